From an optimization exercise on the open Yosys and OpenROAD flow, aimed at small area; shortcuts taken in it are not production practice. Where RTL was checked, it was by simulation tests only, not by an equivalence proof against the original. Order is by start time. A run may have started before the one above it ended, and the first run may already hold edits. The series may have gaps, and a smaller design here may also do less where the tests do not look. Function not checked in runs 7, 14, 16, 18, 21, 23 and 24: the RTL went through the layout flow alone. No activity file was given, so power comes from the tool's default toggle rates.

[flow/design.v]
module pulse_gen_tim
#(parameter WIDTH=25)
(
	input clk, enable, reset,
	input tim,  
	input [WIDTH-1:0] delay_in,
	input [WIDTH-1:0] duration_in,
	input [WIDTH-1:0] T_in,
	output reg out_signal
);
	reg [7:0] count [3:0];
	reg[31:0] value;
	reg		state;
	localparam S0 = 1'b0, S1 = 1'b1;
	reg [31:0] duration;
	reg [31:0] pulse_time;
	reg [31:0] delay;
	reg[20:0] count_tim; 
	reg equality_delay;
	reg equality_time;
	reg equality_dur;
	reg equality_zero;
	reg cout1;
	reg cout2;
	reg cout3;
always @ (posedge clk ) 
begin
	if (reset) begin
		out_signal<=1'b0;
		state <= S0;
		count_tim <= 21'd0;
		count[0] <= 8'd0;
		count[1] <= 8'd0;
		count[2] <= 8'd0;
		count[3] <= 8'd0;end
	else begin
		case (state)
			S0:begin
			  count[0] <= 8'd0;
			  count[1]    <= 8'd0;
			  count[2]    <= 8'd0;
			  count[3]    <= 8'd0;
			if(tim)count_tim<=count_tim+1'b1;
			else if (enable) begin
				state <= S1;
			end
			end
			S1:begin
				if (equality_delay)
					out_signal<=1'b1;
				if (equality_time)
					out_signal<=1'b0;
				if (equality_dur)
				begin
					out_signal<=1'b0;
					state <= S0;
					count_tim<=21'd0;
				end
			  count[0] <= count[0] + 8'd1;
			end
			default:state <= S0;
			endcase
			if(cout1)count[1]  <=count[1]+8'd1;
			if(cout2&&cout1)count[2]  <= count[2]+8'd1;
			if(cout3&&cout2&&cout1)count[3] <= count[3]+8'd1;
	end
end
always @ (posedge clk )begin
	if (reset) begin
	 equality_time <= 1'b0;
	 equality_delay <= 1'b0;
	 equality_dur <= 1'b0;
	 pulse_time <= 32'd0;
	 delay <= 32'd0;
	 duration <= 32'd0;
	 cout1 <= 1'b0;
	 cout2 <= 1'b0;
	 cout3 <= 1'b0;
	 value <= 32'd0;
	end else begin
	 equality_time<=value==pulse_time;
	 equality_delay<=value==delay;
	 equality_dur<=(value>=duration);
	if(state==S0)	begin
		 pulse_time<=T_in;
		 delay<=delay_in;
	end
	if(count_tim>duration_in)
		duration<=duration_in;
	else duration<=duration_in-count_tim;
	 cout1<=(count[0]==8'hfe);
	 cout2<=&count[1]; 
	 cout3<=&count[2]; 
	 value[(7):(0)] <= count[0];
	 value[(15):(8)] <= count[1];
	 value[(23):(16)] <= count[2];
	 value[(31):(24)] <= count[3];
	end
end
endmodule
[flow/run.sh]
#!/bin/bash
# synth_recipe.tcl (not shown) runs the flow's synth.tcl, then flattens the netlist and writes it again
# the make line also repeats each setting of config.mk as NAME=value (left out here)
make -C /OpenROAD-flow-scripts/flow DESIGN_CONFIG=/design/flow/config.mk WORK_HOME=/design/flow/orfs CLKGATE_MAP_FILE= SYNTH_SCRIPT=/design/flow/synth_recipe.tcl finish
[flow/config.mk]
export PLATFORM = sky130hd
export DESIGN_NAME = pulse_gen_tim
export DESIGN_NICKNAME = pulse_gen_tim
export VERILOG_FILES = /design/flow/design.v
export SDC_FILE = /design/flow/constraint.sdc
export NUM_CORES = 4
export LEC_CHECK = 0
export CAP_MARGIN = 20
export CORE_MARGIN = 2
export CORE_UTILIZATION = 40
export PLACE_DENSITY = 0.6
export SLEW_MARGIN = 20
[flow/constraint.sdc]
create_clock -name core_clock -period 5.0 [get_ports {clk}]
set_input_delay 1.0000 -clock core_clock [delete_from_list [all_inputs] [get_ports {clk}]]
set_output_delay 1.0000 -clock core_clock [all_outputs]
set_load 0.01 [all_outputs]
==> summary.md, run 1 <==
| Metric | Value |
|---|---|
| Critical Path, Cell by Cell | `clkdlybuf4s50_1, inv_1, ha_1, fa_1, nand2b_1, a21oi_2, o2111ai_2, nand3_2, a211oi_4, buf_4, mux2i_1, nor2_1` |
| Leakage power total | `4.17 nW` |
| Clock Root Buffer | `sky130_fd_sc_hd__clkbuf_16` |
| Critical path required time | `5280 ps` |
| Worst VDD drop | `218 µV` |
| Count of non-filler cells in the finished layout | `1340` |
| Die footprint | `23300 µm²` |
| WL/cell | `16.1 µm` |
| Starting Density | `40.6%` |
| Max frequency | `0.273 GHz` |
| Slew at the pin closest to its max-slew limit | `912 ps` |
| Die Width | `153 µm` |
| Outcome | `timing/DRC/antenna clean` |
| Setup repair bufs after CTS | `0` |
| Maximum number of pins on one net before global-route repair | `85` |
| Total count of max-transition violations in the final report | `0` |
| Post-CTS resize count | `0` |
| Category of the most critical setup path | `input port to flop` |
| Maximum clock insertion buffer count | `2` |
| Part of the Yosys area used for sequential elements | `38.3%` |
| Max capacitance violation total | `0` |
| Number of global-route vias before repair | `6606` |
| Number of H-tree levels | `4` |
| TritonCTS clock tree | `built` |
| Number of enable flip-flop cells after synthesis | `0` |
| Slowest cell on the critical path | `sky130_fd_sc_hd__a211oi_4` |
| Global-route wire length before repair | `34.6 mm` |
| Sequential cell area | `3390 µm²` |
| Initial DRC Count | `348` |
| Total global routing overflow | `0` |
| Routed vias/inst | `5.10` |
| Hold Path Class | `flop to flop` |
| Largest stage delay, worst path | `570 ps` |
| Top-Level Pins | `80` |
| Number of CTS-inserted buffers | `17` |
| Number of distinct standard cells referenced by the synthesized netlist | `67` |
| Flip-flop and latch count after synthesis | `169` |
| Number of placed cells counting well taps | `1307` |
| Sink count of the clock tree | `169` |
| Asr flop ratio synth | `0%` |
| Synth Flop Type | `sky130_fd_sc_hd__dfxtp_1` |
| Detail Route Antenna Nets | `0` |
| Latest clock arrival within the worst-skew pair | `430 ps` |
| Clk pin slew, worst setup/hold paths | `70 ps` |
| Unrepaired setup endpoints after global routing | `false` |
| PD cells | `296 nW/µm²` |
| Layout fillers | `2095` |
| Detailed Place HPWL | `15.5 mm` |
| Initial DRT Pass Iterations | `4` |
| Post-synthesis average cell area | `9.01 µm²` |
| Layout cells sized above 1 | `6.51%` |
| Antenna cell count | `0` |
| Clock skew after layout | `11.6 ps` |
| Arrival time reported for the critical path endpoint | `3940 ps` |
| Post-layout min period | `3660 ps` |
| Relative slew slack | `39.2%` |
| Worst setup SP type | `input port` |
| Synth Instances | `980` |
| Number of buffers inserted by port buffering | `79` |
| Total number of placement rows | `54` |
| Mapped Nets | `1119` |
| Number of hold-repair buffers added at the cts stage | `0` |
| DR DRC count | `0` |
| Period Utilization, post-route | `73.1%` |
| Maximum fanout along the worst path | `21` |
| Antenna violations before repair | `0` |
| Area taken by multi-input logic gates | `5080 µm²` |
| Core footprint | `21800 µm²` |
| Area added between synthesis and finish | `18.2%` |
| Final setup violation count | `0` |
| Vert. Die Dim | `153 µm` |
| Crit end category | `flop` |
| Number of vias in the routed layout | `6839` |
| Count of yosys warnings during synthesis | `2` |
| Final nets | `1186` |
| Synth Cell Area | `8830 µm²` |
| Routed wire length | `21.6 mm` |
| Count of endpoints failing hold in the final timing report | `0` |
| Post-Route Setup TNS | `0 ps` |
| Final weighted congestion of routability-driven global placement | `0.861` |
| Overall track demand over capacity in global routing | `18.7%` |
## sequential cells by signal (all words and copies together), names as in the netlist
| name | cells |
|---|---|
| out_signal | 1 |
| cout1 | 1 |
| cout2 | 1 |
| state | 1 |
| pulse_time | 25 |
| value | 32 |
| delay | 25 |
| equality_time | 1 |
| duration | 26 |
| count | 32 |
| cout3 | 1 |
| equality_delay | 1 |
| equality_dur | 1 |
| count_tim | 21 |
## per-stage QoR
| stage | utilization, % | hold slack [ps] | power (mW) | setup WS (ps) | instance area (µm²) |
|---|---|---|---|---|---|
| finish | 48.0 | 449 | 3.09 | 1340 | 10400 |
| global route | 48.0 | 476 | 3.23 | 1100 | 10400 |
| CTS | 47.9 | 455 | 3.12 | 1390 | 10400 |
| detailed placement | 45.2 | 444 | 1.84 | 931 | 9840 |
| global placement | 45.2 | 445 | 1.83 | 1010 | 9840 |
| floorplan | - | 395 | 1.71 | 1980 | 8830 |
## path summary, 6_finish.rpt
path                  start           to  slack [ps]  cells after the start
max          duration_in[0]  duration[8]        1340                     12
min           equality_time   out_signal         450                      1
max reg2reg    count_tim[3]  duration[8]        1910                     10
min reg2reg   equality_time   out_signal         450                      1
## report_power, final
part,switching [mW],internal (mW),leakage (nW)
registers,0.0301,1.40,1.38
clock network,0.606,0.677,0.279
logic,0.196,0.188,2.51
## Yosys cell counts (20+ instances only)
cell | n | area, µm²
sky130_fd_sc_hd__mux2i_1 | 69 | 691
sky130_fd_sc_hd__xnor2_1 | 39 | 342
sky130_fd_sc_hd__dfxtp_1 | 169 | 3380
sky130_fd_sc_hd__inv_1 | 53 | 199
sky130_fd_sc_hd__a21oi_1 | 49 | 245
sky130_fd_sc_hd__ha_1 | 59 | 738
sky130_fd_sc_hd__o21ai_0 | 30 | 150
sky130_fd_sc_hd__nor2b_1 | 44 | 275
sky130_fd_sc_hd__nor2_1 | 150 | 563
sky130_fd_sc_hd__nand2_1 | 39 | 146
sky130_fd_sc_hd__xor2_1 | 52 | 455
sky130_fd_sc_hd__nand3_1 | 20 | 100
## per-layer routing
metal	track usage (%)	part of all wire [%]	vias up
met5	0	0	-
met4	4.54	1.4	0
li1	-	-	3524
met2	30.0	46	127
met1	26.2	49	3171
met3	3.44	3.6	17
## kinds of logic after synthesis
family	after synthesis	synth area share, %
compound gates	147	11.5
fa+ha+maj	60	8.58
simple gates	349	20.1
flops	169	38.3
xor+xnor	91	9.02
buf+inv	91	4.19
mux	73	8.33
## worst max-delay path: cells and delay by family
| kind | cells | cell delay, ps |
|---|---|---|
| muxes | 1 | 230 |
| buffers and inverters | 3 | 920 |
| and+or+nand+nor | 3 | 430 |
| adders and majority gates | 2 | 400 |
| AOI/OAI and AO/OA | 3 | 970 |
## cell usage in the layout, fill, tap and decap left out, types with 14 or more instances in the layout
master,synthesis,routed
sky130_fd_sc_hd__inv_1,53,53
sky130_fd_sc_hd__a21oi_1,49,49
sky130_fd_sc_hd__dfxtp_1,169,168
sky130_fd_sc_hd__clkdlybuf4s50_1,0,78
sky130_fd_sc_hd__mux2i_1,69,69
sky130_fd_sc_hd__clkbuf_16,0,17
sky130_fd_sc_hd__nand4_1,15,15
sky130_fd_sc_hd__ha_1,59,59
sky130_fd_sc_hd__nand2_1,39,39
sky130_fd_sc_hd__nor2b_1,44,44
sky130_fd_sc_hd__nor4_1,14,14
sky130_fd_sc_hd__nor2_1,150,150
sky130_fd_sc_hd__o21ai_0,30,30
sky130_fd_sc_hd__xnor2_1,39,39
sky130_fd_sc_hd__xor2_1,52,52
sky130_fd_sc_hd__nand3_1,20,20
## cell type report
type | count | share of cell area [%]
sequential | 169 | 32.4
multi-input combinational | 720 | 48.7
tap | 280 | 3.36
timing repair buffer | 83 | 8.03
clock buffer | 19 | 4.24
clock inverter | 13 | 1.26
inverter | 56 | 2.01
==> run 2, diff against run 1 <==
==> flow/design.v (replaced) <==
module pulse_gen_tim
#(parameter WIDTH=25)
(
	input clk, enable, reset,
	input tim,  
	input [WIDTH-1:0] delay_in,
	input [WIDTH-1:0] duration_in,
	input [WIDTH-1:0] T_in,
	output reg out_signal
);
	reg [7:0] c0, c1, c2;
	reg [1:0] c3;
	reg cout1, cout2, cout3;
	reg state;
	localparam S0 = 1'b0, S1 = 1'b1;
	reg [WIDTH-1:0] pulse_time;
	reg [WIDTH-1:0] delay;
	reg [20:0] count_tim;
	reg [1:0] pre;
	reg [1:0] eq;
	wire [25:0] cnt = {c3, c2, c1, c0};
	wire [WIDTH-1:0] pt_nx = (state == S0) ? T_in : pulse_time;
	wire [WIDTH-1:0] dl_nx = (state == S0) ? delay_in : delay;
	wire [WIDTH-1:0] du_nx = ({4'd0, count_tim} > duration_in) ? duration_in
	                         : duration_in - {4'd0, count_tim};
	wire hit_u = cnt >= {1'b0, du_nx};
	wire hit_t = cnt == {1'b0, pt_nx};
	wire hit_d = cnt == {1'b0, dl_nx};
	wire [1:0] code = {hit_u | hit_t, hit_u | (~hit_t & hit_d)};
	wire clr = reset | (state == S0);
	wire fin = eq[1] & eq[0];
always @(posedge clk) begin
	if (state == S0) begin
		pulse_time <= T_in;
		delay <= delay_in;
	end
end
always @(posedge clk) begin
	if (reset) begin
		out_signal <= 1'b0;
		state <= S0;
		count_tim <= 21'd0;
		cout1 <= 1'b0;
		cout2 <= 1'b0;
		cout3 <= 1'b0;
		pre <= 2'b11;
		eq <= 2'b00;
	end else begin
		case (state)
		S0: begin
			if (tim) count_tim <= count_tim + 1'b1;
			else if (enable) state <= S1;
		end
		S1: begin
			if (eq[1]) out_signal <= 1'b0;
			else if (eq[0]) out_signal <= 1'b1;
			if (fin) begin
				state <= S0;
				count_tim <= 21'd0;
			end
		end
		endcase
		cout1 <= (c0 == 8'hfe);
		cout2 <= &c1;
		cout3 <= &c2;
		pre <= code;
		eq <= pre;
	end
end
always @(posedge clk) begin
	c0 <= clr ? 8'd0 : c0 + 8'd1;
	if (cout1 & ~reset) c1 <= c1 + 8'd1;
	else if (clr) c1 <= 8'd0;
	if (cout2 & cout1 & ~reset) c2 <= c2 + 8'd1;
	else if (clr) c2 <= 8'd0;
	if (cout3 & cout2 & cout1 & ~reset) c3 <= c3 + 2'd1;
	else if (clr) c3 <= 2'd0;
end
endmodule
==> summary.md, run 2 <==
| Metric | Value |
|---|---|
| Outcome | `timing/DRC/antenna clean (unchanged)` |
| Number of hold-repair buffers added at the cts stage | `0 (unchanged)` |
| Unrepaired setup endpoints after global routing | `false (unchanged)` |
| Number of cells on the worst hold path | `1 (unchanged)` |
| Starting Density | `40.7% (was 40.6%)` |
| Initial DRT Pass Iterations | `5 (was 4)` |
| Clock Root Buffer | `sky130_fd_sc_hd__clkbuf_16 (unchanged)` |
| Cell count along the critical path | `18 (was 12)` |
| Slowest cell on the critical path | `sky130_fd_sc_hd__clkdlybuf4s50_1 (was sky130_fd_sc_hd__a211oi_4)` |
| Number of global-route vias before repair | `5299 (was 6606)` |
| WL/cell | `16.3 µm (was 16.1 µm)` |
| Synth Cell Area | `6700 µm² (was 8830 µm²)` |
| Count of yosys warnings during synthesis | `1 (was 2)` |
| Detailed Place HPWL | `13.4 mm (was 15.5 mm)` |
| Detail Route Antenna Nets | `0 (unchanged)` |
| Synth Flop Type | `sky130_fd_sc_hd__dfxtp_1 (unchanged)` |
| Most frequent cell after synthesis | `sky130_fd_sc_hd__dfxtp_1 (unchanged)` |
| Worst setup SP type | `input port (unchanged)` |
| Highest-count cells in the layout ignoring fill and taps | `sky130_fd_sc_hd__dfxtp_1, sky130_fd_sc_hd__clkdlybuf4s50_1, sky130_fd_sc_hd__nor2_1 (was sky130_fd_sc_hd__dfxtp_1, sky130_fd_sc_hd__nor2_1, sky130_fd_sc_hd__clkdlybuf4s50_1)` |
| Routed wire length | `16.8 mm (was 21.6 mm)` |
| Area added between synthesis and finish | `19.9% (was 18.2%)` |
| Clock skew after layout | `11.5 ps (was 11.6 ps)` |
| Sink count of the clock tree | `106 (was 169)` |
| Most common cell after layout, fill and taps aside | `sky130_fd_sc_hd__dfxtp_1 (unchanged)` |
| Post-synth top area share | `26.3% (was 38.3%)` |
| Mapped Nets | `856 (was 1119)` |
| Arrival time reported for the critical path endpoint | `4900 ps (was 3940 ps)` |
| Count of endpoints failing hold in the final timing report | `0 (unchanged)` |
| Worst VDD drop | `191 µV (was 218 µV)` |
| Wire length on met3 | `536 µm (was 773 µm)` |
| Leakage power total | `3.25 nW (was 4.17 nW)` |
| Antenna violations before repair | `0 (unchanged)` |
| Sw power | `0.564 mW (was 0.831 mW)` |
| Worst path top cell family by delay | `compound AO/OA/AOI/OAI gates (unchanged)` |
| Final Core Density | `48.8% (was 48.0%)` |
| Final non-filler cell area | `8030 µm² (was 10400 µm²)` |
| Post-CTS resize count | `0 (unchanged)` |
| Post-synthesis average cell area | `9.24 µm² (was 9.01 µm²)` |
| Hold Path Class | `flop to flop (unchanged)` |
| Maximum number of pins on one net before global-route repair | `32 (was 85)` |
| Overall track demand over capacity in global routing | `19.1% (was 18.7%)` |
| Part of the power in registers | `46.6% (was 46.1%)` |
| Final worst hold slack | `484 ps (was 449 ps)` |
| Clock share of power | `34.3% (was 41.5%)` |
| Total number of placement rows | `47 (was 54)` |
| Max capacitance violation total | `0 (unchanged)` |
| Synth Instances | `725 (was 980)` |
| Die footprint | `17800 µm² (was 23300 µm²)` |
| Latest clock arrival within the worst-skew pair | `360 ps (was 430 ps)` |
| Top sig layer | `met4 (unchanged)` |
| Flip-flop and latch count after synthesis | `106 (was 169)` |
| Met2 routed wirelength | `8.08 mm (was 9.82 mm)` |
| Die Width | `133 µm (was 153 µm)` |
| Total count of max-transition violations in the final report | `0 (unchanged)` |
| Final nets | `935 (was 1186)` |
| Part of the Yosys area used for sequential elements | `34.4% (was 38.3%)` |
| Asr flop ratio synth | `0% (unchanged)` |
| Top-Level Pins | `80 (unchanged)` |
| Met1 wire length | `8.00 mm (was 10.7 mm)` |
| Setup repair bufs after CTS | `0 (unchanged)` |
| Global-route wire length before repair | `26.8 mm (was 34.6 mm)` |
| Vert. Die Dim | `133 µm (was 153 µm)` |
| Post-synthesis cell type with the largest combined area | `sky130_fd_sc_hd__dfxtp_1 (unchanged)` |
| Number of CTS-inserted buffers | `9 (was 17)` |
| Category of the most critical setup path | `input port to flop (unchanged)` |
| Number of buffers inserted by port buffering | `79 (unchanged)` |
| Most common library cells after synthesis | `sky130_fd_sc_hd__dfxtp_1, sky130_fd_sc_hd__nor2_1, sky130_fd_sc_hd__xnor2_1 (was sky130_fd_sc_hd__dfxtp_1, sky130_fd_sc_hd__nor2_1, sky130_fd_sc_hd__mux2i_1)` |
| Initial DRC Count | `260 (was 348)` |
| CP Buf/Inv Count | `2 (was 3)` |
| Maximum fanout along the worst path | `10 (was 21)` |
| Registers with the highest flip-flop counts | `delay: 25 flops, pulse_time: 25 flops, count_tim: 21 flops (was count: 32 flops, value: 32 flops, duration: 26 flops)` |
| Number of distinct standard cells referenced by the synthesized netlist | `56 (was 67)` |
| Clk pin slew, worst setup/hold paths | `80 ps (was 70 ps)` |
| Largest stage delay, worst path | `460 ps (was 570 ps)` |
| PD cells | `254 nW/µm² (was 296 nW/µm²)` |
| Total global routing overflow | `0 (unchanged)` |
| Net Sw Frac | `27.7% (was 26.9%)` |
| Relative slew slack | `48.1% (was 39.2%)` |
| DR DRC count | `0 (unchanged)` |
| Number of H-tree levels | `3 (was 4)` |
| Main area contributors after synthesis | `sky130_fd_sc_hd__dfxtp_1, sky130_fd_sc_hd__ha_1, sky130_fd_sc_hd__edfxtp_1, sky130_fd_sc_hd__mux2_2, sky130_fd_sc_hd__xnor2_1 (was sky130_fd_sc_hd__dfxtp_1, sky130_fd_sc_hd__ha_1, sky130_fd_sc_hd__mux2i_1, sky130_fd_sc_hd__nor2_1, sky130_fd_sc_hd__xor2_1)` |
| P_int | `1.47 mW (was 2.26 mW)` |
| Period Utilization, post-route | `93.0% (was 73.1%)` |
| Critical Path, Cell by Cell | `clkdlybuf4s50_1, ha_1, a21oi_1, o21ai_0, or3_1, o21ai_1, o211ai_1, buf_4, nor2_1, a21oi_1, ha_1, nand2b_1, a21o_1, a21o_1, a211oi_1, o21ai_0, a211oi_1, o21ai_1 (was clkdlybuf4s50_1, inv_1, ha_1, fa_1, nand2b_1, a21oi_2, o2111ai_2, nand3_2, a211oi_4, buf_4, mux2i_1, nor2_1)` |
| Routed vias/inst | `5.28 (was 5.10)` |
| Layout cells sized above 1 | `10.9% (was 6.51%)` |
| Final setup violation count | `0 (unchanged)` |
| Combinational fraction of design power | `19.1% (was 12.4%)` |
| Max frequency | `0.215 GHz (was 0.273 GHz)` |
| Final weighted congestion of routability-driven global placement | `0.870 (was 0.861)` |
| Cell area after placement | `7740 µm² (was 9840 µm²)` |
| TritonCTS clock tree | `built (unchanged)` |
| Critical path required time | `5250 ps (was 5280 ps)` |
| Number of vias in the routed layout | `5434 (was 6839)` |
| Core footprint | `16500 µm² (was 21800 µm²)` |
| Maximum clock insertion buffer count | `2 (unchanged)` |
| Antenna cell count | `0 (unchanged)` |
| Worst reg-to-reg path cell count | `18 (was 10)` |
| Number of enable flip-flop cells after synthesis | `18 (was 0)` |
| Slew at the pin closest to its max-slew limit | `779 ps (was 912 ps)` |
| Post-layout min period | `4650 ps (was 3660 ps)` |
| Crit end category | `flop (unchanged)` |
[run 2: cell count changes after synthesis, sizes merged, moves of 8 or more]
cell	before	now
nor2	150	76
dfxtp	169	88
xnor2	39	56
mux2	4	50
edfxtp	0	18
nor2b	44	8
o21ai	32	23
a21oi	51	36
xor2	52	39
ha	59	51
mux2i	69	15
inv	56	35
[run 2: stage by stage]
stage                     std cells  setup TNS (ps)  worst slack [ps]  power, mW
after floorplan                 725               0               849       1.21
final                          1029               0               348       2.04
after global placement         1013               0              27.9       1.35
after CTS                      1029               0               358       2.06
after global routing           1029               0              28.8       2.13
after detailed placement       1013           -31.5             -22.1       1.36
[run 2: final cells by class]
cell class	instances	area, µm²
multi-input combinational	560	4130
clock inverter	6	60.1
clock buffer	10	229
inverter	35	131
timing repair buffer	92	901
fill	1575	8430
sequential	106	2300
tap	220	275
[run 2: kinds of logic (layout without fill, tap and decap cells)]
family	Yosys count	count (layout)	share of synthesized area (%)
AND/OR/NAND/NOR	237	237	17.9
flip-flops	106	106	34.4
AO/OA/AOI/OAI	111	111	10.5
adder cells (fa/ha/maj)	52	52	9.83
XOR/XNOR	95	95	12.4
buffers and inverters	59	143	4.02
multiplexers	65	65	10.9
[run 2: power groups by stage]
stage / Clock [mW] / Combinational, mW / Sequential [mW]
CTS: 0.717 / 0.389 / 0.951
floorplan: 0 / 0.264 / 0.951
global route: 0.740 / 0.431 / 0.956
global placement: 0 / 0.379 / 0.968
finish: 0.698 / 0.389 / 0.950
detailed placement: 0 / 0.386 / 0.971
[run 2: metal layers]
metal | GRT usage (%) | vias up
met5 | 0 | -
met4 | 6.15 | 0
met3 | 2.51 | 15
met2 | 32.0 | 97
met1 | 25.5 | 2596
li1 | - | 2726
[run 2: worst paths after layout]
kind,startpoint,endpoint,slack (ps)
worst max-delay path,duration_in[6],pre[0],350
worst min-delay path,delay[23],delay[23],480
worst max register to register,count_tim[6],pre[0],1010
worst min register to register,delay[23],delay[23],480
==> run 3, diff against run 2 <==
--- a/flow/design.v
+++ b/flow/design.v
@@ -22,6 +22,6 @@
 	wire [WIDTH-1:0] pt_nx = (state == S0) ? T_in : pulse_time;
 	wire [WIDTH-1:0] dl_nx = (state == S0) ? delay_in : delay;
-	wire [WIDTH-1:0] du_nx = ({4'd0, count_tim} > duration_in) ? duration_in
-	                         : duration_in - {4'd0, count_tim};
+	wire [25:0] dmt = {1'b0, duration_in} - {5'd0, count_tim};
+	wire [WIDTH-1:0] du_nx = dmt[25] ? duration_in : dmt[24:0];
 	wire hit_u = cnt >= {1'b0, du_nx};
 	wire hit_t = cnt == {1'b0, pt_nx};
==> summary.md, run 3 <==
| Metric | Value |
|---|---|
| Maximum clock insertion buffer count | `2 (unchanged)` |
| Worst Slack Setup Final | `171 ps (was 348 ps)` |
| Slowest cell on the critical path | `sky130_fd_sc_hd__or4_4 (was sky130_fd_sc_hd__clkdlybuf4s50_1)` |
| Die footprint | `17600 µm² (was 17800 µm²)` |
| Critical path required time | `5270 ps (was 5250 ps)` |
| Latest clock arrival within the worst-skew pair | `360 ps (about the same)` |
| Most common cell after layout, fill and taps aside | `sky130_fd_sc_hd__dfxtp_1 (unchanged)` |
| Worst reg-to-reg path cell count | `17 (was 18)` |
| Count of non-filler cells in the finished layout | `1047 (was 1029)` |
| Leakage power total | `3.34 nW (was 3.25 nW)` |
| Number of vias in the routed layout | `5387 (was 5434)` |
| Total count of max-transition violations in the final report | `0 (unchanged)` |
| Detail Route Antenna Nets | `0 (unchanged)` |
| Flip-flop and latch count after synthesis | `106 (unchanged)` |
| Clk pin slew, worst setup/hold paths | `80 ps (about the same)` |
| Hold-critical path endpoint | `eq[0] (was delay[23])` |
| Crit Reg-Reg Startpoint | `count_tim[0] (was count_tim[6])` |
| Crit end category | `flop (unchanged)` |
| Number of H-tree levels | `3 (unchanged)` |
| Post-layout min period | `4830 ps (was 4650 ps)` |
| Relative slew slack | `49.4% (was 48.1%)` |
| Overall power of the completed layout | `2.03 mW (was 2.04 mW)` |
| Top-Level Pins | `80 (unchanged)` |
| Period Utilization, post-route | `96.6% (was 93.0%)` |
| Main area contributors after synthesis | `sky130_fd_sc_hd__dfxtp_1, sky130_fd_sc_hd__ha_1, sky130_fd_sc_hd__mux2_2, sky130_fd_sc_hd__edfxtp_1, sky130_fd_sc_hd__xnor2_1 (was sky130_fd_sc_hd__dfxtp_1, sky130_fd_sc_hd__ha_1, sky130_fd_sc_hd__edfxtp_1, sky130_fd_sc_hd__mux2_2, sky130_fd_sc_hd__xnor2_1)` |
| Largest stage delay, worst path | `540 ps (was 460 ps)` |
| Register-to-register path setup slack | `880 ps (was 1010 ps)` |
| Routed wire length | `16.6 mm (was 16.8 mm)` |
| WL/cell | `15.9 µm (was 16.3 µm)` |
| Part of the Yosys area used for sequential elements | `34.7% (was 34.4%)` |
| Detailed Place HPWL | `13.3 mm (was 13.4 mm)` |
| Most frequent cell after synthesis | `sky130_fd_sc_hd__dfxtp_1 (unchanged)` |
| Launch instance of the worst min-delay path | `pre[0] (was delay[23])` |
| Vert. Die Dim | `133 µm (about the same)` |
| Arrival time reported for the critical path endpoint | `5100 ps (was 4900 ps)` |
| Layout cells sized above 1 | `13.7% (was 10.9%)` |
| Number of buffers inserted by port buffering | `79 (unchanged)` |
| Post-Route Setup TNS | `0 ps (unchanged)` |
| Highest-count cells in the layout ignoring fill and taps | `sky130_fd_sc_hd__dfxtp_1, sky130_fd_sc_hd__nor2_1, sky130_fd_sc_hd__clkdlybuf4s50_1 (was sky130_fd_sc_hd__dfxtp_1, sky130_fd_sc_hd__clkdlybuf4s50_1, sky130_fd_sc_hd__nor2_1)` |
| Synth Flop Type | `sky130_fd_sc_hd__dfxtp_1 (unchanged)` |
| Number of hold-repair buffers added at the cts stage | `0 (unchanged)` |
| Outcome | `timing/DRC/antenna clean (unchanged)` |
| Slew at the pin closest to its max-slew limit | `759 ps (was 779 ps)` |
| Overall track demand over capacity in global routing | `18.9% (was 19.1%)` |
| Number of cells on the worst hold path | `1 (unchanged)` |
| Final weighted congestion of routability-driven global placement | `0.862 (was 0.870)` |
| Core footprint | `16400 µm² (was 16500 µm²)` |
| Count of yosys warnings during synthesis | `1 (unchanged)` |
| Worst setup SP type | `input port (unchanged)` |
| PD cells | `250 nW/µm² (was 254 nW/µm²)` |
| Worst VDD drop | `156 µV (was 191 µV)` |
| Category of the most critical setup path | `input port to flop (unchanged)` |
| Worst slack at placement | `-215 ps (was -22.1 ps)` |
| Layout fillers | `1525 (was 1575)` |
| Area added between synthesis and finish | `22.5% (was 19.9%)` |
| Clock skew after layout | `13.8 ps (was 11.5 ps)` |
| Number of global-route vias before repair | `5387 (was 5299)` |
| Synth Cell Area | `6640 µm² (was 6700 µm²)` |
| Max capacitance violation total | `0 (unchanged)` |
| Antenna violations before repair | `0 (unchanged)` |
| TritonCTS clock tree | `built (unchanged)` |
| Hold Path Class | `flop to flop (unchanged)` |
| Final worst hold slack | `455 ps (was 484 ps)` |
| Initial DRT Pass Iterations | `6 (was 5)` |
| Synth Instances | `728 (was 725)` |
| Die Width | `133 µm (about the same)` |
| Post-synthesis average cell area | `9.12 µm² (was 9.24 µm²)` |
| Clock Root Buffer | `sky130_fd_sc_hd__clkbuf_16 (unchanged)` |
| Number of placed cells counting well taps | `1029 (was 1013)` |
| Global-route wire length before repair | `26.5 mm (was 26.8 mm)` |
| Starting Density | `40.5% (was 40.7%)` |
| Antenna cell count | `0 (unchanged)` |
| Routed vias/inst | `5.15 (was 5.28)` |
| Critical Path, Cell by Cell | `clkdlybuf4s50_1, inv_1, ha_1, inv_1, fa_1, a21o_1, a221oi_2, buf_4, o21ai_1, a311oi_2, o31ai_2, nor4_2, xnor2_1, ha_1, nand4b_1, nor2_2, nand2_1, or4_4, o211ai_1 (was clkdlybuf4s50_1, ha_1, a21oi_1, o21ai_0, or3_1, o21ai_1, o211ai_1, buf_4, nor2_1, a21oi_1, ha_1, nand2b_1, a21o_1, a21o_1, a211oi_1, o21ai_0, a211oi_1, o21ai_1)` |
| Initial DRC Count | `277 (was 260)` |
| Post-synth top area share | `26.5% (was 26.3%)` |
| Maximum fanout along the worst path | `3 (was 10)` |
| Sink count of the clock tree | `106 (unchanged)` |
| Final setup violation count | `0 (unchanged)` |
| Final nets | `953 (was 935)` |
| Mapped Nets | `859 (was 856)` |
| Number of distinct standard cells referenced by the synthesized netlist | `57 (was 56)` |
| Maximum number of pins on one net before global-route repair | `34 (was 32)` |
| Reg2Reg Capture Point | `pre[0] (unchanged)` |
| Number of CTS-inserted buffers | `9 (unchanged)` |
| Post-synthesis cell type with the largest combined area | `sky130_fd_sc_hd__dfxtp_1 (unchanged)` |
| Asr flop ratio synth | `0% (unchanged)` |
| DR DRC count | `0 (unchanged)` |
| Count of endpoints failing hold in the final timing report | `0 (unchanged)` |
| Number of enable flip-flop cells after synthesis | `18 (unchanged)` |
| Total global routing overflow | `0 (unchanged)` |
| Total number of placement rows | `47 (unchanged)` |
| Registers with the highest flip-flop counts | `delay: 25 flops, pulse_time: 25 flops, count_tim: 21 flops (unchanged)` |
| Most common library cells after synthesis | `sky130_fd_sc_hd__dfxtp_1, sky130_fd_sc_hd__nor2_1 (was sky130_fd_sc_hd__dfxtp_1, sky130_fd_sc_hd__nor2_1, sky130_fd_sc_hd__xnor2_1)` |
| Max frequency | `0.207 GHz (was 0.215 GHz)` |
## run 3: cell types whose count changed after synthesis, moves of 6 or more
cell and change:
sky130_fd_sc_hd__nand2_1 +10, sky130_fd_sc_hd__xor2_1 +6, sky130_fd_sc_hd__clkbuf_1 +8, sky130_fd_sc_hd__mux2_2 +6, sky130_fd_sc_hd__nor2_1 +8
## run 3: power by group
group / internal [mW] / switching, mW
clock: 0.360 / 0.335
sequential: 0.916 / 0.0335
combinational: 0.211 / 0.180
total: 1.49 / 0.549
## run 3: per-stage QoR
stage,cell area (µm²),utilization [%]
floorplan,6640,-
global placement,7820,47.6
detailed placement,7820,47.6
CTS,8100,49.4
global route,8130,49.6
finish,8130,49.6
## run 3: worst max-delay path, delay by kind of cell
family | cells | cell delay, ps
simple gates | 5 | 1200
compound gates | 6 | 1160
fa+ha+maj | 3 | 870
buf+inv | 4 | 750
xor+xnor | 1 | 130
## run 3: layer usage
| layer | up-vias | part of all wire [%] | GRT usage (%) |
|---|---|---|---|
| li1 | 2729 | - | - |
| met1 | 2501 | 46 | 24.0 |
| met2 | 131 | 48 | 32.8 |
| met3 | 26 | 3.7 | 2.30 |
| met4 | 0 | 2.3 | 7.11 |
| met5 | - | 0 | 0 |
## run 3: final cells by class
| cell class | instances | area (µm²) | share of cell area (%) |
|---|---|---|---|
| inverter | 36 | 135 | 1.66 |
| clock inverter | 5 | 43.8 | 0.538 |
| timing repair buffer | 113 | 1050 | 12.9 |
| multi-input combinational | 556 | 4090 | 50.3 |
| clock buffer | 11 | 243 | 2.98 |
| tap | 220 | 275 | 3.38 |
| sequential | 106 | 2300 | 28.3 |
## run 3: repair_timing
action,CTS,global route
buffers inserted,0,2
setup endpoints to repair,0,2
gates resized for setup,0,4
## run 3: cells by family (layout without fill, tap and decap cells)
logic type | count (synthesis) | after routing | synth area share, %
flip-flops | 106 | 106 | 34.7
buffers and inverters | 66 | 165 | 4.01
AND/OR/NAND/NOR | 241 | 241 | 17.6
multiplexers | 64 | 64 | 10.6
AO/OA/AOI/OAI | 103 | 103 | 10.5
adder cells (fa/ha/maj) | 52 | 52 | 9.91
XOR/XNOR | 96 | 96 | 12.7
## run 3: worst max path at each step
stage                    from  endpoint  cells past startpoint
2_1_floorplan  duration_in[0]    pre[0]                     17
3_3_place_gp   duration_in[0]    pre[0]                     19
3_5_place_dp   duration_in[0]    pre[0]                     19
4_1_cts        duration_in[0]    pre[0]                     19
5_1_grt        duration_in[0]    pre[0]                     19
6_report       duration_in[0]    pre[0]                     19
==> run 4, diff against run 3 <==
==> flow/flow/run.sh (new file) <==
#!/bin/bash
set -euo pipefail
export BUFFER_PORTS_ARGS="-buffer_cell sky130_fd_sc_hd__buf_1"
export CTS_ARGS="-sink_clustering_enable -repair_clock_nets -dont_use_dummy_load"
bash standard.sh > standard.log 2>&1
==> flow/standard.sh (new file) <==
#!/bin/bash
# synth_recipe.tcl (not shown) runs the flow's synth.tcl, then flattens the netlist and writes it again
# the make line also repeats each setting of config.mk as NAME=value (left out here)
make -C /OpenROAD-flow-scripts/flow DESIGN_CONFIG=/design/flow/config.mk WORK_HOME=/design/flow/orfs CLKGATE_MAP_FILE= SYNTH_SCRIPT=/design/flow/synth_recipe.tcl "${@:-finish}"
removed: flow/run.sh
==> summary.md, run 4 <==
| Metric | Value |
|---|---|
| Max capacitance violation total | `0 (unchanged)` |
| Highest-count cells in the layout ignoring fill and taps | `sky130_fd_sc_hd__dfxtp_1, sky130_fd_sc_hd__nor2_1, sky130_fd_sc_hd__buf_1 (was sky130_fd_sc_hd__dfxtp_1, sky130_fd_sc_hd__nor2_1, sky130_fd_sc_hd__clkdlybuf4s50_1)` |
| Last element of the critical path | `pre[0] (unchanged)` |
| Number of placed cells counting well taps | `1004 (was 1029)` |
| Part of the power in registers | `49.8% (was 46.7%)` |
| Reg2Reg Capture Point | `pre[0] (unchanged)` |
| Detail Route Antenna Nets | `0 (unchanged)` |
| Number of enable flip-flop cells after synthesis | `18 (unchanged)` |
| Worst path top cell family by delay | `compound AO/OA/AOI/OAI gates (was simple AND/OR/NAND/NOR gates)` |
| Number of global-route vias before repair | `4953 (was 5387)` |
| Synth Flop Type | `sky130_fd_sc_hd__dfxtp_1 (unchanged)` |
| Worst Slack Setup Final | `478 ps (was 171 ps)` |
| Post-synth top area share | `26.5% (unchanged)` |
| Maximum fanout along the worst path | `4 (was 3)` |
| CP Buf/Inv Count | `3 (was 4)` |
| Max frequency | `0.221 GHz (was 0.207 GHz)` |
| TritonCTS clock tree | `built (unchanged)` |
| DR DRC count | `0 (unchanged)` |
| Final worst hold slack | `444 ps (was 455 ps)` |
| PD cells | `258 nW/µm² (was 250 nW/µm²)` |
| Antenna violations before repair | `0 (unchanged)` |
| Simple-Gate Fraction of Synth Area | `17.6% (unchanged)` |
| Worst slack at placement | `126 ps (was -215 ps)` |
| Main area contributors after synthesis | `sky130_fd_sc_hd__dfxtp_1, sky130_fd_sc_hd__ha_1, sky130_fd_sc_hd__mux2_2, sky130_fd_sc_hd__edfxtp_1, sky130_fd_sc_hd__xnor2_1 (unchanged)` |
| Post-synthesis cell type with the largest combined area | `sky130_fd_sc_hd__dfxtp_1 (unchanged)` |
| Starting Density | `40.5% (unchanged)` |
| Number of hold-repair buffers added at the cts stage | `0 (unchanged)` |
| Total global routing overflow | `0 (unchanged)` |
| Asr flop ratio synth | `0% (unchanged)` |
| Leakage power total | `2.97 nW (was 3.34 nW)` |
| Latest clock arrival within the worst-skew pair | `360 ps (about the same)` |
| Part of the Yosys area used for sequential elements | `34.7% (unchanged)` |
| Critical path required time | `5270 ps (about the same)` |
| Dominant combinational cell family by area after synthesis | `simple AND/OR/NAND/NOR gates (unchanged)` |
| Xor-xnor portion of the synthesized cell area | `12.7% (unchanged)` |
| Slowest cell on the critical path | `sky130_fd_sc_hd__or4_1 (was sky130_fd_sc_hd__or4_4)` |
| Final non-filler cell area | `7370 µm² (was 8130 µm²)` |
| Fraction of the mapped netlist area in compound gates | `10.5% (unchanged)` |
| Total number of placement rows | `47 (unchanged)` |
| Worst reg-to-reg path cell count | `16 (was 17)` |
| WL/cell | `15.2 µm (was 15.9 µm)` |
| Vert. Die Dim | `133 µm (unchanged)` |
| Relative slew slack | `43.5% (was 49.4%)` |
| Count of endpoints failing hold in the final timing report | `0 (unchanged)` |
| Number of buffers inserted by port buffering | `79 (unchanged)` |
| Die Width | `133 µm (unchanged)` |
| Overall track demand over capacity in global routing | `17.8% (was 18.9%)` |
| Registers with the highest flip-flop counts | `delay: 25 flops, pulse_time: 25 flops, count_tim: 21 flops (unchanged)` |
| Maximum number of pins on one net before global-route repair | `38 (was 34)` |
| Overall power of the completed layout | `1.90 mW (was 2.03 mW)` |
| Combinational fraction of design power | `17.5% (was 19.2%)` |
| Sink count of the clock tree | `106 (unchanged)` |
| Most common library cells after synthesis | `sky130_fd_sc_hd__dfxtp_1, sky130_fd_sc_hd__nor2_1 (unchanged)` |
| Final Core Density | `44.9% (was 49.6%)` |
| Worst VDD drop | `156 µV (about the same)` |
| Core footprint | `16400 µm² (unchanged)` |
| Most frequent cell after synthesis | `sky130_fd_sc_hd__dfxtp_1 (unchanged)` |
| Number of CTS-inserted buffers | `9 (unchanged)` |
| P_int | `1.39 mW (was 1.49 mW)` |
| Mapped Nets | `859 (unchanged)` |
| Total count of max-transition violations in the final report | `0 (unchanged)` |
| Synth Cell Area | `6640 µm² (unchanged)` |
| Number of vias in the routed layout | `5175 (was 5387)` |
| Antenna cell count | `0 (unchanged)` |
| Global-route wire length before repair | `24.9 mm (was 26.5 mm)` |
| Cell count along the critical path | `18 (was 19)` |
| Count of yosys warnings during synthesis | `1 (unchanged)` |
| Worst setup SP type | `input port (unchanged)` |
| Flip-flop and latch count after synthesis | `106 (unchanged)` |
| Cell area after placement | `7150 µm² (was 7820 µm²)` |
| Post-CTS resize count | `0 (unchanged)` |
| Post-layout min period | `4520 ps (was 4830 ps)` |
| Number of H-tree levels | `3 (unchanged)` |
| Critical Path, Cell by Cell | `buf_1, inv_1, ha_1, inv_1, fa_1, a21o_1, a221oi_2, o21ai_1, a311oi_2, o31ai_1, nor4_1, xnor2_1, ha_1, nand4b_1, nor2_1, nand2_1, or4_1, o211ai_1 (was clkdlybuf4s50_1, inv_1, ha_1, inv_1, fa_1, a21o_1, a221oi_2, buf_4, o21ai_1, a311oi_2, o31ai_2, nor4_2, xnor2_1, ha_1, nand4b_1, nor2_2, nand2_1, or4_4, o211ai_1)` |
| Number of distinct standard cells referenced by the synthesized netlist | `57 (unchanged)` |
| Most common cell after layout, fill and taps aside | `sky130_fd_sc_hd__dfxtp_1 (unchanged)` |
| Routed vias/inst | `5.11 (was 5.15)` |
| Arrival time reported for the critical path endpoint | `4790 ps (was 5100 ps)` |
| Final setup violation count | `0 (unchanged)` |
| Clk pin slew, worst setup/hold paths | `70 ps (was 80 ps)` |
| Period Utilization, post-route | `90.4% (was 96.6%)` |
| Register-to-register path setup slack | `850 ps (was 880 ps)` |
| Top-Level Pins | `80 (unchanged)` |
| Detailed Place HPWL | `12.2 mm (was 13.3 mm)` |
| Die footprint | `17600 µm² (unchanged)` |
| Initial DRT Pass Iterations | `5 (was 6)` |
| Clock share of power | `32.7% (was 34.1%)` |
| Adder-cell share of the synthesized area | `9.91% (unchanged)` |
| Clock skew after layout | `17.2 ps (was 13.8 ps)` |
| Routed wire length | `15.4 mm (was 16.6 mm)` |
| Largest stage delay, worst path | `570 ps (was 540 ps)` |
| Slew at the pin closest to its max-slew limit | `847 ps (was 759 ps)` |
| Crit Reg-Reg Startpoint | `count_tim[0] (unchanged)` |
| Multiplexer area fraction after synthesis | `10.6% (unchanged)` |
| Unrepaired setup endpoints after global routing | `false` |
| Final nets | `926 (was 953)` |
| Area added between synthesis and finish | `11.0% (was 22.5%)` |
| Post-synthesis average cell area | `9.12 µm² (unchanged)` |
| Initial DRC Count | `351 (was 277)` |
| Synth Instances | `728 (unchanged)` |
| Maximum clock insertion buffer count | `2 (unchanged)` |
| Post-Route Setup TNS | `0 ps (unchanged)` |
| Crit end category | `flop (unchanged)` |
| Hold Path Class | `flop to flop (unchanged)` |
| Layout cells sized above 1 | `9.58% (was 13.7%)` |
| Net Sw Frac | `26.7% (was 27.0%)` |
| Final weighted congestion of routability-driven global placement | `0.882 (was 0.862)` |
| Count of non-filler cells in the finished layout | `1013 (was 1047)` |
| Launching element of the worst setup path | `duration_in[0] (unchanged)` |
| Setup repair bufs after CTS | `0 (unchanged)` |
| Clock Root Buffer | `sky130_fd_sc_hd__clkbuf_16 (unchanged)` |
| Sw power | `0.507 mW (was 0.549 mW)` |
| Outcome | `timing/DRC/antenna clean (unchanged)` |
| Category of the most critical setup path | `input port to flop (unchanged)` |
## run 4: cell types whose count changed in the layout (fill, tap and decap cells not counted), sizes merged
cell,previous run,this run
buf,34,86
clkbuf,11,9
clkdlybuf4s50,79,0
clkinv,2,0
inv,39,36
## run 4: area by class of cell
class	count	area [µm²]
clock buffer	9	225
fill	1648	9040
inverter	36	135
multi-input combinational	556	4070
sequential	106	2300
tap	220	275
timing repair buffer	86	362
## run 4: power by group through the flow
stage | combinational, mW | clock (mW) | sequential, mW
6_report | 0.333 | 0.620 | 0.946
3_5_place_dp | 0.333 | 0 | 0.967
4_1_cts | 0.335 | 0.634 | 0.947
2_1_floorplan | 0.256 | 0 | 0.949
5_1_grt | 0.372 | 0.668 | 0.953
3_3_place_gp | 0.331 | 0 | 0.965
## run 4: layer usage
metal	track usage, %	part of all wire [%]	vias up
met5	0	0	-
met4	6.27	1.9	0
met3	2.53	3.6	21
met2	28.2	44	117
met1	24.9	50	2378
li1	-	-	2659
## run 4: kinds of logic (layout without fill, tap and decap cells)
family | Yosys count | after routing
muxes | 64 | 64
and+or+nand+nor | 241 | 241
xor gates and xnor gates | 96 | 96
adders and majority gates | 52 | 52
DFF | 106 | 106
AOI/OAI and AO/OA | 103 | 103
buffers and inverters | 66 | 131
## run 4: how the worst min path moves through the flow
stage | from | endpoint | slack (ps) | depth (start not counted)
floorplan | pre[0] | eq[0] | 410 | 1
global placement | eq[1] | out_signal | 430 | 1
detailed placement | eq[1] | out_signal | 440 | 1
CTS | eq[1] | out_signal | 450 | 1
global route | pre[0] | eq[0] | 470 | 1
finish | eq[1] | out_signal | 440 | 1
==> run 5, diff against run 4 <==
--- a/flow/config.mk
+++ b/flow/config.mk
@@ -9,4 +9,5 @@
 export CORE_MARGIN = 2
 export CORE_UTILIZATION = 40
+export CTS_BUF_LIST = sky130_fd_sc_hd__clkbuf_8
 export PLACE_DENSITY = 0.6
 export SLEW_MARGIN = 20
==> summary.md, run 5 <==
| Metric | Value |
|---|---|
| Outcome | `timing/DRC/antenna clean (unchanged)` |
| Final nets | `926 (unchanged)` |
| Clock share of power | `32.7% (about the same)` |
| Latest clock arrival within the worst-skew pair | `360 ps (about the same)` |
| Hold Path Class | `flop to flop (unchanged)` |
| Post-CTS resize count | `0 (unchanged)` |
| Die Width | `133 µm (unchanged)` |
| Arrival time reported for the critical path endpoint | `4790 ps (about the same)` |
| Maximum fanout along the worst path | `4 (unchanged)` |
| Starting Density | `40.5% (unchanged)` |
| TritonCTS clock tree | `built (unchanged)` |
| Area added between synthesis and finish | `11.0% (unchanged)` |
| Synth Instances | `728 (unchanged)` |
| Critical path required time | `5270 ps (about the same)` |
| Number of vias in the routed layout | `5175 (unchanged)` |
| CP Buf/Inv Count | `3 (unchanged)` |
| Post-synthesis cell type with the largest combined area | `sky130_fd_sc_hd__dfxtp_1 (unchanged)` |
| Highest-count cells in the layout ignoring fill and taps | `sky130_fd_sc_hd__dfxtp_1, sky130_fd_sc_hd__nor2_1, sky130_fd_sc_hd__buf_1 (unchanged)` |
| Count of endpoints failing hold in the final timing report | `0 (unchanged)` |
| Count of yosys warnings during synthesis | `1 (unchanged)` |
| Combinational fraction of design power | `17.5% (about the same)` |
| Sw power | `0.507 mW (unchanged)` |
| Max frequency | `0.221 GHz (unchanged)` |
| Slowest cell on the critical path | `sky130_fd_sc_hd__or4_1 (unchanged)` |
| Vert. Die Dim | `133 µm (unchanged)` |
| Routed vias/inst | `5.11 (unchanged)` |
| Number of H-tree levels | `3 (unchanged)` |
| Worst setup SP type | `input port (unchanged)` |
| Period Utilization, post-route | `90.4% (unchanged)` |
| Routed wire length | `15.4 mm (unchanged)` |
| Total count of max-transition violations in the final report | `0 (unchanged)` |
| Part of the power in registers | `49.8% (about the same)` |
| Critical Path, Cell by Cell | `buf_1, inv_1, ha_1, inv_1, fa_1, a21o_1, a221oi_2, o21ai_1, a311oi_2, o31ai_1, nor4_1, xnor2_1, ha_1, nand4b_1, nor2_1, nand2_1, or4_1, o211ai_1 (unchanged)` |
| Most frequent cell after synthesis | `sky130_fd_sc_hd__dfxtp_1 (unchanged)` |
| Registers with the highest flip-flop counts | `delay: 25 flops, pulse_time: 25 flops, count_tim: 21 flops (unchanged)` |
| Layout cells sized above 1 | `9.58% (unchanged)` |
| Largest stage delay, worst path | `570 ps (about the same)` |
| Mapped Nets | `859 (unchanged)` |
| Total global routing overflow | `0 (unchanged)` |
| Maximum number of pins on one net before global-route repair | `38 (unchanged)` |
| Setup repair bufs after CTS | `0 (unchanged)` |
| Top-Level Pins | `80 (unchanged)` |
| PD cells | `258 nW/µm² (unchanged)` |
| Clock skew after layout | `17.2 ps (unchanged)` |
| Initial DRT Pass Iterations | `5 (unchanged)` |
| Number of global-route vias before repair | `4953 (unchanged)` |
| Leakage power total | `2.97 nW (unchanged)` |
| Synth Flop Type | `sky130_fd_sc_hd__dfxtp_1 (unchanged)` |
| Core footprint | `16400 µm² (unchanged)` |
| Relative slew slack | `43.5% (unchanged)` |
| Final setup violation count | `0 (unchanged)` |
| Total number of placement rows | `47 (unchanged)` |
| Post-synth top area share | `26.5% (unchanged)` |
| Clk pin slew, worst setup/hold paths | `70 ps (about the same)` |
| Most common cell after layout, fill and taps aside | `sky130_fd_sc_hd__dfxtp_1 (unchanged)` |
| Post-Route Setup TNS | `0 ps (unchanged)` |
| Maximum clock insertion buffer count | `2 (unchanged)` |
| Net Sw Frac | `26.7% (unchanged)` |
| DR DRC count | `0 (unchanged)` |
| Post-synthesis average cell area | `9.12 µm² (unchanged)` |
| Flip-flop and latch count after synthesis | `106 (unchanged)` |
| Die footprint | `17600 µm² (unchanged)` |
| Category of the most critical setup path | `input port to flop (unchanged)` |
| Worst path top cell family by delay | `compound AO/OA/AOI/OAI gates (unchanged)` |
| Detailed Place HPWL | `12.2 mm (unchanged)` |
| Number of enable flip-flop cells after synthesis | `18 (unchanged)` |
| Initial DRC Count | `351 (unchanged)` |
| Main area contributors after synthesis | `sky130_fd_sc_hd__dfxtp_1, sky130_fd_sc_hd__ha_1, sky130_fd_sc_hd__mux2_2, sky130_fd_sc_hd__edfxtp_1, sky130_fd_sc_hd__xnor2_1 (unchanged)` |
| Number of buffers inserted by port buffering | `79 (unchanged)` |
| Crit end category | `flop (unchanged)` |
| Final weighted congestion of routability-driven global placement | `0.882 (unchanged)` |
| WL/cell | `15.2 µm (unchanged)` |
| Synth Cell Area | `6640 µm² (unchanged)` |
| Detail Route Antenna Nets | `0 (unchanged)` |
| Asr flop ratio synth | `0% (unchanged)` |
| Number of CTS-inserted buffers | `9 (unchanged)` |
| Overall track demand over capacity in global routing | `17.8% (unchanged)` |
| Final worst hold slack | `444 ps (unchanged)` |
| Post-layout min period | `4520 ps (unchanged)` |
| Slew at the pin closest to its max-slew limit | `847 ps (unchanged)` |
| Number of hold-repair buffers added at the cts stage | `0 (unchanged)` |
| Sink count of the clock tree | `106 (unchanged)` |
| Number of distinct standard cells referenced by the synthesized netlist | `57 (unchanged)` |
| Max capacitance violation total | `0 (unchanged)` |
| Unrepaired setup endpoints after global routing | `false (unchanged)` |
| Worst VDD drop | `156 µV (unchanged)` |
| Antenna cell count | `0 (unchanged)` |
| Most common library cells after synthesis | `sky130_fd_sc_hd__dfxtp_1, sky130_fd_sc_hd__nor2_1 (unchanged)` |
| P_int | `1.39 mW (unchanged)` |
| Part of the Yosys area used for sequential elements | `34.7% (unchanged)` |
| Clock Root Buffer | `sky130_fd_sc_hd__clkbuf_16 (unchanged)` |
| Antenna violations before repair | `0 (unchanged)` |
| Global-route wire length before repair | `24.9 mm (unchanged)` |
==> run 5: cell counts after synthesis <==
No cell type changed its count.
==> run 5: per-stage QoR <==
step                      power, mW  cells  instance area [µm²]  util [%]  worst slack, ps
final                          1.90   1013                 7370      44.9              478
after CTS                      1.92   1013                 7370      44.9              485
after floorplan                1.21    728                 6640         -              634
after detailed placement       1.30   1004                 7150      43.6              126
after global routing           1.99   1013                 7370      44.9              138
after global placement         1.30   1004                 7150      43.6              217
==> run 5: cell families after synthesis <==
logic type	after synthesis	synth area share, %
DFF	106	34.7
muxes	64	10.6
xor gates and xnor gates	96	12.7
adders and majority gates	52	9.91
buffers and inverters	66	4.01
AOI/OAI and AO/OA	103	10.5
and+or+nand+nor	241	17.6
==> run 5: worst register-to-register path: cells and delay by family, from the launching register on <==
kind	cells	cell delay [ps]
xor+xnor	1	110
fa+ha+maj	3	880
flops	1	400
compound gates	6	1470
simple gates	5	1150
buf+inv	1	50
==> run 5: worst paths after layout <==
check / slack [ps] / from / cells past startpoint / to
setup / recovery: 480 / duration_in[0] / 18 / pre[0]
hold / removal: 440 / eq[1] / 1 / out_signal
setup reg to reg: 850 / count_tim[0] / 16 / pre[0]
hold reg to reg: 440 / eq[1] / 1 / out_signal
==> run 5: per-layer routing <==
metal	vias up	wire [µm]	GRT usage [%]
li1	2659	-	-
met1	2378	7710	24.9
met2	117	6860	28.2
met3	21	562	2.53
met4	0	300	6.27
met5	-	0	0
==> run 5: layout make-up <==
cell class                 instances  area, µm²
multi-input combinational        556       4070
sequential                       106       2300
clock buffer                       9        225
tap                              220        275
timing repair buffer              86        362
inverter                          36        135
fill                            1648       9040
==> run 5: power groups by stage <==
stage | logic (mW) | clock network, mW | registers [mW]
3_3_place_gp | 0.331 | 0 | 0.965
4_1_cts | 0.335 | 0.634 | 0.947
2_1_floorplan | 0.256 | 0 | 0.949
5_1_grt | 0.372 | 0.668 | 0.953
3_5_place_dp | 0.333 | 0 | 0.967
6_report | 0.333 | 0.620 | 0.946
==> run 6, diff against run 5 <==
--- a/flow/config.mk
+++ b/flow/config.mk
@@ -8,6 +8,5 @@
 export CAP_MARGIN = 20
 export CORE_MARGIN = 2
-export CORE_UTILIZATION = 40
-export CTS_BUF_LIST = sky130_fd_sc_hd__clkbuf_8
-export PLACE_DENSITY = 0.6
+export CORE_UTILIZATION = 60
+export PLACE_DENSITY = 0.8
 export SLEW_MARGIN = 20
==> summary.md, run 6 <==
| Metric | Value |
|---|---|
| Vert. Die Dim | `109 µm (was 133 µm)` |
| Initial DRT Pass Iterations | `5 (unchanged)` |
| Maximum clock insertion buffer count | `2 (unchanged)` |
| Clk pin slew, worst setup/hold paths | `90 ps (was 70 ps)` |
| Max frequency | `0.216 GHz (was 0.221 GHz)` |
| Number of CTS-inserted buffers | `9 (unchanged)` |
| Number of vias in the routed layout | `5446 (was 5175)` |
| Relative slew slack | `47.5% (was 43.5%)` |
| Highest-count cells in the layout ignoring fill and taps | `sky130_fd_sc_hd__dfxtp_1, sky130_fd_sc_hd__nor2_1, sky130_fd_sc_hd__buf_1 (unchanged)` |
| Arrival time reported for the critical path endpoint | `4940 ps (was 4790 ps)` |
| Post-layout min period | `4640 ps (was 4520 ps)` |
| Main area contributors after synthesis | `sky130_fd_sc_hd__dfxtp_1, sky130_fd_sc_hd__ha_1, sky130_fd_sc_hd__mux2_2, sky130_fd_sc_hd__edfxtp_1, sky130_fd_sc_hd__xnor2_1 (unchanged)` |
| Layout cells sized above 1 | `9.58% (unchanged)` |
| Starting Density | `61.2% (was 40.5%)` |
| Setup repair bufs after CTS | `0 (unchanged)` |
| WL/cell | `16.4 µm (was 15.2 µm)` |
| Worst VDD drop | `234 µV (was 156 µV)` |
| Routed wire length | `15.3 mm (was 15.4 mm)` |
| Unrepaired setup endpoints after global routing | `false (unchanged)` |
| Detailed Place HPWL | `11.9 mm (was 12.2 mm)` |
| Synth Instances | `728 (unchanged)` |
| Final weighted congestion of routability-driven global placement | `0.860 (was 0.882)` |
| Number of H-tree levels | `3 (unchanged)` |
| Post-CTS resize count | `0 (unchanged)` |
| Most frequent cell after synthesis | `sky130_fd_sc_hd__dfxtp_1 (unchanged)` |
| Max capacitance violation total | `0 (unchanged)` |
| Period Utilization, post-route | `92.7% (was 90.4%)` |
| Post-synth top area share | `26.5% (unchanged)` |
| Number of placed cells counting well taps | `924 (was 1004)` |
| Clock Root Buffer | `sky130_fd_sc_hd__clkbuf_8 (was sky130_fd_sc_hd__clkbuf_16)` |
| Detail Route Antenna Nets | `0 (unchanged)` |
| Worst setup SP type | `input port (unchanged)` |
| Number of global-route vias before repair | `5363 (was 4953)` |
| PD cells | `240 nW/µm² (was 258 nW/µm²)` |
| Initial DRC Count | `319 (was 351)` |
| Die Width | `109 µm (was 133 µm)` |
| Most common cell after layout, fill and taps aside | `sky130_fd_sc_hd__dfxtp_1 (unchanged)` |
| Final non-filler cell area | `7180 µm² (was 7370 µm²)` |
| Total number of placement rows | `38 (was 47)` |
| Post-synthesis average cell area | `9.12 µm² (unchanged)` |
| Final Core Density | `66.2% (was 44.9%)` |
| Final setup violation count | `0 (unchanged)` |
| Sink count of the clock tree | `106 (unchanged)` |
| Overall track demand over capacity in global routing | `26.8% (was 17.8%)` |
| Sequential cell area | `2300 µm² (unchanged)` |
| Most common library cells after synthesis | `sky130_fd_sc_hd__dfxtp_1, sky130_fd_sc_hd__nor2_1 (unchanged)` |
| Outcome | `timing/DRC/antenna clean (unchanged)` |
| Hold Path Class | `flop to flop (unchanged)` |
| Cell area after placement | `7050 µm² (was 7150 µm²)` |
| Routed vias/inst | `5.84 (was 5.11)` |
| Area taken by multi-input logic gates | `4080 µm² (was 4070 µm²)` |
| Clock skew after layout | `34.7 ps (was 17.2 ps)` |
| Global-route wire length before repair | `24.9 mm (about the same)` |
| Maximum number of pins on one net before global-route repair | `58 (was 38)` |
| Count of endpoints failing hold in the final timing report | `0 (unchanged)` |
| Number of hold-repair buffers added at the cts stage | `0 (unchanged)` |
| Layout fillers | `891 (was 1648)` |
| Synth Cell Area | `6640 µm² (unchanged)` |
| Post-synthesis cell type with the largest combined area | `sky130_fd_sc_hd__dfxtp_1 (unchanged)` |
| Crit end category | `flop (unchanged)` |
| Antenna cell count | `0 (unchanged)` |
| Number of distinct standard cells referenced by the synthesized netlist | `57 (unchanged)` |
| Antenna violations before repair | `0 (unchanged)` |
| Count of non-filler cells in the finished layout | `933 (was 1013)` |
| Mapped Nets | `859 (unchanged)` |
| Latest clock arrival within the worst-skew pair | `390 ps (was 360 ps)` |
| Flip-flop and latch count after synthesis | `106 (unchanged)` |
| Synth Flop Type | `sky130_fd_sc_hd__dfxtp_1 (unchanged)` |
| Core footprint | `10800 µm² (was 16400 µm²)` |
| Final nets | `926 (unchanged)` |
| Total count of max-transition violations in the final report | `0 (unchanged)` |
| Slew at the pin closest to its max-slew limit | `787 ps (was 847 ps)` |
| DR DRC count | `0 (unchanged)` |
| Area added between synthesis and finish | `8.16% (was 11.0%)` |
| Critical path required time | `5300 ps (was 5270 ps)` |
| Leakage power total | `2.93 nW (was 2.97 nW)` |
| Asr flop ratio synth | `0% (unchanged)` |
| Total global routing overflow | `0 (unchanged)` |
| TritonCTS clock tree | `built (unchanged)` |
| Number of buffers inserted by port buffering | `79 (unchanged)` |
| Number of enable flip-flop cells after synthesis | `18 (unchanged)` |
| Maximum fanout along the worst path | `4 (unchanged)` |
| Category of the most critical setup path | `input port to flop (unchanged)` |
| Top-Level Pins | `80 (unchanged)` |
| Count of yosys warnings during synthesis | `1 (unchanged)` |
| Post-Route Setup TNS | `0 ps (unchanged)` |
| Part of the Yosys area used for sequential elements | `34.7% (unchanged)` |
| Registers with the highest flip-flop counts | `delay: 25 flops, pulse_time: 25 flops, count_tim: 21 flops (unchanged)` |
| Die footprint | `11900 µm² (was 17600 µm²)` |
## run 6: worst paths after layout
path / slack [ps] / cells past startpoint / from / to
hold / removal: 460 / 1 / eq[1] / out_signal
hold reg to reg: 460 / 1 / eq[1] / out_signal
setup / recovery: 360 / 18 / duration_in[0] / pre[0]
setup reg to reg: 680 / 16 / count_tim[0] / pre[0]
## run 6: cell type report
class | instances | share of cell area (%)
flip-flops and latches | 106 | 32.1
multi-input cells | 556 | 56.8
well taps | 140 | 2.44
inverters | 36 | 1.88
repair buffers | 86 | 5.04
clock buffers | 9 | 1.73
## run 6: critical path, stage by stage
cell and delay, ps:
sky130_fd_sc_hd__buf_1 90, sky130_fd_sc_hd__inv_1 60, sky130_fd_sc_hd__ha_1 170, sky130_fd_sc_hd__inv_1 60, sky130_fd_sc_hd__fa_1 400, sky130_fd_sc_hd__a21o_1 230, sky130_fd_sc_hd__a221oi_4 320, sky130_fd_sc_hd__o21ai_1 190
sky130_fd_sc_hd__a311oi_2 440, sky130_fd_sc_hd__o31ai_1 160, sky130_fd_sc_hd__nor4_1 270, sky130_fd_sc_hd__xnor2_1 120, sky130_fd_sc_hd__ha_1 310, sky130_fd_sc_hd__nand4b_1 110, sky130_fd_sc_hd__nor2_1 220, sky130_fd_sc_hd__nand2_1 110
sky130_fd_sc_hd__or4_1 570, sky130_fd_sc_hd__o211ai_1 110
## run 6: logic make-up (layout without fill, tap and decap cells)
| group | count (synthesis) | after routing | synth area share, % |
|---|---|---|---|
| AO/OA/AOI/OAI | 103 | 103 | 10.5 |
| XOR/XNOR | 96 | 96 | 12.7 |
| adder cells (fa/ha/maj) | 52 | 52 | 9.91 |
| buffers and inverters | 66 | 131 | 4.01 |
| flip-flops | 106 | 106 | 34.7 |
| multiplexers | 64 | 64 | 10.6 |
| AND/OR/NAND/NOR | 241 | 241 | 17.6 |
## run 6: routing by layer
layer | track usage, % | wire length (µm) | vias to the layer above
met5 | 0 | 0 | -
met4 | 6.78 | 295 | 0
met3 | 5.14 | 803 | 25
met2 | 47.3 | 7460 | 140
met1 | 33.6 | 6740 | 2622
li1 | - | - | 2659
## run 6: stage by stage
stage                     power, mW  hold WS (ps)  setup slack (ps)
after floorplan                1.21           414               634
after global placement         1.28           429               147
after detailed placement       1.30           439             0.135
after CTS                      1.73           453               371
after global routing           1.80           485               109
final                          1.72           457               365
## run 6: power breakdown
group	switching, mW	total, mW	internal [mW]
registers	0.0268	0.943	0.916
clock network	0.275	0.437	0.163
logic	0.184	0.344	0.160
==> run 7, diff against run 6 <==
--- a/flow/design.v
+++ b/flow/design.v
@@ -20,9 +20,41 @@
 	reg [1:0] eq;
 	wire [25:0] cnt = {c3, c2, c1, c0};
+	integer i;
+	reg [7:0] c0_inc, c1_inc, c2_inc;
+	reg [1:0] c3_inc;
+	reg [20:0] t_inc;
+	reg [25:0] dmt;      
+	reg [WIDTH-1:0] du_nx;
+	reg hit_u;
+	reg k;
+	always @(*) begin
+		k = 1'b1;
+		for (i = 0; i < 8; i = i + 1) begin c0_inc[i] = c0[i] ^ k; k = k & c0[i]; end
+		k = 1'b1;
+		for (i = 0; i < 8; i = i + 1) begin c1_inc[i] = c1[i] ^ k; k = k & c1[i]; end
+		k = 1'b1;
+		for (i = 0; i < 8; i = i + 1) begin c2_inc[i] = c2[i] ^ k; k = k & c2[i]; end
+		c3_inc = {c3[1] ^ c3[0], ~c3[0]};
+		k = 1'b1;
+		for (i = 0; i < 21; i = i + 1) begin t_inc[i] = count_tim[i] ^ k; k = k & count_tim[i]; end
+		k = 1'b0;
+		for (i = 0; i < 25; i = i + 1) begin
+			if (i < 21) begin
+				dmt[i] = duration_in[i] ^ count_tim[i] ^ k;
+				k = (~duration_in[i] & (count_tim[i] | k)) | (count_tim[i] & k);
+			end else begin
+				dmt[i] = duration_in[i] ^ k;
+				k = ~duration_in[i] & k;
+			end
+		end
+		dmt[25] = k;
+		du_nx = dmt[25] ? duration_in : dmt[24:0];
+		k = 1'b1;
+		for (i = 0; i < 25; i = i + 1)
+			k = (cnt[i] & ~du_nx[i]) | (~(cnt[i] ^ du_nx[i]) & k);
+		hit_u = cnt[25] | k;
+	end
 	wire [WIDTH-1:0] pt_nx = (state == S0) ? T_in : pulse_time;
 	wire [WIDTH-1:0] dl_nx = (state == S0) ? delay_in : delay;
-	wire [25:0] dmt = {1'b0, duration_in} - {5'd0, count_tim};
-	wire [WIDTH-1:0] du_nx = dmt[25] ? duration_in : dmt[24:0];
-	wire hit_u = cnt >= {1'b0, du_nx};
 	wire hit_t = cnt == {1'b0, pt_nx};
 	wire hit_d = cnt == {1'b0, dl_nx};
@@ -49,5 +81,5 @@
 		case (state)
 		S0: begin
-			if (tim) count_tim <= count_tim + 1'b1;
+			if (tim) count_tim <= t_inc;
 			else if (enable) state <= S1;
 		end
@@ -69,10 +101,10 @@
 end
 always @(posedge clk) begin
-	c0 <= clr ? 8'd0 : c0 + 8'd1;
-	if (cout1 & ~reset) c1 <= c1 + 8'd1;
+	c0 <= clr ? 8'd0 : c0_inc;
+	if (cout1 & ~reset) c1 <= c1_inc;
 	else if (clr) c1 <= 8'd0;
-	if (cout2 & cout1 & ~reset) c2 <= c2 + 8'd1;
+	if (cout2 & cout1 & ~reset) c2 <= c2_inc;
 	else if (clr) c2 <= 8'd0;
-	if (cout3 & cout2 & cout1 & ~reset) c3 <= c3 + 2'd1;
+	if (cout3 & cout2 & cout1 & ~reset) c3 <= c3_inc;
 	else if (clr) c3 <= 2'd0;
 end
--- a/flow/config.mk
+++ b/flow/config.mk
@@ -8,5 +8,5 @@
 export CAP_MARGIN = 20
 export CORE_MARGIN = 2
-export CORE_UTILIZATION = 60
-export PLACE_DENSITY = 0.8
+export CORE_UTILIZATION = 40
+export PLACE_DENSITY = 0.6
 export SLEW_MARGIN = 20
==> summary.md, run 7 <==
| Metric | Value |
|---|---|
| Overall track demand over capacity in global routing | `17.7% (was 26.8%)` |
| Flip-flop and latch count after synthesis | `106 (unchanged)` |
| Post-synthesis cell type with the largest combined area | `sky130_fd_sc_hd__dfxtp_1 (unchanged)` |
| Starting Density | `41.0% (was 61.2%)` |
| Final worst hold slack | `440 ps (was 457 ps)` |
| Area added between synthesis and finish | `19.8% (was 8.16%)` |
| Critical path required time | `5220 ps (was 5300 ps)` |
| Count of yosys warnings during synthesis | `1 (unchanged)` |
| Total number of placement rows | `44 (was 38)` |
| Number of CTS-inserted buffers | `9 (unchanged)` |
| DR DRC count | `0 (unchanged)` |
| Top-Level Pins | `80 (unchanged)` |
| Most common cell after layout, fill and taps aside | `sky130_fd_sc_hd__dfxtp_1 (unchanged)` |
| Net Sw Frac | `24.5% (was 28.1%)` |
| Sink count of the clock tree | `106 (unchanged)` |
| Overall power of the completed layout | `1.81 mW (was 1.72 mW)` |
| Antenna violations before repair | `0 (unchanged)` |
| Worst VDD drop | `162 µV (was 234 µV)` |
| Detail Route Antenna Nets | `0 (unchanged)` |
| Number of vias in the routed layout | `4292 (was 5446)` |
| Part of the power in registers | `52.6% (was 54.7%)` |
| Final nets | `822 (was 926)` |
| Asr flop ratio synth | `0% (unchanged)` |
| Maximum clock insertion buffer count | `2 (unchanged)` |
| Relative slew slack | `33.6% (was 47.5%)` |
| Count of endpoints failing hold in the final timing report | `0 (unchanged)` |
| Post-layout min period | `9960 ps (was 4640 ps)` |
| Final weighted congestion of routability-driven global placement | `0.860 (about the same)` |
| Period Utilization, post-route | `199% (was 92.7%)` |
| Layout cells sized above 1 | `21.8% (was 9.58%)` |
| Most frequent cell on the critical path | `sky130_fd_sc_hd__fa_2` |
| Mapped Nets | `703 (was 859)` |
| Sw power | `0.443 mW (was 0.485 mW)` |
| Category of the most critical setup path | `input port to flop (unchanged)` |
| Routed vias/inst | `5.12 (was 5.84)` |
| Routed wire length | `13.6 mm (was 15.3 mm)` |
| Cell area after placement | `6880 µm² (was 7050 µm²)` |
| Post-Route Setup TNS | `-9910 ps (was 0 ps)` |
| Maximum fanout along the worst path | `7 (was 4)` |
| Vert. Die Dim | `126 µm (was 109 µm)` |
| Total global routing overflow | `0 (unchanged)` |
| P_int | `1.37 mW (was 1.24 mW)` |
| Total count of max-transition violations in the final report | `0 (unchanged)` |
| Combinational fraction of design power | `13.9% (was 20.0%)` |
| Detailed Place HPWL | `10.9 mm (was 11.9 mm)` |
| Max frequency | `0.100 GHz (was 0.216 GHz)` |
| Number of global-route vias before repair | `4378 (was 5363)` |
| WL/cell | `16.2 µm (was 16.4 µm)` |
| Antenna cell count | `0 (unchanged)` |
| Die Width | `126 µm (was 109 µm)` |
| Leakage power total | `3.07 nW (was 2.93 nW)` |
| Global-route wire length before repair | `22.1 mm (was 24.9 mm)` |
| Final non-filler cell area | `7170 µm² (was 7180 µm²)` |
| Clock skew after layout | `14.4 ps (was 34.7 ps)` |
| Initial DRT Pass Iterations | `4 (was 5)` |
| Post-synth top area share | `29.4% (was 26.5%)` |
| Clk pin slew, worst setup/hold paths | `50 ps (was 90 ps)` |
| Die footprint | `15900 µm² (was 11900 µm²)` |
| Clock Root Buffer | `sky130_fd_sc_hd__clkbuf_16 (was sky130_fd_sc_hd__clkbuf_8)` |
| Largest stage delay, worst path | `360 ps (was 570 ps)` |
| Worst setup SP type | `input port (unchanged)` |
| Unrepaired setup endpoints after global routing | `true (was false)` |
| Final setup violation count | `2 (was 0)` |
| Part of the Yosys area used for sequential elements | `38.5% (was 34.7%)` |
| Registers with the highest flip-flop counts | `delay: 25 flops, pulse_time: 25 flops, count_tim: 21 flops (unchanged)` |
| Core footprint | `14600 µm² (was 10800 µm²)` |
| Number of distinct standard cells referenced by the synthesized netlist | `43 (was 57)` |
| Outcome | `failed layout checks (was timing/DRC/antenna clean)` |
| Highest-count cells in the layout ignoring fill and taps | `sky130_fd_sc_hd__dfxtp_1, sky130_fd_sc_hd__buf_1, sky130_fd_sc_hd__ha_1 (was sky130_fd_sc_hd__dfxtp_1, sky130_fd_sc_hd__nor2_1, sky130_fd_sc_hd__buf_1)` |
| Number of enable flip-flop cells after synthesis | `18 (unchanged)` |
| TritonCTS clock tree | `built (unchanged)` |
| Hold Path Class | `flop to flop (unchanged)` |
| Worst Slack Setup Final | `-4960 ps (was 365 ps)` |
| Post-synthesis average cell area | `11.1 µm² (was 9.12 µm²)` |
| Synth Flop Type | `sky130_fd_sc_hd__dfxtp_1 (unchanged)` |
| Number of buffers inserted by port buffering | `79 (unchanged)` |
| Initial DRC Count | `163 (was 319)` |
| CP Buf/Inv Count | `5 (was 3)` |
| PD cells | `252 nW/µm² (was 240 nW/µm²)` |
| Layout check failures | `setup timing` |
| Clock share of power | `33.4% (was 25.4%)` |
| Arrival time reported for the critical path endpoint | `10180 ps (was 4940 ps)` |
| Synth Instances | `538 (was 728)` |
| Latest clock arrival within the worst-skew pair | `350 ps (was 390 ps)` |
| Max capacitance violation total | `0 (unchanged)` |
| Most frequent cell after synthesis | `sky130_fd_sc_hd__dfxtp_1 (unchanged)` |
| Maximum number of pins on one net before global-route repair | `40 (was 58)` |
| Worst path top cell family by delay | `adder cells (was compound AO/OA/AOI/OAI gates)` |
| Most common library cells after synthesis | `sky130_fd_sc_hd__dfxtp_1, sky130_fd_sc_hd__ha_1, sky130_fd_sc_hd__nor2_1 (was sky130_fd_sc_hd__dfxtp_1, sky130_fd_sc_hd__nor2_1)` |
| Slowest cell on the critical path | `sky130_fd_sc_hd__fa_2 (was sky130_fd_sc_hd__or4_1)` |
| Synth Cell Area | `5980 µm² (was 6640 µm²)` |
| Slew at the pin closest to its max-slew limit | `995 ps (was 787 ps)` |
| Main area contributors after synthesis | `sky130_fd_sc_hd__dfxtp_1, sky130_fd_sc_hd__ha_1, sky130_fd_sc_hd__edfxtp_1, sky130_fd_sc_hd__mux2_2, sky130_fd_sc_hd__fa_1 (was sky130_fd_sc_hd__dfxtp_1, sky130_fd_sc_hd__ha_1, sky130_fd_sc_hd__mux2_2, sky130_fd_sc_hd__edfxtp_1, sky130_fd_sc_hd__xnor2_1)` |
| Number of H-tree levels | `3 (unchanged)` |
| Crit end category | `flop (unchanged)` |
[run 7: cell count changes after synthesis, sizes merged, moves of 12 or more]
cell   previous run  this run
a21o             20         5
a21oi            31         4
a22oi             3        19
fa                1        20
ha               51        66
nand2            51        21
nand3            21         7
nand4            17         5
nor2             84        44
o21ai            25         8
xnor2            51        17
xor2             45        30
[run 7: cells by family after synthesis]
family | share of synthesized area, %
adder cells (fa/ha/maj) | 20.5
buffers and inverters | 3.87
AO/OA/AOI/OAI | 6.38
XOR/XNOR | 6.88
multiplexers | 13.3
AND/OR/NAND/NOR | 10.6
flip-flops | 38.5
[run 7: through the flow]
step | utilization [%] | worst slack (ps) | cells
final | 49.1 | -4960 | 839
after global routing | 49.1 | -5290 | 839
after CTS | 49.0 | -4960 | 838
after detailed placement | 47.2 | -5490 | 828
after global placement | 47.2 | -5350 | 828
after floorplan | - | -4970 | 538
[run 7: repair_timing]
item / CTS / global route
gates resized for setup: 10 / 2
hold buffers: 0 / 0
gates cloned: 0 / 0
endpoints found under the setup margin: 2 / 2
buffers inserted: 1 / 1
[run 7: power groups by stage]
stage / logic, mW / registers [mW] / clock network, mW
final: 0.252 / 0.952 / 0.605
after CTS: 0.253 / 0.952 / 0.621
after global routing: 0.281 / 0.958 / 0.649
after detailed placement: 0.248 / 0.972 / 0
after global placement: 0.241 / 0.969 / 0
after floorplan: 0.175 / 0.953 / 0
[run 7: metal layers]
metal | global-route usage, % | up-vias | routed length, µm
met2 | 29.4 | 94 | 6320
li1 | - | 2118 | -
met4 | 6.01 | 0 | 261
met3 | 3.58 | 17 | 658
met5 | 0 | - | 0
met1 | 23.1 | 2063 | 6390
[run 7: worst reg2reg max path, delay by kind of cell (launching register included)]
kind,cells,cell delay (ps)
AO/OA/AOI/OAI,6,980
adder cells (fa/ha/maj),25,7420
buffers and inverters,3,250
flip-flops,1,380
multiplexers,1,220
AND/OR/NAND/NOR,1,160
[run 7: layout make-up]
type                            count  area (µm²)
Sequential cell                   106        2300
Multi-Input combinational cell    380        3610
Clock buffer                        9         225
Timing Repair Buffer              125         657
Tap cell                          184         230
Fill cell                        1361        7420
Inverter                           35         144
[run 7: final timing paths]
| path | cells past startpoint | slack [ps] | endpoint | from |
|---|---|---|---|---|
| max | 38 | -4960 | pre[0] | duration_in[0] |
| min reg2reg | 1 | 440 | eq[1] | pre[1] |
| min | 1 | 440 | eq[1] | pre[1] |
| max reg2reg | 36 | -4560 | pre[0] | count_tim[0] |
==> run 8, diff against run 7 <==
==> flow/design.v (replaced) <==
module pulse_gen_tim
#(parameter WIDTH=25)
(
	input clk, enable, reset,
	input tim,  
	input [WIDTH-1:0] delay_in,
	input [WIDTH-1:0] duration_in,
	input [WIDTH-1:0] T_in,
	output reg out_signal
);
	reg [7:0] c0, c1, c2;
	reg [1:0] c3;
	reg cout1, cout2, cout3;
	reg state;
	localparam S0 = 1'b0, S1 = 1'b1;
	reg [WIDTH-1:0] pulse_time;
	reg [WIDTH-1:0] delay;
	reg [20:0] count_tim;
	reg [1:0] pre;
	reg [1:0] eq;
	wire [25:0] cnt = {c3, c2, c1, c0};
	wire [WIDTH-1:0] pt_nx = (state == S0) ? T_in : pulse_time;
	wire [WIDTH-1:0] dl_nx = (state == S0) ? delay_in : delay;
	wire [25:0] dmt = {1'b0, duration_in} - {5'd0, count_tim};
	wire [WIDTH-1:0] du_nx = dmt[25] ? duration_in : dmt[24:0];
	wire hit_u = cnt >= {1'b0, du_nx};
	wire hit_t = cnt == {1'b0, pt_nx};
	wire hit_d = cnt == {1'b0, dl_nx};
	wire [1:0] code = {hit_u | hit_t, hit_u | (~hit_t & hit_d)};
	wire clr = reset | (state == S0);
	wire fin = eq[1] & eq[0];
always @(posedge clk) begin
	if (state == S0) begin
		pulse_time <= T_in;
		delay <= delay_in;
	end
end
always @(posedge clk) begin
	if (reset) begin
		out_signal <= 1'b0;
		state <= S0;
		count_tim <= 21'd0;
		cout1 <= 1'b0;
		cout2 <= 1'b0;
		cout3 <= 1'b0;
		pre <= 2'b11;
		eq <= 2'b00;
	end else begin
		case (state)
		S0: begin
			if (tim) count_tim <= count_tim + 1'b1;
			else if (enable) state <= S1;
		end
		S1: begin
			if (eq[1]) out_signal <= 1'b0;
			else if (eq[0]) out_signal <= 1'b1;
			if (fin) begin
				state <= S0;
				count_tim <= 21'd0;
			end
		end
		endcase
		cout1 <= (c0 == 8'hfe);
		cout2 <= &c1;
		cout3 <= &c2;
		pre <= code;
		eq <= pre;
	end
end
always @(posedge clk) begin
	c0 <= clr ? 8'd0 : c0 + 8'd1;
	if (cout1 & ~reset) c1 <= c1 + 8'd1;
	else if (clr) c1 <= 8'd0;
	if (cout2 & cout1 & ~reset) c2 <= c2 + 8'd1;
	else if (clr) c2 <= 8'd0;
	if (cout3 & cout2 & cout1 & ~reset) c3 <= c3 + 2'd1;
	else if (clr) c3 <= 2'd0;
end
endmodule
==> flow/flow/run.sh (replaced) <==
#!/bin/bash
set -euo pipefail
export BUFFER_PORTS_ARGS="-buffer_cell sky130_fd_sc_hd__buf_1"
export CTS_ARGS="-sink_clustering_enable -repair_clock_nets -dont_use_dummy_load -buf_list sky130_fd_sc_hd__clkbuf_8"
bash standard.sh > standard.log 2>&1
==> summary.md, run 8 <==
| Metric | Value |
|---|---|
| Outcome | `timing/DRC/antenna clean (was failed layout checks)` |
| Post-layout min period | `4490 ps (was 9960 ps)` |
| Sink count of the clock tree | `106 (unchanged)` |
| Crit end category | `flop (unchanged)` |
| Post-synthesis average cell area | `9.12 µm² (was 11.1 µm²)` |
| Most common cell after layout, fill and taps aside | `sky130_fd_sc_hd__dfxtp_1 (unchanged)` |
| Starting Density | `40.5% (was 41.0%)` |
| Main area contributors after synthesis | `sky130_fd_sc_hd__dfxtp_1, sky130_fd_sc_hd__ha_1, sky130_fd_sc_hd__mux2_2, sky130_fd_sc_hd__edfxtp_1, sky130_fd_sc_hd__xnor2_1 (was sky130_fd_sc_hd__dfxtp_1, sky130_fd_sc_hd__ha_1, sky130_fd_sc_hd__edfxtp_1, sky130_fd_sc_hd__mux2_2, sky130_fd_sc_hd__fa_1)` |
| Clk pin slew, worst setup/hold paths | `100 ps (was 50 ps)` |
| Number of hold-repair buffers added at the cts stage | `0 (unchanged)` |
| Critical Path, Cell by Cell | `buf_1, inv_1, ha_1, inv_1, fa_1, a21o_1, a221oi_2, o21ai_1, a311oi_2, o31ai_1, nor4_1, xnor2_1, ha_1, nand4b_1, nor2_1, nand2_1, or4_1, nand3b_1` |
| Maximum fanout along the worst path | `4 (was 7)` |
| Final weighted congestion of routability-driven global placement | `0.882 (was 0.860)` |
| Largest stage delay, worst path | `570 ps (was 360 ps)` |
| Layout fillers | `1655 (was 1361)` |
| Routed wire length | `15.4 mm (was 13.6 mm)` |
| Clock skew after layout | `21.8 ps (was 14.4 ps)` |
| Final nets | `926 (was 822)` |
| Flip-flop and latch count after synthesis | `106 (unchanged)` |
| Maximum clock insertion buffer count | `2 (unchanged)` |
| Total count of max-transition violations in the final report | `0 (unchanged)` |
| Post-synth top area share | `26.5% (was 29.4%)` |
| TritonCTS clock tree | `built (unchanged)` |
| Number of buffers inserted by port buffering | `79 (unchanged)` |
| Routed vias/inst | `5.09 (was 5.12)` |
| Slew at the pin closest to its max-slew limit | `844 ps (was 995 ps)` |
| Detailed Place HPWL | `12.2 mm (was 10.9 mm)` |
| Latest clock arrival within the worst-skew pair | `380 ps (was 350 ps)` |
| Highest-count cells in the layout ignoring fill and taps | `sky130_fd_sc_hd__dfxtp_1, sky130_fd_sc_hd__nor2_1, sky130_fd_sc_hd__buf_1 (was sky130_fd_sc_hd__dfxtp_1, sky130_fd_sc_hd__buf_1, sky130_fd_sc_hd__ha_1)` |
| Maximum number of pins on one net before global-route repair | `38 (was 40)` |
| Cell area after placement | `7150 µm² (was 6880 µm²)` |
| Unrepaired setup endpoints after global routing | `false (was true)` |
| Overall power of the completed layout | `1.72 mW (was 1.81 mW)` |
| Post-synthesis cell type with the largest combined area | `sky130_fd_sc_hd__dfxtp_1 (unchanged)` |
| Relative slew slack | `43.7% (was 33.6%)` |
| Top-Level Pins | `80 (unchanged)` |
| Critical path required time | `5300 ps (was 5220 ps)` |
| Setup repair bufs after CTS | `0 (was 1)` |
| Vert. Die Dim | `133 µm (was 126 µm)` |
| Die footprint | `17600 µm² (was 15900 µm²)` |
| Final Core Density | `44.3% (was 49.1%)` |
| Max capacitance violation total | `0 (unchanged)` |
| Mapped Nets | `859 (was 703)` |
| Post-Route Setup TNS | `0 ps (was -9910 ps)` |
| Total global routing overflow | `0 (unchanged)` |
| Core footprint | `16400 µm² (was 14600 µm²)` |
| Worst setup SP type | `input port (unchanged)` |
| Total number of placement rows | `47 (was 44)` |
| Antenna violations before repair | `0 (unchanged)` |
| Number of CTS-inserted buffers | `9 (unchanged)` |
| Die Width | `133 µm (was 126 µm)` |
| PD cells | `236 nW/µm² (was 252 nW/µm²)` |
| Leakage power total | `2.92 nW (was 3.07 nW)` |
| Registers with the highest flip-flop counts | `delay: 25 flops, pulse_time: 25 flops, count_tim: 21 flops (unchanged)` |
| Overall track demand over capacity in global routing | `17.8% (was 17.7%)` |
| Count of non-filler cells in the finished layout | `1013 (was 839)` |
| Count of endpoints failing hold in the final timing report | `0 (unchanged)` |
| Number of enable flip-flop cells after synthesis | `18 (unchanged)` |
| Area added between synthesis and finish | `9.50% (was 19.8%)` |
| Final non-filler cell area | `7270 µm² (was 7170 µm²)` |
| Period Utilization, post-route | `89.9% (was 199%)` |
| Part of the Yosys area used for sequential elements | `34.7% (was 38.5%)` |
| Synth Flop Type | `sky130_fd_sc_hd__dfxtp_1 (unchanged)` |
| Layout cells sized above 1 | `9.58% (was 21.8%)` |
| Number of distinct standard cells referenced by the synthesized netlist | `57 (was 43)` |
| Hold Path Class | `flop to flop (unchanged)` |
| Category of the most critical setup path | `input port to flop (unchanged)` |
| Most frequent cell after synthesis | `sky130_fd_sc_hd__dfxtp_1 (unchanged)` |
| Initial DRT Pass Iterations | `4 (unchanged)` |
| Worst VDD drop | `116 µV (was 162 µV)` |
| Most common library cells after synthesis | `sky130_fd_sc_hd__dfxtp_1, sky130_fd_sc_hd__nor2_1 (was sky130_fd_sc_hd__dfxtp_1, sky130_fd_sc_hd__ha_1, sky130_fd_sc_hd__nor2_1)` |
| Final setup violation count | `0 (was 2)` |
| Number of vias in the routed layout | `5160 (was 4292)` |
| Asr flop ratio synth | `0% (unchanged)` |
| Number of H-tree levels | `3 (unchanged)` |
| Synth Instances | `728 (was 538)` |
| CP Buf/Inv Count | `3 (was 5)` |
| Max frequency | `0.222 GHz (was 0.100 GHz)` |
| Global-route wire length before repair | `24.8 mm (was 22.1 mm)` |
| Count of yosys warnings during synthesis | `1 (unchanged)` |
| Worst path top cell family by delay | `compound AO/OA/AOI/OAI gates (was adder cells)` |
| Number of global-route vias before repair | `4946 (was 4378)` |
| Detail Route Antenna Nets | `0 (unchanged)` |
| Antenna cell count | `0 (unchanged)` |
| Synth Cell Area | `6640 µm² (was 5980 µm²)` |
| Initial DRC Count | `321 (was 163)` |
| Post-CTS resize count | `0 (was 10)` |
| Arrival time reported for the critical path endpoint | `4800 ps (was 10180 ps)` |
| WL/cell | `15.2 µm (was 16.2 µm)` |
| Slowest cell on the critical path | `sky130_fd_sc_hd__or4_1 (was sky130_fd_sc_hd__fa_2)` |
| Clock Root Buffer | `sky130_fd_sc_hd__clkbuf_8 (was sky130_fd_sc_hd__clkbuf_16)` |
| DR DRC count | `0 (unchanged)` |
| Number of placed cells counting well taps | `1004 (was 828)` |
-- run 8: cell types whose count changed after synthesis, sizes merged, moves of 12 or more --
| cell | previous run | this run |
|---|---|---|
| ha | 66 | 51 |
| nor2 | 44 | 84 |
| nand4 | 5 | 17 |
| a21oi | 4 | 31 |
| o21ai | 8 | 25 |
| xnor2 | 17 | 51 |
| fa | 20 | 1 |
| a22oi | 19 | 3 |
| xor2 | 30 | 45 |
| nand2 | 21 | 51 |
| a21o | 5 | 20 |
| nand3 | 7 | 21 |
-- run 8: cell type report --
type | count | area [µm²] | area share, %
Clock buffer | 9 | 124 | 1.70
Multi-Input combinational cell | 556 | 4070 | 56.0
Tap cell | 220 | 275 | 3.79
Inverter | 36 | 135 | 1.86
Sequential cell | 106 | 2300 | 31.7
Timing Repair Buffer | 86 | 362 | 4.97
-- run 8: logic make-up (layout without fill, tap and decap cells) --
group / after synthesis / after routing / synth area share (%)
buffers and inverters: 66 / 131 / 4.01
adder cells (fa/ha/maj): 52 / 52 / 9.91
AND/OR/NAND/NOR: 241 / 241 / 17.6
flip-flops: 106 / 106 / 34.7
AO/OA/AOI/OAI: 103 / 103 / 10.5
multiplexers: 64 / 64 / 10.6
XOR/XNOR: 96 / 96 / 12.7
-- run 8: per-stage QoR --
stage	hold WS [ps]	worst slack, ps
floorplan	414	634
global placement	433	217
detailed placement	439	126
CTS	453	521
global route	453	172
finish	447	505
-- run 8: metal layers --
layer  wire [µm]  share of wire [%]  track usage (%)
met1        7710                 50             24.8
met2        6870                 45             28.4
met3         534                3.5             2.41
met4         291                1.9             6.45
met5           0                  0                0
-- run 8: worst paths after layout --
kind,slack [ps],startpoint,cells past startpoint,end
worst max-delay path,510,duration_in[0],18,pre[1]
worst max register to register,830,count_tim[0],16,pre[1]
worst min register to register,450,eq[1],1,out_signal
worst min-delay path,450,eq[1],1,out_signal
-- run 8: power breakdown --
group	internal (mW)	total (mW)	switching, mW
Sequential	0.915	0.946	0.0304
Combinational	0.158	0.333	0.175
Clock	0.163	0.439	0.276
==> run 9, diff against run 8 <==
--- a/flow/design.v
+++ b/flow/design.v
@@ -22,7 +22,58 @@
 	wire [WIDTH-1:0] pt_nx = (state == S0) ? T_in : pulse_time;
 	wire [WIDTH-1:0] dl_nx = (state == S0) ? delay_in : delay;
-	wire [25:0] dmt = {1'b0, duration_in} - {5'd0, count_tim};
-	wire [WIDTH-1:0] du_nx = dmt[25] ? duration_in : dmt[24:0];
-	wire hit_u = cnt >= {1'b0, du_nx};
+	reg [26:0] cs_s, cs_c;
+	reg [26:0] yg, yp;
+	reg [25:0] xg, xp;
+	reg [24:0] bg, bp;
+	reg a0, a1, a2;
+	integer i, w;
+	always @(*) begin
+		for (i = 0; i < 27; i = i + 1) begin
+			a0 = (i < 26) ? cnt[i] : 1'b0;
+			a1 = (i < 21) ? count_tim[i] : 1'b0;
+			a2 = (i < 25) ? ~duration_in[i] : 1'b1;
+			cs_s[i] = a0 ^ a1 ^ a2;
+			cs_c[i] = (a0 & a1) | (a0 & a2) | (a1 & a2);
+		end
+		yg = cs_s & {cs_c[25:0], 1'b1};
+		yp = cs_s | {cs_c[25:0], 1'b1};
+		for (w = 27; w > 1; w = (w + 1) / 2) begin
+			for (i = 0; i < w / 2; i = i + 1) begin
+				yg[i] = yg[2*i+1] | (yp[2*i+1] & yg[2*i]);
+				yp[i] = yp[2*i+1] & yp[2*i];
+			end
+			if (w % 2) begin
+				yg[w/2] = yg[w-1];
+				yp[w/2] = yp[w-1];
+			end
+		end
+		xg = cnt & ~{1'b0, duration_in};
+		xp = cnt | ~{1'b0, duration_in};
+		xg[0] = xg[0] | xp[0];
+		for (w = 26; w > 1; w = (w + 1) / 2) begin
+			for (i = 0; i < w / 2; i = i + 1) begin
+				xg[i] = xg[2*i+1] | (xp[2*i+1] & xg[2*i]);
+				xp[i] = xp[2*i+1] & xp[2*i];
+			end
+			if (w % 2) begin
+				xg[w/2] = xg[w-1];
+				xp[w/2] = xp[w-1];
+			end
+		end
+		bg = duration_in & ~{4'd0, count_tim};
+		bp = duration_in | ~{4'd0, count_tim};
+		bg[0] = bg[0] | bp[0];
+		for (w = 25; w > 1; w = (w + 1) / 2) begin
+			for (i = 0; i < w / 2; i = i + 1) begin
+				bg[i] = bg[2*i+1] | (bp[2*i+1] & bg[2*i]);
+				bp[i] = bp[2*i+1] & bp[2*i];
+			end
+			if (w % 2) begin
+				bg[w/2] = bg[w-1];
+				bp[w/2] = bp[w-1];
+			end
+		end
+	end
+	wire hit_u = xg[0] | (bg[0] & yg[0]);
 	wire hit_t = cnt == {1'b0, pt_nx};
 	wire hit_d = cnt == {1'b0, dl_nx};
==> summary.md, run 9 <==
| Metric | Value |
|---|---|
| Outcome | `timing/DRC/antenna clean (unchanged)` |
| Post-synthesis average cell area | `9.25 µm² (was 9.12 µm²)` |
| Synth Flop Type | `sky130_fd_sc_hd__dfxtp_1 (unchanged)` |
| Sink count of the clock tree | `106 (unchanged)` |
| Worst VDD drop | `122 µV (was 116 µV)` |
| Post-synth top area share | `27.7% (was 26.5%)` |
| Post-layout min period | `3370 ps (was 4490 ps)` |
| Number of placed cells counting well taps | `968 (was 1004)` |
| Critical path required time | `5310 ps (was 5300 ps)` |
| Max frequency | `0.297 GHz (was 0.222 GHz)` |
| Slew at the pin closest to its max-slew limit | `753 ps (was 844 ps)` |
| Core footprint | `15700 µm² (was 16400 µm²)` |
| Worst path top cell family by delay | `simple AND/OR/NAND/NOR gates (was compound AO/OA/AOI/OAI gates)` |
| Number of global-route vias before repair | `5097 (was 4946)` |
| Final setup violation count | `0 (unchanged)` |
| Global-route wire length before repair | `25.1 mm (was 24.8 mm)` |
| Relative slew slack | `49.8% (was 43.7%)` |
| PD cells | `237 nW/µm² (was 236 nW/µm²)` |
| Xor-xnor portion of the synthesized cell area | `8.55% (was 12.7%)` |
| Maximum number of pins on one net before global-route repair | `25 (was 38)` |
| Detail Route Antenna Nets | `0 (unchanged)` |
| Period Utilization, post-route | `67.3% (was 89.9%)` |
| Multiplexer area fraction after synthesis | `8.98% (was 10.6%)` |
| Most frequent cell after synthesis | `sky130_fd_sc_hd__dfxtp_1 (unchanged)` |
| Part of the Yosys area used for sequential elements | `36.2% (was 34.7%)` |
| Registers with the highest flip-flop counts | `delay: 25 flops, pulse_time: 25 flops, count_tim: 21 flops (unchanged)` |
| Post-Route Setup TNS | `0 ps (unchanged)` |
| Number of CTS-inserted buffers | `9 (unchanged)` |
| Leakage power total | `2.55 nW (was 2.92 nW)` |
| Total number of placement rows | `46 (was 47)` |
| Routed wire length | `15.7 mm (was 15.4 mm)` |
| Initial DRT Pass Iterations | `4 (unchanged)` |
| Launch instance of the worst min-delay path | `pre[0] (was eq[1])` |
| Most common cell after layout, fill and taps aside | `sky130_fd_sc_hd__dfxtp_1 (unchanged)` |
| Number of distinct standard cells referenced by the synthesized netlist | `63 (was 57)` |
| Setup repair bufs after CTS | `0 (unchanged)` |
| Most common library cells after synthesis | `sky130_fd_sc_hd__dfxtp_1, sky130_fd_sc_hd__nor2_1, sky130_fd_sc_hd__inv_1 (was sky130_fd_sc_hd__dfxtp_1, sky130_fd_sc_hd__nor2_1)` |
| Main area contributors after synthesis | `sky130_fd_sc_hd__dfxtp_1, sky130_fd_sc_hd__edfxtp_1, sky130_fd_sc_hd__mux2_2, sky130_fd_sc_hd__fa_1, sky130_fd_sc_hd__xnor2_1 (was sky130_fd_sc_hd__dfxtp_1, sky130_fd_sc_hd__ha_1, sky130_fd_sc_hd__mux2_2, sky130_fd_sc_hd__edfxtp_1, sky130_fd_sc_hd__xnor2_1)` |
| Most frequent cell on the critical path | `sky130_fd_sc_hd__or4_1` |
| Number of H-tree levels | `3 (unchanged)` |
| Clock Root Buffer | `sky130_fd_sc_hd__clkbuf_8 (unchanged)` |
| Synth Instances | `687 (was 728)` |
| Simple-Gate Fraction of Synth Area | `20.5% (was 17.6%)` |
| Hold Path Class | `flop to flop (unchanged)` |
| Hold-critical path endpoint | `eq[0] (was out_signal)` |
| Crit end category | `flop (unchanged)` |
| Largest stage delay, worst path | `580 ps (was 570 ps)` |
| Clk pin slew, worst setup/hold paths | `90 ps (was 100 ps)` |
| Slowest cell on the critical path | `sky130_fd_sc_hd__fa_1 (was sky130_fd_sc_hd__or4_1)` |
| CP Buf/Inv Count | `2 (was 3)` |
| Part of the power in registers | `57.6% (was 55.1%)` |
| Post-synthesis cell type with the largest combined area | `sky130_fd_sc_hd__dfxtp_1 (unchanged)` |
| Fraction of the mapped netlist area in compound gates | `8.90% (was 10.5%)` |
| Max capacitance violation total | `0 (unchanged)` |
| Post-CTS resize count | `0 (unchanged)` |
| Count of non-filler cells in the finished layout | `977 (was 1013)` |
| Register-to-register path setup slack | `1990 ps (was 830 ps)` |
| Final weighted congestion of routability-driven global placement | `0.855 (was 0.882)` |
| Vert. Die Dim | `130 µm (was 133 µm)` |
| Area added between synthesis and finish | `9.59% (was 9.50%)` |
| Latest clock arrival within the worst-skew pair | `380 ps (about the same)` |
| WL/cell | `16.1 µm (was 15.2 µm)` |
| Flip-flop and latch count after synthesis | `106 (unchanged)` |
| Highest-count cells in the layout ignoring fill and taps | `sky130_fd_sc_hd__dfxtp_1, sky130_fd_sc_hd__nor2_1, sky130_fd_sc_hd__buf_1 (unchanged)` |
| Asr flop ratio synth | `0% (unchanged)` |
| Combinational fraction of design power | `15.8% (was 19.4%)` |
| Number of buffers inserted by port buffering | `79 (unchanged)` |
| Net Sw Frac | `27.0% (was 28.0%)` |
| Category of the most critical setup path | `input port to flop (unchanged)` |
| Adder-cell share of the synthesized area | `11.4% (was 9.91%)` |
| Number of vias in the routed layout | `5005 (was 5160)` |
| Mapped Nets | `800 (was 859)` |
| Crit Reg-Reg Startpoint | `state (was count_tim[0])` |
| Top-Level Pins | `80 (unchanged)` |
| Arrival time reported for the critical path endpoint | `3680 ps (was 4800 ps)` |
| Launching element of the worst setup path | `duration_in[19] (was duration_in[0])` |
| Maximum clock insertion buffer count | `2 (unchanged)` |
| P_int | `1.20 mW (was 1.24 mW)` |
| Number of hold-repair buffers added at the cts stage | `0 (unchanged)` |
| Number of enable flip-flop cells after synthesis | `18 (unchanged)` |
| Count of endpoints failing hold in the final timing report | `0 (unchanged)` |
| Worst setup SP type | `input port (unchanged)` |
| Dominant combinational cell family by area after synthesis | `simple AND/OR/NAND/NOR gates (unchanged)` |
| DR DRC count | `0 (unchanged)` |
| Final nets | `876 (was 926)` |
| TritonCTS clock tree | `built (unchanged)` |
| Antenna cell count | `0 (unchanged)` |
| Overall track demand over capacity in global routing | `19.2% (was 17.8%)` |
| Reg2Reg Capture Point | `pre[0] (was pre[1])` |
| Die Width | `130 µm (was 133 µm)` |
| Maximum fanout along the worst path | `6 (was 4)` |
| Detailed Place HPWL | `12.6 mm (was 12.2 mm)` |
| Initial DRC Count | `316 (was 321)` |
| Sw power | `0.444 mW (was 0.482 mW)` |
| Layout cells sized above 1 | `10.6% (was 9.58%)` |
| Number of cells on the worst hold path | `1 (unchanged)` |
| Clock share of power | `26.6% (was 25.6%)` |
| Total count of max-transition violations in the final report | `0 (unchanged)` |
| Worst reg-to-reg path cell count | `8 (was 16)` |
| Antenna violations before repair | `0 (unchanged)` |
| Routed vias/inst | `5.12 (was 5.09)` |
| Clock skew after layout | `17.7 ps (was 21.8 ps)` |
| Synth Cell Area | `6350 µm² (was 6640 µm²)` |
| Critical Path, Cell by Cell | `buf_1, inv_1, fa_1, o22ai_1, or4_1, or4_1, a211oi_1, a2111o_1, o211a_1, nor2_1, nand3_1 (was buf_1, inv_1, ha_1, inv_1, fa_1, a21o_1, a221oi_2, o21ai_1, a311oi_2, o31ai_1, nor4_1, xnor2_1, ha_1, nand4b_1, nor2_1, nand2_1, or4_1, nand3b_1)` |
| Count of yosys warnings during synthesis | `1 (unchanged)` |
| Starting Density | `40.4% (was 40.5%)` |
| Unrepaired setup endpoints after global routing | `false (unchanged)` |
| Total global routing overflow | `0 (unchanged)` |
| Die footprint | `16900 µm² (was 17600 µm²)` |
run 9: final cells by class:
type | count | area (µm²)
repair buffers | 82 | 319
inverters | 63 | 236
well taps | 216 | 270
multi-input cells | 501 | 3710
fillers | 1581 | 8750
flip-flops and latches | 106 | 2300
clock buffers | 9 | 124
run 9: logic make-up (layout without fill, tap and decap cells):
logic type	Yosys count	count (layout)
AO/OA/AOI/OAI	82	82
XOR/XNOR	62	62
adder cells (fa/ha/maj)	48	48
buffers and inverters	80	154
flip-flops	106	106
multiplexers	50	50
AND/OR/NAND/NOR	259	259
run 9: power groups by stage:
stage,combinational (mW),clock [mW],sequential (mW)
after floorplan,0.201,0,0.951
after global placement,0.254,0,0.966
after detailed placement,0.262,0,0.969
after CTS,0.263,0.451,0.949
after global routing,0.293,0.481,0.955
final,0.261,0.439,0.948
run 9: metrics by stage:
stage	area [µm²]	power (mW)	worst slack [ps]	utilization, %	hold slack [ps]
floorplan	6350	1.15	1730	-	414
global placement	6840	1.22	1370	43.5	448
detailed placement	6840	1.23	1260	43.5	445
CTS	6960	1.66	1650	44.3	447
global route	6960	1.73	1440	44.3	457
finish	6960	1.65	1630	44.3	446
run 9: how the worst max path moves through the flow:
| stage | cells after the start | slack [ps] | endpoint |
|---|---|---|---|
| floorplan | 10 | 1730 | pre[0] |
| global placement | 11 | 1370 | pre[0] |
| detailed placement | 11 | 1260 | pre[0] |
| CTS | 11 | 1650 | pre[0] |
| global route | 11 | 1440 | pre[0] |
| finish | 11 | 1630 | pre[0] |
run 9: per-layer routing:
layer  wire length [µm]  vias to the layer above  track usage [%]
met5                  0                        -                0
met4                246                        0             6.96
met3                601                       13             3.32
met2               7720                       78             33.2
met1               7140                     2405             24.0
li1                   -                     2509                -
==> run 10, diff against run 9 <==
--- a/flow/config.mk
+++ b/flow/config.mk
@@ -8,5 +8,5 @@
 export CAP_MARGIN = 20
 export CORE_MARGIN = 2
-export CORE_UTILIZATION = 40
-export PLACE_DENSITY = 0.6
+export CORE_UTILIZATION = 60
+export PLACE_DENSITY = 0.8
 export SLEW_MARGIN = 20
==> summary.md, run 10 <==
| Metric | Value |
|---|---|
| Outcome | `timing/DRC/antenna clean (unchanged)` |
| Antenna cell count | `0 (unchanged)` |
| Initial DRT Pass Iterations | `5 (was 4)` |
| Maximum clock insertion buffer count | `2 (unchanged)` |
| Overall track demand over capacity in global routing | `27.1% (was 19.2%)` |
| Antenna violations before repair | `0 (unchanged)` |
| Overall power of the completed layout | `1.64 mW (was 1.65 mW)` |
| Die footprint | `11400 µm² (was 16900 µm²)` |
| Final setup violation count | `0 (unchanged)` |
| Number of buffers inserted by port buffering | `79 (unchanged)` |
| Period Utilization, post-route | `67.7% (was 67.3%)` |
| Relative slew slack | `47.4% (was 49.8%)` |
| Synth Cell Area | `6350 µm² (unchanged)` |
| Post-CTS resize count | `0 (unchanged)` |
| Top-Level Pins | `80 (unchanged)` |
| Core footprint | `10300 µm² (was 15700 µm²)` |
| Number of distinct standard cells referenced by the synthesized netlist | `63 (unchanged)` |
| Arrival time reported for the critical path endpoint | `3680 ps (about the same)` |
| Largest stage delay, worst path | `580 ps (about the same)` |
| Crit end category | `flop (unchanged)` |
| Slew at the pin closest to its max-slew limit | `789 ps (was 753 ps)` |
| CP Buf/Inv Count | `2 (unchanged)` |
| WL/cell | `16.5 µm (was 16.1 µm)` |
| Layout fillers | `842 (was 1581)` |
| Number of global-route vias before repair | `5132 (was 5097)` |
| Area taken by multi-input logic gates | `3710 µm² (unchanged)` |
| Clock Root Buffer | `sky130_fd_sc_hd__clkbuf_8 (unchanged)` |
| Main area contributors after synthesis | `sky130_fd_sc_hd__dfxtp_1, sky130_fd_sc_hd__edfxtp_1, sky130_fd_sc_hd__mux2_2, sky130_fd_sc_hd__fa_1, sky130_fd_sc_hd__xnor2_1 (unchanged)` |
| Synth Instances | `687 (unchanged)` |
| Most common cell after layout, fill and taps aside | `sky130_fd_sc_hd__dfxtp_1 (unchanged)` |
| Sink count of the clock tree | `106 (unchanged)` |
| Worst setup SP type | `input port (unchanged)` |
| Mapped Nets | `800 (unchanged)` |
| Part of the Yosys area used for sequential elements | `36.2% (unchanged)` |
| Count of endpoints failing hold in the final timing report | `0 (unchanged)` |
| Number of enable flip-flop cells after synthesis | `18 (unchanged)` |
| Number of H-tree levels | `3 (unchanged)` |
| Flip-flop and latch count after synthesis | `106 (unchanged)` |
| Max capacitance violation total | `0 (unchanged)` |
| Total global routing overflow | `0 (unchanged)` |
| Number of hold-repair buffers added at the cts stage | `0 (unchanged)` |
| Final weighted congestion of routability-driven global placement | `0.885 (was 0.855)` |
| Unrepaired setup endpoints after global routing | `false (unchanged)` |
| Post-synthesis average cell area | `9.25 µm² (unchanged)` |
| Detailed Place HPWL | `11.8 mm (was 12.6 mm)` |
| TritonCTS clock tree | `built (unchanged)` |
| Area added between synthesis and finish | `8.01% (was 9.59%)` |
| DR DRC count | `0 (unchanged)` |
| Maximum number of pins on one net before global-route repair | `26 (was 25)` |
| Starting Density | `61.5% (was 40.4%)` |
| Slowest cell on the critical path | `sky130_fd_sc_hd__fa_1 (unchanged)` |
| Highest-count cells in the layout ignoring fill and taps | `sky130_fd_sc_hd__dfxtp_1, sky130_fd_sc_hd__nor2_1, sky130_fd_sc_hd__buf_1 (unchanged)` |
| Post-synthesis cell type with the largest combined area | `sky130_fd_sc_hd__dfxtp_1 (unchanged)` |
| Most common library cells after synthesis | `sky130_fd_sc_hd__dfxtp_1, sky130_fd_sc_hd__nor2_1, sky130_fd_sc_hd__inv_1 (unchanged)` |
| PD cells | `240 nW/µm² (was 237 nW/µm²)` |
| Die Width | `107 µm (was 130 µm)` |
| Clk pin slew, worst setup/hold paths | `80 ps (was 90 ps)` |
| Final nets | `876 (unchanged)` |
| Routed wire length | `14.8 mm (was 15.7 mm)` |
| Global-route wire length before repair | `24.3 mm (was 25.1 mm)` |
| Total count of max-transition violations in the final report | `0 (unchanged)` |
| Most frequent cell after synthesis | `sky130_fd_sc_hd__dfxtp_1 (unchanged)` |
| Total number of placement rows | `37 (was 46)` |
| Worst path top cell family by delay | `simple AND/OR/NAND/NOR gates (unchanged)` |
| Critical Path, Cell by Cell | `buf_1, inv_1, fa_1, o22ai_1, or4_1, or4_1, a211oi_1, a2111o_1, o211a_1, nor2_1, nand3_1 (unchanged)` |
| Category of the most critical setup path | `input port to flop (unchanged)` |
| Worst VDD drop | `113 µV (was 122 µV)` |
| Registers with the highest flip-flop counts | `delay: 25 flops, pulse_time: 25 flops, count_tim: 21 flops (unchanged)` |
| Latest clock arrival within the worst-skew pair | `380 ps (about the same)` |
| Maximum fanout along the worst path | `6 (unchanged)` |
| Initial DRC Count | `408 (was 316)` |
| Clock skew after layout | `27.4 ps (was 17.7 ps)` |
| Detail Route Antenna Nets | `0 (unchanged)` |
| Routed vias/inst | `5.80 (was 5.12)` |
| Setup repair bufs after CTS | `0 (unchanged)` |
| Vert. Die Dim | `107 µm (was 130 µm)` |
| Post-layout min period | `3390 ps (was 3370 ps)` |
| Post-synth top area share | `27.7% (unchanged)` |
| Synth Flop Type | `sky130_fd_sc_hd__dfxtp_1 (unchanged)` |
| Count of yosys warnings during synthesis | `1 (unchanged)` |
| Max frequency | `0.295 GHz (was 0.297 GHz)` |
| Post-Route Setup TNS | `0 ps (unchanged)` |
| Number of vias in the routed layout | `5200 (was 5005)` |
| Critical path required time | `5300 ps (was 5310 ps)` |
| Layout cells sized above 1 | `10.6% (unchanged)` |
| Most frequent cell on the critical path | `sky130_fd_sc_hd__or4_1 (unchanged)` |
| Leakage power total | `2.55 nW (unchanged)` |
| Asr flop ratio synth | `0% (unchanged)` |
| Sequential cell area | `2300 µm² (unchanged)` |
| Hold Path Class | `flop to flop (unchanged)` |
| Number of CTS-inserted buffers | `9 (unchanged)` |
run 10: cell counts in the layout (fill, tap and decap cells not counted):
No cell type changed its count.
run 10: area by class of cell:
cell class | instances | area share [%]
well taps | 136 | 2.48
repair buffers | 82 | 4.65
flip-flops and latches | 106 | 33.6
clock buffers | 9 | 1.80
inverters | 63 | 3.45
multi-input cells | 501 | 54.1
run 10: worst paths after layout:
| kind | from | end | slack (ps) | depth (start not counted) |
|---|---|---|---|---|
| min | pre[0] | eq[0] | 460 | 1 |
| max reg2reg | state | pre[0] | 1950 | 8 |
| min reg2reg | pre[0] | eq[0] | 460 | 1 |
| max | duration_in[19] | pre[0] | 1610 | 11 |
run 10: kinds of logic after synthesis:
| kind of cell | share of synthesized area [%] |
|---|---|
| AO/OA/AOI/OAI | 8.90 |
| XOR/XNOR | 8.55 |
| adder cells (fa/ha/maj) | 11.4 |
| buffers and inverters | 5.38 |
| flip-flops | 36.2 |
| multiplexers | 8.98 |
| AND/OR/NAND/NOR | 20.5 |
run 10: stage by stage:
step                      area, µm²  cells  hold WS, ps  util, %  worst slack, ps
final                          6860    897          457     66.5             1610
after global routing           6860    897          473     66.5             1500
after detailed placement       6740    888          446     65.3             1270
after CTS                      6860    897          460     66.5             1630
after floorplan                6350    687          414        -             1730
after global placement         6740    888          441     65.3             1370
run 10: layer usage:
layer | vias to the layer above | routed length [µm] | GRT usage (%) | part of all wire, %
met1 | 2467 | 6510 | 35.9 | 44
li1 | 2518 | - | - | -
met5 | - | 0 | 0 | 0
met4 | 0 | 382 | 10.0 | 2.6
met3 | 29 | 904 | 4.07 | 6.1
met2 | 186 | 6980 | 45.1 | 47
run 10: report_power, final:
part           internal [mW]  switching (mW)  leakage (nW)
sequential             0.916          0.0326         0.943
combinational          0.125           0.138          1.55
clock                  0.163           0.270        0.0647
total                   1.20           0.441          2.55
==> run 11, diff against run 10 <==
==> flow/flow/run.sh (replaced) <==
#!/bin/bash
# The standard layout with these changes:
#  - after the standard synthesis, the combinational logic is mapped again
#    by ABC with an area-oriented script (flow/area.abc); flip-flops are
#    kept as they are (same instances, names and cells);
#  - port buffers are the smallest buffer cell (buf_1);
#  - CTS uses clkbuf_8 and inserts no dummy loads.
set -euo pipefail
here=$(pwd)
R=$here/orfs/results/$FLOW_PLATFORM/pulse_gen_tim/base
LIB=$FLOW_HOME/platforms/$FLOW_PLATFORM/lib/sky130_fd_sc_hd__tt_025C_1v80.lib
YOSYS=$(command -v yosys || echo $FLOW_HOME/../tools/install/yosys/bin/yosys)
export BUFFER_PORTS_ARGS="-buffer_cell sky130_fd_sc_hd__buf_1"
export CTS_ARGS="-sink_clustering_enable -repair_clock_nets -dont_use_dummy_load -buf_list sky130_fd_sc_hd__clkbuf_8"

bash standard.sh synth > standard_synth.log 2>&1

cp $R/1_2_yosys.v $here/standard_netlist.v
DU=""
for c in sky130_fd_sc_hd__lpflow_bleeder_1 sky130_fd_sc_hd__lpflow_clkbufkapwr_1 sky130_fd_sc_hd__lpflow_clkbufkapwr_16 sky130_fd_sc_hd__lpflow_clkbufkapwr_2 sky130_fd_sc_hd__lpflow_clkbufkapwr_4 sky130_fd_sc_hd__lpflow_clkbufkapwr_8 sky130_fd_sc_hd__lpflow_clkinvkapwr_1 sky130_fd_sc_hd__lpflow_clkinvkapwr_16 sky130_fd_sc_hd__lpflow_clkinvkapwr_2 sky130_fd_sc_hd__lpflow_clkinvkapwr_4 sky130_fd_sc_hd__lpflow_clkinvkapwr_8 sky130_fd_sc_hd__lpflow_decapkapwr_12 sky130_fd_sc_hd__lpflow_decapkapwr_3 sky130_fd_sc_hd__lpflow_decapkapwr_4 sky130_fd_sc_hd__lpflow_decapkapwr_6 sky130_fd_sc_hd__lpflow_decapkapwr_8 sky130_fd_sc_hd__lpflow_inputiso0n_1 sky130_fd_sc_hd__lpflow_inputiso0p_1 sky130_fd_sc_hd__lpflow_inputiso1n_1 sky130_fd_sc_hd__lpflow_inputiso1p_1 sky130_fd_sc_hd__lpflow_inputisolatch_1 sky130_fd_sc_hd__lpflow_isobufsrc_1 sky130_fd_sc_hd__lpflow_isobufsrc_16 sky130_fd_sc_hd__lpflow_isobufsrc_2 sky130_fd_sc_hd__lpflow_isobufsrc_4 sky130_fd_sc_hd__lpflow_isobufsrc_8 sky130_fd_sc_hd__lpflow_isobufsrckapwr_16 sky130_fd_sc_hd__lpflow_lsbuf_lh_hl_isowell_tap_1 sky130_fd_sc_hd__lpflow_lsbuf_lh_hl_isowell_tap_2 sky130_fd_sc_hd__lpflow_lsbuf_lh_hl_isowell_tap_4 sky130_fd_sc_hd__lpflow_lsbuf_lh_isowell_4 sky130_fd_sc_hd__lpflow_lsbuf_lh_isowell_tap_1 sky130_fd_sc_hd__lpflow_lsbuf_lh_isowell_tap_2 sky130_fd_sc_hd__lpflow_lsbuf_lh_isowell_tap_4 sky130_fd_sc_hd__probe_p_8 sky130_fd_sc_hd__probec_p_8 ; do DU="$DU -dont_use $c"; done
cat > $here/remap.ys <<EOS
read_liberty -ignore_miss_func $LIB
read_verilog $here/standard_netlist.v
hierarchy -top $FLOW_TOP
setattr -mod -set blackbox 1 sky130_fd_sc_hd__df* sky130_fd_sc_hd__edf*
flatten
opt_clean
delete t:\$scopeinfo
abc -liberty $LIB $DU -script $here/flow/area.abc
opt_clean
hilomap -singleton -hicell sky130_fd_sc_hd__conb_1 HI -locell sky130_fd_sc_hd__conb_1 LO
stat -liberty $LIB
write_verilog -noattr -noexpr -nohex -nodec $here/remapped.v
EOS
$YOSYS -s $here/remap.ys > $here/remap.log 2>&1
cp $here/remapped.v $R/1_2_yosys.v
rm -f $R/1_synth.odb $R/1_synth.sdc

bash standard.sh > standard.log 2>&1
==> flow/flow/area.abc (new file) <==
strash; &get -n; &deepsyn -T 60; &put; dch -f; &get -n; &nf -R 1000; &put
--- a/flow/config.mk
+++ b/flow/config.mk
@@ -8,5 +8,5 @@
 export CAP_MARGIN = 20
 export CORE_MARGIN = 2
-export CORE_UTILIZATION = 60
-export PLACE_DENSITY = 0.8
+export CORE_UTILIZATION = 40
+export PLACE_DENSITY = 0.6
 export SLEW_MARGIN = 20
==> summary.md, run 11 <==
| Metric | Value |
|---|---|
| Outcome | `timing/DRC/antenna clean (unchanged)` |
| Largest stage delay, worst path | `250 ps (was 580 ps)` |
| Setup repair bufs after CTS | `0 (unchanged)` |
| Final nets | `825 (was 876)` |
| Crit end category | `flop (unchanged)` |
| Detail Route Antenna Nets | `0 (unchanged)` |
| Most common cell after layout, fill and taps aside | `sky130_fd_sc_hd__dfxtp_1 (unchanged)` |
| Die Width | `123 µm (was 107 µm)` |
| Final Core Density | `45.7% (was 66.5%)` |
| Count of endpoints failing hold in the final timing report | `0 (unchanged)` |
| Top-Level Pins | `80 (unchanged)` |
| Synth Instances | `654 (was 687)` |
| Starting Density | `40.9% (was 61.5%)` |
| Max frequency | `0.232 GHz (was 0.295 GHz)` |
| TritonCTS clock tree | `built (unchanged)` |
| Period Utilization, post-route | `86.1% (was 67.7%)` |
| Arrival time reported for the critical path endpoint | `4530 ps (was 3680 ps)` |
| PD cells | `256 nW/µm² (was 240 nW/µm²)` |
| Top sig layer | `met4 (unchanged)` |
| Category of the most critical setup path | `input port to flop (unchanged)` |
| Initial DRC Count | `374 (was 408)` |
| Latest clock arrival within the worst-skew pair | `380 ps (about the same)` |
| Hold Path Class | `flop to flop (unchanged)` |
| Antenna violations before repair | `0 (unchanged)` |
| Met1 wire length | `6.95 mm (was 6.51 mm)` |
| DR DRC count | `0 (unchanged)` |
| Number of CTS-inserted buffers | `9 (unchanged)` |
| Post-synthesis average cell area | `8.66 µm² (was 9.25 µm²)` |
| Clock Root Buffer | `sky130_fd_sc_hd__clkbuf_8 (unchanged)` |
| Sink count of the clock tree | `106 (unchanged)` |
| Worst slack at placement | `315 ps (was 1270 ps)` |
| Mapped Nets | `733 (was 800)` |
| Number of placed cells counting well taps | `915 (was 888)` |
| Number of vias in the routed layout | `5098 (was 5200)` |
| Critical path required time | `5220 ps (was 5300 ps)` |
| Post-CTS resize count | `0 (unchanged)` |
| Worst setup SP type | `input port (unchanged)` |
| Total count of max-transition violations in the final report | `0 (unchanged)` |
| Clk pin slew, worst setup/hold paths | `110 ps (was 80 ps)` |
| Registers with the highest flip-flop counts | `delay: 25 flops, pulse_time: 25 flops, count_tim: 21 flops (unchanged)` |
| Post-layout min period | `4310 ps (was 3390 ps)` |
| Global-route wire length before repair | `23.3 mm (was 24.3 mm)` |
| Die footprint | `15100 µm² (was 11400 µm²)` |
| Clock skew after layout | `37.4 ps (was 27.4 ps)` |
| Routed wire length | `14.9 mm (was 14.8 mm)` |
| Total global routing overflow | `0 (unchanged)` |
| Final setup violation count | `0 (unchanged)` |
| Overall track demand over capacity in global routing | `19.9% (was 27.1%)` |
| Number of H-tree levels | `3 (unchanged)` |
| Worst VDD drop | `115 µV (was 113 µV)` |
| Count of non-filler cells in the finished layout | `924 (was 897)` |
| Leakage power total | `2.17 nW (was 2.55 nW)` |
| Highest-count cells in the layout ignoring fill and taps | `sky130_fd_sc_hd__dfxtp_1, sky130_fd_sc_hd__buf_1, sky130_fd_sc_hd__clkinv_1 (was sky130_fd_sc_hd__dfxtp_1, sky130_fd_sc_hd__nor2_1, sky130_fd_sc_hd__buf_1)` |
| Slowest cell on the critical path | `sky130_fd_sc_hd__nor3_1 (was sky130_fd_sc_hd__fa_1)` |
| Relative slew slack | `42.6% (was 47.4%)` |
| Layout cells sized above 1 | `1.61% (was 10.6%)` |
| Vert. Die Dim | `123 µm (was 107 µm)` |
| Detailed Place HPWL | `11.7 mm (was 11.8 mm)` |
| WL/cell | `16.1 µm (was 16.5 µm)` |
| Count of yosys warnings during synthesis | `1 (unchanged)` |
| CP Buf/Inv Count | `2 (unchanged)` |
| Post-Route Setup TNS | `0 ps (unchanged)` |
| Worst Slack Setup Final | `693 ps (was 1610 ps)` |
| Worst path top cell family by delay | `simple AND/OR/NAND/NOR gates (unchanged)` |
| Overall power of the completed layout | `1.62 mW (was 1.64 mW)` |
| Maximum clock insertion buffer count | `2 (unchanged)` |
| Maximum number of pins on one net before global-route repair | `58 (was 26)` |
| Slew at the pin closest to its max-slew limit | `861 ps (was 789 ps)` |
| Number of buffers inserted by port buffering | `79 (unchanged)` |
| Critical Path, Cell by Cell | `buf_1, clkinv_1, nor3_1, and3_1, and2_0, and3_1, and2_0, and3_1, and2_0, and3_1, and2_0, and3_1, and2_0, and3_1, and2_0, nand2_1, xnor2_1, nor2_1 (was buf_1, inv_1, fa_1, o22ai_1, or4_1, or4_1, a211oi_1, a2111o_1, o211a_1, nor2_1, nand3_1)` |
| Max capacitance violation total | `0 (unchanged)` |
| Maximum fanout along the worst path | `5 (was 6)` |
| Antenna cell count | `0 (unchanged)` |
| Routed vias/inst | `5.52 (was 5.80)` |
| Total number of placement rows | `43 (was 37)` |
| Area added between synthesis and finish | `11.7% (was 8.01%)` |
| Synth Cell Area | `5660 µm² (was 6350 µm²)` |
| Final weighted congestion of routability-driven global placement | `0.877 (was 0.885)` |
| Number of hold-repair buffers added at the cts stage | `0 (unchanged)` |
| Met2 routed wirelength | `6.71 mm (was 6.98 mm)` |
| Number of global-route vias before repair | `4788 (was 5132)` |
| Core footprint | `13800 µm² (was 10300 µm²)` |
| Wire length on met3 | `836 µm (was 904 µm)` |
| Unrepaired setup endpoints after global routing | `false (unchanged)` |
| Initial DRT Pass Iterations | `5 (unchanged)` |
run 11: area by class of cell:
class	instances	area [µm²]
clock buffer	9	124
fill	1380	7500
inverter	71	267
multi-input combinational	477	3090
sequential	106	2300
tap	180	225
timing repair buffer	81	312
run 11: metal layers:
metal	GRT usage, %	vias to the layer above
met5	0	-
met4	8.52	0
met3	2.58	28
met2	32.2	140
met1	26.7	2370
li1	-	2560
run 11: report_power, final:
part	internal [mW]	total, mW	switching (mW)
clock network	0.163	0.428	0.266
logic	0.101	0.242	0.141
registers	0.916	0.946	0.0303
total	1.18	1.62	0.437
run 11: worst paths after layout:
kind	startpoint	to	slack, ps	depth (start not counted)
worst min register to register	pre[1]	eq[1]	430	1
worst max register to register	count_tim[0]	count_tim[20]	960	17
worst max-delay path	tim	count_tim[20]	690	18
worst min-delay path	pre[1]	eq[1]	430	1
run 11: metrics by stage:
step | cell area [µm²] | hold slack, ps
6_report | 6320 | 426
5_1_grt | 6320 | 434
4_1_cts | 6320 | 429
3_5_place_dp | 6200 | 435
3_3_place_gp | 6200 | 431
2_1_floorplan | 5660 | 412
==> run 12, diff against run 11 <==
--- a/flow/flow/run.sh
+++ b/flow/flow/run.sh
@@ -2,6 +2,6 @@
 # The standard layout with these changes:
 #  - after the standard synthesis, the combinational logic is mapped again
-#    by ABC with an area-oriented script (flow/area.abc); flip-flops are
-#    kept as they are (same instances, names and cells);
+#    by ABC with an area-oriented script (flow/area.abc); flip-flops and
+#    adder cells are kept as they are (same instances, names and cells);
 #  - port buffers are the smallest buffer cell (buf_1);
 #  - CTS uses clkbuf_8 and inserts no dummy loads.
@@ -23,5 +23,5 @@
 read_verilog $here/standard_netlist.v
 hierarchy -top $FLOW_TOP
-setattr -mod -set blackbox 1 sky130_fd_sc_hd__df* sky130_fd_sc_hd__edf*
+setattr -mod -set blackbox 1 sky130_fd_sc_hd__df* sky130_fd_sc_hd__edf* sky130_fd_sc_hd__fa_* sky130_fd_sc_hd__ha_*
 flatten
 opt_clean
==> flow/flow/area.abc (replaced) <==
strash; dc2; &get -n; &st; &dch -f; &nf -R 1000; &put
==> summary.md, run 12 <==
| Metric | Value |
|---|---|
| Leakage power total | `2.27 nW (was 2.17 nW)` |
| Cell area after placement | `6470 µm² (was 6200 µm²)` |
| Final nets | `848 (was 825)` |
| Post-synthesis average cell area | `9.21 µm² (was 8.66 µm²)` |
| Number of buffers inserted by port buffering | `79 (unchanged)` |
| Worst setup SP type | `input port (unchanged)` |
| Outcome | `timing/DRC/antenna clean (unchanged)` |
| Number of H-tree levels | `3 (unchanged)` |
| Clock skew after layout | `23.4 ps (was 37.4 ps)` |
| TritonCTS clock tree | `built (unchanged)` |
| Core footprint | `14500 µm² (was 13800 µm²)` |
| Synth Cell Area | `5920 µm² (was 5660 µm²)` |
| Critical path required time | `5250 ps (was 5220 ps)` |
| Number of vias in the routed layout | `5191 (was 5098)` |
| Starting Density | `40.9% (about the same)` |
| Period Utilization, post-route | `73.9% (was 86.1%)` |
| Die Width | `126 µm (was 123 µm)` |
| Clock Root Buffer | `sky130_fd_sc_hd__clkbuf_8 (unchanged)` |
| Maximum clock insertion buffer count | `2 (unchanged)` |
| Final non-filler cell area | `6600 µm² (was 6320 µm²)` |
| Highest-count cells in the layout ignoring fill and taps | `sky130_fd_sc_hd__clkinv_1, sky130_fd_sc_hd__dfxtp_1, sky130_fd_sc_hd__buf_1 (was sky130_fd_sc_hd__dfxtp_1, sky130_fd_sc_hd__buf_1, sky130_fd_sc_hd__clkinv_1)` |
| Total number of placement rows | `44 (was 43)` |
| Relative slew slack | `47.7% (was 42.6%)` |
| Clk pin slew, worst setup/hold paths | `100 ps (was 110 ps)` |
| Vert. Die Dim | `126 µm (was 123 µm)` |
| Count of endpoints failing hold in the final timing report | `0 (unchanged)` |
| Sink count of the clock tree | `106 (unchanged)` |
| Layout fillers | `1436 (was 1380)` |
| Crit end category | `flop (unchanged)` |
| Global-route wire length before repair | `25.9 mm (was 23.3 mm)` |
| Antenna violations before repair | `0 (unchanged)` |
| Worst reg-to-reg path cell count | `16 (was 17)` |
| Post-layout min period | `3690 ps (was 4310 ps)` |
| Category of the most critical setup path | `input port to flop (unchanged)` |
| Initial DRC Count | `423 (was 374)` |
| Maximum number of pins on one net before global-route repair | `29 (was 58)` |
| Max capacitance violation total | `0 (unchanged)` |
| Overall track demand over capacity in global routing | `20.6% (was 19.9%)` |
| Latest clock arrival within the worst-skew pair | `390 ps (was 380 ps)` |
| Worst VDD drop | `118 µV (was 115 µV)` |
| Slew at the pin closest to its max-slew limit | `784 ps (was 861 ps)` |
| Area added between synthesis and finish | `11.4% (was 11.7%)` |
| Post-Route Setup TNS | `0 ps (unchanged)` |
| Max frequency | `0.271 GHz (was 0.232 GHz)` |
| Number of global-route vias before repair | `5069 (was 4788)` |
| Antenna cell count | `0 (unchanged)` |
| Reg2Reg Capture Point | `pre[0] (was count_tim[20])` |
| Final setup violation count | `0 (unchanged)` |
| Hold-critical path endpoint | `eq[1] (unchanged)` |
| Total count of max-transition violations in the final report | `0 (unchanged)` |
| Number of hold-repair buffers added at the cts stage | `0 (unchanged)` |
| Crit Reg-Reg Startpoint | `c0[1] (was count_tim[0])` |
| Detail Route Antenna Nets | `0 (unchanged)` |
| Top-Level Pins | `80 (unchanged)` |
| Hold Path Class | `flop to flop (unchanged)` |
| Routed wire length | `16.0 mm (was 14.9 mm)` |
| Post-CTS resize count | `0 (unchanged)` |
| Initial DRT Pass Iterations | `5 (unchanged)` |
| Routed vias/inst | `5.66 (was 5.52)` |
| Final weighted congestion of routability-driven global placement | `0.860 (was 0.877)` |
| Arrival time reported for the critical path endpoint | `3950 ps (was 4530 ps)` |
| Setup repair bufs after CTS | `0 (unchanged)` |
| WL/cell | `17.5 µm (was 16.1 µm)` |
| PD cells | `246 nW/µm² (was 256 nW/µm²)` |
| Maximum fanout along the worst path | `2 (was 5)` |
| Mapped Nets | `756 (was 733)` |
| Synth Instances | `643 (was 654)` |
| Number of CTS-inserted buffers | `9 (unchanged)` |
| DR DRC count | `0 (unchanged)` |
| Count of yosys warnings during synthesis | `1 (unchanged)` |
| Unrepaired setup endpoints after global routing | `false (unchanged)` |
| Register-to-register path setup slack | `1440 ps (was 960 ps)` |
| Total global routing overflow | `0 (unchanged)` |
| Number of cells on the worst hold path | `1 (unchanged)` |
| Layout cells sized above 1 | `1.77% (was 1.61%)` |
| Launch instance of the worst min-delay path | `pre[1] (unchanged)` |
| Registers with the highest flip-flop counts | `delay: 25 flops, pulse_time: 25 flops, count_tim: 21 flops (unchanged)` |
| Die footprint | `15800 µm² (was 15100 µm²)` |
| Detailed Place HPWL | `12.6 mm (was 11.7 mm)` |
run 12: how the worst max path moves through the flow:
stage          slack [ps]       endpoint  cells past startpoint      startpoint
2_1_floorplan        1000  count_tim[20]                     14           state
3_3_place_gp         1010         pre[0]                     16  duration_in[1]
3_5_place_dp          940         pre[0]                     16  duration_in[0]
4_1_cts              1330         pre[0]                     16  duration_in[0]
5_1_grt              1060         pre[0]                     16  duration_in[1]
6_report             1310         pre[0]                     16  duration_in[0]
run 12: critical path, stage by stage:
cell and delay, ps:
sky130_fd_sc_hd__buf_1 110, sky130_fd_sc_hd__clkinv_1 120, sky130_fd_sc_hd__fa_1 500, sky130_fd_sc_hd__maj3_1 370, sky130_fd_sc_hd__maj3_1 370, sky130_fd_sc_hd__a21oi_1 130, sky130_fd_sc_hd__o2bb2ai_1 90, sky130_fd_sc_hd__o21ai_0 80
sky130_fd_sc_hd__nand2_1 80, sky130_fd_sc_hd__o2111ai_1 110, sky130_fd_sc_hd__o21ai_0 140, sky130_fd_sc_hd__a221oi_1 280, sky130_fd_sc_hd__o21a_1 170, sky130_fd_sc_hd__a31oi_1 40, sky130_fd_sc_hd__nor3_1 240, sky130_fd_sc_hd__o21ai_0 110
run 12: final cells by class:
| class | count | area [µm²] | share of cell area [%] |
|---|---|---|---|
| clock buffer | 9 | 124 | 1.88 |
| timing repair buffer | 81 | 312 | 4.72 |
| sequential | 106 | 2300 | 34.9 |
| inverter | 87 | 327 | 4.95 |
| multi-input combinational | 450 | 3300 | 50.0 |
| tap | 184 | 230 | 3.49 |
run 12: power breakdown:
| group | internal [mW] | switching, mW |
|---|---|---|
| clock | 0.162 | 0.277 |
| combinational | 0.101 | 0.137 |
| sequential | 0.913 | 0.0333 |
| total | 1.18 | 0.448 |
run 12: stage by stage:
step	setup slack (ps)	instances	utilization [%]	hold WS (ps)	total power, mW
2_1_floorplan	997	643	-	414	1.12
3_3_place_gp	1010	908	44.7	453	1.19
3_5_place_dp	939	908	44.7	429	1.20
4_1_cts	1330	917	45.5	433	1.63
5_1_grt	1060	917	45.6	450	1.70
6_report	1310	917	45.6	428	1.62
run 12: layer usage:
metal	track usage, %	up-vias	part of all wire [%]
met5	0	-	0
met3	3.65	20	6.2
li1	-	2535	-
met2	33.5	161	47
met4	7.91	0	2.1
met1	27.4	2475	45
==> run 13, diff against run 12 <==
--- a/flow/design.v
+++ b/flow/design.v
@@ -27,5 +27,7 @@
 	reg [24:0] bg, bp;
 	reg a0, a1, a2;
-	integer i, w;
+	reg gg, pp, y_co, x_co, b_co;
+	integer i, j;
+	localparam K = 6;
 	always @(*) begin
 		for (i = 0; i < 27; i = i + 1) begin
@@ -38,42 +40,40 @@
 		yg = cs_s & {cs_c[25:0], 1'b1};
 		yp = cs_s | {cs_c[25:0], 1'b1};
-		for (w = 27; w > 1; w = (w + 1) / 2) begin
-			for (i = 0; i < w / 2; i = i + 1) begin
-				yg[i] = yg[2*i+1] | (yp[2*i+1] & yg[2*i]);
-				yp[i] = yp[2*i+1] & yp[2*i];
+		y_co = 1'b0;
+		for (j = 0; j < 27; j = j + K) begin
+			gg = 1'b0;
+			pp = 1'b1;
+			for (i = j; i < j + K && i < 27; i = i + 1) begin
+				gg = yg[i] | (yp[i] & gg);
+				pp = pp & yp[i];
 			end
-			if (w % 2) begin
-				yg[w/2] = yg[w-1];
-				yp[w/2] = yp[w-1];
-			end
+			y_co = gg | (pp & y_co);
 		end
 		xg = cnt & ~{1'b0, duration_in};
 		xp = cnt | ~{1'b0, duration_in};
-		xg[0] = xg[0] | xp[0];
-		for (w = 26; w > 1; w = (w + 1) / 2) begin
-			for (i = 0; i < w / 2; i = i + 1) begin
-				xg[i] = xg[2*i+1] | (xp[2*i+1] & xg[2*i]);
-				xp[i] = xp[2*i+1] & xp[2*i];
+		x_co = 1'b1;
+		for (j = 0; j < 26; j = j + K) begin
+			gg = 1'b0;
+			pp = 1'b1;
+			for (i = j; i < j + K && i < 26; i = i + 1) begin
+				gg = xg[i] | (xp[i] & gg);
+				pp = pp & xp[i];
 			end
-			if (w % 2) begin
-				xg[w/2] = xg[w-1];
-				xp[w/2] = xp[w-1];
-			end
+			x_co = gg | (pp & x_co);
 		end
 		bg = duration_in & ~{4'd0, count_tim};
 		bp = duration_in | ~{4'd0, count_tim};
-		bg[0] = bg[0] | bp[0];
-		for (w = 25; w > 1; w = (w + 1) / 2) begin
-			for (i = 0; i < w / 2; i = i + 1) begin
-				bg[i] = bg[2*i+1] | (bp[2*i+1] & bg[2*i]);
-				bp[i] = bp[2*i+1] & bp[2*i];
+		b_co = 1'b1;
+		for (j = 0; j < 25; j = j + K) begin
+			gg = 1'b0;
+			pp = 1'b1;
+			for (i = j; i < j + K && i < 25; i = i + 1) begin
+				gg = bg[i] | (bp[i] & gg);
+				pp = pp & bp[i];
 			end
-			if (w % 2) begin
-				bg[w/2] = bg[w-1];
-				bp[w/2] = bp[w-1];
-			end
+			b_co = gg | (pp & b_co);
 		end
 	end
-	wire hit_u = xg[0] | (bg[0] & yg[0]);
+	wire hit_u = x_co | (b_co & y_co);
 	wire hit_t = cnt == {1'b0, pt_nx};
 	wire hit_d = cnt == {1'b0, dl_nx};
--- a/flow/flow/run.sh
+++ b/flow/flow/run.sh
@@ -2,6 +2,6 @@
 # The standard layout with these changes:
 #  - after the standard synthesis, the combinational logic is mapped again
-#    by ABC with an area-oriented script (flow/area.abc); flip-flops and
-#    adder cells are kept as they are (same instances, names and cells);
+#    by ABC with an area-oriented script (flow/area.abc); flip-flops are
+#    kept as they are (same instances, names and cells);
 #  - port buffers are the smallest buffer cell (buf_1);
 #  - CTS uses clkbuf_8 and inserts no dummy loads.
@@ -23,5 +23,5 @@
 read_verilog $here/standard_netlist.v
 hierarchy -top $FLOW_TOP
-setattr -mod -set blackbox 1 sky130_fd_sc_hd__df* sky130_fd_sc_hd__edf* sky130_fd_sc_hd__fa_* sky130_fd_sc_hd__ha_*
+setattr -mod -set blackbox 1 sky130_fd_sc_hd__df* sky130_fd_sc_hd__edf*
 flatten
 opt_clean
==> flow/flow/area.abc (replaced) <==
strash; &get -n; &deepsyn -T 60; &put; dch -f; &get -n; &nf -R 1000; &put
==> summary.md, run 13 <==
| Metric | Value |
|---|---|
| Last element of the critical path | `count_tim[20] (was pre[0])` |
| Number of global-route vias before repair | `4547 (was 5069)` |
| Sequential cell area | `2300 µm² (unchanged)` |
| Number of buffers inserted by port buffering | `79 (unchanged)` |
| PD cells | `259 nW/µm² (was 246 nW/µm²)` |
| Area taken by multi-input logic gates | `3010 µm² (was 3300 µm²)` |
| Maximum number of pins on one net before global-route repair | `55 (was 29)` |
| Hold Path Class | `flop to flop (unchanged)` |
| Worst slack at placement | `417 ps (was 939 ps)` |
| Worst VDD drop | `121 µV (was 118 µV)` |
| Global-route wire length before repair | `22.4 mm (was 25.9 mm)` |
| Worst Slack Setup Final | `789 ps (was 1310 ps)` |
| Layout fillers | `1405 (was 1436)` |
| Crit end category | `flop (unchanged)` |
| Reg2Reg Capture Point | `count_tim[20] (was pre[0])` |
| Detailed Place HPWL | `10.8 mm (was 12.6 mm)` |
| Final worst hold slack | `450 ps (was 428 ps)` |
| TritonCTS clock tree | `built (unchanged)` |
| WL/cell | `15.7 µm (was 17.5 µm)` |
| Worst setup SP type | `input port (unchanged)` |
| Clock share of power | `26.5% (was 27.1%)` |
| Clock skew after layout | `21.7 ps (was 23.4 ps)` |
| DR DRC count | `0 (unchanged)` |
| Sw power | `0.439 mW (was 0.448 mW)` |
| Worst reg-to-reg path cell count | `17 (was 16)` |
| Routed wire length | `14.1 mm (was 16.0 mm)` |
| Post-synthesis average cell area | `8.87 µm² (was 9.21 µm²)` |
| Routed vias/inst | `5.43 (was 5.66)` |
| Clk pin slew, worst setup/hold paths | `80 ps (was 100 ps)` |
| Clock Root Buffer | `sky130_fd_sc_hd__clkbuf_8 (unchanged)` |
| Critical path required time | `5220 ps (was 5250 ps)` |
| Die Width | `122 µm (was 126 µm)` |
| Synth Cell Area | `5590 µm² (was 5920 µm²)` |
| Net Sw Frac | `27.1% (was 27.6%)` |
| Number of cells on the worst hold path | `1 (unchanged)` |
| Maximum clock insertion buffer count | `2 (unchanged)` |
| Synth Instances | `630 (was 643)` |
| Slew at the pin closest to its max-slew limit | `867 ps (was 784 ps)` |
| Total number of placement rows | `43 (was 44)` |
| Latest clock arrival within the worst-skew pair | `380 ps (was 390 ps)` |
| Die footprint | `14900 µm² (was 15800 µm²)` |
| Mapped Nets | `709 (was 756)` |
| Final nets | `800 (was 848)` |
| Number of hold-repair buffers added at the cts stage | `0 (unchanged)` |
| Crit Reg-Reg Startpoint | `state (was c0[1])` |
| Final weighted congestion of routability-driven global placement | `0.849 (was 0.860)` |
| Overall track demand over capacity in global routing | `19.4% (was 20.6%)` |
| Most common cell after layout, fill and taps aside | `sky130_fd_sc_hd__dfxtp_1` |
| Top-Level Pins | `80 (unchanged)` |
| Period Utilization, post-route | `84.2% (was 73.9%)` |
| Post-CTS resize count | `0 (unchanged)` |
| Launch instance of the worst min-delay path | `eq[1] (was pre[1])` |
| Total count of max-transition violations in the final report | `0 (unchanged)` |
| Arrival time reported for the critical path endpoint | `4440 ps (was 3950 ps)` |
| Layout cells sized above 1 | `1.53% (was 1.77%)` |
| Category of the most critical setup path | `input port to flop (unchanged)` |
| Count of yosys warnings during synthesis | `1 (unchanged)` |
| Initial DRT Pass Iterations | `5 (unchanged)` |
| Register-to-register path setup slack | `1090 ps (was 1440 ps)` |
| Number of CTS-inserted buffers | `9 (unchanged)` |
| Antenna violations before repair | `0 (unchanged)` |
| Area added between synthesis and finish | `11.7% (was 11.4%)` |
| Maximum fanout along the worst path | `5 (was 2)` |
| Combinational fraction of design power | `14.8% (was 14.7%)` |
| Final Core Density | `45.3% (was 45.6%)` |
| Registers with the highest flip-flop counts | `delay: 25 flops, pulse_time: 25 flops, count_tim: 21 flops (unchanged)` |
| Count of endpoints failing hold in the final timing report | `0 (unchanged)` |
| Post-Route Setup TNS | `0 ps (unchanged)` |
| Number of vias in the routed layout | `4886 (was 5191)` |
| Max capacitance violation total | `0 (unchanged)` |
| Part of the power in registers | `58.8% (was 58.3%)` |
| Launching element of the worst setup path | `tim (was duration_in[0])` |
| Highest-count cells in the layout ignoring fill and taps | `sky130_fd_sc_hd__dfxtp_1, sky130_fd_sc_hd__buf_1, sky130_fd_sc_hd__clkinv_1 (was sky130_fd_sc_hd__clkinv_1, sky130_fd_sc_hd__dfxtp_1, sky130_fd_sc_hd__buf_1)` |
| Antenna cell count | `0 (unchanged)` |
| Outcome | `timing/DRC/antenna clean (unchanged)` |
| Max frequency | `0.237 GHz (was 0.271 GHz)` |
| Vert. Die Dim | `122 µm (was 126 µm)` |
| Initial DRC Count | `271 (was 423)` |
| Unrepaired setup endpoints after global routing | `false (unchanged)` |
| Total global routing overflow | `0 (unchanged)` |
| Number of H-tree levels | `3 (unchanged)` |
| Sink count of the clock tree | `106 (unchanged)` |
| Detail Route Antenna Nets | `0 (unchanged)` |
| Setup repair bufs after CTS | `0 (unchanged)` |
| P_int | `1.18 mW (about the same)` |
| Starting Density | `40.6% (was 40.9%)` |
| Relative slew slack | `42.2% (was 47.7%)` |
| Final setup violation count | `0 (unchanged)` |
| Post-layout min period | `4210 ps (was 3690 ps)` |
| Core footprint | `13800 µm² (was 14500 µm²)` |
| Leakage power total | `2.11 nW (was 2.27 nW)` |
## run 13: layout make-up
| class | count | share of cell area [%] |
|---|---|---|
| Inverter | 75 | 4.51 |
| Timing Repair Buffer | 80 | 4.87 |
| Tap cell | 180 | 3.61 |
| Multi-Input combinational cell | 449 | 48.1 |
| Clock buffer | 9 | 1.98 |
| Sequential cell | 106 | 36.9 |
## run 13: critical path: stages
cell	delay (ps)
sky130_fd_sc_hd__buf_1	100
sky130_fd_sc_hd__and3_1	260
sky130_fd_sc_hd__and3_1	220
sky130_fd_sc_hd__and2_0	250
sky130_fd_sc_hd__and3_1	230
sky130_fd_sc_hd__and2_0	260
sky130_fd_sc_hd__and3_1	230
sky130_fd_sc_hd__and2_0	240
sky130_fd_sc_hd__and3_1	230
sky130_fd_sc_hd__and2_0	250
sky130_fd_sc_hd__and3_1	230
sky130_fd_sc_hd__and2_0	240
sky130_fd_sc_hd__and3_1	230
sky130_fd_sc_hd__and2_0	190
sky130_fd_sc_hd__nand2_1	90
sky130_fd_sc_hd__xnor2_1	140
sky130_fd_sc_hd__nor2_1	50
## run 13: metal layers
layer,share of wire (%),up-vias,global-route usage [%]
met5,0,-,0
met4,3.0,0,8.84
met3,4.9,26,2.97
met2,44,125,31.0
met1,48,2243,25.9
li1,-,2492,-
## run 13: worst min-delay path by stage
stage                 endpoint
global route             eq[0]
floorplan           out_signal
CTS                 out_signal
finish              out_signal
global placement         eq[1]
detailed placement       eq[1]
## run 13: metrics by stage
step / total power [mW] / instance area [µm²] / instances
global placement: 1.20 / 6120 / 890
finish: 1.62 / 6240 / 899
detailed placement: 1.21 / 6120 / 890
CTS: 1.63 / 6240 / 899
floorplan: 1.12 / 5590 / 630
global route: 1.69 / 6240 / 899
## run 13: power by group through the flow
stage	Clock [mW]	Sequential [mW]	Combinational (mW)
4_1_cts	0.442	0.950	0.240
2_1_floorplan	0	0.968	0.155
6_report	0.428	0.950	0.239
3_5_place_dp	0	0.970	0.238
5_1_grt	0.470	0.957	0.265
3_3_place_gp	0	0.967	0.233
==> run 14, diff against run 13 <==
--- a/flow/design.v
+++ b/flow/design.v
@@ -24,14 +24,27 @@
 	reg [26:0] cs_s, cs_c;
 	reg [26:0] yg, yp;
-	reg [25:0] xg, xp;
 	reg [24:0] bg, bp;
+	reg [20:0] tg;
 	reg a0, a1, a2;
-	reg gg, pp, y_co, x_co, b_co;
+	reg gg, pp, y_co, b_co;
 	integer i, j;
 	localparam K = 6;
 	always @(*) begin
+		bg = duration_in & ~{4'd0, count_tim};
+		bp = duration_in | ~{4'd0, count_tim};
+		b_co = 1'b1;
+		for (j = 0; j < 25; j = j + K) begin
+			gg = 1'b0;
+			pp = 1'b1;
+			for (i = j; i < j + K && i < 25; i = i + 1) begin
+				gg = bg[i] | (bp[i] & gg);
+				pp = pp & bp[i];
+			end
+			b_co = gg | (pp & b_co);
+		end
+		tg = count_tim & {21{b_co}};
 		for (i = 0; i < 27; i = i + 1) begin
 			a0 = (i < 26) ? cnt[i] : 1'b0;
-			a1 = (i < 21) ? count_tim[i] : 1'b0;
+			a1 = (i < 21) ? tg[i] : 1'b0;
 			a2 = (i < 25) ? ~duration_in[i] : 1'b1;
 			cs_s[i] = a0 ^ a1 ^ a2;
@@ -50,30 +63,6 @@
 			y_co = gg | (pp & y_co);
 		end
-		xg = cnt & ~{1'b0, duration_in};
-		xp = cnt | ~{1'b0, duration_in};
-		x_co = 1'b1;
-		for (j = 0; j < 26; j = j + K) begin
-			gg = 1'b0;
-			pp = 1'b1;
-			for (i = j; i < j + K && i < 26; i = i + 1) begin
-				gg = xg[i] | (xp[i] & gg);
-				pp = pp & xp[i];
-			end
-			x_co = gg | (pp & x_co);
-		end
-		bg = duration_in & ~{4'd0, count_tim};
-		bp = duration_in | ~{4'd0, count_tim};
-		b_co = 1'b1;
-		for (j = 0; j < 25; j = j + K) begin
-			gg = 1'b0;
-			pp = 1'b1;
-			for (i = j; i < j + K && i < 25; i = i + 1) begin
-				gg = bg[i] | (bp[i] & gg);
-				pp = pp & bp[i];
-			end
-			b_co = gg | (pp & b_co);
-		end
 	end
-	wire hit_u = x_co | (b_co & y_co);
+	wire hit_u = y_co;
 	wire hit_t = cnt == {1'b0, pt_nx};
 	wire hit_d = cnt == {1'b0, dl_nx};
==> summary.md, run 14 <==
| Metric | Value |
|---|---|
| Launch instance of the worst min-delay path | `eq[1] (unchanged)` |
| Maximum clock insertion buffer count | `2 (unchanged)` |
| Layout fillers | `1348 (was 1405)` |
| Worst Slack Setup Final | `-255 ps (was 789 ps)` |
| Worst path top cell family by delay | `compound AO/OA/AOI/OAI gates (was simple AND/OR/NAND/NOR gates)` |
| Routed wire length | `14.6 mm (was 14.1 mm)` |
| Crit end category | `flop (unchanged)` |
| Period Utilization, post-route | `105% (was 84.2%)` |
| Maximum fanout along the worst path | `7 (was 5)` |
| Detail Route Antenna Nets | `0 (unchanged)` |
| TritonCTS clock tree | `built (unchanged)` |
| Arrival time reported for the critical path endpoint | `5590 ps (was 4440 ps)` |
| Slew at the pin closest to its max-slew limit | `841 ps (was 867 ps)` |
| Sequential cell area | `2300 µm² (unchanged)` |
| Overall track demand over capacity in global routing | `20.4% (was 19.4%)` |
| Final weighted congestion of routability-driven global placement | `0.906 (was 0.849)` |
| WL/cell | `15.9 µm (was 15.7 µm)` |
| Number of CTS-inserted buffers | `9 (unchanged)` |
| Post-Route Setup TNS | `-505 ps (was 0 ps)` |
| Top-Level Pins | `80 (unchanged)` |
| Total number of placement rows | `42 (was 43)` |
| Detailed Place HPWL | `11.5 mm (was 10.8 mm)` |
| Area added between synthesis and finish | `18.5% (was 11.7%)` |
| Worst setup SP type | `input port (unchanged)` |
| Number of H-tree levels | `3 (unchanged)` |
| Launching element of the worst setup path | `duration_in[1] (was tim)` |
| Die footprint | `14700 µm² (was 14900 µm²)` |
| Mapped Nets | `708 (was 709)` |
| Post-synthesis average cell area | `8.77 µm² (was 8.87 µm²)` |
| Vert. Die Dim | `121 µm (was 122 µm)` |
| Die Width | `121 µm (was 122 µm)` |
| Category of the most critical setup path | `input port to flop (unchanged)` |
| Max capacitance violation total | `0 (unchanged)` |
| Highest-count cells in the layout ignoring fill and taps | `sky130_fd_sc_hd__dfxtp_1, sky130_fd_sc_hd__clkinv_1, sky130_fd_sc_hd__buf_1 (was sky130_fd_sc_hd__dfxtp_1, sky130_fd_sc_hd__buf_1, sky130_fd_sc_hd__clkinv_1)` |
| Routed vias/inst | `5.50 (was 5.43)` |
| Clock skew after layout | `25.0 ps (was 21.7 ps)` |
| Latest clock arrival within the worst-skew pair | `380 ps (about the same)` |
| Layout cells sized above 1 | `8.71% (was 1.53%)` |
| Area taken by multi-input logic gates | `3050 µm² (was 3010 µm²)` |
| Final worst hold slack | `479 ps (was 450 ps)` |
| Met1 wire length | `6.52 mm (was 6.75 mm)` |
| Global-route wire length before repair | `23.5 mm (was 22.4 mm)` |
| Worst VDD drop | `220 µV (was 121 µV)` |
| Max frequency | `0.190 GHz (was 0.237 GHz)` |
| Count of endpoints failing hold in the final timing report | `0 (unchanged)` |
| Registers with the highest flip-flop counts | `delay: 25 flops, pulse_time: 25 flops, count_tim: 21 flops (unchanged)` |
| Initial DRC Count | `289 (was 271)` |
| Core footprint | `13300 µm² (was 13800 µm²)` |
| Met2 routed wirelength | `6.91 mm (was 6.27 mm)` |
| Critical path required time | `5330 ps (was 5220 ps)` |
| Antenna violations before repair | `0 (unchanged)` |
| Clock Root Buffer | `sky130_fd_sc_hd__clkbuf_8 (unchanged)` |
| Sink count of the clock tree | `106 (unchanged)` |
| PD cells | `251 nW/µm² (was 259 nW/µm²)` |
| Number of vias in the routed layout | `5074 (was 4886)` |
| Synth Instances | `629 (was 630)` |
| Slowest cell on the critical path | `sky130_fd_sc_hd__a222oi_1 (was sky130_fd_sc_hd__and3_1)` |
| Starting Density | `41.3% (was 40.6%)` |
| Number of hold-repair buffers added at the cts stage | `0 (unchanged)` |
| Final nets | `827 (was 800)` |
| Maximum number of pins on one net before global-route repair | `56 (was 55)` |
| Most common cell after layout, fill and taps aside | `sky130_fd_sc_hd__dfxtp_1 (unchanged)` |
| Clk pin slew, worst setup/hold paths | `100 ps (was 80 ps)` |
| Antenna cell count | `0 (unchanged)` |
| DR DRC count | `0 (unchanged)` |
| Total count of max-transition violations in the final report | `0 (unchanged)` |
| Relative slew slack | `44.0% (was 42.2%)` |
| Overall power of the completed layout | `1.64 mW (was 1.62 mW)` |
| Number of buffers inserted by port buffering | `79 (unchanged)` |
| Outcome | `failed layout checks (was timing/DRC/antenna clean)` |
| Count of yosys warnings during synthesis | `1 (unchanged)` |
| Largest stage delay, worst path | `330 ps (was 260 ps)` |
| Hold Path Class | `flop to flop (unchanged)` |
| Number of global-route vias before repair | `4834 (was 4547)` |
| Total global routing overflow | `0 (unchanged)` |
| Post-layout min period | `5260 ps (was 4210 ps)` |
| Initial DRT Pass Iterations | `5 (unchanged)` |
| Top sig layer | `met4 (unchanged)` |
| Synth Cell Area | `5510 µm² (was 5590 µm²)` |
| Final setup violation count | `2 (was 0)` |
| Crit Reg-Reg Startpoint | `count_tim[0] (was state)` |
| CP Buf/Inv Count | `2 (was 1)` |
| Layout check failures | `setup timing` |
| Wire length on met3 | `900 µm (was 695 µm)` |
| Unrepaired setup endpoints after global routing | `true (was false)` |
| Leakage power total | `2.25 nW (was 2.11 nW)` |
-- run 14: area by class of cell --
cell class,count,share of cell area (%)
inverter,79,4.73
timing repair buffer,108,8.16
clock buffer,9,1.90
multi-input combinational,444,46.6
sequential,106,35.2
tap,176,3.37
-- run 14: through the flow --
| stage | instance area (µm²) | instances | worst slack [ps] | utilization, % |
|---|---|---|---|---|
| floorplan | 5590 | 629 | -236 | - |
| global placement | 6320 | 912 | -874 | 47.4 |
| detailed placement | 6320 | 912 | -969 | 47.4 |
| CTS | 6480 | 921 | -329 | 48.5 |
| global route | 6540 | 922 | -653 | 49.0 |
| finish | 6540 | 922 | -255 | 49.0 |
-- run 14: repair_timing --
action                                  4_1_cts  5_1_grt
endpoints found under the setup margin        2        2
pin swaps                                     6       12
setup buffers                                 0        1
resized for setup                             9       10
-- run 14: worst reg2reg max path: cells and delay by family, from the launching register on --
| kind | cells | cell delay [ps] |
|---|---|---|
| adder cells (fa/ha/maj) | 2 | 610 |
| AND/OR/NAND/NOR | 5 | 610 |
| XOR/XNOR | 1 | 170 |
| AO/OA/AOI/OAI | 22 | 3240 |
| flip-flops | 1 | 320 |
-- run 14: layer usage --
| metal | up-vias | GRT usage, % |
|---|---|---|
| li1 | 2514 | - |
| met1 | 2385 | 27.2 |
| met2 | 152 | 33.1 |
| met3 | 23 | 3.62 |
| met4 | 0 | 7.54 |
| met5 | - | 0 |
-- run 14: power breakdown --
group | switching, mW | internal [mW]
Combinational | 0.144 | 0.115
Sequential | 0.0299 | 0.917
Clock | 0.271 | 0.163
Total | 0.444 | 1.19
-- run 14: final timing paths --
kind                                   end  slack (ps)  cells past startpoint
worst max-delay path                pre[1]        -260                     31
worst min register to register  out_signal         480                      1
worst max register to register      pre[1]          40                     30
worst min-delay path            out_signal         480                      1
==> run 15, diff against run 14 <==
--- a/flow/design.v
+++ b/flow/design.v
@@ -24,27 +24,14 @@
 	reg [26:0] cs_s, cs_c;
 	reg [26:0] yg, yp;
+	reg [25:0] xg, xp;
 	reg [24:0] bg, bp;
-	reg [20:0] tg;
 	reg a0, a1, a2;
-	reg gg, pp, y_co, b_co;
+	reg gg, pp, y_co, x_co, b_co;
 	integer i, j;
 	localparam K = 6;
 	always @(*) begin
-		bg = duration_in & ~{4'd0, count_tim};
-		bp = duration_in | ~{4'd0, count_tim};
-		b_co = 1'b1;
-		for (j = 0; j < 25; j = j + K) begin
-			gg = 1'b0;
-			pp = 1'b1;
-			for (i = j; i < j + K && i < 25; i = i + 1) begin
-				gg = bg[i] | (bp[i] & gg);
-				pp = pp & bp[i];
-			end
-			b_co = gg | (pp & b_co);
-		end
-		tg = count_tim & {21{b_co}};
 		for (i = 0; i < 27; i = i + 1) begin
 			a0 = (i < 26) ? cnt[i] : 1'b0;
-			a1 = (i < 21) ? tg[i] : 1'b0;
+			a1 = (i < 21) ? count_tim[i] : 1'b0;
 			a2 = (i < 25) ? ~duration_in[i] : 1'b1;
 			cs_s[i] = a0 ^ a1 ^ a2;
@@ -63,6 +50,30 @@
 			y_co = gg | (pp & y_co);
 		end
+		xg = cnt & ~{1'b0, duration_in};
+		xp = cnt | ~{1'b0, duration_in};
+		x_co = 1'b1;
+		for (j = 0; j < 26; j = j + K) begin
+			gg = 1'b0;
+			pp = 1'b1;
+			for (i = j; i < j + K && i < 26; i = i + 1) begin
+				gg = xg[i] | (xp[i] & gg);
+				pp = pp & xp[i];
+			end
+			x_co = gg | (pp & x_co);
+		end
+		bg = duration_in & ~{4'd0, count_tim};
+		bp = duration_in | ~{4'd0, count_tim};
+		b_co = 1'b1;
+		for (j = 0; j < 25; j = j + K) begin
+			gg = 1'b0;
+			pp = 1'b1;
+			for (i = j; i < j + K && i < 25; i = i + 1) begin
+				gg = bg[i] | (bp[i] & gg);
+				pp = pp & bp[i];
+			end
+			b_co = gg | (pp & b_co);
+		end
 	end
-	wire hit_u = y_co;
+	wire hit_u = x_co | (b_co & y_co);
 	wire hit_t = cnt == {1'b0, pt_nx};
 	wire hit_d = cnt == {1'b0, dl_nx};
--- a/flow/flow/run.sh
+++ b/flow/flow/run.sh
@@ -5,5 +5,5 @@
 #    kept as they are (same instances, names and cells);
 #  - port buffers are the smallest buffer cell (buf_1);
-#  - CTS uses clkbuf_8 and inserts no dummy loads.
+#  - CTS uses clkbuf_8, clusters of up to 30 sinks, and inserts no dummy loads.
 set -euo pipefail
 here=$(pwd)
@@ -12,5 +12,5 @@
 YOSYS=$(command -v yosys || echo $FLOW_HOME/../tools/install/yosys/bin/yosys)
 export BUFFER_PORTS_ARGS="-buffer_cell sky130_fd_sc_hd__buf_1"
-export CTS_ARGS="-sink_clustering_enable -repair_clock_nets -dont_use_dummy_load -buf_list sky130_fd_sc_hd__clkbuf_8"
+export CTS_ARGS="-sink_clustering_enable -repair_clock_nets -dont_use_dummy_load -buf_list sky130_fd_sc_hd__clkbuf_8 -sink_clustering_size 30 -sink_clustering_max_diameter 100"
 
 bash standard.sh synth > standard_synth.log 2>&1
==> summary.md, run 15 <==
| Metric | Value |
|---|---|
| Registers with the highest flip-flop counts | `delay: 25 flops, pulse_time: 25 flops, count_tim: 21 flops (unchanged)` |
| Leakage power total | `2.11 nW (was 2.25 nW)` |
| Category of the most critical setup path | `input port to flop (unchanged)` |
| Cell count along the critical path | `17 (was 31)` |
| Initial DRC Count | `271 (was 289)` |
| Highest-count cells in the layout ignoring fill and taps | `sky130_fd_sc_hd__dfxtp_1, sky130_fd_sc_hd__buf_1, sky130_fd_sc_hd__clkinv_1 (was sky130_fd_sc_hd__dfxtp_1, sky130_fd_sc_hd__clkinv_1, sky130_fd_sc_hd__buf_1)` |
| Routed vias/inst | `5.43 (was 5.50)` |
| Most frequent cell on the critical path | `sky130_fd_sc_hd__and3_1` |
| Post-CTS resize count | `0 (was 9)` |
| Part of the power in registers | `58.8% (was 57.8%)` |
| Number of CTS-inserted buffers | `9 (unchanged)` |
| Clock Root Buffer | `sky130_fd_sc_hd__clkbuf_8 (unchanged)` |
| Maximum clock insertion buffer count | `2 (unchanged)` |
| Layout cells sized above 1 | `1.53% (was 8.71%)` |
| Number of vias in the routed layout | `4886 (was 5074)` |
| Max frequency | `0.237 GHz (was 0.190 GHz)` |
| Number of global-route vias before repair | `4547 (was 4834)` |
| Final setup violation count | `0 (was 2)` |
| Sink count of the clock tree | `106 (unchanged)` |
| Period Utilization, post-route | `84.2% (was 105%)` |
| Synth Instances | `630 (was 629)` |
| Overall power of the completed layout | `1.62 mW (was 1.64 mW)` |
| TritonCTS clock tree | `built (unchanged)` |
| Sw power | `0.439 mW (was 0.444 mW)` |
| P_int | `1.18 mW (was 1.19 mW)` |
| Number of H-tree levels | `3 (unchanged)` |
| Total number of placement rows | `43 (was 42)` |
| Largest stage delay, worst path | `260 ps (was 330 ps)` |
| Die footprint | `14900 µm² (was 14700 µm²)` |
| CP Buf/Inv Count | `1 (was 2)` |
| Arrival time reported for the critical path endpoint | `4440 ps (was 5590 ps)` |
| Slowest cell on the critical path | `sky130_fd_sc_hd__and3_1 (was sky130_fd_sc_hd__a222oi_1)` |
| Mapped Nets | `709 (was 708)` |
| Starting Density | `40.6% (was 41.3%)` |
| Combinational fraction of design power | `14.8% (was 15.8%)` |
| Most common cell after layout, fill and taps aside | `sky130_fd_sc_hd__dfxtp_1 (unchanged)` |
| Launch instance of the worst min-delay path | `eq[1] (unchanged)` |
| Maximum fanout along the worst path | `5 (was 7)` |
| PD cells | `259 nW/µm² (was 251 nW/µm²)` |
| Routed wire length | `14.1 mm (was 14.6 mm)` |
| Outcome | `timing/DRC/antenna clean (was failed layout checks)` |
| Post-synthesis average cell area | `8.87 µm² (was 8.77 µm²)` |
| Latest clock arrival within the worst-skew pair | `380 ps (about the same)` |
| Setup repair bufs after CTS | `0 (unchanged)` |
| Worst VDD drop | `121 µV (was 220 µV)` |
| Worst reg-to-reg path cell count | `17 (was 30)` |
| Crit Reg-Reg Startpoint | `state (was count_tim[0])` |
| Worst setup SP type | `input port (unchanged)` |
| Final nets | `800 (was 827)` |
| Initial DRT Pass Iterations | `5 (unchanged)` |
| Detail Route Antenna Nets | `0 (unchanged)` |
| Cell area after placement | `6120 µm² (was 6320 µm²)` |
| Critical Path, Cell by Cell | `buf_1, and3_1, and3_1, and2_0, and3_1, and2_0, and3_1, and2_0, and3_1, and2_0, and3_1, and2_0, and3_1, and2_0, nand2_1, xnor2_1, nor2_1` |
| WL/cell | `15.7 µm (was 15.9 µm)` |
| Final worst hold slack | `450 ps (was 479 ps)` |
| Relative slew slack | `42.2% (was 44.0%)` |
| Hold Path Class | `flop to flop (unchanged)` |
| Post-layout min period | `4210 ps (was 5260 ps)` |
| Net Sw Frac | `27.1% (about the same)` |
| Antenna violations before repair | `0 (unchanged)` |
| Die Width | `122 µm (was 121 µm)` |
| Overall track demand over capacity in global routing | `19.4% (was 20.4%)` |
| Unrepaired setup endpoints after global routing | `false (was true)` |
| Final weighted congestion of routability-driven global placement | `0.849 (was 0.906)` |
| Detailed Place HPWL | `10.8 mm (was 11.5 mm)` |
| Total global routing overflow | `0 (unchanged)` |
| Final non-filler cell area | `6240 µm² (was 6540 µm²)` |
| Critical path required time | `5220 ps (was 5330 ps)` |
| Top-Level Pins | `80 (unchanged)` |
| Number of hold-repair buffers added at the cts stage | `0 (unchanged)` |
| Number of cells on the worst hold path | `1 (unchanged)` |
| Total count of max-transition violations in the final report | `0 (unchanged)` |
| Synth Cell Area | `5590 µm² (was 5510 µm²)` |
| Max capacitance violation total | `0 (unchanged)` |
| Core footprint | `13800 µm² (was 13300 µm²)` |
| Crit end category | `flop (unchanged)` |
| Slew at the pin closest to its max-slew limit | `867 ps (was 841 ps)` |
| DR DRC count | `0 (unchanged)` |
| Area added between synthesis and finish | `11.7% (was 18.5%)` |
| Clk pin slew, worst setup/hold paths | `80 ps (was 100 ps)` |
| Count of yosys warnings during synthesis | `1 (unchanged)` |
| Launching element of the worst setup path | `tim (was duration_in[1])` |
| Clock skew after layout | `21.7 ps (was 25.0 ps)` |
| Vert. Die Dim | `122 µm (was 121 µm)` |
| Layout fillers | `1405 (was 1348)` |
| Global-route wire length before repair | `22.4 mm (was 23.5 mm)` |
| Post-Route Setup TNS | `0 ps (was -505 ps)` |
| Number of buffers inserted by port buffering | `79 (unchanged)` |
| Antenna cell count | `0 (unchanged)` |
| Maximum number of pins on one net before global-route repair | `55 (was 56)` |
| Worst path top cell family by delay | `simple AND/OR/NAND/NOR gates (was compound AO/OA/AOI/OAI gates)` |
| Count of endpoints failing hold in the final timing report | `0 (unchanged)` |
| Clock share of power | `26.5% (about the same)` |
[run 15: metal layers]
layer	global-route usage, %	vias to the layer above	share of wire [%]
met1	25.9	2243	48
met5	0	-	0
met3	2.97	26	4.9
met4	8.84	0	3.0
met2	31.0	125	44
li1	-	2492	-
[run 15: layout make-up]
cell class	instances	area, µm²	share of cell area (%)
Multi-Input combinational cell	449	3010	48.1
Inverter	75	282	4.51
Sequential cell	106	2300	36.9
Timing Repair Buffer	80	304	4.87
Clock buffer	9	124	1.98
Tap cell	180	225	3.61
[run 15: final timing paths]
path / to / slack [ps]
min reg2reg: out_signal / 450
max reg2reg: count_tim[20] / 1090
min: out_signal / 450
max: count_tim[20] / 790
[run 15: stage by stage]
step / setup WS (ps) / instances / util, %
after floorplan: 496 / 630 / -
after global placement: 533 / 890 / 44.4
after detailed placement: 417 / 890 / 44.4
after CTS: 786 / 899 / 45.3
after global routing: 281 / 899 / 45.3
final: 789 / 899 / 45.3
[run 15: worst reg2reg max path, stage by stage, from the launching register on]
cell and delay, ps:
sky130_fd_sc_hd__dfxtp_2 340, sky130_fd_sc_hd__clkinv_1 90, sky130_fd_sc_hd__and3_1 250, sky130_fd_sc_hd__and3_1 220
sky130_fd_sc_hd__and2_0 250, sky130_fd_sc_hd__and3_1 230, sky130_fd_sc_hd__and2_0 260, sky130_fd_sc_hd__and3_1 230
sky130_fd_sc_hd__and2_0 240, sky130_fd_sc_hd__and3_1 230, sky130_fd_sc_hd__and2_0 250, sky130_fd_sc_hd__and3_1 230
sky130_fd_sc_hd__and2_0 240, sky130_fd_sc_hd__and3_1 230, sky130_fd_sc_hd__and2_0 190, sky130_fd_sc_hd__nand2_1 90
sky130_fd_sc_hd__xnor2_1 140, sky130_fd_sc_hd__nor2_1 50
[run 15: power by group through the flow]
stage          Combinational, mW  Sequential, mW  Clock, mW
6_report                   0.239           0.950      0.428
5_1_grt                    0.265           0.957      0.470
4_1_cts                    0.240           0.950      0.442
3_5_place_dp               0.238           0.970          0
3_3_place_gp               0.233           0.967          0
2_1_floorplan              0.155           0.968          0
==> run 16, diff against run 15 <==
--- a/flow/design.v
+++ b/flow/design.v
@@ -24,5 +24,5 @@
 	reg [26:0] cs_s, cs_c;
 	reg [26:0] yg, yp;
-	reg [25:0] xg, xp;
+	reg [20:0] xg, xp;
 	reg [24:0] bg, bp;
 	reg a0, a1, a2;
@@ -50,11 +50,11 @@
 			y_co = gg | (pp & y_co);
 		end
-		xg = cnt & ~{1'b0, duration_in};
-		xp = cnt | ~{1'b0, duration_in};
+		xg = cnt[20:0] & ~duration_in[20:0];
+		xp = cnt[20:0] | ~duration_in[20:0];
 		x_co = 1'b1;
-		for (j = 0; j < 26; j = j + K) begin
+		for (j = 0; j < 21; j = j + K) begin
 			gg = 1'b0;
 			pp = 1'b1;
-			for (i = j; i < j + K && i < 26; i = i + 1) begin
+			for (i = j; i < j + K && i < 21; i = i + 1) begin
 				gg = xg[i] | (xp[i] & gg);
 				pp = pp & xp[i];
@@ -62,4 +62,5 @@
 			x_co = gg | (pp & x_co);
 		end
+		x_co = x_co | (|cnt[25:21]);
 		bg = duration_in & ~{4'd0, count_tim};
 		bp = duration_in | ~{4'd0, count_tim};
@@ -75,5 +76,5 @@
 		end
 	end
-	wire hit_u = x_co | (b_co & y_co);
+	wire hit_u = b_co ? y_co : x_co;
 	wire hit_t = cnt == {1'b0, pt_nx};
 	wire hit_d = cnt == {1'b0, dl_nx};
--- a/flow/flow/run.sh
+++ b/flow/flow/run.sh
@@ -5,5 +5,5 @@
 #    kept as they are (same instances, names and cells);
 #  - port buffers are the smallest buffer cell (buf_1);
-#  - CTS uses clkbuf_8, clusters of up to 30 sinks, and inserts no dummy loads.
+#  - CTS uses clkbuf_8 and inserts no dummy loads.
 set -euo pipefail
 here=$(pwd)
@@ -12,5 +12,5 @@
 YOSYS=$(command -v yosys || echo $FLOW_HOME/../tools/install/yosys/bin/yosys)
 export BUFFER_PORTS_ARGS="-buffer_cell sky130_fd_sc_hd__buf_1"
-export CTS_ARGS="-sink_clustering_enable -repair_clock_nets -dont_use_dummy_load -buf_list sky130_fd_sc_hd__clkbuf_8 -sink_clustering_size 30 -sink_clustering_max_diameter 100"
+export CTS_ARGS="-sink_clustering_enable -repair_clock_nets -dont_use_dummy_load -buf_list sky130_fd_sc_hd__clkbuf_8"
 
 bash standard.sh synth > standard_synth.log 2>&1
==> summary.md, run 16 <==
| Metric | Value |
|---|---|
| P_int | `1.18 mW (about the same)` |
| Highest-count cells in the layout ignoring fill and taps | `sky130_fd_sc_hd__dfxtp_1, sky130_fd_sc_hd__clkinv_1, sky130_fd_sc_hd__buf_1 (was sky130_fd_sc_hd__dfxtp_1, sky130_fd_sc_hd__buf_1, sky130_fd_sc_hd__clkinv_1)` |
| Clk pin slew, worst setup/hold paths | `90 ps (was 80 ps)` |
| Unrepaired setup endpoints after global routing | `false (unchanged)` |
| Total count of max-transition violations in the final report | `0 (unchanged)` |
| Die Width | `122 µm (about the same)` |
| Number of hold-repair buffers added at the cts stage | `0 (unchanged)` |
| Leakage power total | `2.12 nW (was 2.11 nW)` |
| Maximum number of pins on one net before global-route repair | `55 (unchanged)` |
| Max frequency | `0.224 GHz (was 0.237 GHz)` |
| Final weighted congestion of routability-driven global placement | `0.937 (was 0.849)` |
| Total number of placement rows | `43 (unchanged)` |
| Combinational fraction of design power | `15.4% (was 14.8%)` |
| Area added between synthesis and finish | `11.7% (about the same)` |
| Antenna violations before repair | `0 (unchanged)` |
| TritonCTS clock tree | `built (unchanged)` |
| WL/cell | `16.7 µm (was 15.7 µm)` |
| Number of global-route vias before repair | `4899 (was 4547)` |
| Count of yosys warnings during synthesis | `1 (unchanged)` |
| Slew at the pin closest to its max-slew limit | `992 ps (was 867 ps)` |
| Max capacitance violation total | `0 (unchanged)` |
| Layout fillers | `1402 (was 1405)` |
| Maximum clock insertion buffer count | `2 (unchanged)` |
| Number of H-tree levels | `3 (unchanged)` |
| Outcome | `timing/DRC/antenna clean (unchanged)` |
| Final setup violation count | `0 (unchanged)` |
| Antenna cell count | `0 (unchanged)` |
| Final nets | `801 (was 800)` |
| Starting Density | `40.7% (was 40.6%)` |
| Sink count of the clock tree | `106 (unchanged)` |
| Most common cell after layout, fill and taps aside | `sky130_fd_sc_hd__dfxtp_1 (unchanged)` |
| Mapped Nets | `710 (was 709)` |
| Hold Path Class | `flop to flop (unchanged)` |
| Detail Route Antenna Nets | `0 (unchanged)` |
| Overall power of the completed layout | `1.64 mW (was 1.62 mW)` |
| Routed wire length | `15.1 mm (was 14.1 mm)` |
| Critical path required time | `5260 ps (was 5220 ps)` |
| Initial DRC Count | `278 (was 271)` |
| Count of endpoints failing hold in the final timing report | `0 (unchanged)` |
| Post-Route Setup TNS | `0 ps (unchanged)` |
| Global-route wire length before repair | `24.2 mm (was 22.4 mm)` |
| Arrival time reported for the critical path endpoint | `4720 ps (was 4440 ps)` |
| Synth Cell Area | `5610 µm² (was 5590 µm²)` |
| Registers with the highest flip-flop counts | `delay: 25 flops, pulse_time: 25 flops, count_tim: 21 flops (unchanged)` |
| Part of the power in registers | `58.1% (was 58.8%)` |
| Latest clock arrival within the worst-skew pair | `380 ps (about the same)` |
| Overall track demand over capacity in global routing | `20.9% (was 19.4%)` |
| Routed vias/inst | `5.60 (was 5.43)` |
| Number of buffers inserted by port buffering | `79 (unchanged)` |
| Synth Instances | `631 (was 630)` |
| Clock Root Buffer | `sky130_fd_sc_hd__clkbuf_8 (unchanged)` |
| Number of vias in the routed layout | `5042 (was 4886)` |
| Relative slew slack | `33.9% (was 42.2%)` |
| Crit end category | `flop (unchanged)` |
| Number of placed cells counting well taps | `891 (was 890)` |
| PD cells | `261 nW/µm² (was 259 nW/µm²)` |
| Sw power | `0.452 mW (was 0.439 mW)` |
| Clock skew after layout | `16.7 ps (was 21.7 ps)` |
| Post-CTS resize count | `0 (unchanged)` |
| Die footprint | `15000 µm² (was 14900 µm²)` |
| Core footprint | `13800 µm² (unchanged)` |
| Worst setup SP type | `input port (unchanged)` |
| Post-layout min period | `4460 ps (was 4210 ps)` |
| Worst VDD drop | `103 µV (was 121 µV)` |
| Clock share of power | `26.6% (was 26.5%)` |
| Category of the most critical setup path | `input port to flop (unchanged)` |
| Layout cells sized above 1 | `1.53% (about the same)` |
| Period Utilization, post-route | `89.2% (was 84.2%)` |
| Net Sw Frac | `27.7% (was 27.1%)` |
| Setup repair bufs after CTS | `0 (unchanged)` |
| Post-synthesis average cell area | `8.89 µm² (was 8.87 µm²)` |
| Top-Level Pins | `80 (unchanged)` |
| Count of non-filler cells in the finished layout | `900 (was 899)` |
| Total global routing overflow | `0 (unchanged)` |
| Maximum fanout along the worst path | `4 (was 5)` |
| Vert. Die Dim | `122 µm (about the same)` |
| DR DRC count | `0 (unchanged)` |
| Detailed Place HPWL | `11.4 mm (was 10.8 mm)` |
| Number of CTS-inserted buffers | `9 (unchanged)` |
| Initial DRT Pass Iterations | `5 (unchanged)` |
==> run 16: power groups by stage <==
stage	registers (mW)	logic, mW	clock network, mW
2_1_floorplan	0.968	0.162	0
3_3_place_gp	0.967	0.244	0
3_5_place_dp	0.970	0.250	0
4_1_cts	0.950	0.252	0.442
5_1_grt	0.957	0.280	0.471
6_report	0.950	0.251	0.434
==> run 16: worst max-delay path, cell delays in order <==
cell and delay [ps]:
sky130_fd_sc_hd__buf_1 110, sky130_fd_sc_hd__clkinv_1 120, sky130_fd_sc_hd__maj3_1 350, sky130_fd_sc_hd__maj3_1 360, sky130_fd_sc_hd__o21ai_0 80, sky130_fd_sc_hd__nand3_1 110
sky130_fd_sc_hd__a222oi_1 290, sky130_fd_sc_hd__o22ai_1 110, sky130_fd_sc_hd__a221oi_1 280, sky130_fd_sc_hd__a221oi_1 90, sky130_fd_sc_hd__a221oi_1 230, sky130_fd_sc_hd__a221oi_1 80
sky130_fd_sc_hd__a221oi_1 260, sky130_fd_sc_hd__a221oi_1 80, sky130_fd_sc_hd__a221oi_1 250, sky130_fd_sc_hd__nor2_1 80, sky130_fd_sc_hd__a221oi_1 220, sky130_fd_sc_hd__o221ai_1 170
sky130_fd_sc_hd__o211ai_1 100, sky130_fd_sc_hd__a32o_1 240, sky130_fd_sc_hd__o41ai_1 100
==> run 16: stage by stage <==
step	area, µm²	hold WS (ps)	utilization (%)	setup slack [ps]
2_1_floorplan	5610	412	-	515
3_3_place_gp	6140	427	44.6	219
3_5_place_dp	6140	448	44.6	178
4_1_cts	6260	461	45.5	551
5_1_grt	6260	479	45.5	159
6_report	6260	457	45.5	538
==> run 16: worst paths after layout <==
check / depth (start not counted) / slack (ps) / to / start
max: 21 / 540 / pre[0] / duration_in[1]
min: 1 / 460 / out_signal / eq[1]
max reg2reg: 20 / 740 / pre[0] / c0[0]
min reg2reg: 1 / 460 / out_signal / eq[1]
==> run 16: final cells by class <==
cell class,count,area (µm²),share of cell area [%]
inverter,79,297,4.73
tap,180,225,3.60
multi-input combinational,446,3010,48.1
timing repair buffer,80,304,4.85
clock buffer,9,124,1.98
sequential,106,2300,36.8
==> run 16: metal layers <==
layer | GRT usage, % | wire length (µm)
met4 | 6.82 | 230
met1 | 27.9 | 7160
met5 | 0 | 0
met3 | 3.67 | 734
met2 | 34.3 | 6930
==> run 17, diff against run 16 <==
--- a/flow/design.v
+++ b/flow/design.v
@@ -24,5 +24,5 @@
 	reg [26:0] cs_s, cs_c;
 	reg [26:0] yg, yp;
-	reg [20:0] xg, xp;
+	reg [25:0] xg, xp;
 	reg [24:0] bg, bp;
 	reg a0, a1, a2;
@@ -50,11 +50,11 @@
 			y_co = gg | (pp & y_co);
 		end
-		xg = cnt[20:0] & ~duration_in[20:0];
-		xp = cnt[20:0] | ~duration_in[20:0];
+		xg = cnt & ~{1'b0, duration_in};
+		xp = cnt | ~{1'b0, duration_in};
 		x_co = 1'b1;
-		for (j = 0; j < 21; j = j + K) begin
+		for (j = 0; j < 26; j = j + K) begin
 			gg = 1'b0;
 			pp = 1'b1;
-			for (i = j; i < j + K && i < 21; i = i + 1) begin
+			for (i = j; i < j + K && i < 26; i = i + 1) begin
 				gg = xg[i] | (xp[i] & gg);
 				pp = pp & xp[i];
@@ -62,5 +62,4 @@
 			x_co = gg | (pp & x_co);
 		end
-		x_co = x_co | (|cnt[25:21]);
 		bg = duration_in & ~{4'd0, count_tim};
 		bp = duration_in | ~{4'd0, count_tim};
@@ -76,5 +75,5 @@
 		end
 	end
-	wire hit_u = b_co ? y_co : x_co;
+	wire hit_u = x_co | (b_co & y_co);
 	wire hit_t = cnt == {1'b0, pt_nx};
 	wire hit_d = cnt == {1'b0, dl_nx};
==> flow/flow/area.abc (replaced) <==
strash; &get -n; &deepsyn -T 60; &put; dch -f; amap; topo
==> summary.md, run 17 <==
| Metric | Value |
|---|---|
| Area added between synthesis and finish | `12.6% (was 11.7%)` |
| Maximum clock insertion buffer count | `2 (unchanged)` |
| Global-route wire length before repair | `25.6 mm (was 24.2 mm)` |
| Highest-count cells in the layout ignoring fill and taps | `sky130_fd_sc_hd__clkinv_1, sky130_fd_sc_hd__nor2_1, sky130_fd_sc_hd__dfxtp_1 (was sky130_fd_sc_hd__dfxtp_1, sky130_fd_sc_hd__clkinv_1, sky130_fd_sc_hd__buf_1)` |
| Number of vias in the routed layout | `5280 (was 5042)` |
| Reg2Reg Capture Point | `pre[0] (unchanged)` |
| Number of global-route vias before repair | `5088 (was 4899)` |
| Count of yosys warnings during synthesis | `1 (unchanged)` |
| Register-to-register path setup slack | `620 ps (was 740 ps)` |
| Final Core Density | `45.7% (was 45.5%)` |
| Detailed Place HPWL | `12.1 mm (was 11.4 mm)` |
| Count of endpoints failing hold in the final timing report | `0 (unchanged)` |
| Total count of max-transition violations in the final report | `0 (unchanged)` |
| Final nets | `836 (was 801)` |
| Hold-critical path endpoint | `eq[0] (was out_signal)` |
| Layout cells sized above 1 | `1.85% (was 1.53%)` |
| Number of buffers inserted by port buffering | `79 (unchanged)` |
| Routed vias/inst | `5.67 (was 5.60)` |
| Synth Instances | `663 (was 631)` |
| Max capacitance violation total | `0 (unchanged)` |
| Layout fillers | `1352 (was 1402)` |
| Max frequency | `0.228 GHz (was 0.224 GHz)` |
| PD cells | `271 nW/µm² (was 261 nW/µm²)` |
| Number of H-tree levels | `3 (unchanged)` |
| Post-CTS resize count | `0 (unchanged)` |
| Number of cells on the worst hold path | `1 (unchanged)` |
| Hold Path Class | `flop to flop (unchanged)` |
| Core footprint | `13100 µm² (was 13800 µm²)` |
| Slew at the pin closest to its max-slew limit | `874 ps (was 992 ps)` |
| Maximum number of pins on one net before global-route repair | `59 (was 55)` |
| Number of CTS-inserted buffers | `9 (unchanged)` |
| Starting Density | `40.6% (was 40.7%)` |
| Final setup violation count | `0 (unchanged)` |
| Crit end category | `flop (unchanged)` |
| Clock Root Buffer | `sky130_fd_sc_hd__clkbuf_8 (unchanged)` |
| Worst reg-to-reg path cell count | `27 (was 20)` |
| Die Width | `119 µm (was 122 µm)` |
| Detail Route Antenna Nets | `0 (unchanged)` |
| Top-Level Pins | `80 (unchanged)` |
| Initial DRC Count | `392 (was 278)` |
| Die footprint | `14200 µm² (was 15000 µm²)` |
| Cell area after placement | `5860 µm² (was 6140 µm²)` |
| Number of hold-repair buffers added at the cts stage | `0 (unchanged)` |
| Antenna violations before repair | `0 (unchanged)` |
| Antenna cell count | `0 (unchanged)` |
| Clock skew after layout | `16.7 ps (about the same)` |
| Total global routing overflow | `0 (unchanged)` |
| Worst VDD drop | `114 µV (was 103 µV)` |
| Mapped Nets | `742 (was 710)` |
| TritonCTS clock tree | `built (unchanged)` |
| DR DRC count | `0 (unchanged)` |
| Post-Route Setup TNS | `0 ps (unchanged)` |
| Overall track demand over capacity in global routing | `22.7% (was 20.9%)` |
| Registers with the highest flip-flop counts | `delay: 25 flops, pulse_time: 25 flops, count_tim: 21 flops (unchanged)` |
| Worst setup SP type | `input port (unchanged)` |
| Vert. Die Dim | `119 µm (was 122 µm)` |
| Outcome | `timing/DRC/antenna clean (unchanged)` |
| Overall power of the completed layout | `1.62 mW (was 1.64 mW)` |
| Launch instance of the worst min-delay path | `pre[0] (was eq[1])` |
| Post-layout min period | `4380 ps (was 4460 ps)` |
| Total number of placement rows | `42 (was 43)` |
| Final weighted congestion of routability-driven global placement | `0.942 (was 0.937)` |
| Period Utilization, post-route | `87.7% (was 89.2%)` |
| WL/cell | `16.6 µm (was 16.7 µm)` |
| Unrepaired setup endpoints after global routing | `false (unchanged)` |
| Synth Cell Area | `5310 µm² (was 5610 µm²)` |
| Leakage power total | `1.95 nW (was 2.12 nW)` |
| Arrival time reported for the critical path endpoint | `4650 ps (was 4720 ps)` |
| Most common cell after layout, fill and taps aside | `sky130_fd_sc_hd__clkinv_1 (was sky130_fd_sc_hd__dfxtp_1)` |
| Critical path required time | `5270 ps (was 5260 ps)` |
| Sink count of the clock tree | `106 (unchanged)` |
| Relative slew slack | `41.6% (was 33.9%)` |
| Initial DRT Pass Iterations | `5 (unchanged)` |
| Post-synthesis average cell area | `8.01 µm² (was 8.89 µm²)` |
| Latest clock arrival within the worst-skew pair | `380 ps (about the same)` |
| Category of the most critical setup path | `input port to flop (unchanged)` |
| Setup repair bufs after CTS | `0 (unchanged)` |
| Crit Reg-Reg Startpoint | `c0[3] (was c0[0])` |
| Final non-filler cell area | `5980 µm² (was 6260 µm²)` |
| Maximum fanout along the worst path | `5 (was 4)` |
| Clk pin slew, worst setup/hold paths | `90 ps (about the same)` |
| Routed wire length | `15.5 mm (was 15.1 mm)` |
[run 17: cell type report]
class | count | area [µm²] | share of cell area [%]
Clock buffer | 9 | 124 | 2.07
Multi-Input combinational cell | 460 | 2650 | 44.2
Inverter | 97 | 364 | 6.08
Tap cell | 176 | 220 | 3.68
Sequential cell | 106 | 2300 | 38.5
Timing Repair Buffer | 83 | 327 | 5.46
[run 17: per-stage QoR]
step,worst slack (ps),hold slack [ps],cells
floorplan,1020,414,663
global placement,447,422,922
detailed placement,247,428,922
CTS,645,450,931
global route,111,464,931
finish,617,447,931
[run 17: worst max-delay path by stage]
stage                     slack [ps]            from  cells after the start             to
final                            620  duration_in[3]                     28         pre[0]
after CTS                        650  duration_in[3]                     28         pre[0]
after detailed placement         250  duration_in[3]                     28         pre[0]
after global placement           450  duration_in[3]                     28         pre[1]
after floorplan                 1020           state                      9         pre[0]
after global routing             110             tim                     25  count_tim[20]
[run 17: power by group]
part	switching [mW]	total, mW	internal [mW]
logic	0.155	0.244	0.0888
registers	0.0215	0.939	0.918
clock network	0.279	0.441	0.163
total	0.455	1.62	1.17
[run 17: layer usage]
metal	global-route usage, %	part of all wire (%)	vias to the layer above
met5	0	0	-
met1	30.7	47	2430
met3	3.78	5.4	20
met4	7.22	1.5	0
met2	37.1	46	151
li1	-	-	2679
[run 17: worst max-delay path: stages]
cell and delay (ps):
sky130_fd_sc_hd__buf_1 160, sky130_fd_sc_hd__nand2_1 90, sky130_fd_sc_hd__o21ai_0 110, sky130_fd_sc_hd__nor2_1 100, sky130_fd_sc_hd__nor3_1 380, sky130_fd_sc_hd__nor2_1 100, sky130_fd_sc_hd__a221oi_1 290, sky130_fd_sc_hd__o21ai_0 130
sky130_fd_sc_hd__o2111ai_1 240, sky130_fd_sc_hd__a222oi_1 110, sky130_fd_sc_hd__nor3_1 140, sky130_fd_sc_hd__a221o_1 130, sky130_fd_sc_hd__o221ai_1 110, sky130_fd_sc_hd__nand2_1 80, sky130_fd_sc_hd__o221ai_1 110, sky130_fd_sc_hd__nand2_1 80
sky130_fd_sc_hd__o221ai_1 110, sky130_fd_sc_hd__nand2_1 90, sky130_fd_sc_hd__o221ai_1 130, sky130_fd_sc_hd__nand2_1 90, sky130_fd_sc_hd__o221ai_1 110, sky130_fd_sc_hd__nand2_1 80, sky130_fd_sc_hd__o221a_1 160, sky130_fd_sc_hd__a221oi_1 50
sky130_fd_sc_hd__nor4_1 180, sky130_fd_sc_hd__nor2_1 80, sky130_fd_sc_hd__nor2_1 130, sky130_fd_sc_hd__o41ai_1 100
==> run 18, diff against run 17 <==
--- a/flow/design.v
+++ b/flow/design.v
@@ -24,5 +24,5 @@
 	reg [26:0] cs_s, cs_c;
 	reg [26:0] yg, yp;
-	reg [25:0] xg, xp;
+	reg [20:0] xg, xp;
 	reg [24:0] bg, bp;
 	reg a0, a1, a2;
@@ -50,11 +50,11 @@
 			y_co = gg | (pp & y_co);
 		end
-		xg = cnt & ~{1'b0, duration_in};
-		xp = cnt | ~{1'b0, duration_in};
+		xg = cnt[20:0] & ~duration_in[20:0];
+		xp = cnt[20:0] | ~duration_in[20:0];
 		x_co = 1'b1;
-		for (j = 0; j < 26; j = j + K) begin
+		for (j = 0; j < 21; j = j + K) begin
 			gg = 1'b0;
 			pp = 1'b1;
-			for (i = j; i < j + K && i < 26; i = i + 1) begin
+			for (i = j; i < j + K && i < 21; i = i + 1) begin
 				gg = xg[i] | (xp[i] & gg);
 				pp = pp & xp[i];
@@ -62,4 +62,5 @@
 			x_co = gg | (pp & x_co);
 		end
+		x_co = x_co | (|cnt[25:21]);
 		bg = duration_in & ~{4'd0, count_tim};
 		bp = duration_in | ~{4'd0, count_tim};
@@ -75,5 +76,5 @@
 		end
 	end
-	wire hit_u = x_co | (b_co & y_co);
+	wire hit_u = b_co ? y_co : x_co;
 	wire hit_t = cnt == {1'b0, pt_nx};
 	wire hit_d = cnt == {1'b0, dl_nx};
==> summary.md, run 18 <==
| Metric | Value |
|---|---|
| Period Utilization, post-route | `91.9% (was 87.7%)` |
| Die Width | `120 µm (was 119 µm)` |
| CP Buf/Inv Count | `6 (was 1)` |
| Clock skew after layout | `25.9 ps (was 16.7 ps)` |
| Final non-filler cell area | `6150 µm² (was 5980 µm²)` |
| Number of vias in the routed layout | `5313 (was 5280)` |
| DR DRC count | `0 (unchanged)` |
| Arrival time reported for the critical path endpoint | `4890 ps (was 4650 ps)` |
| Cell area after placement | `5970 µm² (was 5860 µm²)` |
| Final weighted congestion of routability-driven global placement | `0.952 (was 0.942)` |
| Net Sw Frac | `28.2% (was 28.0%)` |
| Relative slew slack | `37.8% (was 41.6%)` |
| Number of H-tree levels | `3 (unchanged)` |
| Register-to-register path setup slack | `520 ps (was 620 ps)` |
| Hold Path Class | `flop to flop (unchanged)` |
| Mapped Nets | `757 (was 742)` |
| Registers with the highest flip-flop counts | `delay: 25 flops, pulse_time: 25 flops, count_tim: 21 flops (unchanged)` |
| Clk pin slew, worst setup/hold paths | `100 ps (was 90 ps)` |
| Final Core Density | `46.6% (was 45.7%)` |
| Number of placed cells counting well taps | `941 (was 922)` |
| Routed vias/inst | `5.59 (was 5.67)` |
| Die footprint | `14400 µm² (was 14200 µm²)` |
| TritonCTS clock tree | `built (unchanged)` |
| Overall track demand over capacity in global routing | `21.7% (was 22.7%)` |
| Number of CTS-inserted buffers | `9 (unchanged)` |
| Leakage power total | `2.00 nW (was 1.95 nW)` |
| P_int | `1.18 mW (was 1.17 mW)` |
| Most common cell after layout, fill and taps aside | `sky130_fd_sc_hd__clkinv_1 (unchanged)` |
| Highest-count cells in the layout ignoring fill and taps | `sky130_fd_sc_hd__clkinv_1, sky130_fd_sc_hd__nor2_1, sky130_fd_sc_hd__dfxtp_1 (unchanged)` |
| Clock Root Buffer | `sky130_fd_sc_hd__clkbuf_8 (unchanged)` |
| Total number of placement rows | `42 (unchanged)` |
| Slowest cell on the critical path | `sky130_fd_sc_hd__a222oi_1 (was sky130_fd_sc_hd__nor3_1)` |
| Launching element of the worst setup path | `duration_in[1] (was duration_in[3])` |
| Crit end category | `flop (unchanged)` |
| Worst setup SP type | `input port (unchanged)` |
| Clock share of power | `26.7% (was 27.2%)` |
| Number of global-route vias before repair | `4984 (was 5088)` |
| Slew at the pin closest to its max-slew limit | `933 ps (was 874 ps)` |
| Max capacitance violation total | `0 (unchanged)` |
| Starting Density | `40.9% (was 40.6%)` |
| Category of the most critical setup path | `input port to flop (unchanged)` |
| Layout cells sized above 1 | `4.26% (was 1.85%)` |
| Maximum fanout along the worst path | `3 (was 5)` |
| Sw power | `0.463 mW (was 0.455 mW)` |
| Layout fillers | `1334 (was 1352)` |
| Routed wire length | `15.3 mm (was 15.5 mm)` |
| Top-Level Pins | `80 (unchanged)` |
| Crit Reg-Reg Startpoint | `c0[3] (unchanged)` |
| Sequential cell area | `2300 µm² (about the same)` |
| Initial DRT Pass Iterations | `5 (unchanged)` |
| Maximum clock insertion buffer count | `2 (unchanged)` |
| Largest stage delay, worst path | `330 ps (was 380 ps)` |
| Reg2Reg Capture Point | `pre[0] (unchanged)` |
| Maximum number of pins on one net before global-route repair | `55 (was 59)` |
| Number of hold-repair buffers added at the cts stage | `0 (unchanged)` |
| Outcome | `timing/DRC/antenna clean (unchanged)` |
| Synth Instances | `678 (was 663)` |
| Total global routing overflow | `0 (unchanged)` |
| Vert. Die Dim | `120 µm (was 119 µm)` |
| Total count of max-transition violations in the final report | `0 (unchanged)` |
| Detail Route Antenna Nets | `0 (unchanged)` |
| Antenna violations before repair | `0 (unchanged)` |
| Sink count of the clock tree | `106 (unchanged)` |
| Launch instance of the worst min-delay path | `eq[1] (was pre[0])` |
| Antenna cell count | `0 (unchanged)` |
| Number of buffers inserted by port buffering | `79 (unchanged)` |
| Max frequency | `0.218 GHz (was 0.228 GHz)` |
| Latest clock arrival within the worst-skew pair | `390 ps (was 380 ps)` |
| Worst reg-to-reg path cell count | `28 (was 27)` |
| Post-synthesis average cell area | `7.95 µm² (was 8.01 µm²)` |
| Unrepaired setup endpoints after global routing | `true (was false)` |
| Hold-critical path endpoint | `out_signal (was eq[0])` |
| Count of yosys warnings during synthesis | `1 (unchanged)` |
| PD cells | `267 nW/µm² (was 271 nW/µm²)` |
| Number of cells on the worst hold path | `1 (unchanged)` |
| Global-route wire length before repair | `24.7 mm (was 25.6 mm)` |
| Area added between synthesis and finish | `14.0% (was 12.6%)` |
| Initial DRC Count | `441 (was 392)` |
| Combinational fraction of design power | `15.8% (was 15.0%)` |
| Synth Cell Area | `5390 µm² (was 5310 µm²)` |
| Count of endpoints failing hold in the final timing report | `0 (unchanged)` |
| Worst path top cell family by delay | `compound AO/OA/AOI/OAI gates (unchanged)` |
| Worst VDD drop | `129 µV (was 114 µV)` |
| Count of non-filler cells in the finished layout | `951 (was 931)` |
| Post-layout min period | `4600 ps (was 4380 ps)` |
| Critical path required time | `5290 ps (was 5270 ps)` |
| Core footprint | `13200 µm² (was 13100 µm²)` |
| WL/cell | `16.1 µm (was 16.6 µm)` |
| Area taken by multi-input logic gates | `2750 µm² (was 2650 µm²)` |
| Final setup violation count | `0 (unchanged)` |
| Final nets | `856 (was 836)` |
| Part of the power in registers | `57.5% (was 57.8%)` |
| Detailed Place HPWL | `12.0 mm (was 12.1 mm)` |
## run 18: metal layers
| metal | GRT usage (%) | share of wire (%) | wire, µm |
|---|---|---|---|
| met1 | 28.3 | 46 | 7020 |
| met2 | 36.2 | 47 | 7160 |
| met3 | 3.90 | 5.9 | 913 |
| met4 | 7.28 | 1.7 | 263 |
| met5 | 0 | 0 | 0 |
## run 18: area by class of cell
| class | count | area share (%) |
|---|---|---|
| timing repair buffer | 88 | 5.94 |
| sequential | 106 | 37.5 |
| clock buffer | 9 | 2.02 |
| tap | 176 | 3.58 |
| inverter | 102 | 6.29 |
| multi-input combinational | 470 | 44.7 |
## run 18: metrics by stage
step                      TNS [ps]  power [mW]  hold WS, ps  worst slack, ps
final                            0        1.64          462              404
after global routing         -20.1        1.71          477            -20.1
after CTS                        0        1.64          447              271
after detailed placement      -167        1.22          440             -115
after global placement       -12.0        1.21          427            -12.0
after floorplan                  0        1.12          414              673
## run 18: power groups by stage
stage	Combinational (mW)	Clock, mW	Sequential, mW
5_1_grt	0.287	0.476	0.949
4_1_cts	0.254	0.446	0.943
3_3_place_gp	0.249	0	0.961
6_report	0.259	0.439	0.943
3_5_place_dp	0.253	0	0.963
2_1_floorplan	0.158	0	0.960
## run 18: what timing repair did
item | in CTS | in global routing
gates resized for setup | 0 | 19
setup endpoints to repair | 0 | 2
buffers inserted | 0 | 1
hold endpoints to repair | 0 | 0
## run 18: worst max path at each step
stage | to | slack [ps] | cells past startpoint
after floorplan | pre[0] | 670 | 28
after global placement | pre[0] | -10 | 28
after detailed placement | pre[0] | -120 | 28
after CTS | pre[0] | 270 | 28
after global routing | pre[0] | -20 | 29
final | pre[0] | 400 | 29
## run 18: worst reg2reg max path: cells and delay by family, from the launching register on
| family | cells | cell delay, ps |
|---|---|---|
| AO/OA/AOI/OAI | 12 | 1970 |
| AND/OR/NAND/NOR | 12 | 1500 |
| buffers and inverters | 4 | 500 |
| flip-flops | 1 | 460 |
==> run 19, diff against run 18 <==
--- a/flow/design.v
+++ b/flow/design.v
@@ -24,5 +24,5 @@
 	reg [26:0] cs_s, cs_c;
 	reg [26:0] yg, yp;
-	reg [20:0] xg, xp;
+	reg [25:0] xg, xp;
 	reg [24:0] bg, bp;
 	reg a0, a1, a2;
@@ -50,11 +50,11 @@
 			y_co = gg | (pp & y_co);
 		end
-		xg = cnt[20:0] & ~duration_in[20:0];
-		xp = cnt[20:0] | ~duration_in[20:0];
+		xg = cnt & ~{1'b0, duration_in};
+		xp = cnt | ~{1'b0, duration_in};
 		x_co = 1'b1;
-		for (j = 0; j < 21; j = j + K) begin
+		for (j = 0; j < 26; j = j + K) begin
 			gg = 1'b0;
 			pp = 1'b1;
-			for (i = j; i < j + K && i < 21; i = i + 1) begin
+			for (i = j; i < j + K && i < 26; i = i + 1) begin
 				gg = xg[i] | (xp[i] & gg);
 				pp = pp & xp[i];
@@ -62,5 +62,4 @@
 			x_co = gg | (pp & x_co);
 		end
-		x_co = x_co | (|cnt[25:21]);
 		bg = duration_in & ~{4'd0, count_tim};
 		bp = duration_in | ~{4'd0, count_tim};
@@ -76,5 +75,5 @@
 		end
 	end
-	wire hit_u = b_co ? y_co : x_co;
+	wire hit_u = x_co | (b_co & y_co);
 	wire hit_t = cnt == {1'b0, pt_nx};
 	wire hit_d = cnt == {1'b0, dl_nx};
--- a/flow/flow/run.sh
+++ b/flow/flow/run.sh
@@ -5,5 +5,5 @@
 #    kept as they are (same instances, names and cells);
 #  - port buffers are the smallest buffer cell (buf_1);
-#  - CTS uses clkbuf_8 and inserts no dummy loads.
+#  - CTS uses a clkbuf_16 root, clkbuf_4 elsewhere, and inserts no dummy loads.
 set -euo pipefail
 here=$(pwd)
@@ -12,5 +12,5 @@
 YOSYS=$(command -v yosys || echo $FLOW_HOME/../tools/install/yosys/bin/yosys)
 export BUFFER_PORTS_ARGS="-buffer_cell sky130_fd_sc_hd__buf_1"
-export CTS_ARGS="-sink_clustering_enable -repair_clock_nets -dont_use_dummy_load -buf_list sky130_fd_sc_hd__clkbuf_8"
+export CTS_ARGS="-sink_clustering_enable -repair_clock_nets -dont_use_dummy_load -buf_list sky130_fd_sc_hd__clkbuf_4 -root_buf sky130_fd_sc_hd__clkbuf_16"
 
 bash standard.sh synth > standard_synth.log 2>&1
==> summary.md, run 19 <==
| Metric | Value |
|---|---|
| Unrepaired setup endpoints after global routing | `false (was true)` |
| Period Utilization, post-route | `88.0% (was 91.9%)` |
| Met2 routed wirelength | `7.07 mm (was 7.16 mm)` |
| Antenna cell count | `0 (unchanged)` |
| Latest clock arrival within the worst-skew pair | `350 ps (was 390 ps)` |
| PD cells | `296 nW/µm² (was 267 nW/µm²)` |
| Max frequency | `0.227 GHz (was 0.218 GHz)` |
| Mapped Nets | `742 (was 757)` |
| Hold Path Class | `flop to flop (unchanged)` |
| Global-route wire length before repair | `25.6 mm (was 24.7 mm)` |
| Most common cell after layout, fill and taps aside | `sky130_fd_sc_hd__clkinv_1 (unchanged)` |
| Detailed Place HPWL | `12.1 mm (was 12.0 mm)` |
| Clock Root Buffer | `sky130_fd_sc_hd__clkbuf_16 (was sky130_fd_sc_hd__clkbuf_8)` |
| Crit Reg-Reg Startpoint | `c0[3] (unchanged)` |
| Leakage power total | `1.99 nW (was 2.00 nW)` |
| Worst Slack Setup Final | `598 ps (was 404 ps)` |
| Die footprint | `14200 µm² (was 14400 µm²)` |
| Registers with the highest flip-flop counts | `delay: 25 flops, pulse_time: 25 flops, count_tim: 21 flops (unchanged)` |
| Met1 wire length | `7.25 mm (was 7.02 mm)` |
| Slew at the pin closest to its max-slew limit | `870 ps (was 933 ps)` |
| Cell count along the critical path | `28 (was 29)` |
| Highest-count cells in the layout ignoring fill and taps | `sky130_fd_sc_hd__clkinv_1, sky130_fd_sc_hd__nor2_1, sky130_fd_sc_hd__dfxtp_1 (unchanged)` |
| Register-to-register path setup slack | `640 ps (was 520 ps)` |
| Worst setup SP type | `input port (unchanged)` |
| DR DRC count | `0 (unchanged)` |
| Number of H-tree levels | `3 (unchanged)` |
| Clk pin slew, worst setup/hold paths | `70 ps (was 100 ps)` |
| Post-CTS resize count | `0 (unchanged)` |
| Critical path required time | `5240 ps (was 5290 ps)` |
| Number of global-route vias before repair | `5064 (was 4984)` |
| Max capacitance violation total | `0 (unchanged)` |
| Count of non-filler cells in the finished layout | `931 (was 951)` |
| Layout fillers | `1343 (was 1334)` |
| Number of hold-repair buffers added at the cts stage | `0 (unchanged)` |
| Synth Instances | `663 (was 678)` |
| Crit end category | `flop (unchanged)` |
| Starting Density | `40.6% (was 40.9%)` |
| Worst slack at placement | `247 ps (was -115 ps)` |
| Count of yosys warnings during synthesis | `1 (unchanged)` |
| Clock skew after layout | `9.74 ps (was 25.9 ps)` |
| Sink count of the clock tree | `106 (unchanged)` |
| Outcome | `timing/DRC/antenna clean (unchanged)` |
| Maximum fanout along the worst path | `5 (was 3)` |
| Synth Cell Area | `5310 µm² (was 5390 µm²)` |
| Number of vias in the routed layout | `5292 (was 5313)` |
| WL/cell | `16.5 µm (was 16.1 µm)` |
| TritonCTS clock tree | `built (unchanged)` |
| Area added between synthesis and finish | `14.6% (was 14.0%)` |
| Slowest cell on the critical path | `sky130_fd_sc_hd__nor3_1 (was sky130_fd_sc_hd__a222oi_1)` |
| Core footprint | `13100 µm² (was 13200 µm²)` |
| Maximum number of pins on one net before global-route repair | `59 (was 55)` |
| Post-Route Setup TNS | `0 ps (unchanged)` |
| Worst path top cell family by delay | `compound AO/OA/AOI/OAI gates (unchanged)` |
| Post-synthesis average cell area | `8.01 µm² (was 7.95 µm²)` |
| Detail Route Antenna Nets | `0 (unchanged)` |
| Initial DRC Count | `405 (was 441)` |
| Routed wire length | `15.4 mm (was 15.3 mm)` |
| Most frequent cell on the critical path | `sky130_fd_sc_hd__nand2_1` |
| Count of endpoints failing hold in the final timing report | `0 (unchanged)` |
| Sequential cell area | `2300 µm² (about the same)` |
| Setup repair bufs after CTS | `0 (unchanged)` |
| Total number of placement rows | `42 (unchanged)` |
| Last element of the critical path | `pre[0] (unchanged)` |
| Initial DRT Pass Iterations | `6 (was 5)` |
| Final nets | `836 (was 856)` |
| Top sig layer | `met4 (unchanged)` |
| Arrival time reported for the critical path endpoint | `4640 ps (was 4890 ps)` |
| Area taken by multi-input logic gates | `2650 µm² (was 2750 µm²)` |
| Wire length on met3 | `773 µm (was 913 µm)` |
| Vert. Die Dim | `119 µm (was 120 µm)` |
| Number of placed cells counting well taps | `922 (was 941)` |
| Number of buffers inserted by port buffering | `79 (unchanged)` |
| Post-layout min period | `4400 ps (was 4600 ps)` |
| Worst reg-to-reg path cell count | `27 (was 28)` |
| Final weighted congestion of routability-driven global placement | `0.942 (was 0.952)` |
| Worst VDD drop | `164 µV (was 129 µV)` |
| Maximum clock insertion buffer count | `2 (unchanged)` |
| Die Width | `119 µm (was 120 µm)` |
| Final setup violation count | `0 (unchanged)` |
| Number of CTS-inserted buffers | `9 (unchanged)` |
| Launch instance of the worst min-delay path | `pre[0] (was eq[1])` |
| Layout cells sized above 1 | `1.85% (was 4.26%)` |
| Antenna violations before repair | `0 (unchanged)` |
| Relative slew slack | `41.8% (was 37.8%)` |
| Total count of max-transition violations in the final report | `0 (unchanged)` |
| Category of the most critical setup path | `input port to flop (unchanged)` |
| Overall track demand over capacity in global routing | `22.8% (was 21.7%)` |
| Routed vias/inst | `5.68 (was 5.59)` |
| Top-Level Pins | `80 (unchanged)` |
| CP Buf/Inv Count | `1 (was 6)` |
| Largest stage delay, worst path | `380 ps (was 330 ps)` |
| Total global routing overflow | `0 (unchanged)` |
| Launching element of the worst setup path | `duration_in[3] (was duration_in[1])` |
| Reg2Reg Capture Point | `pre[0] (unchanged)` |
-- run 19: layout make-up --
type / count / area share [%]
Inverter: 97 / 5.98
Timing Repair Buffer: 83 / 5.37
Clock buffer: 9 / 3.70
Multi-Input combinational cell: 460 / 43.5
Sequential cell: 106 / 37.8
Tap cell: 176 / 3.62
-- run 19: worst min path at each step --
stage	to	cells after the start
after floorplan	eq[0]	1
after global placement	out_signal	1
after detailed placement	eq[0]	1
after CTS	eq[0]	1
after global routing	eq[0]	1
final	eq[0]	1
-- run 19: metal layers --
layer / track usage [%] / vias up
met3: 2.97 / 26
met4: 8.63 / 0
li1: - / 2688
met1: 30.6 / 2416
met5: 0 / -
met2: 37.2 / 162
-- run 19: where the power goes --
part           internal [mW]  switching, mW  total [mW]
combinational         0.0888          0.155       0.243
sequential             0.918         0.0217       0.940
clock                  0.318          0.297       0.615
total                   1.33          0.473        1.80
-- run 19: stage by stage --
step	instance area, µm²	util, %	power [mW]	hold slack (ps)
2_1_floorplan	5310	-	1.11	414
3_3_place_gp	5860	44.8	1.19	422
6_report	6090	46.5	1.80	440
4_1_cts	6090	46.5	1.81	444
3_5_place_dp	5860	44.8	1.20	428
5_1_grt	6090	46.5	1.89	459
==> run 20, diff against run 19 <==
--- a/flow/flow/run.sh
+++ b/flow/flow/run.sh
@@ -5,5 +5,5 @@
 #    kept as they are (same instances, names and cells);
 #  - port buffers are the smallest buffer cell (buf_1);
-#  - CTS uses a clkbuf_16 root, clkbuf_4 elsewhere, and inserts no dummy loads.
+#  - CTS uses clkbuf_8 and inserts no dummy loads.
 set -euo pipefail
 here=$(pwd)
@@ -12,5 +12,5 @@
 YOSYS=$(command -v yosys || echo $FLOW_HOME/../tools/install/yosys/bin/yosys)
 export BUFFER_PORTS_ARGS="-buffer_cell sky130_fd_sc_hd__buf_1"
-export CTS_ARGS="-sink_clustering_enable -repair_clock_nets -dont_use_dummy_load -buf_list sky130_fd_sc_hd__clkbuf_4 -root_buf sky130_fd_sc_hd__clkbuf_16"
+export CTS_ARGS="-sink_clustering_enable -repair_clock_nets -dont_use_dummy_load -buf_list sky130_fd_sc_hd__clkbuf_8"
 
 bash standard.sh synth > standard_synth.log 2>&1
==> flow/flow/area.abc (replaced) <==
strash; &get -n; &deepsyn -J 100 -T 600; &put; dch -f; amap; topo
==> summary.md, run 20 <==
| Metric | Value |
|---|---|
| Outcome | `timing/DRC/antenna clean (unchanged)` |
| Relative slew slack | `41.6% (was 41.8%)` |
| Area added between synthesis and finish | `12.6% (was 14.6%)` |
| Number of global-route vias before repair | `5088 (was 5064)` |
| Final setup violation count | `0 (unchanged)` |
| Slew at the pin closest to its max-slew limit | `874 ps (was 870 ps)` |
| Setup repair bufs after CTS | `0 (unchanged)` |
| Sink count of the clock tree | `106 (unchanged)` |
| Post-synthesis average cell area | `8.01 µm² (unchanged)` |
| TritonCTS clock tree | `built (unchanged)` |
| Post-Route Setup TNS | `0 ps (unchanged)` |
| Clock skew after layout | `16.7 ps (was 9.74 ps)` |
| Detail Route Antenna Nets | `0 (unchanged)` |
| DR DRC count | `0 (unchanged)` |
| Maximum number of pins on one net before global-route repair | `59 (unchanged)` |
| Count of endpoints failing hold in the final timing report | `0 (unchanged)` |
| Synth Instances | `663 (unchanged)` |
| Total global routing overflow | `0 (unchanged)` |
| Total number of placement rows | `42 (unchanged)` |
| Final nets | `836 (unchanged)` |
| Final weighted congestion of routability-driven global placement | `0.942 (unchanged)` |
| Number of H-tree levels | `3 (unchanged)` |
| Unrepaired setup endpoints after global routing | `false (unchanged)` |
| Vert. Die Dim | `119 µm (unchanged)` |
| Arrival time reported for the critical path endpoint | `4650 ps (was 4640 ps)` |
| WL/cell | `16.6 µm (was 16.5 µm)` |
| Count of yosys warnings during synthesis | `1 (unchanged)` |
| Period Utilization, post-route | `87.7% (was 88.0%)` |
| Category of the most critical setup path | `input port to flop (unchanged)` |
| Reg2Reg Capture Point | `pre[0] (unchanged)` |
| Highest-count cells in the layout ignoring fill and taps | `sky130_fd_sc_hd__clkinv_1, sky130_fd_sc_hd__nor2_1, sky130_fd_sc_hd__dfxtp_1 (unchanged)` |
| Number of vias in the routed layout | `5280 (was 5292)` |
| Overall power of the completed layout | `1.62 mW (was 1.80 mW)` |
| Crit end category | `flop (unchanged)` |
| Number of CTS-inserted buffers | `9 (unchanged)` |
| Maximum fanout along the worst path | `5 (unchanged)` |
| Number of hold-repair buffers added at the cts stage | `0 (unchanged)` |
| Starting Density | `40.6% (unchanged)` |
| Antenna cell count | `0 (unchanged)` |
| Post-layout min period | `4380 ps (was 4400 ps)` |
| Routed wire length | `15.5 mm (was 15.4 mm)` |
| Top-Level Pins | `80 (unchanged)` |
| Number of buffers inserted by port buffering | `79 (unchanged)` |
| Most common cell after layout, fill and taps aside | `sky130_fd_sc_hd__clkinv_1 (unchanged)` |
| Overall track demand over capacity in global routing | `22.7% (was 22.8%)` |
| PD cells | `271 nW/µm² (was 296 nW/µm²)` |
| Clock Root Buffer | `sky130_fd_sc_hd__clkbuf_8 (was sky130_fd_sc_hd__clkbuf_16)` |
| Total count of max-transition violations in the final report | `0 (unchanged)` |
| Clk pin slew, worst setup/hold paths | `90 ps (was 70 ps)` |
| Registers with the highest flip-flop counts | `delay: 25 flops, pulse_time: 25 flops, count_tim: 21 flops (unchanged)` |
| Antenna violations before repair | `0 (unchanged)` |
| Launch instance of the worst min-delay path | `pre[0] (unchanged)` |
| Crit Reg-Reg Startpoint | `c0[3] (unchanged)` |
| Die footprint | `14200 µm² (unchanged)` |
| Post-CTS resize count | `0 (unchanged)` |
| Initial DRC Count | `392 (was 405)` |
| Die Width | `119 µm (unchanged)` |
| Last element of the critical path | `pre[0] (unchanged)` |
| Synth Cell Area | `5310 µm² (unchanged)` |
| Routed vias/inst | `5.67 (was 5.68)` |
| Register-to-register path setup slack | `620 ps (was 640 ps)` |
| Global-route wire length before repair | `25.6 mm (about the same)` |
| Max frequency | `0.228 GHz (was 0.227 GHz)` |
| Initial DRT Pass Iterations | `5 (was 6)` |
| Critical path required time | `5270 ps (was 5240 ps)` |
| Worst VDD drop | `114 µV (was 164 µV)` |
| Leakage power total | `1.95 nW (was 1.99 nW)` |
| Worst setup SP type | `input port (unchanged)` |
| Detailed Place HPWL | `12.1 mm (unchanged)` |
| Core footprint | `13100 µm² (unchanged)` |
| Worst reg-to-reg path cell count | `27 (unchanged)` |
| Hold Path Class | `flop to flop (unchanged)` |
| Mapped Nets | `742 (unchanged)` |
| Layout cells sized above 1 | `1.85% (unchanged)` |
| Latest clock arrival within the worst-skew pair | `380 ps (was 350 ps)` |
| Maximum clock insertion buffer count | `2 (unchanged)` |
| Max capacitance violation total | `0 (unchanged)` |
| Launching element of the worst setup path | `duration_in[3] (unchanged)` |
==> run 20: stage by stage <==
stage | util, % | hold slack [ps] | instances | setup slack [ps] | instance area, µm²
2_1_floorplan | - | 414 | 663 | 1020 | 5310
3_3_place_gp | 44.8 | 422 | 922 | 447 | 5860
3_5_place_dp | 44.8 | 428 | 922 | 247 | 5860
4_1_cts | 45.7 | 450 | 931 | 645 | 5980
5_1_grt | 45.7 | 464 | 931 | 111 | 5980
6_report | 45.7 | 447 | 931 | 617 | 5980
==> run 20: final cells by class <==
class	instances	area [µm²]
Tap cell	176	220
Clock buffer	9	124
Timing Repair Buffer	83	327
Sequential cell	106	2300
Fill cell	1352	7100
Inverter	97	364
Multi-Input combinational cell	460	2650
==> run 20: critical path, cell delays in order <==
cell                        delay [ps]
sky130_fd_sc_hd__buf_1             160
sky130_fd_sc_hd__nand2_1            90
sky130_fd_sc_hd__o21ai_0           110
sky130_fd_sc_hd__nor2_1            100
sky130_fd_sc_hd__nor3_1            380
sky130_fd_sc_hd__nor2_1            100
sky130_fd_sc_hd__a221oi_1          290
sky130_fd_sc_hd__o21ai_0           130
sky130_fd_sc_hd__o2111ai_1         240
sky130_fd_sc_hd__a222oi_1          110
sky130_fd_sc_hd__nor3_1            140
sky130_fd_sc_hd__a221o_1           130
sky130_fd_sc_hd__o221ai_1          110
sky130_fd_sc_hd__nand2_1            80
sky130_fd_sc_hd__o221ai_1          110
sky130_fd_sc_hd__nand2_1            80
sky130_fd_sc_hd__o221ai_1          110
sky130_fd_sc_hd__nand2_1            90
sky130_fd_sc_hd__o221ai_1          130
sky130_fd_sc_hd__nand2_1            90
sky130_fd_sc_hd__o221ai_1          110
sky130_fd_sc_hd__nand2_1            80
sky130_fd_sc_hd__o221a_1           160
sky130_fd_sc_hd__a221oi_1           50
sky130_fd_sc_hd__nor4_1            180
sky130_fd_sc_hd__nor2_1             80
sky130_fd_sc_hd__nor2_1            130
sky130_fd_sc_hd__o41ai_1           100
==> run 20: routing by layer <==
metal	routed length [µm]	track usage, %	vias up
li1	-	-	2679
met1	7270	30.7	2430
met2	7120	37.1	151
met3	843	3.78	20
met4	234	7.22	0
met5	0	0	-
==> run 20: report_power, final <==
group          switching, mW  internal [mW]
Clock                  0.279          0.163
Combinational          0.155         0.0888
Sequential            0.0215          0.918
Total                  0.455           1.17
==> run 20: worst min path at each step <==
stage	to	slack, ps	cells after the start
floorplan	eq[0]	410	1
global placement	out_signal	420	1
detailed placement	eq[0]	430	1
CTS	eq[0]	450	1
global route	eq[0]	460	1
finish	eq[0]	450	1
==> run 21, diff against run 20 <==
--- a/flow/design.v
+++ b/flow/design.v
@@ -24,14 +24,28 @@
 	reg [26:0] cs_s, cs_c;
 	reg [26:0] yg, yp;
-	reg [25:0] xg, xp;
 	reg [24:0] bg, bp;
+	reg [20:0] tg;
 	reg a0, a1, a2;
-	reg gg, pp, y_co, x_co, b_co;
-	integer i, j;
-	localparam K = 6;
+	reg y_co, b_co;
+	integer i, w;
 	always @(*) begin
+		bg = duration_in & ~{4'd0, count_tim};
+		bp = duration_in | ~{4'd0, count_tim};
+		bg[0] = bg[0] | bp[0];
+		for (w = 25; w > 1; w = (w + 1) / 2) begin
+			for (i = 0; i < w / 2; i = i + 1) begin
+				bg[i] = bg[2*i+1] | (bp[2*i+1] & bg[2*i]);
+				bp[i] = bp[2*i+1] & bp[2*i];
+			end
+			if (w % 2) begin
+				bg[w/2] = bg[w-1];
+				bp[w/2] = bp[w-1];
+			end
+		end
+		b_co = bg[0];
+		tg = count_tim & {21{b_co}};
 		for (i = 0; i < 27; i = i + 1) begin
 			a0 = (i < 26) ? cnt[i] : 1'b0;
-			a1 = (i < 21) ? count_tim[i] : 1'b0;
+			a1 = (i < 21) ? tg[i] : 1'b0;
 			a2 = (i < 25) ? ~duration_in[i] : 1'b1;
 			cs_s[i] = a0 ^ a1 ^ a2;
@@ -40,40 +54,17 @@
 		yg = cs_s & {cs_c[25:0], 1'b1};
 		yp = cs_s | {cs_c[25:0], 1'b1};
-		y_co = 1'b0;
-		for (j = 0; j < 27; j = j + K) begin
-			gg = 1'b0;
-			pp = 1'b1;
-			for (i = j; i < j + K && i < 27; i = i + 1) begin
-				gg = yg[i] | (yp[i] & gg);
-				pp = pp & yp[i];
+		for (w = 27; w > 1; w = (w + 1) / 2) begin
+			for (i = 0; i < w / 2; i = i + 1) begin
+				yg[i] = yg[2*i+1] | (yp[2*i+1] & yg[2*i]);
+				yp[i] = yp[2*i+1] & yp[2*i];
 			end
-			y_co = gg | (pp & y_co);
+			if (w % 2) begin
+				yg[w/2] = yg[w-1];
+				yp[w/2] = yp[w-1];
+			end
 		end
-		xg = cnt & ~{1'b0, duration_in};
-		xp = cnt | ~{1'b0, duration_in};
-		x_co = 1'b1;
-		for (j = 0; j < 26; j = j + K) begin
-			gg = 1'b0;
-			pp = 1'b1;
-			for (i = j; i < j + K && i < 26; i = i + 1) begin
-				gg = xg[i] | (xp[i] & gg);
-				pp = pp & xp[i];
-			end
-			x_co = gg | (pp & x_co);
-		end
-		bg = duration_in & ~{4'd0, count_tim};
-		bp = duration_in | ~{4'd0, count_tim};
-		b_co = 1'b1;
-		for (j = 0; j < 25; j = j + K) begin
-			gg = 1'b0;
-			pp = 1'b1;
-			for (i = j; i < j + K && i < 25; i = i + 1) begin
-				gg = bg[i] | (bp[i] & gg);
-				pp = pp & bp[i];
-			end
-			b_co = gg | (pp & b_co);
-		end
+		y_co = yg[0];
 	end
-	wire hit_u = x_co | (b_co & y_co);
+	wire hit_u = y_co;
 	wire hit_t = cnt == {1'b0, pt_nx};
 	wire hit_d = cnt == {1'b0, dl_nx};
==> summary.md, run 21 <==
| Metric | Value |
|---|---|
| Antenna violations before repair | `0 (unchanged)` |
| Total global routing overflow | `0 (unchanged)` |
| DR DRC count | `0 (unchanged)` |
| Die footprint | `14100 µm² (was 14200 µm²)` |
| Maximum fanout along the worst path | `3 (was 5)` |
| Die Width | `119 µm (about the same)` |
| Slew at the pin closest to its max-slew limit | `963 ps (was 874 ps)` |
| Sink count of the clock tree | `106 (unchanged)` |
| Post-synthesis average cell area | `8.04 µm² (was 8.01 µm²)` |
| PD cells | `256 nW/µm² (was 271 nW/µm²)` |
| Number of buffers inserted by port buffering | `79 (unchanged)` |
| Number of placed cells counting well taps | `946 (was 922)` |
| Max frequency | `0.207 GHz (was 0.228 GHz)` |
| Clock Root Buffer | `sky130_fd_sc_hd__clkbuf_8 (unchanged)` |
| Worst VDD drop | `149 µV (was 114 µV)` |
| Mapped Nets | `733 (was 742)` |
| Count of non-filler cells in the finished layout | `958 (was 931)` |
| Detail Route Antenna Nets | `0 (unchanged)` |
| Routed wire length | `16.8 mm (was 15.5 mm)` |
| Total count of max-transition violations in the final report | `0 (unchanged)` |
| Slowest cell on the critical path | `sky130_fd_sc_hd__or4_1 (was sky130_fd_sc_hd__nor3_1)` |
| Last element of the critical path | `pre[0] (unchanged)` |
| Final Core Density | `50.7% (was 45.7%)` |
| Area taken by multi-input logic gates | `2780 µm² (was 2650 µm²)` |
| Starting Density | `41.3% (was 40.6%)` |
| Max capacitance violation total | `0 (unchanged)` |
| Core footprint | `12700 µm² (was 13100 µm²)` |
| Final setup violation count | `0 (unchanged)` |
| Final nets | `867 (was 836)` |
| Routed vias/inst | `5.76 (was 5.67)` |
| Synth Cell Area | `5260 µm² (was 5310 µm²)` |
| Period Utilization, post-route | `96.4% (was 87.7%)` |
| Maximum clock insertion buffer count | `2 (unchanged)` |
| Top-Level Pins | `80 (unchanged)` |
| Total number of placement rows | `41 (was 42)` |
| WL/cell | `17.5 µm (was 16.6 µm)` |
| Sequential cell area | `2300 µm² (unchanged)` |
| Vert. Die Dim | `119 µm (about the same)` |
| Cell count along the critical path | `31 (was 28)` |
| Number of hold-repair buffers added at the cts stage | `0 (unchanged)` |
| Count of yosys warnings during synthesis | `1 (unchanged)` |
| Number of vias in the routed layout | `5514 (was 5280)` |
| Layout cells sized above 1 | `11.3% (was 1.85%)` |
| Number of H-tree levels | `3 (unchanged)` |
| Crit Reg-Reg Startpoint | `count_tim[1] (was c0[3])` |
| Most frequent cell on the critical path | `sky130_fd_sc_hd__o21ai_1 (was sky130_fd_sc_hd__nand2_1)` |
| Worst path top cell family by delay | `compound AO/OA/AOI/OAI gates (unchanged)` |
| Maximum number of pins on one net before global-route repair | `54 (was 59)` |
| Arrival time reported for the critical path endpoint | `5110 ps (was 4650 ps)` |
| Worst reg-to-reg path cell count | `29 (was 27)` |
| Final worst hold slack | `435 ps (was 447 ps)` |
| Synth Instances | `654 (was 663)` |
| Relative slew slack | `35.7% (was 41.6%)` |
| Register-to-register path setup slack | `370 ps (was 620 ps)` |
| Largest stage delay, worst path | `410 ps (was 380 ps)` |
| CP Buf/Inv Count | `4 (was 1)` |
| Highest-count cells in the layout ignoring fill and taps | `sky130_fd_sc_hd__clkinv_1, sky130_fd_sc_hd__nor2_1, sky130_fd_sc_hd__dfxtp_1 (unchanged)` |
| Critical path required time | `5290 ps (was 5270 ps)` |
| Worst setup SP type | `input port (unchanged)` |
| Crit end category | `flop (unchanged)` |
| Layout fillers | `1339 (was 1352)` |
| Area added between synthesis and finish | `22.8% (was 12.6%)` |
| TritonCTS clock tree | `built (unchanged)` |
| Most common cell after layout, fill and taps aside | `sky130_fd_sc_hd__clkinv_1 (unchanged)` |
| Global-route wire length before repair | `26.2 mm (was 25.6 mm)` |
| Post-layout min period | `4820 ps (was 4380 ps)` |
| Initial DRT Pass Iterations | `5 (unchanged)` |
| Detailed Place HPWL | `12.9 mm (was 12.1 mm)` |
| Final weighted congestion of routability-driven global placement | `0.847 (was 0.942)` |
| Number of CTS-inserted buffers | `9 (unchanged)` |
| Registers with the highest flip-flop counts | `delay: 25 flops, pulse_time: 25 flops, count_tim: 21 flops (unchanged)` |
| Outcome | `timing/DRC/antenna clean (unchanged)` |
| Number of global-route vias before repair | `5259 (was 5088)` |
| Initial DRC Count | `429 (was 392)` |
| Clock skew after layout | `28.2 ps (was 16.7 ps)` |
| Latest clock arrival within the worst-skew pair | `380 ps (about the same)` |
| Leakage power total | `2.23 nW (was 1.95 nW)` |
| Overall track demand over capacity in global routing | `23.6% (was 22.7%)` |
| Category of the most critical setup path | `input port to flop (unchanged)` |
| Overall power of the completed layout | `1.65 mW (was 1.62 mW)` |
| Clk pin slew, worst setup/hold paths | `100 ps (was 90 ps)` |
| Hold Path Class | `flop to flop (unchanged)` |
| Antenna cell count | `0 (unchanged)` |
| Launching element of the worst setup path | `duration_in[1] (was duration_in[3])` |
| Count of endpoints failing hold in the final timing report | `0 (unchanged)` |
| Reg2Reg Capture Point | `pre[0] (unchanged)` |
## run 21: routing by layer
metal	part of all wire, %	track usage, %	wire length, µm	up-vias
met4	3.4	10.5	563	0
met3	6.0	3.33	1000	45
met5	0	0	0	-
li1	-	-	-	2712
met2	46	38.5	7750	197
met1	45	31.0	7480	2560
## run 21: worst min-delay path by stage
stage	startpoint	endpoint	slack [ps]	cells past startpoint
after floorplan	eq[1]	out_signal	410	1
after global placement	pre[0]	eq[0]	420	1
after detailed placement	eq[1]	out_signal	430	1
after CTS	eq[1]	out_signal	440	1
after global routing	eq[1]	out_signal	460	1
final	eq[1]	out_signal	430	1
## run 21: where the power goes
group / internal (mW) / switching, mW
Combinational: 0.107 / 0.165
Sequential: 0.918 / 0.0232
Clock: 0.163 / 0.276
## run 21: worst register-to-register path, delay by kind of cell, from the launching register on
kind	cells	cell delay (ps)
AND/OR/NAND/NOR	8	1320
AO/OA/AOI/OAI	19	2370
buffers and inverters	2	300
flip-flops	1	550
## run 21: repair_timing
| action | in CTS | in global routing |
|---|---|---|
| gates resized for setup | 10 | 52 |
| pin swaps | 4 | 11 |
| endpoints found under the setup margin | 2 | 2 |
| setup buffers | 0 | 3 |
## run 21: layout make-up
type / count / area share, %
Tap cell: 172 / 3.34
Sequential cell: 106 / 35.7
Timing Repair Buffer: 123 / 10.1
Clock buffer: 9 / 1.92
Inverter: 98 / 5.89
Multi-Input combinational cell: 450 / 43.1
## run 21: metrics by stage
step	worst slack (ps)	TNS, ps	area [µm²]
2_1_floorplan	41.1	0	5260
3_3_place_gp	-375	-715	6080
3_5_place_dp	-511	-980	6080
4_1_cts	-4.84	-4.84	6230
5_1_grt	-135	-263	6450
6_report	179	0	6450
==> run 22, diff against run 21 <==
--- a/flow/design.v
+++ b/flow/design.v
@@ -24,28 +24,14 @@
 	reg [26:0] cs_s, cs_c;
 	reg [26:0] yg, yp;
+	reg [25:0] xg, xp;
 	reg [24:0] bg, bp;
-	reg [20:0] tg;
 	reg a0, a1, a2;
-	reg y_co, b_co;
-	integer i, w;
+	reg gg, pp, y_co, x_co, b_co;
+	integer i, j;
+	localparam K = 6;
 	always @(*) begin
-		bg = duration_in & ~{4'd0, count_tim};
-		bp = duration_in | ~{4'd0, count_tim};
-		bg[0] = bg[0] | bp[0];
-		for (w = 25; w > 1; w = (w + 1) / 2) begin
-			for (i = 0; i < w / 2; i = i + 1) begin
-				bg[i] = bg[2*i+1] | (bp[2*i+1] & bg[2*i]);
-				bp[i] = bp[2*i+1] & bp[2*i];
-			end
-			if (w % 2) begin
-				bg[w/2] = bg[w-1];
-				bp[w/2] = bp[w-1];
-			end
-		end
-		b_co = bg[0];
-		tg = count_tim & {21{b_co}};
 		for (i = 0; i < 27; i = i + 1) begin
 			a0 = (i < 26) ? cnt[i] : 1'b0;
-			a1 = (i < 21) ? tg[i] : 1'b0;
+			a1 = (i < 21) ? count_tim[i] : 1'b0;
 			a2 = (i < 25) ? ~duration_in[i] : 1'b1;
 			cs_s[i] = a0 ^ a1 ^ a2;
@@ -54,17 +40,40 @@
 		yg = cs_s & {cs_c[25:0], 1'b1};
 		yp = cs_s | {cs_c[25:0], 1'b1};
-		for (w = 27; w > 1; w = (w + 1) / 2) begin
-			for (i = 0; i < w / 2; i = i + 1) begin
-				yg[i] = yg[2*i+1] | (yp[2*i+1] & yg[2*i]);
-				yp[i] = yp[2*i+1] & yp[2*i];
+		y_co = 1'b0;
+		for (j = 0; j < 27; j = j + K) begin
+			gg = 1'b0;
+			pp = 1'b1;
+			for (i = j; i < j + K && i < 27; i = i + 1) begin
+				gg = yg[i] | (yp[i] & gg);
+				pp = pp & yp[i];
 			end
-			if (w % 2) begin
-				yg[w/2] = yg[w-1];
-				yp[w/2] = yp[w-1];
+			y_co = gg | (pp & y_co);
+		end
+		xg = cnt & ~{1'b0, duration_in};
+		xp = cnt | ~{1'b0, duration_in};
+		x_co = 1'b1;
+		for (j = 0; j < 26; j = j + K) begin
+			gg = 1'b0;
+			pp = 1'b1;
+			for (i = j; i < j + K && i < 26; i = i + 1) begin
+				gg = xg[i] | (xp[i] & gg);
+				pp = pp & xp[i];
 			end
+			x_co = gg | (pp & x_co);
 		end
-		y_co = yg[0];
+		bg = duration_in & ~{4'd0, count_tim};
+		bp = duration_in | ~{4'd0, count_tim};
+		b_co = 1'b1;
+		for (j = 0; j < 25; j = j + K) begin
+			gg = 1'b0;
+			pp = 1'b1;
+			for (i = j; i < j + K && i < 25; i = i + 1) begin
+				gg = bg[i] | (bp[i] & gg);
+				pp = pp & bp[i];
+			end
+			b_co = gg | (pp & b_co);
+		end
 	end
-	wire hit_u = y_co;
+	wire hit_u = x_co | (b_co & y_co);
 	wire hit_t = cnt == {1'b0, pt_nx};
 	wire hit_d = cnt == {1'b0, dl_nx};
--- a/flow/flow/run.sh
+++ b/flow/flow/run.sh
@@ -12,5 +12,5 @@
 YOSYS=$(command -v yosys || echo $FLOW_HOME/../tools/install/yosys/bin/yosys)
 export BUFFER_PORTS_ARGS="-buffer_cell sky130_fd_sc_hd__buf_1"
-export CTS_ARGS="-sink_clustering_enable -repair_clock_nets -dont_use_dummy_load -buf_list sky130_fd_sc_hd__clkbuf_8"
+export CTS_ARGS="-sink_clustering_enable -repair_clock_nets -dont_use_dummy_load -buf_list \"sky130_fd_sc_hd__clkbuf_4 sky130_fd_sc_hd__clkbuf_8\""
 
 bash standard.sh synth > standard_synth.log 2>&1
==> summary.md, run 22 <==
| Metric | Value |
|---|---|
| Max capacitance violation total | `0 (unchanged)` |
| Layout cells sized above 1 | `1.85% (was 11.3%)` |
| TritonCTS clock tree | `built (unchanged)` |
| Final nets | `836 (was 867)` |
| Registers with the highest flip-flop counts | `delay: 25 flops, pulse_time: 25 flops, count_tim: 21 flops (unchanged)` |
| Final weighted congestion of routability-driven global placement | `0.942 (was 0.847)` |
| Launching element of the worst setup path | `duration_in[3] (was duration_in[1])` |
| Number of hold-repair buffers added at the cts stage | `0 (unchanged)` |
| Total number of placement rows | `42 (was 41)` |
| PD cells | `271 nW/µm² (was 256 nW/µm²)` |
| Clock Root Buffer | `sky130_fd_sc_hd__clkbuf_8 (unchanged)` |
| Layout fillers | `1352 (was 1339)` |
| Routed vias/inst | `5.67 (was 5.76)` |
| Sink count of the clock tree | `106 (unchanged)` |
| Register-to-register path setup slack | `620 ps (was 370 ps)` |
| Die Width | `119 µm (about the same)` |
| Starting Density | `40.6% (was 41.3%)` |
| WL/cell | `16.6 µm (was 17.5 µm)` |
| Synth Cell Area | `5310 µm² (was 5260 µm²)` |
| Number of placed cells counting well taps | `922 (was 946)` |
| Top sig layer | `met4 (unchanged)` |
| Count of endpoints failing hold in the final timing report | `0 (unchanged)` |
| Number of buffers inserted by port buffering | `79 (unchanged)` |
| Global-route wire length before repair | `25.6 mm (was 26.2 mm)` |
| Hold Path Class | `flop to flop (unchanged)` |
| Antenna violations before repair | `0 (unchanged)` |
| Number of CTS-inserted buffers | `9 (unchanged)` |
| Post-layout min period | `4380 ps (was 4820 ps)` |
| Number of H-tree levels | `3 (unchanged)` |
| Crit Reg-Reg Startpoint | `c0[3] (was count_tim[1])` |
| Setup repair bufs after CTS | `0 (unchanged)` |
| Detail Route Antenna Nets | `0 (unchanged)` |
| Highest-count cells in the layout ignoring fill and taps | `sky130_fd_sc_hd__clkinv_1, sky130_fd_sc_hd__nor2_1, sky130_fd_sc_hd__dfxtp_1 (unchanged)` |
| Die footprint | `14200 µm² (was 14100 µm²)` |
| Vert. Die Dim | `119 µm (about the same)` |
| Max frequency | `0.228 GHz (was 0.207 GHz)` |
| Slew at the pin closest to its max-slew limit | `874 ps (was 963 ps)` |
| Reg2Reg Capture Point | `pre[0] (unchanged)` |
| Worst VDD drop | `114 µV (was 149 µV)` |
| Detailed Place HPWL | `12.1 mm (was 12.9 mm)` |
| Maximum number of pins on one net before global-route repair | `59 (was 54)` |
| Area added between synthesis and finish | `12.6% (was 22.8%)` |
| Met2 routed wirelength | `7.12 mm (was 7.75 mm)` |
| Leakage power total | `1.95 nW (was 2.23 nW)` |
| Period Utilization, post-route | `87.7% (was 96.4%)` |
| Crit end category | `flop (unchanged)` |
| Final worst hold slack | `447 ps (was 435 ps)` |
| Antenna cell count | `0 (unchanged)` |
| Outcome | `timing/DRC/antenna clean (unchanged)` |
| Final setup violation count | `0 (unchanged)` |
| Synth Instances | `663 (was 654)` |
| Category of the most critical setup path | `input port to flop (unchanged)` |
| Count of yosys warnings during synthesis | `1 (unchanged)` |
| Maximum fanout along the worst path | `5 (was 3)` |
| Initial DRC Count | `392 (was 429)` |
| Relative slew slack | `41.6% (was 35.7%)` |
| Post-CTS resize count | `0 (was 10)` |
| Initial DRT Pass Iterations | `5 (unchanged)` |
| Wire length on met3 | `843 µm (was 1.00 mm)` |
| Number of vias in the routed layout | `5280 (was 5514)` |
| Clk pin slew, worst setup/hold paths | `90 ps (was 100 ps)` |
| Critical path required time | `5270 ps (was 5290 ps)` |
| Latest clock arrival within the worst-skew pair | `380 ps (about the same)` |
| Arrival time reported for the critical path endpoint | `4650 ps (was 5110 ps)` |
| Clock skew after layout | `16.7 ps (was 28.2 ps)` |
| Met1 wire length | `7.27 mm (was 7.48 mm)` |
| Count of non-filler cells in the finished layout | `931 (was 958)` |
| Number of global-route vias before repair | `5088 (was 5259)` |
| Top-Level Pins | `80 (unchanged)` |
| Mapped Nets | `742 (was 733)` |
| Total global routing overflow | `0 (unchanged)` |
| Most common cell after layout, fill and taps aside | `sky130_fd_sc_hd__clkinv_1 (unchanged)` |
| Unrepaired setup endpoints after global routing | `false` |
| Post-Route Setup TNS | `0 ps (unchanged)` |
| Overall power of the completed layout | `1.62 mW (was 1.65 mW)` |
| Core footprint | `13100 µm² (was 12700 µm²)` |
| Worst setup SP type | `input port (unchanged)` |
| Maximum clock insertion buffer count | `2 (unchanged)` |
| Routed wire length | `15.5 mm (was 16.8 mm)` |
| Last element of the critical path | `pre[0] (unchanged)` |
| Worst reg-to-reg path cell count | `27 (was 29)` |
| DR DRC count | `0 (unchanged)` |
| Post-synthesis average cell area | `8.01 µm² (was 8.04 µm²)` |
| Overall track demand over capacity in global routing | `22.7% (was 23.6%)` |
| Total count of max-transition violations in the final report | `0 (unchanged)` |
[run 22: how the worst min path moves through the flow]
stage	cells after the start	slack, ps	from	to
floorplan	1	410	pre[0]	eq[0]
detailed placement	1	430	pre[0]	eq[0]
global placement	1	420	eq[1]	out_signal
finish	1	450	pre[0]	eq[0]
CTS	1	450	pre[0]	eq[0]
global route	1	460	pre[0]	eq[0]
[run 22: layout make-up]
cell class | count | area [µm²] | share of cell area (%)
sequential | 106 | 2300 | 38.5
tap | 176 | 220 | 3.68
timing repair buffer | 83 | 327 | 5.46
inverter | 97 | 364 | 6.08
multi-input combinational | 460 | 2650 | 44.2
clock buffer | 9 | 124 | 2.07
[run 22: worst max-delay path: stages]
cell and delay (ps):
sky130_fd_sc_hd__buf_1 160, sky130_fd_sc_hd__nand2_1 90, sky130_fd_sc_hd__o21ai_0 110, sky130_fd_sc_hd__nor2_1 100, sky130_fd_sc_hd__nor3_1 380, sky130_fd_sc_hd__nor2_1 100
sky130_fd_sc_hd__a221oi_1 290, sky130_fd_sc_hd__o21ai_0 130, sky130_fd_sc_hd__o2111ai_1 240, sky130_fd_sc_hd__a222oi_1 110, sky130_fd_sc_hd__nor3_1 140, sky130_fd_sc_hd__a221o_1 130
sky130_fd_sc_hd__o221ai_1 110, sky130_fd_sc_hd__nand2_1 80, sky130_fd_sc_hd__o221ai_1 110, sky130_fd_sc_hd__nand2_1 80, sky130_fd_sc_hd__o221ai_1 110, sky130_fd_sc_hd__nand2_1 90
sky130_fd_sc_hd__o221ai_1 130, sky130_fd_sc_hd__nand2_1 90, sky130_fd_sc_hd__o221ai_1 110, sky130_fd_sc_hd__nand2_1 80, sky130_fd_sc_hd__o221a_1 160, sky130_fd_sc_hd__a221oi_1 50
sky130_fd_sc_hd__nor4_1 180, sky130_fd_sc_hd__nor2_1 80, sky130_fd_sc_hd__nor2_1 130, sky130_fd_sc_hd__o41ai_1 100
[run 22: metrics by stage]
stage | setup WS, ps | cell area (µm²) | util [%]
2_1_floorplan | 1020 | 5310 | -
3_3_place_gp | 447 | 5860 | 44.8
3_5_place_dp | 247 | 5860 | 44.8
4_1_cts | 645 | 5980 | 45.7
5_1_grt | 111 | 5980 | 45.7
6_report | 617 | 5980 | 45.7
[run 22: layer usage]
| layer | vias up | track usage, % |
|---|---|---|
| met2 | 151 | 37.1 |
| li1 | 2679 | - |
| met5 | - | 0 |
| met3 | 20 | 3.78 |
| met1 | 2430 | 30.7 |
| met4 | 0 | 7.22 |
[run 22: report_power, final]
group          switching [mW]  internal (mW)
logic                   0.155         0.0888
clock network           0.279          0.163
registers              0.0215          0.918
==> run 23, diff against run 22 <==
--- a/flow/design.v
+++ b/flow/design.v
@@ -29,5 +29,5 @@
 	reg gg, pp, y_co, x_co, b_co;
 	integer i, j;
-	localparam K = 6;
+	localparam K = 10;
 	always @(*) begin
 		for (i = 0; i < 27; i = i + 1) begin
--- a/flow/flow/run.sh
+++ b/flow/flow/run.sh
@@ -12,5 +12,5 @@
 YOSYS=$(command -v yosys || echo $FLOW_HOME/../tools/install/yosys/bin/yosys)
 export BUFFER_PORTS_ARGS="-buffer_cell sky130_fd_sc_hd__buf_1"
-export CTS_ARGS="-sink_clustering_enable -repair_clock_nets -dont_use_dummy_load -buf_list \"sky130_fd_sc_hd__clkbuf_4 sky130_fd_sc_hd__clkbuf_8\""
+export CTS_ARGS="-sink_clustering_enable -repair_clock_nets -dont_use_dummy_load -buf_list sky130_fd_sc_hd__clkbuf_8"
 
 bash standard.sh synth > standard_synth.log 2>&1
==> summary.md, run 23 <==
| Metric | Value |
|---|---|
| Outcome | `timing/DRC/antenna clean (unchanged)` |
| Final nets | `850 (was 836)` |
| DR DRC count | `0 (unchanged)` |
| Relative slew slack | `56.0% (was 41.6%)` |
| Setup repair bufs after CTS | `0 (unchanged)` |
| Post-synthesis average cell area | `7.91 µm² (was 8.01 µm²)` |
| TritonCTS clock tree | `built (unchanged)` |
| Max frequency | `0.223 GHz (was 0.228 GHz)` |
| Most common cell after layout, fill and taps aside | `sky130_fd_sc_hd__clkinv_1 (unchanged)` |
| Worst slack at placement | `167 ps (was 247 ps)` |
| Clock skew after layout | `33.1 ps (was 16.7 ps)` |
| Post-CTS resize count | `0 (unchanged)` |
| Total number of placement rows | `42 (unchanged)` |
| Final setup violation count | `0 (unchanged)` |
| Clock Root Buffer | `sky130_fd_sc_hd__clkbuf_8 (unchanged)` |
| Max capacitance violation total | `0 (unchanged)` |
| Count of yosys warnings during synthesis | `1 (unchanged)` |
| Final non-filler cell area | `6030 µm² (was 5980 µm²)` |
| Overall power of the completed layout | `1.65 mW (was 1.62 mW)` |
| Leakage power total | `1.93 nW (was 1.95 nW)` |
| Count of non-filler cells in the finished layout | `945 (was 931)` |
| Worst Slack Setup Final | `518 ps (was 617 ps)` |
| Routed vias/inst | `5.79 (was 5.67)` |
| Post-layout min period | `4480 ps (was 4380 ps)` |
| Period Utilization, post-route | `89.6% (was 87.7%)` |
| Initial DRT Pass Iterations | `5 (unchanged)` |
| Starting Density | `40.8% (was 40.6%)` |
| Total global routing overflow | `0 (unchanged)` |
| Area added between synthesis and finish | `12.5% (was 12.6%)` |
| Sequential cell area | `2300 µm² (unchanged)` |
| Number of hold-repair buffers added at the cts stage | `0 (unchanged)` |
| Synth Cell Area | `5360 µm² (was 5310 µm²)` |
| Post-Route Setup TNS | `0 ps (unchanged)` |
| Core footprint | `13100 µm² (about the same)` |
| Cell area after placement | `5900 µm² (was 5860 µm²)` |
| Maximum number of pins on one net before global-route repair | `55 (was 59)` |
| Arrival time reported for the critical path endpoint | `4760 ps (was 4650 ps)` |
| Maximum fanout along the worst path | `4 (was 5)` |
| Overall track demand over capacity in global routing | `23.5% (was 22.7%)` |
| Routed wire length | `16.6 mm (was 15.5 mm)` |
| Count of endpoints failing hold in the final timing report | `0 (unchanged)` |
| Slew at the pin closest to its max-slew limit | `660 ps (was 874 ps)` |
| Number of CTS-inserted buffers | `9 (unchanged)` |
| Detail Route Antenna Nets | `0 (unchanged)` |
| Global-route wire length before repair | `26.1 mm (was 25.6 mm)` |
| Number of placed cells counting well taps | `936 (was 922)` |
| Final Core Density | `45.9% (was 45.7%)` |
| Top-Level Pins | `80 (unchanged)` |
| Number of global-route vias before repair | `5060 (was 5088)` |
| Hold Path Class | `flop to flop (unchanged)` |
| Initial DRC Count | `511 (was 392)` |
| Highest-count cells in the layout ignoring fill and taps | `sky130_fd_sc_hd__clkinv_1, sky130_fd_sc_hd__nor2_1, sky130_fd_sc_hd__dfxtp_1 (unchanged)` |
| Latest clock arrival within the worst-skew pair | `390 ps (was 380 ps)` |
| Sink count of the clock tree | `106 (unchanged)` |
| PD cells | `274 nW/µm² (was 271 nW/µm²)` |
| Die footprint | `14300 µm² (was 14200 µm²)` |
| Maximum clock insertion buffer count | `2 (unchanged)` |
| Final weighted congestion of routability-driven global placement | `0.939 (was 0.942)` |
| Number of vias in the routed layout | `5471 (was 5280)` |
| Worst setup SP type | `input port (unchanged)` |
| Registers with the highest flip-flop counts | `delay: 25 flops, pulse_time: 25 flops, count_tim: 21 flops (unchanged)` |
| Critical path required time | `5280 ps (was 5270 ps)` |
| Vert. Die Dim | `120 µm (was 119 µm)` |
| Clk pin slew, worst setup/hold paths | `110 ps (was 90 ps)` |
| Layout cells sized above 1 | `1.95% (was 1.85%)` |
| Detailed Place HPWL | `12.7 mm (was 12.1 mm)` |
| Final worst hold slack | `448 ps (was 447 ps)` |
| WL/cell | `17.6 µm (was 16.6 µm)` |
| Layout fillers | `1350 (was 1352)` |
| Die Width | `120 µm (was 119 µm)` |
| Antenna cell count | `0 (unchanged)` |
| Area taken by multi-input logic gates | `2660 µm² (was 2650 µm²)` |
| Total count of max-transition violations in the final report | `0 (unchanged)` |
| Mapped Nets | `756 (was 742)` |
| Synth Instances | `677 (was 663)` |
| Number of buffers inserted by port buffering | `79 (unchanged)` |
| Number of H-tree levels | `3 (unchanged)` |
| Worst VDD drop | `114 µV (about the same)` |
| Crit end category | `flop (unchanged)` |
| Category of the most critical setup path | `input port to flop (unchanged)` |
| Unrepaired setup endpoints after global routing | `false (unchanged)` |
| Antenna violations before repair | `0 (unchanged)` |
==> run 23: cell types whose count changed in the layout (fill, tap and decap cells not counted), sizes merged, moves of 4 or more <==
cell and delta:
a21o -6, o22a -15, nand2b +4, a22oi -5, clkinv +8, nor2 +8, o21ai +11, a2111oi -6
nand2 -21, o22ai +11, a21oi +8, a22o +13
==> run 23: cell type report <==
type                            instances  area share [%]
Timing Repair Buffer                   83            5.42
Multi-Input combinational cell        466            44.1
Tap cell                              176            3.65
Inverter                              105            6.54
Clock buffer                            9            2.06
Sequential cell                       106            38.2
==> run 23: layer usage <==
| layer | share of wire (%) | wire length, µm | track usage [%] | up-vias |
|---|---|---|---|---|
| li1 | - | - | - | 2712 |
| met3 | 4.7 | 785 | 2.61 | 23 |
| met4 | 2.2 | 367 | 8.97 | 0 |
| met1 | 46 | 7630 | 32.1 | 2574 |
| met5 | 0 | 0 | 0 | - |
| met2 | 47 | 7820 | 38.1 | 162 |
==> run 23: worst paths after layout <==
path | from | cells after the start | slack, ps | end
worst max register to register | c0[3] | 25 | 610 | pre[0]
worst min register to register | eq[1] | 1 | 450 | out_signal
worst max-delay path | duration_in[3] | 26 | 520 | pre[0]
worst min-delay path | eq[1] | 1 | 450 | out_signal
==> run 23: power breakdown <==
group	total, mW	leakage [nW]	internal [mW]	switching (mW)
clock network	0.446	0.0647	0.163	0.284
registers	0.946	0.943	0.920	0.0268
logic	0.257	0.927	0.0928	0.164
total	1.65	1.93	1.18	0.475
==> run 23: critical path, cell delays in order <==
cell and delay (ps):
sky130_fd_sc_hd__buf_1 150, sky130_fd_sc_hd__clkinv_1 110, sky130_fd_sc_hd__nor2_1 150, sky130_fd_sc_hd__nor2_1 70, sky130_fd_sc_hd__o21ai_0 260, sky130_fd_sc_hd__a221oi_1 150
sky130_fd_sc_hd__a211oi_1 250, sky130_fd_sc_hd__o22ai_1 160, sky130_fd_sc_hd__a222oi_1 270, sky130_fd_sc_hd__nor3_1 80, sky130_fd_sc_hd__a221o_1 270, sky130_fd_sc_hd__o221a_1 120
sky130_fd_sc_hd__a221oi_1 260, sky130_fd_sc_hd__nor4_1 70, sky130_fd_sc_hd__nand2b_1 150, sky130_fd_sc_hd__nand2_1 70, sky130_fd_sc_hd__nand2_1 50, sky130_fd_sc_hd__o221ai_1 70
sky130_fd_sc_hd__nand2_1 70, sky130_fd_sc_hd__o221a_1 120, sky130_fd_sc_hd__a221oi_1 230, sky130_fd_sc_hd__nor4_1 80, sky130_fd_sc_hd__nor2_1 100, sky130_fd_sc_hd__nor2_1 50
sky130_fd_sc_hd__nor3b_1 260, sky130_fd_sc_hd__o41ai_1 130
==> run 24, diff against run 23 <==
--- a/flow/design.v
+++ b/flow/design.v
@@ -29,5 +29,5 @@
 	reg gg, pp, y_co, x_co, b_co;
 	integer i, j;
-	localparam K = 10;
+	localparam K = 8;
 	always @(*) begin
 		for (i = 0; i < 27; i = i + 1) begin
==> summary.md, run 24 <==
| Metric | Value |
|---|---|
| Outcome | `timing/DRC/antenna clean (unchanged)` |
| Number of vias in the routed layout | `5371 (was 5471)` |
| Hold-critical path endpoint | `out_signal (unchanged)` |
| Registers with the highest flip-flop counts | `delay: 25 flops, pulse_time: 25 flops, count_tim: 21 flops (unchanged)` |
| Clock skew after layout | `18.6 ps (was 33.1 ps)` |
| Unrepaired setup endpoints after global routing | `false (unchanged)` |
| Worst setup SP type | `input port (unchanged)` |
| Sw power | `0.457 mW (was 0.475 mW)` |
| WL/cell | `17.0 µm (was 17.6 µm)` |
| DR DRC count | `0 (unchanged)` |
| Slew at the pin closest to its max-slew limit | `827 ps (was 660 ps)` |
| Die footprint | `14300 µm² (about the same)` |
| Number of hold-repair buffers added at the cts stage | `0 (unchanged)` |
| Synth Cell Area | `5350 µm² (was 5360 µm²)` |
| Maximum fanout along the worst path | `4 (unchanged)` |
| Clk pin slew, worst setup/hold paths | `100 ps (was 110 ps)` |
| Category of the most critical setup path | `input port to flop (unchanged)` |
| Initial DRT Pass Iterations | `5 (unchanged)` |
| Routed wire length | `15.9 mm (was 16.6 mm)` |
| Setup repair bufs after CTS | `0 (unchanged)` |
| Count of endpoints failing hold in the final timing report | `0 (unchanged)` |
| Number of global-route vias before repair | `5080 (was 5060)` |
| Vert. Die Dim | `120 µm (about the same)` |
| P_int | `1.17 mW (was 1.18 mW)` |
| Top-Level Pins | `80 (unchanged)` |
| Largest stage delay, worst path | `420 ps (was 270 ps)` |
| Worst path top cell family by delay | `simple AND/OR/NAND/NOR gates (was compound AO/OA/AOI/OAI gates)` |
| Slowest cell on the critical path | `sky130_fd_sc_hd__or4_1 (was sky130_fd_sc_hd__a222oi_1)` |
| Combinational fraction of design power | `15.3% (was 15.6%)` |
| Global-route wire length before repair | `25.4 mm (was 26.1 mm)` |
| Detail Route Antenna Nets | `0 (unchanged)` |
| Area added between synthesis and finish | `12.4% (was 12.5%)` |
| Overall power of the completed layout | `1.63 mW (was 1.65 mW)` |
| Reg2Reg Capture Point | `pre[1] (was pre[0])` |
| Starting Density | `40.7% (was 40.8%)` |
| Total global routing overflow | `0 (unchanged)` |
| Count of non-filler cells in the finished layout | `932 (was 945)` |
| Worst VDD drop | `91.2 µV (was 114 µV)` |
| Launch instance of the worst min-delay path | `eq[1] (unchanged)` |
| Core footprint | `13100 µm² (unchanged)` |
| Latest clock arrival within the worst-skew pair | `390 ps (about the same)` |
| Critical path required time | `5320 ps (was 5280 ps)` |
| Final weighted congestion of routability-driven global placement | `0.871 (was 0.939)` |
| Final nets | `837 (was 850)` |
| Most common cell after layout, fill and taps aside | `sky130_fd_sc_hd__nor2_1 (was sky130_fd_sc_hd__clkinv_1)` |
| Launching element of the worst setup path | `duration_in[1] (was duration_in[3])` |
| Most frequent cell on the critical path | `sky130_fd_sc_hd__nor2_1 (unchanged)` |
| Post-Route Setup TNS | `0 ps (unchanged)` |
| Routed vias/inst | `5.76 (was 5.79)` |
| Maximum clock insertion buffer count | `2 (unchanged)` |
| Part of the power in registers | `57.7% (was 57.4%)` |
| Sink count of the clock tree | `106 (unchanged)` |
| Total number of placement rows | `42 (unchanged)` |
| Number of placed cells counting well taps | `923 (was 936)` |
| Final setup violation count | `0 (unchanged)` |
| Number of CTS-inserted buffers | `9 (unchanged)` |
| Leakage power total | `1.91 nW (was 1.93 nW)` |
| Crit Reg-Reg Startpoint | `count_tim[1] (was c0[3])` |
| Relative slew slack | `44.7% (was 56.0%)` |
| Crit end category | `flop (unchanged)` |
| Number of cells on the worst hold path | `1 (unchanged)` |
| Max frequency | `0.224 GHz (was 0.223 GHz)` |
| Final worst hold slack | `459 ps (was 448 ps)` |
| Antenna cell count | `0 (unchanged)` |
| Die Width | `120 µm (about the same)` |
| PD cells | `271 nW/µm² (was 274 nW/µm²)` |
| Clock share of power | `27.0% (about the same)` |
| Number of H-tree levels | `3 (unchanged)` |
| Post-layout min period | `4470 ps (was 4480 ps)` |
| TritonCTS clock tree | `built (unchanged)` |
| Detailed Place HPWL | `12.3 mm (was 12.7 mm)` |
| Net Sw Frac | `28.1% (was 28.8%)` |
| Arrival time reported for the critical path endpoint | `4790 ps (was 4760 ps)` |
| Highest-count cells in the layout ignoring fill and taps | `sky130_fd_sc_hd__nor2_1, sky130_fd_sc_hd__clkinv_1, sky130_fd_sc_hd__dfxtp_1 (was sky130_fd_sc_hd__clkinv_1, sky130_fd_sc_hd__nor2_1, sky130_fd_sc_hd__dfxtp_1)` |
| CP Buf/Inv Count | `2 (unchanged)` |
| Final Core Density | `45.8% (was 45.9%)` |
| Post-synthesis average cell area | `8.05 µm² (was 7.91 µm²)` |
| Mapped Nets | `744 (was 756)` |
| Layout fillers | `1369 (was 1350)` |
| Clock Root Buffer | `sky130_fd_sc_hd__clkbuf_8 (unchanged)` |
| Number of buffers inserted by port buffering | `79 (unchanged)` |
| Maximum number of pins on one net before global-route repair | `55 (unchanged)` |
| Synth Instances | `665 (was 677)` |
| Layout cells sized above 1 | `1.72% (was 1.95%)` |
| Max capacitance violation total | `0 (unchanged)` |
| Worst reg-to-reg path cell count | `24 (was 25)` |
| Overall track demand over capacity in global routing | `22.5% (was 23.5%)` |
| Post-CTS resize count | `0 (unchanged)` |
| Antenna violations before repair | `0 (unchanged)` |
| Period Utilization, post-route | `89.4% (was 89.6%)` |
| Total count of max-transition violations in the final report | `0 (unchanged)` |
| Count of yosys warnings during synthesis | `1 (unchanged)` |
| Register-to-register path setup slack | `790 ps (was 610 ps)` |
| Initial DRC Count | `520 (was 511)` |
| Hold Path Class | `flop to flop (unchanged)` |
[run 24: worst max path at each step]
| stage | endpoint | slack [ps] | cells after the start |
|---|---|---|---|
| finish | pre[1] | 530 | 27 |
| global route | pre[0] | 70 | 27 |
| CTS | pre[0] | 620 | 27 |
| detailed placement | pre[0] | 280 | 27 |
| global placement | pre[0] | 380 | 27 |
| floorplan | pre[0] | 950 | 23 |
[run 24: power groups by stage]
stage | registers [mW] | clock network (mW) | logic, mW
floorplan | 0.958 | 0 | 0.154
global placement | 0.958 | 0 | 0.240
detailed placement | 0.960 | 0 | 0.245
CTS | 0.940 | 0.445 | 0.246
global route | 0.946 | 0.478 | 0.274
finish | 0.940 | 0.440 | 0.250
[run 24: through the flow]
| step | setup WS, ps | instance area (µm²) |
|---|---|---|
| after floorplan | 950 | 5350 |
| after global placement | 382 | 5890 |
| after detailed placement | 277 | 5890 |
| after CTS | 625 | 6010 |
| after global routing | 72.5 | 6010 |
| final | 528 | 6010 |
[run 24: layout make-up]
class,instances,area [µm²],share of cell area (%)
multi-input cells,460,2680,44.5
flip-flops and latches,106,2300,38.3
inverters,99,372,6.18
repair buffers,82,319,5.30
well taps,176,220,3.66
clock buffers,9,124,2.06
[run 24: metal layers]
metal | up-vias | track usage (%) | share of wire, %
met3 | 27 | 2.85 | 5.1
met2 | 151 | 36.4 | 45
met1 | 2504 | 30.1 | 47
met4 | 0 | 10.2 | 3.1
li1 | 2689 | - | -
met5 | - | 0 | 0

separate check: timing with driven ports:
The flow's constraints put no driver on any port. The routed layouts listed below were extracted and timed again, unchanged, in two steps.
Step 1 sets driving cells, clkbuf_16 on the clock port and buf_2 on the other inputs (assumed; they add their load-dependent delay and slew).
Step 2 adds t to the input delays and takes it off the output delays; t is the mean of the earliest and latest rising clock arrival at the registers after step 1. Input paths then give back, and output paths get back, about the clock's delay inside the block.
Three values: no drivers, after step 1, after step 2; two values: the first two.
run	shift t [ns]	setup WS [ns]	worst register clock-pin slew, ns	worst slew at a driven data input, ns
run 1	0.467	1.343 / 1.365 / 0.898	0.07 / 0.07	0.05
run 2	0.400	0.348 / 0.368 / -0.032	0.08 / 0.08	0.05
run 3	0.398	0.171 / 0.194 / -0.204	0.08 / 0.08	0.04
run 4	0.392	0.478 / 0.495 / 0.103	0.08 / 0.08	0.04
run 5	0.392	0.478 / 0.495 / 0.103	0.08 / 0.08	0.04
run 6	0.409	0.365 / 0.377 / -0.033	0.11 / 0.11	0.04
run 7	0.386	-4.959 / -4.957 / -5.343	0.07 / 0.07	0.05
run 8	0.410	0.505 / 0.517 / 0.107	0.11 / 0.11	0.04
run 9	0.408	1.635 / 1.635 / 1.227	0.10 / 0.10	0.06
run 10	0.399	1.613 / 1.626 / 1.227	0.11 / 0.11	0.04
run 11	0.392	0.693 / 0.702 / 0.310	0.11 / 0.11	0.04
run 12	0.416	1.307 / 1.318 / 0.902	0.10 / 0.10	0.04
run 13	0.408	0.789 / 0.802 / 0.393	0.10 / 0.10	0.04
run 14	0.404	-0.255 / -0.273 / -0.678	0.11 / 0.11	0.05
run 15	0.408	0.789 / 0.802 / 0.393	0.10 / 0.10	0.04
run 16	0.410	0.538 / 0.551 / 0.140	0.10 / 0.10	0.04
run 17	0.409	0.617 / 0.621 / 0.223	0.10 / 0.10	0.04
run 18	0.411	0.404 / 0.417 / 0.006	0.10 / 0.10	0.04
run 19	0.389	0.598 / 0.616 / 0.227	0.07 / 0.07	0.04
run 20	0.409	0.617 / 0.621 / 0.223	0.10 / 0.10	0.04
run 21	0.406	0.179 / 0.172 / -0.234	0.10 / 0.10	0.05
run 22	0.409	0.617 / 0.621 / 0.223	0.10 / 0.10	0.04
run 23	0.415	0.518 / 0.531 / 0.116	0.11 / 0.11	0.04
run 24	0.411	0.528 / 0.540 / 0.129	0.10 / 0.10	0.04
With both steps, setup timing fails in run 2, run 3, run 6 and run 21, where it was met with ideal ports. The setup slack of run 1, which loses most, moves by +0.022 ns with the drivers and by -0.445 ns with both steps.
